What follows belongs to an exercise in optimizing a design on an open flow for small area; a production flow would make more cautious choices.
In this exercise RTL edits were held to simulation tests only and were not proved equivalent to the original.
Order is by start time. A run may have started before the one above it ended, and the first run may already hold edits.
Not every run is shown, and edits may drop behaviour that the tests do not exercise.

## design/flow/config.mk

```make
export PLATFORM = sky130hd
export DESIGN_NAME = RiscvTesterUncached
export DESIGN_NICKNAME = RiscvTesterUncached
export VERILOG_FILES = /design/flow/design.v
export SDC_FILE = /design/flow/constraint.sdc
export NUM_CORES = 4
export LEC_CHECK = 0
export CAP_MARGIN = 20
export CORE_MARGIN = 2
export CORE_UTILIZATION = 40
export SLEW_MARGIN = 20
```

## design/flow/constraint.sdc

```tcl
create_clock -name core_clock -period 11.0 [get_ports {clk}]
set_input_delay 2.2000 -clock core_clock [delete_from_list [all_inputs] [get_ports {clk}]]
set_output_delay 2.2000 -clock core_clock [all_outputs]
set_load 0.01 [all_outputs]
```

## design/flow/design.v

```verilog
module RiscvTesterUncached (
  output              io_i_cmd_valid,
  input               io_i_cmd_ready,
  output     [31:0]   io_i_cmd_payload_pc,
  input               io_i_rsp_valid,
  output              io_i_rsp_ready,
  input      [31:0]   io_i_rsp_payload_instruction,
  input      [31:0]   io_i_rsp_payload_pc,
  output              io_d_cmd_valid,
  input               io_d_cmd_ready,
  output              io_d_cmd_payload_wr,
  output     [31:0]   io_d_cmd_payload_address,
  output     [31:0]   io_d_cmd_payload_data,
  output     [1:0]    io_d_cmd_payload_size,
  input               io_d_rsp_valid,
  output              io_d_rsp_ready,
  input      [31:0]   io_d_rsp_payload,
  output              io_iCheck_valid,
  output     [31:0]   io_iCheck_payload_address,
  output     [31:0]   io_iCheck_payload_data,
  input               io_iCmdDrive,
  input               io_iRspDrive,
  input               io_dCmdDrive,
  input               io_dRspDrive,
  input               io_doCacheFlush,
  output              io_cpuCmdLog_valid,
  output              io_cpuCmdLog_payload_wr,
  output     [31:0]   io_cpuCmdLog_payload_address,
  output     [31:0]   io_cpuCmdLog_payload_data,
  output     [1:0]    io_cpuCmdLog_payload_size,
  output              io_cpuRspLog_valid,
  output     [31:0]   io_cpuRspLog_payload,
  input      [3:0]    io_interrupt,
  input               clk,
  input               reset
);
  wire                _zz_68;
  wire                _zz_69;
  wire                _zz_70;
  wire                _zz_71;
  wire                _zz_72;
  wire                _zz_73;
  wire                _zz_74;
  wire                _zz_75;
  wire                core_io_i_cmd_valid;
  wire       [31:0]   core_io_i_cmd_payload_pc;
  wire                core_io_i_rsp_ready;
  wire                core_io_d_cmd_valid;
  wire                core_io_d_cmd_payload_wr;
  wire       [31:0]   core_io_d_cmd_payload_address;
  wire       [31:0]   core_io_d_cmd_payload_data;
  wire       [1:0]    core_io_d_cmd_payload_size;
  wire                core_io_d_rsp_ready;
  wire                core__zz_32;
  wire       [31:0]   core__zz_33;
  wire       [31:0]   core__zz_34;
  wire                core__zz_35;
  wire                core__zz_36;
  wire                core__zz_37;
  wire       [31:0]   core__zz_38;
  wire       [31:0]   core__zz_39;
  wire       [1:0]    core__zz_40;
  wire                core__zz_41;
  wire       [31:0]   core__zz_42;
  wire                _zz_76;
  wire                _zz_77;
  wire                _zz_78;
  wire                _zz_79;
  wire                _zz_80;
  wire                _zz_81;
  wire                _zz_82;
  wire                _zz_83;
  wire                _zz_84;
  wire                _zz_85;
  wire                _zz_86;
  wire                _zz_87;
  wire                _zz_1;
  wire                _zz_2;
  wire                _zz_3;
  wire       [31:0]   _zz_4;
  wire       [31:0]   _zz_5;
  wire       [1:0]    _zz_6;
  wire                _zz_7;
  wire                _zz_8;
  wire                _zz_9;
  wire       [31:0]   _zz_10;
  wire       [31:0]   _zz_11;
  wire       [1:0]    _zz_12;
  reg                 _zz_13;
  reg                 _zz_14;
  reg        [31:0]   _zz_15;
  reg        [31:0]   _zz_16;
  reg        [1:0]    _zz_17;
  wire                _zz_18;
  wire                _zz_19;
  wire                _zz_20;
  wire       [31:0]   _zz_21;
  wire       [31:0]   _zz_22;
  wire       [1:0]    _zz_23;
  reg                 _zz_24;
  reg                 _zz_25;
  reg        [31:0]   _zz_26;
  reg        [31:0]   _zz_27;
  reg        [1:0]    _zz_28;
  wire                _zz_29;
  wire                _zz_30;
  wire                _zz_31;
  wire       [31:0]   _zz_32;
  wire       [31:0]   _zz_33;
  wire       [1:0]    _zz_34;
  reg                 _zz_35;
  reg                 _zz_36;
  reg        [31:0]   _zz_37;
  reg        [31:0]   _zz_38;
  reg        [1:0]    _zz_39;
  wire                _zz_40;
  wire                _zz_41;
  wire                _zz_42;
  wire       [31:0]   _zz_43;
  wire       [31:0]   _zz_44;
  wire       [1:0]    _zz_45;
  reg                 _zz_46;
  reg                 _zz_47;
  reg        [31:0]   _zz_48;
  reg        [31:0]   _zz_49;
  reg        [1:0]    _zz_50;
  wire                _zz_51;
  wire                _zz_52;
  wire                _zz_53;
  wire       [31:0]   _zz_54;
  wire       [31:0]   _zz_55;
  wire       [1:0]    _zz_56;
  reg                 _zz_57;
  reg                 _zz_58;
  reg        [31:0]   _zz_59;
  reg        [31:0]   _zz_60;
  reg        [1:0]    _zz_61;
  wire                _zz_62;
  reg                 _zz_63;
  reg                 _zz_64;
  reg        [31:0]   _zz_65;
  reg        [31:0]   _zz_66;
  reg        [1:0]    _zz_67;
  wire                io_d_rsp_m2sPipe_valid;
  wire                io_d_rsp_m2sPipe_ready;
  wire       [31:0]   io_d_rsp_m2sPipe_payload;
  reg                 io_d_rsp_m2sPipe_rValid;
  reg        [31:0]   io_d_rsp_m2sPipe_rData;
  wire                io_d_rsp_m2sPipe_s2mPipe_valid;
  wire                io_d_rsp_m2sPipe_s2mPipe_ready;
  wire       [31:0]   io_d_rsp_m2sPipe_s2mPipe_payload;
  reg                 io_d_rsp_m2sPipe_s2mPipe_rValid;
  reg        [31:0]   io_d_rsp_m2sPipe_s2mPipe_rData;
  wire                io_d_rsp_m2sPipe_s2mPipe_s2mPipe_valid;
  wire                io_d_rsp_m2sPipe_s2mPipe_s2mPipe_ready;
  wire       [31:0]   io_d_rsp_m2sPipe_s2mPipe_s2mPipe_payload;
  reg                 io_d_rsp_m2sPipe_s2mPipe_s2mPipe_rValid;
  reg        [31:0]   io_d_rsp_m2sPipe_s2mPipe_s2mPipe_rData;
  wire                io_d_rsp_m2sPipe_s2mPipe_s2mPipe_s2mPipe_valid;
  wire                io_d_rsp_m2sPipe_s2mPipe_s2mPipe_s2mPipe_ready;
  wire       [31:0]   io_d_rsp_m2sPipe_s2mPipe_s2mPipe_s2mPipe_payload;
  reg                 io_d_rsp_m2sPipe_s2mPipe_s2mPipe_s2mPipe_rValid;
  reg        [31:0]   io_d_rsp_m2sPipe_s2mPipe_s2mPipe_s2mPipe_rData;
  wire                io_d_rsp_m2sPipe_s2mPipe_s2mPipe_s2mPipe_s2mPipe_valid;
  wire                io_d_rsp_m2sPipe_s2mPipe_s2mPipe_s2mPipe_s2mPipe_ready;
  wire       [31:0]   io_d_rsp_m2sPipe_s2mPipe_s2mPipe_s2mPipe_s2mPipe_payload;
  reg                 io_d_rsp_m2sPipe_s2mPipe_s2mPipe_s2mPipe_s2mPipe_rValid;
  reg        [31:0]   io_d_rsp_m2sPipe_s2mPipe_s2mPipe_s2mPipe_s2mPipe_rData;
  wire                io_d_rsp_m2sPipe_s2mPipe_s2mPipe_s2mPipe_s2mPipe_s2mPipe_valid;
  wire                io_d_rsp_m2sPipe_s2mPipe_s2mPipe_s2mPipe_s2mPipe_s2mPipe_ready;
  wire       [31:0]   io_d_rsp_m2sPipe_s2mPipe_s2mPipe_s2mPipe_s2mPipe_s2mPipe_payload;
  reg                 io_d_rsp_m2sPipe_s2mPipe_s2mPipe_s2mPipe_s2mPipe_s2mPipe_rValid;
  reg        [31:0]   io_d_rsp_m2sPipe_s2mPipe_s2mPipe_s2mPipe_s2mPipe_s2mPipe_rData;
  wire                io_d_rsp_m2sPipe_s2mPipe_s2mPipe_s2mPipe_s2mPipe_s2mPipe_s2mPipe_valid;
  wire                io_d_rsp_m2sPipe_s2mPipe_s2mPipe_s2mPipe_s2mPipe_s2mPipe_s2mPipe_ready;
  wire       [31:0]   io_d_rsp_m2sPipe_s2mPipe_s2mPipe_s2mPipe_s2mPipe_s2mPipe_s2mPipe_payload;
  reg                 io_d_rsp_m2sPipe_s2mPipe_s2mPipe_s2mPipe_s2mPipe_s2mPipe_s2mPipe_rValid;
  reg        [31:0]   io_d_rsp_m2sPipe_s2mPipe_s2mPipe_s2mPipe_s2mPipe_s2mPipe_s2mPipe_rData;
  assign _zz_76 = (_zz_2 && (! _zz_8));
  assign _zz_77 = (_zz_8 && (! _zz_19));
  assign _zz_78 = (_zz_19 && (! _zz_30));
  assign _zz_79 = (_zz_30 && (! _zz_41));
  assign _zz_80 = (_zz_41 && (! _zz_52));
  assign _zz_81 = (_zz_52 && (! _zz_62));
  assign _zz_82 = (io_d_rsp_m2sPipe_ready && (! io_d_rsp_m2sPipe_s2mPipe_ready));
  assign _zz_83 = (io_d_rsp_m2sPipe_s2mPipe_ready && (! io_d_rsp_m2sPipe_s2mPipe_s2mPipe_ready));
  assign _zz_84 = (io_d_rsp_m2sPipe_s2mPipe_s2mPipe_ready && (! io_d_rsp_m2sPipe_s2mPipe_s2mPipe_s2mPipe_ready));
  assign _zz_85 = (io_d_rsp_m2sPipe_s2mPipe_s2mPipe_s2mPipe_ready && (! io_d_rsp_m2sPipe_s2mPipe_s2mPipe_s2mPipe_s2mPipe_ready));
  assign _zz_86 = (io_d_rsp_m2sPipe_s2mPipe_s2mPipe_s2mPipe_s2mPipe_ready && (! io_d_rsp_m2sPipe_s2mPipe_s2mPipe_s2mPipe_s2mPipe_s2mPipe_ready));
  assign _zz_87 = (io_d_rsp_m2sPipe_s2mPipe_s2mPipe_s2mPipe_s2mPipe_s2mPipe_ready && (! io_d_rsp_m2sPipe_s2mPipe_s2mPipe_s2mPipe_s2mPipe_s2mPipe_s2mPipe_ready));
  RiscvCore core (
    .io_interrupt_1                  (_zz_68                                                                          ),  
    .io_interrupt_0                  (_zz_69                                                                          ),  
    .io_interrupt_3                  (_zz_70                                                                          ),  
    .io_interrupt_2                  (_zz_71                                                                          ),  
    .io_i_cmd_valid                  (core_io_i_cmd_valid                                                             ),  
    .io_i_cmd_ready                  (_zz_72                                                                          ),  
    .io_i_cmd_payload_pc             (core_io_i_cmd_payload_pc[31:0]                                                  ),  
    .io_i_rsp_valid                  (_zz_73                                                                          ),  
    .io_i_rsp_ready                  (core_io_i_rsp_ready                                                             ),  
    .io_i_rsp_payload_instruction    (io_i_rsp_payload_instruction[31:0]                                              ),  
    .io_i_rsp_payload_pc             (io_i_rsp_payload_pc[31:0]                                                       ),  
    .io_d_cmd_valid                  (core_io_d_cmd_valid                                                             ),  
    .io_d_cmd_ready                  (_zz_74                                                                          ),  
    .io_d_cmd_payload_wr             (core_io_d_cmd_payload_wr                                                        ),  
    .io_d_cmd_payload_address        (core_io_d_cmd_payload_address[31:0]                                             ),  
    .io_d_cmd_payload_data           (core_io_d_cmd_payload_data[31:0]                                                ),  
    .io_d_cmd_payload_size           (core_io_d_cmd_payload_size[1:0]                                                 ),  
    .io_d_rsp_valid                  (_zz_75                                                                          ),  
    .io_d_rsp_ready                  (core_io_d_rsp_ready                                                             ),  
    .io_d_rsp_payload                (io_d_rsp_m2sPipe_s2mPipe_s2mPipe_s2mPipe_s2mPipe_s2mPipe_s2mPipe_payload[31:0]  ),  
    ._zz_32                          (core__zz_32                                                                     ),  
    ._zz_33                          (core__zz_33[31:0]                                                               ),  
    ._zz_34                          (core__zz_34[31:0]                                                               ),  
    ._zz_35                          (core__zz_35                                                                     ),  
    ._zz_36                          (core__zz_36                                                                     ),  
    ._zz_37                          (core__zz_37                                                                     ),  
    ._zz_38                          (core__zz_38[31:0]                                                               ),  
    ._zz_39                          (core__zz_39[31:0]                                                               ),  
    ._zz_40                          (core__zz_40[1:0]                                                                ),  
    ._zz_41                          (core__zz_41                                                                     ),  
    ._zz_42                          (core__zz_42[31:0]                                                               ),  
    .clk                             (clk                                                                             ),  
    .reset                           (reset                                                                           )   
  );
  assign _zz_68 = io_interrupt[1];
  assign _zz_69 = io_interrupt[0];
  assign _zz_70 = io_interrupt[3];
  assign _zz_71 = io_interrupt[2];
  assign _zz_72 = (io_i_cmd_ready && io_iCmdDrive);
  assign io_i_cmd_valid = (core_io_i_cmd_valid && io_iCmdDrive);
  assign io_i_cmd_payload_pc = core_io_i_cmd_payload_pc;
  assign _zz_73 = (io_i_rsp_valid && io_iRspDrive);
  assign io_i_rsp_ready = (core_io_i_rsp_ready && io_iRspDrive);
  assign _zz_1 = (core_io_d_cmd_valid && io_dCmdDrive);
  assign _zz_74 = (_zz_2 && io_dCmdDrive);
  assign _zz_3 = core_io_d_cmd_payload_wr;
  assign _zz_4 = core_io_d_cmd_payload_address;
  assign _zz_5 = core_io_d_cmd_payload_data;
  assign _zz_6 = core_io_d_cmd_payload_size;
  assign _zz_7 = (_zz_1 || _zz_13);
  assign _zz_2 = (! _zz_13);
  assign _zz_9 = (_zz_13 ? _zz_14 : _zz_3);
  assign _zz_10 = (_zz_13 ? _zz_15 : _zz_4);
  assign _zz_11 = (_zz_13 ? _zz_16 : _zz_5);
  assign _zz_12 = (_zz_13 ? _zz_17 : _zz_6);
  assign _zz_18 = (_zz_7 || _zz_24);
  assign _zz_8 = (! _zz_24);
  assign _zz_20 = (_zz_24 ? _zz_25 : _zz_9);
  assign _zz_21 = (_zz_24 ? _zz_26 : _zz_10);
  assign _zz_22 = (_zz_24 ? _zz_27 : _zz_11);
  assign _zz_23 = (_zz_24 ? _zz_28 : _zz_12);
  assign _zz_29 = (_zz_18 || _zz_35);
  assign _zz_19 = (! _zz_35);
  assign _zz_31 = (_zz_35 ? _zz_36 : _zz_20);
  assign _zz_32 = (_zz_35 ? _zz_37 : _zz_21);
  assign _zz_33 = (_zz_35 ? _zz_38 : _zz_22);
  assign _zz_34 = (_zz_35 ? _zz_39 : _zz_23);
  assign _zz_40 = (_zz_29 || _zz_46);
  assign _zz_30 = (! _zz_46);
  assign _zz_42 = (_zz_46 ? _zz_47 : _zz_31);
  assign _zz_43 = (_zz_46 ? _zz_48 : _zz_32);
  assign _zz_44 = (_zz_46 ? _zz_49 : _zz_33);
  assign _zz_45 = (_zz_46 ? _zz_50 : _zz_34);
  assign _zz_51 = (_zz_40 || _zz_57);
  assign _zz_41 = (! _zz_57);
  assign _zz_53 = (_zz_57 ? _zz_58 : _zz_42);
  assign _zz_54 = (_zz_57 ? _zz_59 : _zz_43);
  assign _zz_55 = (_zz_57 ? _zz_60 : _zz_44);
  assign _zz_56 = (_zz_57 ? _zz_61 : _zz_45);
  assign _zz_52 = (! _zz_63);
  assign io_d_cmd_valid = (_zz_51 || _zz_63);
  assign _zz_62 = io_d_cmd_ready;
  assign io_d_cmd_payload_wr = (_zz_63 ? _zz_64 : _zz_53);
  assign io_d_cmd_payload_address = (_zz_63 ? _zz_65 : _zz_54);
  assign io_d_cmd_payload_data = (_zz_63 ? _zz_66 : _zz_55);
  assign io_d_cmd_payload_size = (_zz_63 ? _zz_67 : _zz_56);
  assign io_d_rsp_ready = ((1'b1 && (! io_d_rsp_m2sPipe_valid)) || io_d_rsp_m2sPipe_ready);
  assign io_d_rsp_m2sPipe_valid = io_d_rsp_m2sPipe_rValid;
  assign io_d_rsp_m2sPipe_payload = io_d_rsp_m2sPipe_rData;
  assign io_d_rsp_m2sPipe_s2mPipe_valid = (io_d_rsp_m2sPipe_valid || io_d_rsp_m2sPipe_s2mPipe_rValid);
  assign io_d_rsp_m2sPipe_ready = (! io_d_rsp_m2sPipe_s2mPipe_rValid);
  assign io_d_rsp_m2sPipe_s2mPipe_payload = (io_d_rsp_m2sPipe_s2mPipe_rValid ? io_d_rsp_m2sPipe_s2mPipe_rData : io_d_rsp_m2sPipe_payload);
  assign io_d_rsp_m2sPipe_s2mPipe_s2mPipe_valid = (io_d_rsp_m2sPipe_s2mPipe_valid || io_d_rsp_m2sPipe_s2mPipe_s2mPipe_rValid);
  assign io_d_rsp_m2sPipe_s2mPipe_ready = (! io_d_rsp_m2sPipe_s2mPipe_s2mPipe_rValid);
  assign io_d_rsp_m2sPipe_s2mPipe_s2mPipe_payload = (io_d_rsp_m2sPipe_s2mPipe_s2mPipe_rValid ? io_d_rsp_m2sPipe_s2mPipe_s2mPipe_rData : io_d_rsp_m2sPipe_s2mPipe_payload);
  assign io_d_rsp_m2sPipe_s2mPipe_s2mPipe_s2mPipe_valid = (io_d_rsp_m2sPipe_s2mPipe_s2mPipe_valid || io_d_rsp_m2sPipe_s2mPipe_s2mPipe_s2mPipe_rValid);
  assign io_d_rsp_m2sPipe_s2mPipe_s2mPipe_ready = (! io_d_rsp_m2sPipe_s2mPipe_s2mPipe_s2mPipe_rValid);
  assign io_d_rsp_m2sPipe_s2mPipe_s2mPipe_s2mPipe_payload = (io_d_rsp_m2sPipe_s2mPipe_s2mPipe_s2mPipe_rValid ? io_d_rsp_m2sPipe_s2mPipe_s2mPipe_s2mPipe_rData : io_d_rsp_m2sPipe_s2mPipe_s2mPipe_payload);
  assign io_d_rsp_m2sPipe_s2mPipe_s2mPipe_s2mPipe_s2mPipe_valid = (io_d_rsp_m2sPipe_s2mPipe_s2mPipe_s2mPipe_valid || io_d_rsp_m2sPipe_s2mPipe_s2mPipe_s2mPipe_s2mPipe_rValid);
  assign io_d_rsp_m2sPipe_s2mPipe_s2mPipe_s2mPipe_ready = (! io_d_rsp_m2sPipe_s2mPipe_s2mPipe_s2mPipe_s2mPipe_rValid);
  assign io_d_rsp_m2sPipe_s2mPipe_s2mPipe_s2mPipe_s2mPipe_payload = (io_d_rsp_m2sPipe_s2mPipe_s2mPipe_s2mPipe_s2mPipe_rValid ? io_d_rsp_m2sPipe_s2mPipe_s2mPipe_s2mPipe_s2mPipe_rData : io_d_rsp_m2sPipe_s2mPipe_s2mPipe_s2mPipe_payload);
  assign io_d_rsp_m2sPipe_s2mPipe_s2mPipe_s2mPipe_s2mPipe_s2mPipe_valid = (io_d_rsp_m2sPipe_s2mPipe_s2mPipe_s2mPipe_s2mPipe_valid || io_d_rsp_m2sPipe_s2mPipe_s2mPipe_s2mPipe_s2mPipe_s2mPipe_rValid);
  assign io_d_rsp_m2sPipe_s2mPipe_s2mPipe_s2mPipe_s2mPipe_ready = (! io_d_rsp_m2sPipe_s2mPipe_s2mPipe_s2mPipe_s2mPipe_s2mPipe_rValid);
  assign io_d_rsp_m2sPipe_s2mPipe_s2mPipe_s2mPipe_s2mPipe_s2mPipe_payload = (io_d_rsp_m2sPipe_s2mPipe_s2mPipe_s2mPipe_s2mPipe_s2mPipe_rValid ? io_d_rsp_m2sPipe_s2mPipe_s2mPipe_s2mPipe_s2mPipe_s2mPipe_rData : io_d_rsp_m2sPipe_s2mPipe_s2mPipe_s2mPipe_s2mPipe_payload);
  assign io_d_rsp_m2sPipe_s2mPipe_s2mPipe_s2mPipe_s2mPipe_s2mPipe_s2mPipe_valid = (io_d_rsp_m2sPipe_s2mPipe_s2mPipe_s2mPipe_s2mPipe_s2mPipe_valid || io_d_rsp_m2sPipe_s2mPipe_s2mPipe_s2mPipe_s2mPipe_s2mPipe_s2mPipe_rValid);
  assign io_d_rsp_m2sPipe_s2mPipe_s2mPipe_s2mPipe_s2mPipe_s2mPipe_ready = (! io_d_rsp_m2sPipe_s2mPipe_s2mPipe_s2mPipe_s2mPipe_s2mPipe_s2mPipe_rValid);
  assign io_d_rsp_m2sPipe_s2mPipe_s2mPipe_s2mPipe_s2mPipe_s2mPipe_s2mPipe_payload = (io_d_rsp_m2sPipe_s2mPipe_s2mPipe_s2mPipe_s2mPipe_s2mPipe_s2mPipe_rValid ? io_d_rsp_m2sPipe_s2mPipe_s2mPipe_s2mPipe_s2mPipe_s2mPipe_s2mPipe_rData : io_d_rsp_m2sPipe_s2mPipe_s2mPipe_s2mPipe_s2mPipe_s2mPipe_payload);
  assign io_d_rsp_m2sPipe_s2mPipe_s2mPipe_s2mPipe_s2mPipe_s2mPipe_s2mPipe_ready = (core_io_d_rsp_ready && io_dRspDrive);
  assign _zz_75 = (io_d_rsp_m2sPipe_s2mPipe_s2mPipe_s2mPipe_s2mPipe_s2mPipe_s2mPipe_valid && io_dRspDrive);
  assign io_iCheck_valid = core__zz_32;
  assign io_iCheck_payload_address = core__zz_33;
  assign io_iCheck_payload_data = core__zz_34;
  assign io_cpuCmdLog_valid = (core__zz_35 && core__zz_36);
  assign io_cpuCmdLog_payload_wr = core__zz_37;
  assign io_cpuCmdLog_payload_address = core__zz_38;
  assign io_cpuCmdLog_payload_data = core__zz_39;
  assign io_cpuCmdLog_payload_size = core__zz_40;
  assign io_cpuRspLog_valid = core__zz_41;
  assign io_cpuRspLog_payload = core__zz_42;
  always @ (posedge clk or posedge reset) begin
    if (reset) begin
      _zz_13 <= 1'b0;
      _zz_24 <= 1'b0;
      _zz_35 <= 1'b0;
      _zz_46 <= 1'b0;
      _zz_57 <= 1'b0;
      _zz_63 <= 1'b0;
      io_d_rsp_m2sPipe_rValid <= 1'b0;
      io_d_rsp_m2sPipe_s2mPipe_rValid <= 1'b0;
      io_d_rsp_m2sPipe_s2mPipe_s2mPipe_rValid <= 1'b0;
      io_d_rsp_m2sPipe_s2mPipe_s2mPipe_s2mPipe_rValid <= 1'b0;
      io_d_rsp_m2sPipe_s2mPipe_s2mPipe_s2mPipe_s2mPipe_rValid <= 1'b0;
      io_d_rsp_m2sPipe_s2mPipe_s2mPipe_s2mPipe_s2mPipe_s2mPipe_rValid <= 1'b0;
      io_d_rsp_m2sPipe_s2mPipe_s2mPipe_s2mPipe_s2mPipe_s2mPipe_s2mPipe_rValid <= 1'b0;
    end else begin
      if(_zz_8)begin
        _zz_13 <= 1'b0;
      end
      if(_zz_76)begin
        _zz_13 <= _zz_1;
      end
      if(_zz_19)begin
        _zz_24 <= 1'b0;
      end
      if(_zz_77)begin
        _zz_24 <= _zz_7;
      end
      if(_zz_30)begin
        _zz_35 <= 1'b0;
      end
      if(_zz_78)begin
        _zz_35 <= _zz_18;
      end
      if(_zz_41)begin
        _zz_46 <= 1'b0;
      end
      if(_zz_79)begin
        _zz_46 <= _zz_29;
      end
      if(_zz_52)begin
        _zz_57 <= 1'b0;
      end
      if(_zz_80)begin
        _zz_57 <= _zz_40;
      end
      if(_zz_62)begin
        _zz_63 <= 1'b0;
      end
      if(_zz_81)begin
        _zz_63 <= _zz_51;
      end
      if(io_d_rsp_ready)begin
        io_d_rsp_m2sPipe_rValid <= io_d_rsp_valid;
      end
      if(io_d_rsp_m2sPipe_s2mPipe_ready)begin
        io_d_rsp_m2sPipe_s2mPipe_rValid <= 1'b0;
      end
      if(_zz_82)begin
        io_d_rsp_m2sPipe_s2mPipe_rValid <= io_d_rsp_m2sPipe_valid;
      end
      if(io_d_rsp_m2sPipe_s2mPipe_s2mPipe_ready)begin
        io_d_rsp_m2sPipe_s2mPipe_s2mPipe_rValid <= 1'b0;
      end
      if(_zz_83)begin
        io_d_rsp_m2sPipe_s2mPipe_s2mPipe_rValid <= io_d_rsp_m2sPipe_s2mPipe_valid;
      end
      if(io_d_rsp_m2sPipe_s2mPipe_s2mPipe_s2mPipe_ready)begin
        io_d_rsp_m2sPipe_s2mPipe_s2mPipe_s2mPipe_rValid <= 1'b0;
      end
      if(_zz_84)begin
        io_d_rsp_m2sPipe_s2mPipe_s2mPipe_s2mPipe_rValid <= io_d_rsp_m2sPipe_s2mPipe_s2mPipe_valid;
      end
      if(io_d_rsp_m2sPipe_s2mPipe_s2mPipe_s2mPipe_s2mPipe_ready)begin
        io_d_rsp_m2sPipe_s2mPipe_s2mPipe_s2mPipe_s2mPipe_rValid <= 1'b0;
      end
      if(_zz_85)begin
        io_d_rsp_m2sPipe_s2mPipe_s2mPipe_s2mPipe_s2mPipe_rValid <= io_d_rsp_m2sPipe_s2mPipe_s2mPipe_s2mPipe_valid;
      end
      if(io_d_rsp_m2sPipe_s2mPipe_s2mPipe_s2mPipe_s2mPipe_s2mPipe_ready)begin
        io_d_rsp_m2sPipe_s2mPipe_s2mPipe_s2mPipe_s2mPipe_s2mPipe_rValid <= 1'b0;
      end
      if(_zz_86)begin
        io_d_rsp_m2sPipe_s2mPipe_s2mPipe_s2mPipe_s2mPipe_s2mPipe_rValid <= io_d_rsp_m2sPipe_s2mPipe_s2mPipe_s2mPipe_s2mPipe_valid;
      end
      if(io_d_rsp_m2sPipe_s2mPipe_s2mPipe_s2mPipe_s2mPipe_s2mPipe_s2mPipe_ready)begin
        io_d_rsp_m2sPipe_s2mPipe_s2mPipe_s2mPipe_s2mPipe_s2mPipe_s2mPipe_rValid <= 1'b0;
      end
      if(_zz_87)begin
        io_d_rsp_m2sPipe_s2mPipe_s2mPipe_s2mPipe_s2mPipe_s2mPipe_s2mPipe_rValid <= io_d_rsp_m2sPipe_s2mPipe_s2mPipe_s2mPipe_s2mPipe_s2mPipe_valid;
      end
    end
  end
  always @ (posedge clk) begin
    if(_zz_76)begin
      _zz_14 <= _zz_3;
      _zz_15 <= _zz_4;
      _zz_16 <= _zz_5;
      _zz_17 <= _zz_6;
    end
    if(_zz_77)begin
      _zz_25 <= _zz_9;
      _zz_26 <= _zz_10;
      _zz_27 <= _zz_11;
      _zz_28 <= _zz_12;
    end
    if(_zz_78)begin
      _zz_36 <= _zz_20;
      _zz_37 <= _zz_21;
      _zz_38 <= _zz_22;
      _zz_39 <= _zz_23;
    end
    if(_zz_79)begin
      _zz_47 <= _zz_31;
      _zz_48 <= _zz_32;
      _zz_49 <= _zz_33;
      _zz_50 <= _zz_34;
    end
    if(_zz_80)begin
      _zz_58 <= _zz_42;
      _zz_59 <= _zz_43;
      _zz_60 <= _zz_44;
      _zz_61 <= _zz_45;
    end
    if(_zz_81)begin
      _zz_64 <= _zz_53;
      _zz_65 <= _zz_54;
      _zz_66 <= _zz_55;
      _zz_67 <= _zz_56;
    end
    if(io_d_rsp_ready)begin
      io_d_rsp_m2sPipe_rData <= io_d_rsp_payload;
    end
    if(_zz_82)begin
      io_d_rsp_m2sPipe_s2mPipe_rData <= io_d_rsp_m2sPipe_payload;
    end
    if(_zz_83)begin
      io_d_rsp_m2sPipe_s2mPipe_s2mPipe_rData <= io_d_rsp_m2sPipe_s2mPipe_payload;
    end
    if(_zz_84)begin
      io_d_rsp_m2sPipe_s2mPipe_s2mPipe_s2mPipe_rData <= io_d_rsp_m2sPipe_s2mPipe_s2mPipe_payload;
    end
    if(_zz_85)begin
      io_d_rsp_m2sPipe_s2mPipe_s2mPipe_s2mPipe_s2mPipe_rData <= io_d_rsp_m2sPipe_s2mPipe_s2mPipe_s2mPipe_payload;
    end
    if(_zz_86)begin
      io_d_rsp_m2sPipe_s2mPipe_s2mPipe_s2mPipe_s2mPipe_s2mPipe_rData <= io_d_rsp_m2sPipe_s2mPipe_s2mPipe_s2mPipe_s2mPipe_payload;
    end
    if(_zz_87)begin
      io_d_rsp_m2sPipe_s2mPipe_s2mPipe_s2mPipe_s2mPipe_s2mPipe_s2mPipe_rData <= io_d_rsp_m2sPipe_s2mPipe_s2mPipe_s2mPipe_s2mPipe_s2mPipe_payload;
    end
  end
endmodule
module RiscvCore (
  input               io_interrupt_1,
  input               io_interrupt_0,
  input               io_interrupt_3,
  input               io_interrupt_2,
  output              io_i_cmd_valid,
  input               io_i_cmd_ready,
  output     [31:0]   io_i_cmd_payload_pc,
  input               io_i_rsp_valid,
  output              io_i_rsp_ready,
  input      [31:0]   io_i_rsp_payload_instruction,
  input      [31:0]   io_i_rsp_payload_pc,
  output              io_d_cmd_valid,
  input               io_d_cmd_ready,
  output              io_d_cmd_payload_wr,
  output     [31:0]   io_d_cmd_payload_address,
  output     [31:0]   io_d_cmd_payload_data,
  output     [1:0]    io_d_cmd_payload_size,
  input               io_d_rsp_valid,
  output              io_d_rsp_ready,
  input      [31:0]   io_d_rsp_payload,
  output              _zz_32,
  output     [31:0]   _zz_33,
  output     [31:0]   _zz_34,
  output              _zz_35,
  output              _zz_36,
  output              _zz_37,
  output     [31:0]   _zz_38,
  output     [31:0]   _zz_39,
  output     [1:0]    _zz_40,
  output              _zz_41,
  output     [31:0]   _zz_42,
  input               clk,
  input               reset
);
  reg                 _zz_43;
  wire                _zz_44;
  reg                 _zz_45;
  reg        [31:0]   _zz_46;
  reg        [31:0]   _zz_47;
  wire       [31:0]   execute0_alu_io_result;
  wire       [31:0]   execute0_alu_io_adder;
  wire                DivExtension_divider_io_cmd_ready;
  wire                DivExtension_divider_io_rsp_valid;
  wire       [31:0]   DivExtension_divider_io_rsp_payload_quotient;
  wire       [31:0]   DivExtension_divider_io_rsp_payload_remainder;
  wire                DivExtension_divider_io_rsp_payload_error;
  wire                _zz_48;
  wire                _zz_49;
  wire                _zz_50;
  wire                _zz_51;
  wire                _zz_52;
  wire                _zz_53;
  wire                _zz_54;
  wire                _zz_55;
  wire                _zz_56;
  wire                _zz_57;
  wire                _zz_58;
  wire                _zz_59;
  wire                _zz_60;
  wire                _zz_61;
  wire                _zz_62;
  wire                _zz_63;
  wire                _zz_64;
  wire                _zz_65;
  wire                _zz_66;
  wire                _zz_67;
  wire                _zz_68;
  wire                _zz_69;
  wire                _zz_70;
  wire                _zz_71;
  wire       [1:0]    _zz_72;
  wire                _zz_73;
  wire                _zz_74;
  wire                _zz_75;
  wire                _zz_76;
  wire                _zz_77;
  wire                _zz_78;
  wire                _zz_79;
  wire                _zz_80;
  wire       [1:0]    _zz_81;
  wire       [1:0]    _zz_82;
  wire       [2:0]    _zz_83;
  wire       [31:0]   _zz_84;
  wire       [0:0]    _zz_85;
  wire       [1:0]    _zz_86;
  wire       [19:0]   _zz_87;
  wire       [11:0]   _zz_88;
  wire       [31:0]   _zz_89;
  wire       [4:0]    _zz_90;
  wire       [11:0]   _zz_91;
  wire       [11:0]   _zz_92;
  wire       [3:0]    _zz_93;
  wire       [32:0]   _zz_94;
  wire       [2:0]    _zz_95;
  wire       [1:0]    _zz_96;
  wire       [2:0]    _zz_97;
  wire       [1:0]    _zz_98;
  wire       [1:0]    _zz_99;
  wire       [0:0]    _zz_100;
  wire       [1:0]    _zz_101;
  wire       [1:0]    _zz_102;
  wire       [1:0]    _zz_103;
  wire       [1:0]    _zz_104;
  wire       [49:0]   _zz_105;
  wire       [35:0]   _zz_106;
  wire       [49:0]   _zz_107;
  wire       [35:0]   _zz_108;
  wire       [32:0]   _zz_109;
  wire       [35:0]   _zz_110;
  wire       [49:0]   _zz_111;
  wire       [49:0]   _zz_112;
  wire       [65:0]   _zz_113;
  wire       [65:0]   _zz_114;
  wire       [31:0]   _zz_115;
  wire       [31:0]   _zz_116;
  wire       [4:0]    _zz_117;
  wire       [32:0]   _zz_118;
  wire       [31:0]   _zz_119;
  wire       [32:0]   _zz_120;
  wire                _zz_121;
  wire                _zz_122;
  wire       [15:0]   _zz_123;
  wire       [15:0]   _zz_124;
  reg                 _zz_1;
  reg                 _zz_2;
  reg                 iCmd_valid;
  wire                iCmd_ready;
  wire       [31:0]   iCmd_payload_pc;
  wire                iRsp_valid;
  reg                 iRsp_ready;
  wire       [31:0]   iRsp_payload_instruction;
  wire       [31:0]   iRsp_payload_pc;
  wire                dCmd_valid;
  wire                dCmd_ready;
  wire                dCmd_payload_wr;
  wire       [31:0]   dCmd_payload_address;
  wire       [31:0]   dCmd_payload_data;
  wire       [1:0]    dCmd_payload_size;
  wire                dRsp_valid;
  reg                 dRsp_ready;
  wire       [31:0]   dRsp_payload;
  wire                prefetch_halt;
  reg        [31:0]   prefetch_pc;
  reg                 prefetch_inc;
  reg        [31:0]   prefetch_pcNext;
  reg                 prefetch_pcLoad_valid;
  reg        [31:0]   prefetch_pcLoad_payload;
  reg                 prefetch_resetDone;
  wire                fetch_outInst_valid;
  wire                fetch_outInst_ready;
  wire       [31:0]   fetch_outInst_payload_pc;
  wire       [31:0]   fetch_outInst_payload_instruction;
  wire       [13:0]   fetch_outInst_payload_branchCacheLine_pc;
  wire       [1:0]    fetch_outInst_payload_branchCacheLine_history;
  reg                 fetch_throwIt;
  wire                fetch_flush;
  reg                 fetch_pendingPrefetch_incrementIt;
  reg                 fetch_pendingPrefetch_decrementIt;
  wire       [1:0]    fetch_pendingPrefetch_valueNext;
  reg        [1:0]    fetch_pendingPrefetch_value;
  wire                fetch_pendingPrefetch_willOverflowIfInc;
  wire                fetch_pendingPrefetch_willOverflow;
  reg        [1:0]    fetch_pendingPrefetch_finalIncrement;
  reg        [1:0]    fetch_throwRemaining;
  wire                fetch_throwNextIRsp;
  reg                 iRsp_thrown_valid;
  wire                iRsp_thrown_ready;
  wire       [31:0]   iRsp_thrown_payload_instruction;
  wire       [31:0]   iRsp_thrown_payload_pc;
  wire                decode_inInst_valid;
  reg                 decode_inInst_ready;
  wire       [31:0]   decode_inInst_payload_pc;
  wire       [31:0]   decode_inInst_payload_instruction;
  wire       [13:0]   decode_inInst_payload_branchCacheLine_pc;
  wire       [1:0]    decode_inInst_payload_branchCacheLine_history;
  reg                 fetch_outInst_m2sPipe_rValid;
  reg        [31:0]   fetch_outInst_m2sPipe_rData_pc;
  reg        [31:0]   fetch_outInst_m2sPipe_rData_instruction;
  reg        [13:0]   fetch_outInst_m2sPipe_rData_branchCacheLine_pc;
  reg        [1:0]    fetch_outInst_m2sPipe_rData_branchCacheLine_history;
  reg                 decode_ctrl_instVal;
  reg        [3:0] decode_ctrl_br;
  reg                 decode_ctrl_jmp;
  reg        [1:0] decode_ctrl_op0;
  reg        [1:0] decode_ctrl_op1;
  reg        [3:0] decode_ctrl_alu;
  reg        [1:0] decode_ctrl_wb;
  reg                 decode_ctrl_rfen;
  reg                 decode_ctrl_execute0AluBypass;
  reg                 decode_ctrl_execute1AluBypass;
  wire                decode_ctrl_canInternalyStallWriteBack0;
  reg                 decode_ctrl_men;
  reg        [0:0] decode_ctrl_m;
  wire       [1:0] decode_ctrl_msk;
  reg        [1:0] decode_ctrl_csr;
  wire       [2:0] decode_ctrl_mfs;
  reg                 decode_ctrl_useSrc0;
  reg                 decode_ctrl_useSrc1;
  reg        [1:0]    decode_ctrl_extensionTag;
  reg                 decode_ctrl_fencei;
  wire       [1:0] _zz_3;
  wire                _zz_4;
  wire       [3:0] _zz_5;
  wire       [3:0] _zz_6;
  wire       [3:0] _zz_7;
  wire       [1:0] _zz_8;
  wire                decode_hazard;
  reg                 decode_throwIt;
  reg                 decode_halt;
  wire       [4:0]    decode_addr0;
  wire       [4:0]    decode_addr1;
  wire                decode_addr0IsZero;
  wire                decode_addr1IsZero;
  wire       [31:0]   decode_srcInstruction;
  wire       [4:0]    decode_regFileReadAddress0;
  wire       [4:0]    decode_regFileReadAddress1;
  wire       [31:0]   decode_src0;
  wire       [31:0]   decode_src1;
  wire                _zz_9;
  reg        [10:0]   _zz_10;
  wire                _zz_11;
  reg        [18:0]   _zz_12;
  wire       [31:0]   decode_brjmpImm;
  wire       [31:0]   decode_brJumpPc;
  wire                decode_branchCacheHit;
  wire                decode_staticBranchPrediction;
  wire                decode_shouldTakeBranch;
  wire                decode_outInst_valid;
  wire                decode_outInst_ready;
  wire       [31:0]   decode_outInst_payload_pc;
  wire       [31:0]   decode_outInst_payload_instruction;
  wire                decode_outInst_payload_ctrl_instVal;
  wire       [3:0] decode_outInst_payload_ctrl_br;
  wire                decode_outInst_payload_ctrl_jmp;
  wire       [1:0] decode_outInst_payload_ctrl_op0;
  wire       [1:0] decode_outInst_payload_ctrl_op1;
  wire       [3:0] decode_outInst_payload_ctrl_alu;
  wire       [1:0] decode_outInst_payload_ctrl_wb;
  wire                decode_outInst_payload_ctrl_rfen;
  wire                decode_outInst_payload_ctrl_execute0AluBypass;
  wire                decode_outInst_payload_ctrl_execute1AluBypass;
  wire                decode_outInst_payload_ctrl_canInternalyStallWriteBack0;
  wire                decode_outInst_payload_ctrl_men;
  wire       [0:0] decode_outInst_payload_ctrl_m;
  wire       [1:0] decode_outInst_payload_ctrl_msk;
  wire       [1:0] decode_outInst_payload_ctrl_csr;
  wire       [2:0] decode_outInst_payload_ctrl_mfs;
  wire                decode_outInst_payload_ctrl_useSrc0;
  wire                decode_outInst_payload_ctrl_useSrc1;
  wire       [1:0]    decode_outInst_payload_ctrl_extensionTag;
  wire                decode_outInst_payload_ctrl_fencei;
  wire       [31:0]   decode_outInst_payload_src0;
  wire       [31:0]   decode_outInst_payload_src1;
  wire       [31:0]   decode_outInst_payload_alu_op0;
  wire       [31:0]   decode_outInst_payload_alu_op1;
  wire                decode_outInst_payload_doSub;
  wire                decode_outInst_payload_predictorHasBranch;
  wire                decode_outInst_payload_branchHistory_valid;
  wire       [1:0]    decode_outInst_payload_branchHistory_payload;
  wire                decode_pcLoad_valid;
  wire       [31:0]   decode_pcLoad_payload;
  reg                 decode_inInst_thrown_valid;
  wire                decode_inInst_thrown_ready;
  wire       [31:0]   decode_inInst_thrown_payload_pc;
  wire       [31:0]   decode_inInst_thrown_payload_instruction;
  wire       [13:0]   decode_inInst_thrown_payload_branchCacheLine_pc;
  wire       [1:0]    decode_inInst_thrown_payload_branchCacheLine_history;
  wire                _zz_13;
  reg        [31:0]   _zz_14;
  wire                _zz_15;
  reg        [19:0]   _zz_16;
  wire                _zz_17;
  reg        [19:0]   _zz_18;
  reg        [31:0]   _zz_19;
  wire                decode_flush;
  wire                execute0_inInst_valid;
  reg                 execute0_inInst_ready;
  wire       [31:0]   execute0_inInst_payload_pc;
  wire       [31:0]   execute0_inInst_payload_instruction;
  wire                execute0_inInst_payload_ctrl_instVal;
  wire       [3:0] execute0_inInst_payload_ctrl_br;
  wire                execute0_inInst_payload_ctrl_jmp;
  wire       [1:0] execute0_inInst_payload_ctrl_op0;
  wire       [1:0] execute0_inInst_payload_ctrl_op1;
  wire       [3:0] execute0_inInst_payload_ctrl_alu;
  wire       [1:0] execute0_inInst_payload_ctrl_wb;
  wire                execute0_inInst_payload_ctrl_rfen;
  wire                execute0_inInst_payload_ctrl_execute0AluBypass;
  wire                execute0_inInst_payload_ctrl_execute1AluBypass;
  wire                execute0_inInst_payload_ctrl_canInternalyStallWriteBack0;
  wire                execute0_inInst_payload_ctrl_men;
  wire       [0:0] execute0_inInst_payload_ctrl_m;
  wire       [1:0] execute0_inInst_payload_ctrl_msk;
  wire       [1:0] execute0_inInst_payload_ctrl_csr;
  wire       [2:0] execute0_inInst_payload_ctrl_mfs;
  wire                execute0_inInst_payload_ctrl_useSrc0;
  wire                execute0_inInst_payload_ctrl_useSrc1;
  wire       [1:0]    execute0_inInst_payload_ctrl_extensionTag;
  wire                execute0_inInst_payload_ctrl_fencei;
  wire       [31:0]   execute0_inInst_payload_src0;
  wire       [31:0]   execute0_inInst_payload_src1;
  wire       [31:0]   execute0_inInst_payload_alu_op0;
  wire       [31:0]   execute0_inInst_payload_alu_op1;
  wire                execute0_inInst_payload_doSub;
  wire                execute0_inInst_payload_predictorHasBranch;
  wire                execute0_inInst_payload_branchHistory_valid;
  wire       [1:0]    execute0_inInst_payload_branchHistory_payload;
  reg                 decode_outInst_m2sPipe_rValid;
  reg        [31:0]   decode_outInst_m2sPipe_rData_pc;
  reg        [31:0]   decode_outInst_m2sPipe_rData_instruction;
  reg                 decode_outInst_m2sPipe_rData_ctrl_instVal;
  reg        [3:0] decode_outInst_m2sPipe_rData_ctrl_br;
  reg                 decode_outInst_m2sPipe_rData_ctrl_jmp;
  reg        [1:0] decode_outInst_m2sPipe_rData_ctrl_op0;
  reg        [1:0] decode_outInst_m2sPipe_rData_ctrl_op1;
  reg        [3:0] decode_outInst_m2sPipe_rData_ctrl_alu;
  reg        [1:0] decode_outInst_m2sPipe_rData_ctrl_wb;
  reg                 decode_outInst_m2sPipe_rData_ctrl_rfen;
  reg                 decode_outInst_m2sPipe_rData_ctrl_execute0AluBypass;
  reg                 decode_outInst_m2sPipe_rData_ctrl_execute1AluBypass;
  reg                 decode_outInst_m2sPipe_rData_ctrl_canInternalyStallWriteBack0;
  reg                 decode_outInst_m2sPipe_rData_ctrl_men;
  reg        [0:0] decode_outInst_m2sPipe_rData_ctrl_m;
  reg        [1:0] decode_outInst_m2sPipe_rData_ctrl_msk;
  reg        [1:0] decode_outInst_m2sPipe_rData_ctrl_csr;
  reg        [2:0] decode_outInst_m2sPipe_rData_ctrl_mfs;
  reg                 decode_outInst_m2sPipe_rData_ctrl_useSrc0;
  reg                 decode_outInst_m2sPipe_rData_ctrl_useSrc1;
  reg        [1:0]    decode_outInst_m2sPipe_rData_ctrl_extensionTag;
  reg                 decode_outInst_m2sPipe_rData_ctrl_fencei;
  reg        [31:0]   decode_outInst_m2sPipe_rData_src0;
  reg        [31:0]   decode_outInst_m2sPipe_rData_src1;
  reg        [31:0]   decode_outInst_m2sPipe_rData_alu_op0;
  reg        [31:0]   decode_outInst_m2sPipe_rData_alu_op1;
  reg                 decode_outInst_m2sPipe_rData_doSub;
  reg                 decode_outInst_m2sPipe_rData_predictorHasBranch;
  reg                 decode_outInst_m2sPipe_rData_branchHistory_valid;
  reg        [1:0]    decode_outInst_m2sPipe_rData_branchHistory_payload;
  reg                 execute0_throwIt;
  reg                 execute0_halt;
  wire                execute0_haltFromDataRequest;
  wire                execute0_br_signed;
  wire       [32:0]   execute0_br_src0Ext;
  wire       [32:0]   execute0_br_src1Ext;
  wire                execute0_br_ltx;
  wire                execute0_br_eq;
  reg        [1:0] execute0_br_pc_sel;
  wire                execute0_outInst_valid;
  wire                execute0_outInst_ready;
  wire       [31:0]   execute0_outInst_payload_pc;
  wire       [31:0]   execute0_outInst_payload_instruction;
  wire                execute0_outInst_payload_ctrl_instVal;
  wire       [3:0] execute0_outInst_payload_ctrl_br;
  wire                execute0_outInst_payload_ctrl_jmp;
  wire       [1:0] execute0_outInst_payload_ctrl_op0;
  wire       [1:0] execute0_outInst_payload_ctrl_op1;
  wire       [3:0] execute0_outInst_payload_ctrl_alu;
  wire       [1:0] execute0_outInst_payload_ctrl_wb;
  wire                execute0_outInst_payload_ctrl_rfen;
  wire                execute0_outInst_payload_ctrl_execute0AluBypass;
  wire                execute0_outInst_payload_ctrl_execute1AluBypass;
  wire                execute0_outInst_payload_ctrl_canInternalyStallWriteBack0;
  wire                execute0_outInst_payload_ctrl_men;
  wire       [0:0] execute0_outInst_payload_ctrl_m;
  wire       [1:0] execute0_outInst_payload_ctrl_msk;
  wire       [1:0] execute0_outInst_payload_ctrl_csr;
  wire       [2:0] execute0_outInst_payload_ctrl_mfs;
  wire                execute0_outInst_payload_ctrl_useSrc0;
  wire                execute0_outInst_payload_ctrl_useSrc1;
  wire       [1:0]    execute0_outInst_payload_ctrl_extensionTag;
  wire                execute0_outInst_payload_ctrl_fencei;
  wire                execute0_outInst_payload_br_eq;
  wire                execute0_outInst_payload_br_ltx;
  wire       [31:0]   execute0_outInst_payload_src1;
  reg        [31:0]   execute0_outInst_payload_result;
  wire       [31:0]   execute0_outInst_payload_adder;
  wire                execute0_outInst_payload_predictorHasBranch;
  wire                execute0_outInst_payload_branchHistory_valid;
  wire       [1:0]    execute0_outInst_payload_branchHistory_payload;
  wire       [31:0]   execute0_outInst_payload_pcPlus4;
  wire       [1:0] execute0_outInst_payload_pc_sel;
  wire                execute0_outInst_payload_unalignedMemoryAccessException;
  wire                execute0_outInst_payload_needMemRsp;
  wire       [31:0]   execute0_outInst_payload_dCmdAddress;
  reg                 execute0_inInst_thrown_valid;
  wire                execute0_inInst_thrown_ready;
  wire       [31:0]   execute0_inInst_thrown_payload_pc;
  wire       [31:0]   execute0_inInst_thrown_payload_instruction;
  wire                execute0_inInst_thrown_payload_ctrl_instVal;
  wire       [3:0] execute0_inInst_thrown_payload_ctrl_br;
  wire                execute0_inInst_thrown_payload_ctrl_jmp;
  wire       [1:0] execute0_inInst_thrown_payload_ctrl_op0;
  wire       [1:0] execute0_inInst_thrown_payload_ctrl_op1;
  wire       [3:0] execute0_inInst_thrown_payload_ctrl_alu;
  wire       [1:0] execute0_inInst_thrown_payload_ctrl_wb;
  wire                execute0_inInst_thrown_payload_ctrl_rfen;
  wire                execute0_inInst_thrown_payload_ctrl_execute0AluBypass;
  wire                execute0_inInst_thrown_payload_ctrl_execute1AluBypass;
  wire                execute0_inInst_thrown_payload_ctrl_canInternalyStallWriteBack0;
  wire                execute0_inInst_thrown_payload_ctrl_men;
  wire       [0:0] execute0_inInst_thrown_payload_ctrl_m;
  wire       [1:0] execute0_inInst_thrown_payload_ctrl_msk;
  wire       [1:0] execute0_inInst_thrown_payload_ctrl_csr;
  wire       [2:0] execute0_inInst_thrown_payload_ctrl_mfs;
  wire                execute0_inInst_thrown_payload_ctrl_useSrc0;
  wire                execute0_inInst_thrown_payload_ctrl_useSrc1;
  wire       [1:0]    execute0_inInst_thrown_payload_ctrl_extensionTag;
  wire                execute0_inInst_thrown_payload_ctrl_fencei;
  wire       [31:0]   execute0_inInst_thrown_payload_src0;
  wire       [31:0]   execute0_inInst_thrown_payload_src1;
  wire       [31:0]   execute0_inInst_thrown_payload_alu_op0;
  wire       [31:0]   execute0_inInst_thrown_payload_alu_op1;
  wire                execute0_inInst_thrown_payload_doSub;
  wire                execute0_inInst_thrown_payload_predictorHasBranch;
  wire                execute0_inInst_thrown_payload_branchHistory_valid;
  wire       [1:0]    execute0_inInst_thrown_payload_branchHistory_payload;
  wire                _zz_20;
  reg                 _zz_21;
  reg        [1:0]    _zz_22;
  reg        [1:0]    execute0_pendingDataCmd_readCount;
  wire                execute0_pendingDataCmd_readCountInc;
  wire                execute0_pendingDataCmd_readCountDec;
  reg                 execute0_flush;
  wire                execute1_inInst_valid;
  reg                 execute1_inInst_ready;
  wire       [31:0]   execute1_inInst_payload_pc;
  wire       [31:0]   execute1_inInst_payload_instruction;
  wire                execute1_inInst_payload_ctrl_instVal;
  wire       [3:0] execute1_inInst_payload_ctrl_br;
  wire                execute1_inInst_payload_ctrl_jmp;
  wire       [1:0] execute1_inInst_payload_ctrl_op0;
  wire       [1:0] execute1_inInst_payload_ctrl_op1;
  wire       [3:0] execute1_inInst_payload_ctrl_alu;
  wire       [1:0] execute1_inInst_payload_ctrl_wb;
  wire                execute1_inInst_payload_ctrl_rfen;
  wire                execute1_inInst_payload_ctrl_execute0AluBypass;
  wire                execute1_inInst_payload_ctrl_execute1AluBypass;
  wire                execute1_inInst_payload_ctrl_canInternalyStallWriteBack0;
  wire                execute1_inInst_payload_ctrl_men;
  wire       [0:0] execute1_inInst_payload_ctrl_m;
  wire       [1:0] execute1_inInst_payload_ctrl_msk;
  wire       [1:0] execute1_inInst_payload_ctrl_csr;
  wire       [2:0] execute1_inInst_payload_ctrl_mfs;
  wire                execute1_inInst_payload_ctrl_useSrc0;
  wire                execute1_inInst_payload_ctrl_useSrc1;
  wire       [1:0]    execute1_inInst_payload_ctrl_extensionTag;
  wire                execute1_inInst_payload_ctrl_fencei;
  wire                execute1_inInst_payload_br_eq;
  wire                execute1_inInst_payload_br_ltx;
  wire       [31:0]   execute1_inInst_payload_src1;
  wire       [31:0]   execute1_inInst_payload_result;
  reg        [31:0]   execute1_inInst_payload_adder;
  wire                execute1_inInst_payload_predictorHasBranch;
  wire                execute1_inInst_payload_branchHistory_valid;
  wire       [1:0]    execute1_inInst_payload_branchHistory_payload;
  wire       [31:0]   execute1_inInst_payload_pcPlus4;
  reg        [1:0] execute1_inInst_payload_pc_sel;
  wire                execute1_inInst_payload_unalignedMemoryAccessException;
  wire                execute1_inInst_payload_needMemRsp;
  wire       [31:0]   execute1_inInst_payload_dCmdAddress;
  reg                 execute0_outInst_m2sPipe_rValid;
  reg        [31:0]   execute0_outInst_m2sPipe_rData_pc;
  reg        [31:0]   execute0_outInst_m2sPipe_rData_instruction;
  reg                 execute0_outInst_m2sPipe_rData_ctrl_instVal;
  reg        [3:0] execute0_outInst_m2sPipe_rData_ctrl_br;
  reg                 execute0_outInst_m2sPipe_rData_ctrl_jmp;
  reg        [1:0] execute0_outInst_m2sPipe_rData_ctrl_op0;
  reg        [1:0] execute0_outInst_m2sPipe_rData_ctrl_op1;
  reg        [3:0] execute0_outInst_m2sPipe_rData_ctrl_alu;
  reg        [1:0] execute0_outInst_m2sPipe_rData_ctrl_wb;
  reg                 execute0_outInst_m2sPipe_rData_ctrl_rfen;
  reg                 execute0_outInst_m2sPipe_rData_ctrl_execute0AluBypass;
  reg                 execute0_outInst_m2sPipe_rData_ctrl_execute1AluBypass;
  reg                 execute0_outInst_m2sPipe_rData_ctrl_canInternalyStallWriteBack0;
  reg                 execute0_outInst_m2sPipe_rData_ctrl_men;
  reg        [0:0] execute0_outInst_m2sPipe_rData_ctrl_m;
  reg        [1:0] execute0_outInst_m2sPipe_rData_ctrl_msk;
  reg        [1:0] execute0_outInst_m2sPipe_rData_ctrl_csr;
  reg        [2:0] execute0_outInst_m2sPipe_rData_ctrl_mfs;
  reg                 execute0_outInst_m2sPipe_rData_ctrl_useSrc0;
  reg                 execute0_outInst_m2sPipe_rData_ctrl_useSrc1;
  reg        [1:0]    execute0_outInst_m2sPipe_rData_ctrl_extensionTag;
  reg                 execute0_outInst_m2sPipe_rData_ctrl_fencei;
  reg                 execute0_outInst_m2sPipe_rData_br_eq;
  reg                 execute0_outInst_m2sPipe_rData_br_ltx;
  reg        [31:0]   execute0_outInst_m2sPipe_rData_src1;
  reg        [31:0]   execute0_outInst_m2sPipe_rData_result;
  reg        [31:0]   execute0_outInst_m2sPipe_rData_adder;
  reg                 execute0_outInst_m2sPipe_rData_predictorHasBranch;
  reg                 execute0_outInst_m2sPipe_rData_branchHistory_valid;
  reg        [1:0]    execute0_outInst_m2sPipe_rData_branchHistory_payload;
  reg        [31:0]   execute0_outInst_m2sPipe_rData_pcPlus4;
  reg        [1:0] execute0_outInst_m2sPipe_rData_pc_sel;
  reg                 execute0_outInst_m2sPipe_rData_unalignedMemoryAccessException;
  reg                 execute0_outInst_m2sPipe_rData_needMemRsp;
  reg        [31:0]   execute0_outInst_m2sPipe_rData_dCmdAddress;
  reg                 execute1_halt;
  reg                 execute1_throwIt;
  wire                execute1_pcLoad_valid;
  wire       [31:0]   execute1_pcLoad_payload;
  reg                 _zz_23;
  wire       [13:0]   execute1_line_pc;
  reg        [1:0]    execute1_line_history;
  wire       [2:0]    execute1_newHistory;
  wire                execute1_outInst_valid;
  wire                execute1_outInst_ready;
  wire       [31:0]   execute1_outInst_payload_pc;
  wire       [31:0]   execute1_outInst_payload_instruction;
  wire                execute1_outInst_payload_ctrl_instVal;
  wire       [3:0] execute1_outInst_payload_ctrl_br;
  wire                execute1_outInst_payload_ctrl_jmp;
  wire       [1:0] execute1_outInst_payload_ctrl_op0;
  wire       [1:0] execute1_outInst_payload_ctrl_op1;
  wire       [3:0] execute1_outInst_payload_ctrl_alu;
  wire       [1:0] execute1_outInst_payload_ctrl_wb;
  wire                execute1_outInst_payload_ctrl_rfen;
  wire                execute1_outInst_payload_ctrl_execute0AluBypass;
  wire                execute1_outInst_payload_ctrl_execute1AluBypass;
  wire                execute1_outInst_payload_ctrl_canInternalyStallWriteBack0;
  wire                execute1_outInst_payload_ctrl_men;
  wire       [0:0] execute1_outInst_payload_ctrl_m;
  wire       [1:0] execute1_outInst_payload_ctrl_msk;
  wire       [1:0] execute1_outInst_payload_ctrl_csr;
  wire       [2:0] execute1_outInst_payload_ctrl_mfs;
  wire                execute1_outInst_payload_ctrl_useSrc0;
  wire                execute1_outInst_payload_ctrl_useSrc1;
  wire       [1:0]    execute1_outInst_payload_ctrl_extensionTag;
  wire                execute1_outInst_payload_ctrl_fencei;
  reg        [31:0]   execute1_outInst_payload_result;
  wire       [4:0]    execute1_outInst_payload_regFileAddress;
  wire       [31:0]   execute1_outInst_payload_pcPlus4;
  wire                execute1_outInst_payload_unalignedMemoryAccessException;
  wire                execute1_outInst_payload_needMemRsp;
  wire       [31:0]   execute1_outInst_payload_dCmdAddress;
  reg                 execute1_inInst_thrown_valid;
  wire                execute1_inInst_thrown_ready;
  wire       [31:0]   execute1_inInst_thrown_payload_pc;
  wire       [31:0]   execute1_inInst_thrown_payload_instruction;
  wire                execute1_inInst_thrown_payload_ctrl_instVal;
  wire       [3:0] execute1_inInst_thrown_payload_ctrl_br;
  wire                execute1_inInst_thrown_payload_ctrl_jmp;
  wire       [1:0] execute1_inInst_thrown_payload_ctrl_op0;
  wire       [1:0] execute1_inInst_thrown_payload_ctrl_op1;
  wire       [3:0] execute1_inInst_thrown_payload_ctrl_alu;
  wire       [1:0] execute1_inInst_thrown_payload_ctrl_wb;
  wire                execute1_inInst_thrown_payload_ctrl_rfen;
  wire                execute1_inInst_thrown_payload_ctrl_execute0AluBypass;
  wire                execute1_inInst_thrown_payload_ctrl_execute1AluBypass;
  wire                execute1_inInst_thrown_payload_ctrl_canInternalyStallWriteBack0;
  wire                execute1_inInst_thrown_payload_ctrl_men;
  wire       [0:0] execute1_inInst_thrown_payload_ctrl_m;
  wire       [1:0] execute1_inInst_thrown_payload_ctrl_msk;
  wire       [1:0] execute1_inInst_thrown_payload_ctrl_csr;
  wire       [2:0] execute1_inInst_thrown_payload_ctrl_mfs;
  wire                execute1_inInst_thrown_payload_ctrl_useSrc0;
  wire                execute1_inInst_thrown_payload_ctrl_useSrc1;
  wire       [1:0]    execute1_inInst_thrown_payload_ctrl_extensionTag;
  wire                execute1_inInst_thrown_payload_ctrl_fencei;
  wire                execute1_inInst_thrown_payload_br_eq;
  wire                execute1_inInst_thrown_payload_br_ltx;
  wire       [31:0]   execute1_inInst_thrown_payload_src1;
  wire       [31:0]   execute1_inInst_thrown_payload_result;
  wire       [31:0]   execute1_inInst_thrown_payload_adder;
  wire                execute1_inInst_thrown_payload_predictorHasBranch;
  wire                execute1_inInst_thrown_payload_branchHistory_valid;
  wire       [1:0]    execute1_inInst_thrown_payload_branchHistory_payload;
  wire       [31:0]   execute1_inInst_thrown_payload_pcPlus4;
  wire       [1:0] execute1_inInst_thrown_payload_pc_sel;
  wire                execute1_inInst_thrown_payload_unalignedMemoryAccessException;
  wire                execute1_inInst_thrown_payload_needMemRsp;
  wire       [31:0]   execute1_inInst_thrown_payload_dCmdAddress;
  wire                _zz_24;
  reg                 execute1_flush;
  wire                writeBack_inInst_valid;
  reg                 writeBack_inInst_ready;
  wire       [31:0]   writeBack_inInst_payload_pc;
  wire       [31:0]   writeBack_inInst_payload_instruction;
  wire                writeBack_inInst_payload_ctrl_instVal;
  wire       [3:0] writeBack_inInst_payload_ctrl_br;
  wire                writeBack_inInst_payload_ctrl_jmp;
  wire       [1:0] writeBack_inInst_payload_ctrl_op0;
  wire       [1:0] writeBack_inInst_payload_ctrl_op1;
  wire       [3:0] writeBack_inInst_payload_ctrl_alu;
  wire       [1:0] writeBack_inInst_payload_ctrl_wb;
  wire                writeBack_inInst_payload_ctrl_rfen;
  wire                writeBack_inInst_payload_ctrl_execute0AluBypass;
  wire                writeBack_inInst_payload_ctrl_execute1AluBypass;
  wire                writeBack_inInst_payload_ctrl_canInternalyStallWriteBack0;
  wire                writeBack_inInst_payload_ctrl_men;
  wire       [0:0] writeBack_inInst_payload_ctrl_m;
  wire       [1:0] writeBack_inInst_payload_ctrl_msk;
  wire       [1:0] writeBack_inInst_payload_ctrl_csr;
  wire       [2:0] writeBack_inInst_payload_ctrl_mfs;
  wire                writeBack_inInst_payload_ctrl_useSrc0;
  wire                writeBack_inInst_payload_ctrl_useSrc1;
  wire       [1:0]    writeBack_inInst_payload_ctrl_extensionTag;
  wire                writeBack_inInst_payload_ctrl_fencei;
  reg        [31:0]   writeBack_inInst_payload_result;
  wire       [4:0]    writeBack_inInst_payload_regFileAddress;
  wire       [31:0]   writeBack_inInst_payload_pcPlus4;
  wire                writeBack_inInst_payload_unalignedMemoryAccessException;
  wire                writeBack_inInst_payload_needMemRsp;
  wire       [31:0]   writeBack_inInst_payload_dCmdAddress;
  reg                 execute1_outInst_m2sPipe_rValid;
  reg        [31:0]   execute1_outInst_m2sPipe_rData_pc;
  reg        [31:0]   execute1_outInst_m2sPipe_rData_instruction;
  reg                 execute1_outInst_m2sPipe_rData_ctrl_instVal;
  reg        [3:0] execute1_outInst_m2sPipe_rData_ctrl_br;
  reg                 execute1_outInst_m2sPipe_rData_ctrl_jmp;
  reg        [1:0] execute1_outInst_m2sPipe_rData_ctrl_op0;
  reg        [1:0] execute1_outInst_m2sPipe_rData_ctrl_op1;
  reg        [3:0] execute1_outInst_m2sPipe_rData_ctrl_alu;
  reg        [1:0] execute1_outInst_m2sPipe_rData_ctrl_wb;
  reg                 execute1_outInst_m2sPipe_rData_ctrl_rfen;
  reg                 execute1_outInst_m2sPipe_rData_ctrl_execute0AluBypass;
  reg                 execute1_outInst_m2sPipe_rData_ctrl_execute1AluBypass;
  reg                 execute1_outInst_m2sPipe_rData_ctrl_canInternalyStallWriteBack0;
  reg                 execute1_outInst_m2sPipe_rData_ctrl_men;
  reg        [0:0] execute1_outInst_m2sPipe_rData_ctrl_m;
  reg        [1:0] execute1_outInst_m2sPipe_rData_ctrl_msk;
  reg        [1:0] execute1_outInst_m2sPipe_rData_ctrl_csr;
  reg        [2:0] execute1_outInst_m2sPipe_rData_ctrl_mfs;
  reg                 execute1_outInst_m2sPipe_rData_ctrl_useSrc0;
  reg                 execute1_outInst_m2sPipe_rData_ctrl_useSrc1;
  reg        [1:0]    execute1_outInst_m2sPipe_rData_ctrl_extensionTag;
  reg                 execute1_outInst_m2sPipe_rData_ctrl_fencei;
  reg        [31:0]   execute1_outInst_m2sPipe_rData_result;
  reg        [4:0]    execute1_outInst_m2sPipe_rData_regFileAddress;
  reg        [31:0]   execute1_outInst_m2sPipe_rData_pcPlus4;
  reg                 execute1_outInst_m2sPipe_rData_unalignedMemoryAccessException;
  reg                 execute1_outInst_m2sPipe_rData_needMemRsp;
  reg        [31:0]   execute1_outInst_m2sPipe_rData_dCmdAddress;
  reg                 writeBack_throwIt;
  reg                 writeBack_halt;
  reg        [7:0]    writeBack_irq_sources;
  reg        [7:0]    writeBack_irq_mask;
  wire       [7:0]    writeBack_irq_masked;
  wire                writeBack_irq_inhibate;
  reg                 writeBack_pcLoad_valid;
  reg        [31:0]   writeBack_pcLoad_payload;
  reg                 writeBack_flushMemoryResponse;
  wire                _zz_25;
  reg        [31:0]   _zz_26;
  wire                _zz_27;
  reg        [31:0]   _zz_28;
  reg        [31:0]   writeBack_dataRspFormated;
  reg        [31:0]   writeBack_regFileData;
  wire                writeBack_outInst_valid;
  wire                writeBack_outInst_ready;
  wire       [4:0]    writeBack_outInst_payload_addr;
  wire       [31:0]   writeBack_outInst_payload_data;
  reg                 writeBack_inInst_thrown_valid;
  wire                writeBack_inInst_thrown_ready;
  wire       [31:0]   writeBack_inInst_thrown_payload_pc;
  wire       [31:0]   writeBack_inInst_thrown_payload_instruction;
  wire                writeBack_inInst_thrown_payload_ctrl_instVal;
  wire       [3:0] writeBack_inInst_thrown_payload_ctrl_br;
  wire                writeBack_inInst_thrown_payload_ctrl_jmp;
  wire       [1:0] writeBack_inInst_thrown_payload_ctrl_op0;
  wire       [1:0] writeBack_inInst_thrown_payload_ctrl_op1;
  wire       [3:0] writeBack_inInst_thrown_payload_ctrl_alu;
  wire       [1:0] writeBack_inInst_thrown_payload_ctrl_wb;
  wire                writeBack_inInst_thrown_payload_ctrl_rfen;
  wire                writeBack_inInst_thrown_payload_ctrl_execute0AluBypass;
  wire                writeBack_inInst_thrown_payload_ctrl_execute1AluBypass;
  wire                writeBack_inInst_thrown_payload_ctrl_canInternalyStallWriteBack0;
  wire                writeBack_inInst_thrown_payload_ctrl_men;
  wire       [0:0] writeBack_inInst_thrown_payload_ctrl_m;
  wire       [1:0] writeBack_inInst_thrown_payload_ctrl_msk;
  wire       [1:0] writeBack_inInst_thrown_payload_ctrl_csr;
  wire       [2:0] writeBack_inInst_thrown_payload_ctrl_mfs;
  wire                writeBack_inInst_thrown_payload_ctrl_useSrc0;
  wire                writeBack_inInst_thrown_payload_ctrl_useSrc1;
  wire       [1:0]    writeBack_inInst_thrown_payload_ctrl_extensionTag;
  wire                writeBack_inInst_thrown_payload_ctrl_fencei;
  wire       [31:0]   writeBack_inInst_thrown_payload_result;
  wire       [4:0]    writeBack_inInst_thrown_payload_regFileAddress;
  wire       [31:0]   writeBack_inInst_thrown_payload_pcPlus4;
  wire                writeBack_inInst_thrown_payload_unalignedMemoryAccessException;
  wire                writeBack_inInst_thrown_payload_needMemRsp;
  wire       [31:0]   writeBack_inInst_thrown_payload_dCmdAddress;
  wire                _zz_29;
  wire                writeBack_regFileWrite_valid;
  wire       [4:0]    writeBack_regFileWrite_payload_address;
  wire       [31:0]   writeBack_regFileWrite_payload_data;
  wire                writeBack_flush;
  wire                writeBackBuffer_inInst_valid;
  wire                writeBackBuffer_inInst_ready;
  wire       [4:0]    writeBackBuffer_inInst_payload_addr;
  wire       [31:0]   writeBackBuffer_inInst_payload_data;
  reg                 writeBack_outInst_m2sPipe_rValid;
  reg        [4:0]    writeBack_outInst_m2sPipe_rData_addr;
  reg        [31:0]   writeBack_outInst_m2sPipe_rData_data;
  reg                 hazardTracker_src0Hazard;
  reg                 hazardTracker_src1Hazard;
  wire                hazardTracker_W2R_addr0Match;
  wire                hazardTracker_W2R_addr1Match;
  wire                hazardTracker_A_addr0Match;
  wire                hazardTracker_A_addr1Match;
  wire                hazardTracker_E1_addr0Match;
  wire                hazardTracker_E1_addr1Match;
  wire                hazardTracker_E0_addr0Match;
  wire                hazardTracker_E0_addr1Match;
  reg                 MulExtension_s1_aSigned;
  reg                 MulExtension_s1_bSigned;
  wire       [31:0]   MulExtension_s1_a;
  wire       [31:0]   MulExtension_s1_b;
  wire       [15:0]   MulExtension_s1_aULow;
  wire       [15:0]   MulExtension_s1_bULow;
  wire       [16:0]   MulExtension_s1_aSLow;
  wire       [16:0]   MulExtension_s1_bSLow;
  wire       [16:0]   MulExtension_s1_aHigh;
  wire       [16:0]   MulExtension_s1_bHigh;
  wire       [31:0]   MulExtension_s1_mul_ll;
  wire       [33:0]   MulExtension_s1_mul_lh;
  wire       [33:0]   MulExtension_s1_mul_hl;
  wire       [33:0]   MulExtension_s1_mul_hh;
  reg        [31:0]   MulExtension_s2_mul_ll;
  reg        [33:0]   MulExtension_s2_mul_lh;
  reg        [33:0]   MulExtension_s2_mul_hl;
  reg        [33:0]   MulExtension_s2_mul_hh;
  wire       [49:0]   MulExtension_s2_low;
  reg        [49:0]   MulExtension_s3_low;
  reg        [33:0]   MulExtension_s3_mul_hh;
  wire       [65:0]   MulExtension_s3_result;
  reg                 DivExtension_rspReady;
  reg        [31:0]   DivExtension_rsp;
  wire       [4:0]    barrelShifterLight_s1_amplitude;
  wire                barrelShifterLight_s1_isShift;
  reg                 SimpleInterrupExtension_inIrq;
  reg        [31:0]   SimpleInterrupExtension_exitPc;
  reg        [7:0]    SimpleInterrupExtension_irqValue;
  reg                 _zz_30;
  reg                 _zz_31;
  reg [31:0] regFile [0:31];
  assign _zz_48 = (fetch_throwIt || fetch_throwNextIRsp);
  assign _zz_49 = ((decode_inInst_payload_instruction & 32'h00000003) == 32'h00000003);
  assign _zz_50 = ((decode_inInst_payload_instruction & 32'h0000005c) == 32'h0);
  assign _zz_51 = ((decode_inInst_payload_instruction & 32'h0000007c) == 32'h00000014);
  assign _zz_52 = ((decode_inInst_payload_instruction & 32'h0000007c) == 32'h00000034);
  assign _zz_53 = ((decode_inInst_payload_instruction & 32'h0000005c) == 32'h00000010);
  assign _zz_54 = ((decode_inInst_payload_instruction & 32'h00000020) == 32'h0);
  assign _zz_55 = ((! _zz_4) || (((decode_inInst_payload_instruction & 32'hbe000000) == 32'h0) && (! (decode_inInst_payload_instruction[30] && (! decode_inInst_payload_instruction[14])))));
  assign _zz_56 = ((decode_inInst_payload_instruction & 32'hbe000000) == 32'h0);
  assign _zz_57 = (((decode_inInst_payload_instruction[30] == 1'b0) || (decode_inInst_payload_instruction[14 : 12] == 3'b000)) || (decode_inInst_payload_instruction[14 : 12] == 3'b101));
  assign _zz_58 = ((decode_inInst_payload_instruction & 32'h0000007c) == 32'h0000006c);
  assign _zz_59 = ((decode_inInst_payload_instruction & 32'h0000007c) == 32'h00000064);
  assign _zz_60 = ((decode_inInst_payload_instruction & 32'h0000007c) == 32'h00000060);
  assign _zz_61 = ((decode_inInst_payload_instruction & 32'h0000007c) == 32'h00000070);
  assign _zz_62 = ((decode_inInst_payload_instruction & 32'hfe00407f) == 32'h02000033);
  assign _zz_63 = ((decode_inInst_payload_instruction & 32'hfe00407f) == 32'h02004033);
  assign _zz_64 = ((decode_inInst_payload_instruction & 32'hf800007f) == 32'h0000000b);
  assign _zz_65 = ((decode_inInst_payload_instruction & 32'h00000020) == 32'h0);
  assign _zz_66 = ((! SimpleInterrupExtension_inIrq) && (! writeBack_irq_inhibate));
  assign _zz_67 = ((writeBack_irq_masked & 8'h02) != 8'h0);
  assign _zz_68 = (execute0_inInst_valid && (execute0_inInst_payload_ctrl_extensionTag == 2'b10));
  assign _zz_69 = (execute0_inInst_valid && barrelShifterLight_s1_isShift);
  assign _zz_70 = (barrelShifterLight_s1_amplitude != 5'h0);
  assign _zz_71 = (execute1_inInst_payload_ctrl_extensionTag == 2'b11);
  assign _zz_72 = execute1_inInst_payload_instruction[26 : 25];
  assign _zz_73 = (execute1_inInst_valid && (execute1_inInst_payload_ctrl_extensionTag == 2'b10));
  assign _zz_74 = (((decode_inInst_valid && (! execute0_inInst_valid)) && (! execute1_inInst_valid)) && (! writeBack_inInst_valid));
  assign _zz_75 = (writeBack_inInst_valid && writeBack_inInst_payload_ctrl_rfen);
  assign _zz_76 = (1'b1 || (! writeBack_outInst_valid));
  assign _zz_77 = (execute1_inInst_valid && execute1_outInst_payload_ctrl_rfen);
  assign _zz_78 = ((1'b1 || (! execute1_inInst_payload_ctrl_execute1AluBypass)) || (! execute1_outInst_valid));
  assign _zz_79 = (execute0_inInst_valid && execute0_outInst_payload_ctrl_rfen);
  assign _zz_80 = ((1'b1 || (! execute0_inInst_payload_ctrl_execute0AluBypass)) || (! execute0_outInst_valid));
  assign _zz_81 = execute0_inInst_payload_instruction[13 : 12];
  assign _zz_82 = writeBack_inInst_payload_instruction[13 : 12];
  assign _zz_83 = (prefetch_inc ? 3'b100 : 3'b000);
  assign _zz_84 = {29'd0, _zz_83};
  assign _zz_85 = iRsp_valid;
  assign _zz_86 = {1'd0, _zz_85};
  assign _zz_87 = {{{decode_inInst_payload_instruction[31],decode_inInst_payload_instruction[19 : 12]},decode_inInst_payload_instruction[20]},decode_inInst_payload_instruction[30 : 21]};
  assign _zz_88 = {{{decode_inInst_payload_instruction[31],decode_inInst_payload_instruction[7]},decode_inInst_payload_instruction[30 : 25]},decode_inInst_payload_instruction[11 : 8]};
  assign _zz_89 = (decode_inInst_payload_pc + decode_brjmpImm);
  assign _zz_90 = decode_inInst_payload_instruction[19 : 15];
  assign _zz_91 = decode_inInst_payload_instruction[31 : 20];
  assign _zz_92 = {decode_inInst_payload_instruction[31 : 25],decode_inInst_payload_instruction[11 : 7]};
  assign _zz_93 = execute0_inInst_payload_ctrl_br;
  assign _zz_94 = (execute0_br_src0Ext - execute0_br_src1Ext);
  assign _zz_95 = {{1{execute1_inInst_payload_branchHistory_payload[1]}}, execute1_inInst_payload_branchHistory_payload};
  assign _zz_96 = ((execute1_inInst_payload_pc_sel == 2'b00) ? _zz_98 : _zz_99);
  assign _zz_97 = {{1{_zz_96[1]}}, _zz_96};
  assign _zz_98 = 2'b01;
  assign _zz_99 = 2'b11;
  assign _zz_100 = (execute1_inInst_payload_pc_sel != 2'b00);
  assign _zz_101 = execute1_newHistory[2 : 1];
  assign _zz_102 = 2'b10;
  assign _zz_103 = execute1_newHistory[2 : 1];
  assign _zz_104 = 2'b01;
  assign _zz_105 = ($signed(_zz_107) + $signed(_zz_111));
  assign _zz_106 = ($signed(_zz_108) + $signed(_zz_110));
  assign _zz_107 = {{14{_zz_106[35]}}, _zz_106};
  assign _zz_108 = 36'h0;
  assign _zz_109 = {1'b0,MulExtension_s2_mul_ll};
  assign _zz_110 = {{3{_zz_109[32]}}, _zz_109};
  assign _zz_111 = ({16'd0,MulExtension_s2_mul_lh} <<< 16);
  assign _zz_112 = ({16'd0,MulExtension_s2_mul_hl} <<< 16);
  assign _zz_113 = {{16{MulExtension_s3_low[49]}}, MulExtension_s3_low};
  assign _zz_114 = ({32'd0,MulExtension_s3_mul_hh} <<< 32);
  assign _zz_115 = MulExtension_s3_low[31 : 0];
  assign _zz_116 = MulExtension_s3_result[63 : 32];
  assign _zz_117 = (execute0_inInst_payload_alu_op1[4 : 0] - 5'h01);
  assign _zz_118 = ({1'd0,execute0_inInst_payload_alu_op0} <<< 1);
  assign _zz_119 = (_zz_120 >>> 1);
  assign _zz_120 = {((execute0_inInst_payload_ctrl_alu == 4'b1101) && execute0_inInst_payload_alu_op0[31]),execute0_inInst_payload_alu_op0};
  assign _zz_121 = 1'b1;
  assign _zz_122 = 1'b1;
  assign _zz_123 = execute1_inInst_payload_pc[17 : 2];
  assign _zz_124 = {execute1_line_history,execute1_line_pc};
  always @ (posedge clk) begin
    if(_zz_121) begin
      _zz_46 <= regFile[decode_regFileReadAddress0];
    end
  end
  always @ (posedge clk) begin
    if(_zz_122) begin
      _zz_47 <= regFile[decode_regFileReadAddress1];
    end
  end
  always @ (posedge clk) begin
    if(_zz_1) begin
      regFile[writeBack_regFileWrite_payload_address] <= writeBack_regFileWrite_payload_data;
    end
  end
  Alu_1 execute0_alu (
    .io_func      (execute0_inInst_payload_ctrl_alu[3:0]  ),  
    .io_doSub     (execute0_inInst_payload_doSub          ),  
    .io_src0      (execute0_inInst_payload_alu_op0[31:0]  ),  
    .io_src1      (execute0_inInst_payload_alu_op1[31:0]  ),  
    .io_result    (execute0_alu_io_result[31:0]           ),  
    .io_adder     (execute0_alu_io_adder[31:0]            )   
  );
  MixedDivider DivExtension_divider (
    .io_flush                      (execute1_throwIt                                     ),  
    .io_cmd_valid                  (_zz_43                                               ),  
    .io_cmd_ready                  (DivExtension_divider_io_cmd_ready                    ),  
    .io_cmd_payload_numerator      (execute0_inInst_payload_alu_op0[31:0]                ),  
    .io_cmd_payload_denominator    (execute0_inInst_payload_alu_op1[31:0]                ),  
    .io_cmd_payload_signed         (_zz_44                                               ),  
    .io_rsp_valid                  (DivExtension_divider_io_rsp_valid                    ),  
    .io_rsp_ready                  (_zz_45                                               ),  
    .io_rsp_payload_quotient       (DivExtension_divider_io_rsp_payload_quotient[31:0]   ),  
    .io_rsp_payload_remainder      (DivExtension_divider_io_rsp_payload_remainder[31:0]  ),  
    .io_rsp_payload_error          (DivExtension_divider_io_rsp_payload_error            ),  
    .clk                           (clk                                                  ),  
    .reset                         (reset                                                )   
  );
  always @ (*) begin
    _zz_1 = 1'b0;
    if(writeBack_regFileWrite_valid)begin
      _zz_1 = 1'b1;
    end
  end
  always @ (*) begin
    _zz_2 = 1'b0;
    if(((((execute1_inInst_valid && execute1_inInst_ready) && (execute1_inInst_payload_ctrl_br != 4'b0011)) && (execute1_inInst_payload_ctrl_br != 4'b1000)) && (execute1_inInst_payload_ctrl_br != 4'b0010)))begin
      if((($signed(_zz_101) != $signed(_zz_102)) && ($signed(_zz_103) != $signed(_zz_104))))begin
        _zz_2 = 1'b1;
      end
    end
  end
  assign prefetch_halt = 1'b0;
  always @ (*) begin
    prefetch_pcNext = (prefetch_pc + _zz_84);
    if(prefetch_pcLoad_valid)begin
      prefetch_pcNext = prefetch_pcLoad_payload;
    end
  end
  always @ (*) begin
    iCmd_valid = (prefetch_resetDone && (! prefetch_halt));
    if((fetch_pendingPrefetch_value == 2'b11))begin
      iCmd_valid = 1'b0;
    end
  end
  assign iCmd_payload_pc = prefetch_pcNext;
  always @ (*) begin
    fetch_throwIt = 1'b0;
    if(fetch_flush)begin
      fetch_throwIt = 1'b1;
    end
    if(decode_flush)begin
      fetch_throwIt = 1'b1;
    end
    if(execute0_flush)begin
      fetch_throwIt = 1'b1;
    end
    if(execute1_flush)begin
      fetch_throwIt = 1'b1;
    end
    if(writeBack_flush)begin
      fetch_throwIt = 1'b1;
    end
  end
  assign fetch_flush = 1'b0;
  always @ (*) begin
    fetch_pendingPrefetch_incrementIt = 1'b0;
    if((iCmd_valid && iCmd_ready))begin
      fetch_pendingPrefetch_incrementIt = 1'b1;
    end
  end
  always @ (*) begin
    fetch_pendingPrefetch_decrementIt = 1'b0;
    if((iRsp_valid && iRsp_ready))begin
      fetch_pendingPrefetch_decrementIt = 1'b1;
    end
  end
  assign fetch_pendingPrefetch_willOverflowIfInc = ((fetch_pendingPrefetch_value == 2'b11) && (! fetch_pendingPrefetch_decrementIt));
  assign fetch_pendingPrefetch_willOverflow = (fetch_pendingPrefetch_willOverflowIfInc && fetch_pendingPrefetch_incrementIt);
  always @ (*) begin
    if((fetch_pendingPrefetch_incrementIt && (! fetch_pendingPrefetch_decrementIt)))begin
      fetch_pendingPrefetch_finalIncrement = 2'b01;
    end else begin
      if(((! fetch_pendingPrefetch_incrementIt) && fetch_pendingPrefetch_decrementIt))begin
        fetch_pendingPrefetch_finalIncrement = 2'b11;
      end else begin
        fetch_pendingPrefetch_finalIncrement = 2'b00;
      end
    end
  end
  assign fetch_pendingPrefetch_valueNext = (fetch_pendingPrefetch_value + fetch_pendingPrefetch_finalIncrement);
  assign fetch_throwNextIRsp = (fetch_throwRemaining != 2'b00);
  always @ (*) begin
    iRsp_thrown_valid = iRsp_valid;
    if(_zz_48)begin
      iRsp_thrown_valid = 1'b0;
    end
  end
  always @ (*) begin
    iRsp_ready = iRsp_thrown_ready;
    if(_zz_48)begin
      iRsp_ready = 1'b1;
    end
  end
  assign iRsp_thrown_payload_instruction = iRsp_payload_instruction;
  assign iRsp_thrown_payload_pc = iRsp_payload_pc;
  assign fetch_outInst_valid = iRsp_thrown_valid;
  assign iRsp_thrown_ready = fetch_outInst_ready;
  assign fetch_outInst_payload_pc = iRsp_payload_pc;
  assign fetch_outInst_payload_instruction = iRsp_payload_instruction;
  assign fetch_outInst_payload_branchCacheLine_pc = 14'h0;
  assign fetch_outInst_payload_branchCacheLine_history = 2'b00;
  assign fetch_outInst_ready = ((1'b1 && (! decode_inInst_valid)) || decode_inInst_ready);
  assign decode_inInst_valid = fetch_outInst_m2sPipe_rValid;
  assign decode_inInst_payload_pc = fetch_outInst_m2sPipe_rData_pc;
  assign decode_inInst_payload_instruction = fetch_outInst_m2sPipe_rData_instruction;
  assign decode_inInst_payload_branchCacheLine_pc = fetch_outInst_m2sPipe_rData_branchCacheLine_pc;
  assign decode_inInst_payload_branchCacheLine_history = fetch_outInst_m2sPipe_rData_branchCacheLine_history;
  always @ (*) begin
    decode_ctrl_instVal = 1'b0;
    if(_zz_49)begin
      if(_zz_50)begin
        decode_ctrl_instVal = 1'b1;
      end
      if(_zz_51)begin
        decode_ctrl_instVal = 1'b1;
      end
      if(_zz_52)begin
        decode_ctrl_instVal = 1'b1;
      end
      if(_zz_53)begin
        if(_zz_54)begin
          if(_zz_55)begin
            decode_ctrl_instVal = 1'b1;
          end
        end else begin
          if(_zz_56)begin
            if(_zz_57)begin
              decode_ctrl_instVal = 1'b1;
            end
          end
        end
      end
      if(_zz_58)begin
        decode_ctrl_instVal = 1'b1;
      end
      if(_zz_59)begin
        decode_ctrl_instVal = 1'b1;
      end
      if(_zz_60)begin
        decode_ctrl_instVal = 1'b1;
      end
      if(_zz_61)begin
        decode_ctrl_instVal = 1'b1;
      end
    end
    if(_zz_62)begin
      decode_ctrl_instVal = 1'b1;
    end
    if(_zz_63)begin
      decode_ctrl_instVal = 1'b1;
    end
    if(_zz_64)begin
      decode_ctrl_instVal = 1'b1;
    end
  end
  always @ (*) begin
    decode_ctrl_br = 4'b1000;
    if(_zz_49)begin
      if(_zz_58)begin
        decode_ctrl_br = 4'b0010;
      end
      if(_zz_59)begin
        decode_ctrl_br = 4'b0011;
      end
      if(_zz_60)begin
        decode_ctrl_br = _zz_7;
      end
    end
  end
  always @ (*) begin
    decode_ctrl_jmp = 1'b0;
    if(_zz_49)begin
      if(_zz_58)begin
        decode_ctrl_jmp = 1'b1;
      end
      if(_zz_59)begin
        decode_ctrl_jmp = 1'b1;
      end
    end
  end
  always @ (*) begin
    decode_ctrl_op0 = 2'b00;
    if(_zz_49)begin
      if(_zz_50)begin
        decode_ctrl_op0 = 2'b00;
      end
      if(_zz_51)begin
        decode_ctrl_op0 = 2'b01;
      end
      if(_zz_52)begin
        decode_ctrl_op0 = 2'b01;
      end
      if(_zz_53)begin
        if(_zz_54)begin
          if(_zz_55)begin
            decode_ctrl_op0 = 2'b00;
          end
        end else begin
          if(_zz_56)begin
            if(_zz_57)begin
              decode_ctrl_op0 = 2'b00;
            end
          end
        end
      end
      if(_zz_58)begin
        decode_ctrl_op0 = 2'b11;
      end
      if(_zz_59)begin
        decode_ctrl_op0 = 2'b00;
      end
      if(_zz_60)begin
        decode_ctrl_op0 = 2'b11;
      end
      if(_zz_61)begin
        if(((decode_inInst_payload_instruction & 32'h00004000) == 32'h00004000))begin
          decode_ctrl_op0 = 2'b10;
        end else begin
          decode_ctrl_op0 = 2'b00;
        end
      end
    end
    if(_zz_62)begin
      decode_ctrl_op0 = 2'b00;
    end
    if(_zz_63)begin
      decode_ctrl_op0 = 2'b00;
    end
  end
  always @ (*) begin
    decode_ctrl_op1 = 2'b00;
    if(_zz_49)begin
      if(_zz_50)begin
        if(_zz_65)begin
          decode_ctrl_op1 = 2'b01;
        end else begin
          decode_ctrl_op1 = 2'b10;
        end
      end
      if(_zz_51)begin
        decode_ctrl_op1 = 2'b11;
      end
      if(_zz_53)begin
        if(_zz_54)begin
          if(_zz_55)begin
            decode_ctrl_op1 = 2'b01;
          end
        end else begin
          if(_zz_56)begin
            if(_zz_57)begin
              decode_ctrl_op1 = 2'b00;
            end
          end
        end
      end
      if(_zz_58)begin
        decode_ctrl_op1 = 2'b11;
      end
      if(_zz_59)begin
        decode_ctrl_op1 = 2'b01;
      end
      if(_zz_60)begin
        decode_ctrl_op1 = 2'b11;
      end
    end
    if(_zz_62)begin
      decode_ctrl_op1 = 2'b00;
    end
    if(_zz_63)begin
      decode_ctrl_op1 = 2'b00;
    end
  end
  always @ (*) begin
    decode_ctrl_alu = 4'b0000;
    if(_zz_49)begin
      if(_zz_50)begin
        decode_ctrl_alu = 4'b0000;
      end
      if(_zz_51)begin
        decode_ctrl_alu = 4'b0000;
      end
      if(_zz_52)begin
        decode_ctrl_alu = 4'b1111;
      end
      if(_zz_53)begin
        if(_zz_54)begin
          if(_zz_55)begin
            decode_ctrl_alu = _zz_5;
          end
        end else begin
          if(_zz_56)begin
            if(_zz_57)begin
              decode_ctrl_alu = _zz_6;
            end
          end
        end
      end
      if(_zz_58)begin
        decode_ctrl_alu = 4'b0000;
      end
      if(_zz_59)begin
        decode_ctrl_alu = 4'b0000;
      end
      if(_zz_60)begin
        decode_ctrl_alu = 4'b0000;
      end
      if(_zz_61)begin
        decode_ctrl_alu = 4'b1111;
      end
    end
    if(_zz_64)begin
      decode_ctrl_alu = 4'b1111;
    end
  end
  always @ (*) begin
    decode_ctrl_wb = 2'b00;
    if(_zz_49)begin
      if(_zz_50)begin
        if(_zz_65)begin
          decode_ctrl_wb = 2'b01;
        end
      end
      if(_zz_51)begin
        decode_ctrl_wb = 2'b00;
      end
      if(_zz_52)begin
        decode_ctrl_wb = 2'b00;
      end
      if(_zz_53)begin
        if(_zz_54)begin
          if(_zz_55)begin
            decode_ctrl_wb = 2'b00;
          end
        end else begin
          if(_zz_56)begin
            if(_zz_57)begin
              decode_ctrl_wb = 2'b00;
            end
          end
        end
      end
      if(_zz_58)begin
        decode_ctrl_wb = 2'b10;
      end
      if(_zz_59)begin
        decode_ctrl_wb = 2'b10;
      end
      if(_zz_61)begin
        decode_ctrl_wb = 2'b11;
      end
    end
    if(_zz_62)begin
      decode_ctrl_wb = 2'b00;
    end
    if(_zz_63)begin
      decode_ctrl_wb = 2'b00;
    end
    if(_zz_64)begin
      decode_ctrl_wb = 2'b00;
    end
  end
  always @ (*) begin
    decode_ctrl_rfen = 1'b0;
    if(_zz_49)begin
      if(_zz_50)begin
        if(_zz_65)begin
          decode_ctrl_rfen = 1'b1;
        end
      end
      if(_zz_51)begin
        decode_ctrl_rfen = 1'b1;
      end
      if(_zz_52)begin
        decode_ctrl_rfen = 1'b1;
      end
      if(_zz_53)begin
        if(_zz_54)begin
          if(_zz_55)begin
            decode_ctrl_rfen = 1'b1;
          end
        end else begin
          if(_zz_56)begin
            if(_zz_57)begin
              decode_ctrl_rfen = 1'b1;
            end
          end
        end
      end
      if(_zz_58)begin
        decode_ctrl_rfen = 1'b1;
      end
      if(_zz_59)begin
        decode_ctrl_rfen = 1'b1;
      end
      if(_zz_61)begin
        decode_ctrl_rfen = 1'b1;
      end
    end
    if(_zz_62)begin
      decode_ctrl_rfen = 1'b1;
    end
    if(_zz_63)begin
      decode_ctrl_rfen = 1'b1;
    end
    if(_zz_64)begin
      if(decode_inInst_payload_instruction[25])begin
        decode_ctrl_rfen = 1'b1;
      end
    end
  end
  always @ (*) begin
    decode_ctrl_execute0AluBypass = 1'b0;
    if(_zz_49)begin
      if(_zz_51)begin
        decode_ctrl_execute0AluBypass = 1'b1;
      end
      if(_zz_52)begin
        decode_ctrl_execute0AluBypass = 1'b1;
      end
      if(_zz_53)begin
        if(_zz_54)begin
          if(_zz_55)begin
            decode_ctrl_execute0AluBypass = (! _zz_4);
          end
        end else begin
          if(_zz_56)begin
            if(_zz_57)begin
              decode_ctrl_execute0AluBypass = (! _zz_4);
            end
          end
        end
      end
    end
    if(_zz_62)begin
      decode_ctrl_execute0AluBypass = 1'b0;
    end
    if(_zz_63)begin
      decode_ctrl_execute0AluBypass = 1'b0;
    end
  end
  always @ (*) begin
    decode_ctrl_execute1AluBypass = 1'b0;
    if(_zz_49)begin
      if(_zz_51)begin
        decode_ctrl_execute1AluBypass = 1'b1;
      end
      if(_zz_52)begin
        decode_ctrl_execute1AluBypass = 1'b1;
      end
      if(_zz_53)begin
        if(_zz_54)begin
          if(_zz_55)begin
            decode_ctrl_execute1AluBypass = 1'b1;
          end
        end else begin
          if(_zz_56)begin
            if(_zz_57)begin
              decode_ctrl_execute1AluBypass = 1'b1;
            end
          end
        end
      end
    end
    if(_zz_62)begin
      decode_ctrl_execute1AluBypass = 1'b0;
    end
    if(_zz_63)begin
      decode_ctrl_execute1AluBypass = 1'b1;
    end
  end
  assign decode_ctrl_canInternalyStallWriteBack0 = 1'b0;
  always @ (*) begin
    decode_ctrl_men = 1'b0;
    if(_zz_49)begin
      if(_zz_50)begin
        decode_ctrl_men = 1'b1;
      end
    end
  end
  always @ (*) begin
    decode_ctrl_m = 1'b0;
    if(_zz_49)begin
      if(_zz_50)begin
        if(_zz_65)begin
          decode_ctrl_m = 1'b0;
        end else begin
          decode_ctrl_m = 1'b1;
        end
      end
    end
  end
  assign _zz_3 = decode_inInst_payload_instruction[13 : 12];
  assign decode_ctrl_msk = _zz_3;
  always @ (*) begin
    decode_ctrl_csr = 2'b00;
    if(_zz_49)begin
      if(_zz_61)begin
        decode_ctrl_csr = _zz_8;
      end
    end
  end
  assign decode_ctrl_mfs = 3'b000;
  always @ (*) begin
    decode_ctrl_useSrc0 = 1'b0;
    if(_zz_49)begin
      if(_zz_50)begin
        decode_ctrl_useSrc0 = 1'b1;
      end
      if(_zz_53)begin
        if(_zz_54)begin
          if(_zz_55)begin
            decode_ctrl_useSrc0 = 1'b1;
          end
        end else begin
          if(_zz_56)begin
            if(_zz_57)begin
              decode_ctrl_useSrc0 = 1'b1;
            end
          end
        end
      end
      if(_zz_59)begin
        decode_ctrl_useSrc0 = 1'b1;
      end
      if(_zz_60)begin
        decode_ctrl_useSrc0 = 1'b1;
      end
    end
    if(_zz_62)begin
      decode_ctrl_useSrc0 = 1'b1;
    end
    if(_zz_63)begin
      decode_ctrl_useSrc0 = 1'b1;
    end
  end
  always @ (*) begin
    decode_ctrl_useSrc1 = 1'b0;
    if(_zz_49)begin
      if(_zz_50)begin
        if(! _zz_65) begin
          decode_ctrl_useSrc1 = 1'b1;
        end
      end
      if(_zz_53)begin
        if(! _zz_54) begin
          if(_zz_56)begin
            if(_zz_57)begin
              decode_ctrl_useSrc1 = 1'b1;
            end
          end
        end
      end
      if(_zz_60)begin
        decode_ctrl_useSrc1 = 1'b1;
      end
    end
    if(_zz_62)begin
      decode_ctrl_useSrc1 = 1'b1;
    end
    if(_zz_63)begin
      decode_ctrl_useSrc1 = 1'b1;
    end
  end
  always @ (*) begin
    decode_ctrl_extensionTag = 2'b00;
    if(_zz_62)begin
      decode_ctrl_extensionTag = 2'b01;
    end
    if(_zz_63)begin
      decode_ctrl_extensionTag = 2'b10;
    end
    if(_zz_64)begin
      decode_ctrl_extensionTag = 2'b11;
    end
  end
  always @ (*) begin
    decode_ctrl_fencei = 1'b0;
    if(_zz_49)begin
      decode_ctrl_fencei = ((decode_inInst_payload_instruction & 32'hfffffffc) == 32'h0000100c);
    end
  end
  assign _zz_4 = ((decode_inInst_payload_instruction & 32'h00003000) == 32'h00001000);
  assign _zz_5 = {(_zz_4 && decode_inInst_payload_instruction[30]),decode_inInst_payload_instruction[14 : 12]};
  assign _zz_6 = {decode_inInst_payload_instruction[30],decode_inInst_payload_instruction[14 : 12]};
  assign _zz_7 = {1'b0,decode_inInst_payload_instruction[14 : 12]};
  assign _zz_8 = decode_inInst_payload_instruction[13 : 12];
  always @ (*) begin
    decode_throwIt = 1'b0;
    if(decode_flush)begin
      decode_throwIt = 1'b1;
    end
    if(execute0_flush)begin
      decode_throwIt = 1'b1;
    end
    if(execute1_flush)begin
      decode_throwIt = 1'b1;
    end
    if(writeBack_flush)begin
      decode_throwIt = 1'b1;
    end
  end
  always @ (*) begin
    decode_halt = 1'b0;
    if(decode_hazard)begin
      decode_halt = 1'b1;
    end
    if(_zz_66)begin
      if(! _zz_67) begin
        if(_zz_31)begin
          decode_halt = 1'b1;
        end
      end
    end
  end
  assign decode_addr0 = decode_inInst_payload_instruction[19 : 15];
  assign decode_addr1 = decode_inInst_payload_instruction[24 : 20];
  assign decode_addr0IsZero = (decode_addr0 == 5'h0);
  assign decode_addr1IsZero = (decode_addr1 == 5'h0);
  assign decode_srcInstruction = ((decode_inInst_valid && (! decode_inInst_ready)) ? decode_inInst_payload_instruction : fetch_outInst_payload_instruction);
  assign decode_regFileReadAddress0 = decode_srcInstruction[19 : 15];
  assign decode_regFileReadAddress1 = decode_srcInstruction[24 : 20];
  assign decode_src0 = _zz_46;
  assign decode_src1 = _zz_47;
  assign _zz_9 = _zz_87[19];
  always @ (*) begin
    _zz_10[10] = _zz_9;
    _zz_10[9] = _zz_9;
    _zz_10[8] = _zz_9;
    _zz_10[7] = _zz_9;
    _zz_10[6] = _zz_9;
    _zz_10[5] = _zz_9;
    _zz_10[4] = _zz_9;
    _zz_10[3] = _zz_9;
    _zz_10[2] = _zz_9;
    _zz_10[1] = _zz_9;
    _zz_10[0] = _zz_9;
  end
  assign _zz_11 = _zz_88[11];
  always @ (*) begin
    _zz_12[18] = _zz_11;
    _zz_12[17] = _zz_11;
    _zz_12[16] = _zz_11;
    _zz_12[15] = _zz_11;
    _zz_12[14] = _zz_11;
    _zz_12[13] = _zz_11;
    _zz_12[12] = _zz_11;
    _zz_12[11] = _zz_11;
    _zz_12[10] = _zz_11;
    _zz_12[9] = _zz_11;
    _zz_12[8] = _zz_11;
    _zz_12[7] = _zz_11;
    _zz_12[6] = _zz_11;
    _zz_12[5] = _zz_11;
    _zz_12[4] = _zz_11;
    _zz_12[3] = _zz_11;
    _zz_12[2] = _zz_11;
    _zz_12[1] = _zz_11;
    _zz_12[0] = _zz_11;
  end
  assign decode_brjmpImm = (decode_ctrl_jmp ? {{_zz_10,{{{decode_inInst_payload_instruction[31],decode_inInst_payload_instruction[19 : 12]},decode_inInst_payload_instruction[20]},decode_inInst_payload_instruction[30 : 21]}},1'b0} : {{_zz_12,{{{decode_inInst_payload_instruction[31],decode_inInst_payload_instruction[7]},decode_inInst_payload_instruction[30 : 25]},decode_inInst_payload_instruction[11 : 8]}},1'b0});
  assign decode_brJumpPc = _zz_89;
  assign decode_branchCacheHit = (decode_inInst_payload_branchCacheLine_pc == decode_inInst_payload_pc[31 : 18]);
  assign decode_staticBranchPrediction = (decode_brjmpImm[31] || (decode_ctrl_br == 4'b0010));
  assign decode_shouldTakeBranch = 1'b0;
  assign decode_pcLoad_valid = ((((((decode_inInst_valid && (! decode_throwIt)) && (! decode_hazard)) && decode_outInst_ready) && ((decode_ctrl_br != 4'b0011) && (decode_ctrl_br != 4'b1000))) && decode_ctrl_instVal) && decode_shouldTakeBranch);
  assign decode_pcLoad_payload = decode_brJumpPc;
  always @ (*) begin
    decode_inInst_thrown_valid = decode_inInst_valid;
    if(decode_throwIt)begin
      decode_inInst_thrown_valid = 1'b0;
    end
  end
  always @ (*) begin
    decode_inInst_ready = decode_inInst_thrown_ready;
    if(decode_throwIt)begin
      decode_inInst_ready = 1'b1;
    end
  end
  assign decode_inInst_thrown_payload_pc = decode_inInst_payload_pc;
  assign decode_inInst_thrown_payload_instruction = decode_inInst_payload_instruction;
  assign decode_inInst_thrown_payload_branchCacheLine_pc = decode_inInst_payload_branchCacheLine_pc;
  assign decode_inInst_thrown_payload_branchCacheLine_history = decode_inInst_payload_branchCacheLine_history;
  assign _zz_13 = (! decode_halt);
  assign decode_inInst_thrown_ready = (decode_outInst_ready && _zz_13);
  assign decode_outInst_valid = (decode_inInst_thrown_valid && _zz_13);
  assign decode_outInst_payload_pc = decode_inInst_payload_pc;
  assign decode_outInst_payload_instruction = decode_inInst_payload_instruction;
  assign decode_outInst_payload_ctrl_instVal = decode_ctrl_instVal;
  assign decode_outInst_payload_ctrl_br = decode_ctrl_br;
  assign decode_outInst_payload_ctrl_jmp = decode_ctrl_jmp;
  assign decode_outInst_payload_ctrl_op0 = decode_ctrl_op0;
  assign decode_outInst_payload_ctrl_op1 = decode_ctrl_op1;
  assign decode_outInst_payload_ctrl_alu = decode_ctrl_alu;
  assign decode_outInst_payload_ctrl_wb = decode_ctrl_wb;
  assign decode_outInst_payload_ctrl_rfen = decode_ctrl_rfen;
  assign decode_outInst_payload_ctrl_execute0AluBypass = decode_ctrl_execute0AluBypass;
  assign decode_outInst_payload_ctrl_execute1AluBypass = decode_ctrl_execute1AluBypass;
  assign decode_outInst_payload_ctrl_canInternalyStallWriteBack0 = decode_ctrl_canInternalyStallWriteBack0;
  assign decode_outInst_payload_ctrl_men = decode_ctrl_men;
  assign decode_outInst_payload_ctrl_m = decode_ctrl_m;
  assign decode_outInst_payload_ctrl_msk = decode_ctrl_msk;
  assign decode_outInst_payload_ctrl_csr = decode_ctrl_csr;
  assign decode_outInst_payload_ctrl_mfs = decode_ctrl_mfs;
  assign decode_outInst_payload_ctrl_useSrc0 = decode_ctrl_useSrc0;
  assign decode_outInst_payload_ctrl_useSrc1 = decode_ctrl_useSrc1;
  assign decode_outInst_payload_ctrl_extensionTag = decode_ctrl_extensionTag;
  assign decode_outInst_payload_ctrl_fencei = decode_ctrl_fencei;
  assign decode_outInst_payload_doSub = (decode_outInst_payload_ctrl_alu != 4'b0000);
  assign decode_outInst_payload_src0 = ((! decode_addr0IsZero) ? decode_src0 : 32'h0);
  assign decode_outInst_payload_src1 = ((! decode_addr1IsZero) ? decode_src1 : 32'h0);
  always @ (*) begin
    case(decode_outInst_payload_ctrl_op0)
      2'b01 : begin
        _zz_14 = {decode_inInst_payload_instruction[31 : 12],12'h0};
      end
      2'b10 : begin
        _zz_14 = {27'd0, _zz_90};
      end
      2'b11 : begin
        _zz_14 = decode_brjmpImm;
      end
      default : begin
        _zz_14 = decode_outInst_payload_src0;
      end
    endcase
  end
  assign decode_outInst_payload_alu_op0 = _zz_14;
  assign _zz_15 = _zz_91[11];
  always @ (*) begin
    _zz_16[19] = _zz_15;
    _zz_16[18] = _zz_15;
    _zz_16[17] = _zz_15;
    _zz_16[16] = _zz_15;
    _zz_16[15] = _zz_15;
    _zz_16[14] = _zz_15;
    _zz_16[13] = _zz_15;
    _zz_16[12] = _zz_15;
    _zz_16[11] = _zz_15;
    _zz_16[10] = _zz_15;
    _zz_16[9] = _zz_15;
    _zz_16[8] = _zz_15;
    _zz_16[7] = _zz_15;
    _zz_16[6] = _zz_15;
    _zz_16[5] = _zz_15;
    _zz_16[4] = _zz_15;
    _zz_16[3] = _zz_15;
    _zz_16[2] = _zz_15;
    _zz_16[1] = _zz_15;
    _zz_16[0] = _zz_15;
  end
  assign _zz_17 = _zz_92[11];
  always @ (*) begin
    _zz_18[19] = _zz_17;
    _zz_18[18] = _zz_17;
    _zz_18[17] = _zz_17;
    _zz_18[16] = _zz_17;
    _zz_18[15] = _zz_17;
    _zz_18[14] = _zz_17;
    _zz_18[13] = _zz_17;
    _zz_18[12] = _zz_17;
    _zz_18[11] = _zz_17;
    _zz_18[10] = _zz_17;
    _zz_18[9] = _zz_17;
    _zz_18[8] = _zz_17;
    _zz_18[7] = _zz_17;
    _zz_18[6] = _zz_17;
    _zz_18[5] = _zz_17;
    _zz_18[4] = _zz_17;
    _zz_18[3] = _zz_17;
    _zz_18[2] = _zz_17;
    _zz_18[1] = _zz_17;
    _zz_18[0] = _zz_17;
  end
  always @ (*) begin
    case(decode_outInst_payload_ctrl_op1)
      2'b01 : begin
        _zz_19 = {_zz_16,decode_inInst_payload_instruction[31 : 20]};
      end
      2'b10 : begin
        _zz_19 = {_zz_18,{decode_inInst_payload_instruction[31 : 25],decode_inInst_payload_instruction[11 : 7]}};
      end
      2'b11 : begin
        _zz_19 = decode_inInst_payload_pc;
      end
      default : begin
        _zz_19 = decode_outInst_payload_src1;
      end
    endcase
  end
  assign decode_outInst_payload_alu_op1 = _zz_19;
  assign decode_outInst_payload_predictorHasBranch = decode_pcLoad_valid;
  assign decode_outInst_payload_branchHistory_valid = decode_branchCacheHit;
  assign decode_outInst_payload_branchHistory_payload = decode_inInst_payload_branchCacheLine_history;
  assign decode_flush = 1'b0;
  assign decode_outInst_ready = ((1'b0 && (! execute0_inInst_valid)) || execute0_inInst_ready);
  assign execute0_inInst_valid = decode_outInst_m2sPipe_rValid;
  assign execute0_inInst_payload_pc = decode_outInst_m2sPipe_rData_pc;
  assign execute0_inInst_payload_instruction = decode_outInst_m2sPipe_rData_instruction;
  assign execute0_inInst_payload_ctrl_instVal = decode_outInst_m2sPipe_rData_ctrl_instVal;
  assign execute0_inInst_payload_ctrl_br = decode_outInst_m2sPipe_rData_ctrl_br;
  assign execute0_inInst_payload_ctrl_jmp = decode_outInst_m2sPipe_rData_ctrl_jmp;
  assign execute0_inInst_payload_ctrl_op0 = decode_outInst_m2sPipe_rData_ctrl_op0;
  assign execute0_inInst_payload_ctrl_op1 = decode_outInst_m2sPipe_rData_ctrl_op1;
  assign execute0_inInst_payload_ctrl_alu = decode_outInst_m2sPipe_rData_ctrl_alu;
  assign execute0_inInst_payload_ctrl_wb = decode_outInst_m2sPipe_rData_ctrl_wb;
  assign execute0_inInst_payload_ctrl_rfen = decode_outInst_m2sPipe_rData_ctrl_rfen;
  assign execute0_inInst_payload_ctrl_execute0AluBypass = decode_outInst_m2sPipe_rData_ctrl_execute0AluBypass;
  assign execute0_inInst_payload_ctrl_execute1AluBypass = decode_outInst_m2sPipe_rData_ctrl_execute1AluBypass;
  assign execute0_inInst_payload_ctrl_canInternalyStallWriteBack0 = decode_outInst_m2sPipe_rData_ctrl_canInternalyStallWriteBack0;
  assign execute0_inInst_payload_ctrl_men = decode_outInst_m2sPipe_rData_ctrl_men;
  assign execute0_inInst_payload_ctrl_m = decode_outInst_m2sPipe_rData_ctrl_m;
  assign execute0_inInst_payload_ctrl_msk = decode_outInst_m2sPipe_rData_ctrl_msk;
  assign execute0_inInst_payload_ctrl_csr = decode_outInst_m2sPipe_rData_ctrl_csr;
  assign execute0_inInst_payload_ctrl_mfs = decode_outInst_m2sPipe_rData_ctrl_mfs;
  assign execute0_inInst_payload_ctrl_useSrc0 = decode_outInst_m2sPipe_rData_ctrl_useSrc0;
  assign execute0_inInst_payload_ctrl_useSrc1 = decode_outInst_m2sPipe_rData_ctrl_useSrc1;
  assign execute0_inInst_payload_ctrl_extensionTag = decode_outInst_m2sPipe_rData_ctrl_extensionTag;
  assign execute0_inInst_payload_ctrl_fencei = decode_outInst_m2sPipe_rData_ctrl_fencei;
  assign execute0_inInst_payload_src0 = decode_outInst_m2sPipe_rData_src0;
  assign execute0_inInst_payload_src1 = decode_outInst_m2sPipe_rData_src1;
  assign execute0_inInst_payload_alu_op0 = decode_outInst_m2sPipe_rData_alu_op0;
  assign execute0_inInst_payload_alu_op1 = decode_outInst_m2sPipe_rData_alu_op1;
  assign execute0_inInst_payload_doSub = decode_outInst_m2sPipe_rData_doSub;
  assign execute0_inInst_payload_predictorHasBranch = decode_outInst_m2sPipe_rData_predictorHasBranch;
  assign execute0_inInst_payload_branchHistory_valid = decode_outInst_m2sPipe_rData_branchHistory_valid;
  assign execute0_inInst_payload_branchHistory_payload = decode_outInst_m2sPipe_rData_branchHistory_payload;
  always @ (*) begin
    execute0_throwIt = 1'b0;
    if(execute0_flush)begin
      execute0_throwIt = 1'b1;
    end
    if(execute1_flush)begin
      execute0_throwIt = 1'b1;
    end
    if(writeBack_flush)begin
      execute0_throwIt = 1'b1;
    end
  end
  always @ (*) begin
    execute0_halt = 1'b0;
    if((((execute0_inInst_valid && execute0_inInst_payload_ctrl_men) && (execute0_inInst_payload_ctrl_m == 1'b0)) && (execute0_pendingDataCmd_readCount == 2'b10)))begin
      execute0_halt = 1'b1;
    end
    if(((execute0_inInst_valid && execute0_inInst_payload_ctrl_men) && (execute0_inInst_payload_ctrl_m == 1'b0)))begin
      if((execute1_inInst_valid && execute1_inInst_payload_ctrl_canInternalyStallWriteBack0))begin
        execute0_halt = 1'b1;
      end
      if(((writeBack_inInst_valid && (! writeBack_inInst_ready)) && writeBack_inInst_payload_ctrl_canInternalyStallWriteBack0))begin
        execute0_halt = 1'b1;
      end
    end
    if(_zz_68)begin
      if((! DivExtension_divider_io_cmd_ready))begin
        execute0_halt = 1'b1;
      end
    end
    if(_zz_69)begin
      if(_zz_70)begin
        execute0_halt = 1'b1;
      end
    end
  end
  assign execute0_haltFromDataRequest = ((execute0_inInst_valid && execute0_inInst_payload_ctrl_men) && (! dCmd_ready));
  assign execute0_br_signed = (! _zz_93[1]);
  assign execute0_br_src0Ext = {(execute0_inInst_payload_src0[31] && execute0_br_signed),execute0_inInst_payload_src0};
  assign execute0_br_src1Ext = {(execute0_inInst_payload_src1[31] && execute0_br_signed),execute0_inInst_payload_src1};
  assign execute0_br_ltx = _zz_94[32];
  assign execute0_br_eq = (execute0_inInst_payload_src0 == execute0_inInst_payload_src1);
  always @ (*) begin
    case(execute0_inInst_payload_ctrl_br)
      4'b0001 : begin
        execute0_br_pc_sel = ((! execute0_br_eq) ? 2'b01 : 2'b00);
      end
      4'b0000 : begin
        execute0_br_pc_sel = (execute0_br_eq ? 2'b01 : 2'b00);
      end
      4'b0101, 4'b0111 : begin
        execute0_br_pc_sel = ((! execute0_br_ltx) ? 2'b01 : 2'b00);
      end
      4'b0100, 4'b0110 : begin
        execute0_br_pc_sel = (execute0_br_ltx ? 2'b01 : 2'b00);
      end
      4'b0010 : begin
        execute0_br_pc_sel = 2'b10;
      end
      4'b0011 : begin
        execute0_br_pc_sel = 2'b11;
      end
      default : begin
        execute0_br_pc_sel = 2'b00;
      end
    endcase
  end
  always @ (*) begin
    execute0_inInst_thrown_valid = execute0_inInst_valid;
    if(execute0_throwIt)begin
      execute0_inInst_thrown_valid = 1'b0;
    end
  end
  always @ (*) begin
    execute0_inInst_ready = execute0_inInst_thrown_ready;
    if(execute0_throwIt)begin
      execute0_inInst_ready = 1'b1;
    end
  end
  assign execute0_inInst_thrown_payload_pc = execute0_inInst_payload_pc;
  assign execute0_inInst_thrown_payload_instruction = execute0_inInst_payload_instruction;
  assign execute0_inInst_thrown_payload_ctrl_instVal = execute0_inInst_payload_ctrl_instVal;
  assign execute0_inInst_thrown_payload_ctrl_br = execute0_inInst_payload_ctrl_br;
  assign execute0_inInst_thrown_payload_ctrl_jmp = execute0_inInst_payload_ctrl_jmp;
  assign execute0_inInst_thrown_payload_ctrl_op0 = execute0_inInst_payload_ctrl_op0;
  assign execute0_inInst_thrown_payload_ctrl_op1 = execute0_inInst_payload_ctrl_op1;
  assign execute0_inInst_thrown_payload_ctrl_alu = execute0_inInst_payload_ctrl_alu;
  assign execute0_inInst_thrown_payload_ctrl_wb = execute0_inInst_payload_ctrl_wb;
  assign execute0_inInst_thrown_payload_ctrl_rfen = execute0_inInst_payload_ctrl_rfen;
  assign execute0_inInst_thrown_payload_ctrl_execute0AluBypass = execute0_inInst_payload_ctrl_execute0AluBypass;
  assign execute0_inInst_thrown_payload_ctrl_execute1AluBypass = execute0_inInst_payload_ctrl_execute1AluBypass;
  assign execute0_inInst_thrown_payload_ctrl_canInternalyStallWriteBack0 = execute0_inInst_payload_ctrl_canInternalyStallWriteBack0;
  assign execute0_inInst_thrown_payload_ctrl_men = execute0_inInst_payload_ctrl_men;
  assign execute0_inInst_thrown_payload_ctrl_m = execute0_inInst_payload_ctrl_m;
  assign execute0_inInst_thrown_payload_ctrl_msk = execute0_inInst_payload_ctrl_msk;
  assign execute0_inInst_thrown_payload_ctrl_csr = execute0_inInst_payload_ctrl_csr;
  assign execute0_inInst_thrown_payload_ctrl_mfs = execute0_inInst_payload_ctrl_mfs;
  assign execute0_inInst_thrown_payload_ctrl_useSrc0 = execute0_inInst_payload_ctrl_useSrc0;
  assign execute0_inInst_thrown_payload_ctrl_useSrc1 = execute0_inInst_payload_ctrl_useSrc1;
  assign execute0_inInst_thrown_payload_ctrl_extensionTag = execute0_inInst_payload_ctrl_extensionTag;
  assign execute0_inInst_thrown_payload_ctrl_fencei = execute0_inInst_payload_ctrl_fencei;
  assign execute0_inInst_thrown_payload_src0 = execute0_inInst_payload_src0;
  assign execute0_inInst_thrown_payload_src1 = execute0_inInst_payload_src1;
  assign execute0_inInst_thrown_payload_alu_op0 = execute0_inInst_payload_alu_op0;
  assign execute0_inInst_thrown_payload_alu_op1 = execute0_inInst_payload_alu_op1;
  assign execute0_inInst_thrown_payload_doSub = execute0_inInst_payload_doSub;
  assign execute0_inInst_thrown_payload_predictorHasBranch = execute0_inInst_payload_predictorHasBranch;
  assign execute0_inInst_thrown_payload_branchHistory_valid = execute0_inInst_payload_branchHistory_valid;
  assign execute0_inInst_thrown_payload_branchHistory_payload = execute0_inInst_payload_branchHistory_payload;
  assign _zz_20 = (! (execute0_halt || execute0_haltFromDataRequest));
  assign execute0_inInst_thrown_ready = (execute0_outInst_ready && _zz_20);
  assign execute0_outInst_valid = (execute0_inInst_thrown_valid && _zz_20);
  assign execute0_outInst_payload_pc = execute0_inInst_payload_pc;
  assign execute0_outInst_payload_instruction = execute0_inInst_payload_instruction;
  assign execute0_outInst_payload_predictorHasBranch = execute0_inInst_payload_predictorHasBranch;
  assign execute0_outInst_payload_branchHistory_valid = execute0_inInst_payload_branchHistory_valid;
  assign execute0_outInst_payload_branchHistory_payload = execute0_inInst_payload_branchHistory_payload;
  assign execute0_outInst_payload_ctrl_instVal = execute0_inInst_payload_ctrl_instVal;
  assign execute0_outInst_payload_ctrl_br = execute0_inInst_payload_ctrl_br;
  assign execute0_outInst_payload_ctrl_jmp = execute0_inInst_payload_ctrl_jmp;
  assign execute0_outInst_payload_ctrl_op0 = execute0_inInst_payload_ctrl_op0;
  assign execute0_outInst_payload_ctrl_op1 = execute0_inInst_payload_ctrl_op1;
  assign execute0_outInst_payload_ctrl_alu = execute0_inInst_payload_ctrl_alu;
  assign execute0_outInst_payload_ctrl_wb = execute0_inInst_payload_ctrl_wb;
  assign execute0_outInst_payload_ctrl_rfen = execute0_inInst_payload_ctrl_rfen;
  assign execute0_outInst_payload_ctrl_execute0AluBypass = execute0_inInst_payload_ctrl_execute0AluBypass;
  assign execute0_outInst_payload_ctrl_execute1AluBypass = execute0_inInst_payload_ctrl_execute1AluBypass;
  assign execute0_outInst_payload_ctrl_canInternalyStallWriteBack0 = execute0_inInst_payload_ctrl_canInternalyStallWriteBack0;
  assign execute0_outInst_payload_ctrl_men = execute0_inInst_payload_ctrl_men;
  assign execute0_outInst_payload_ctrl_m = execute0_inInst_payload_ctrl_m;
  assign execute0_outInst_payload_ctrl_msk = execute0_inInst_payload_ctrl_msk;
  assign execute0_outInst_payload_ctrl_csr = execute0_inInst_payload_ctrl_csr;
  assign execute0_outInst_payload_ctrl_mfs = execute0_inInst_payload_ctrl_mfs;
  assign execute0_outInst_payload_ctrl_useSrc0 = execute0_inInst_payload_ctrl_useSrc0;
  assign execute0_outInst_payload_ctrl_useSrc1 = execute0_inInst_payload_ctrl_useSrc1;
  assign execute0_outInst_payload_ctrl_extensionTag = execute0_inInst_payload_ctrl_extensionTag;
  assign execute0_outInst_payload_ctrl_fencei = execute0_inInst_payload_ctrl_fencei;
  assign execute0_outInst_payload_br_eq = execute0_br_eq;
  assign execute0_outInst_payload_br_ltx = execute0_br_ltx;
  assign execute0_outInst_payload_pc_sel = execute0_br_pc_sel;
  assign execute0_outInst_payload_src1 = execute0_inInst_payload_src1;
  always @ (*) begin
    execute0_outInst_payload_result = execute0_alu_io_result;
    if(_zz_69)begin
      execute0_outInst_payload_result = execute0_inInst_payload_alu_op0;
    end
  end
  assign execute0_outInst_payload_adder = execute0_alu_io_adder;
  assign execute0_outInst_payload_pcPlus4 = (execute0_inInst_payload_pc + 32'h00000004);
  assign execute0_outInst_payload_needMemRsp = (execute0_inInst_payload_ctrl_men && (execute0_inInst_payload_ctrl_m == 1'b0));
  assign execute0_outInst_payload_dCmdAddress = dCmd_payload_address;
  always @ (*) begin
    case(execute0_outInst_payload_ctrl_msk)
      2'b01 : begin
        _zz_21 = dCmd_payload_address[0];
      end
      2'b10 : begin
        _zz_21 = (dCmd_payload_address[0] || dCmd_payload_address[1]);
      end
      default : begin
        _zz_21 = 1'b0;
      end
    endcase
  end
  assign execute0_outInst_payload_unalignedMemoryAccessException = (execute0_inInst_payload_ctrl_men && _zz_21);
  assign dCmd_valid = (((((execute0_inInst_valid && execute0_inInst_payload_ctrl_men) && (! execute0_outInst_payload_unalignedMemoryAccessException)) && (! execute0_halt)) && (! execute0_throwIt)) && execute0_outInst_ready);
  assign dCmd_payload_wr = (execute0_inInst_payload_ctrl_m == 1'b1);
  assign dCmd_payload_address = execute0_outInst_payload_adder;
  assign dCmd_payload_data = execute0_inInst_payload_src1;
  always @ (*) begin
    case(execute0_inInst_payload_ctrl_msk)
      2'b00 : begin
        _zz_22 = 2'b00;
      end
      2'b01 : begin
        _zz_22 = 2'b01;
      end
      default : begin
        _zz_22 = 2'b10;
      end
    endcase
  end
  assign dCmd_payload_size = _zz_22;
  assign execute0_pendingDataCmd_readCountInc = ((dCmd_valid && dCmd_ready) && (! dCmd_payload_wr));
  assign execute0_pendingDataCmd_readCountDec = (dRsp_valid && dRsp_ready);
  always @ (*) begin
    execute0_flush = 1'b0;
    if(execute1_pcLoad_valid)begin
      execute0_flush = 1'b1;
    end
  end
  assign execute0_outInst_ready = ((1'b0 && (! execute1_inInst_valid)) || execute1_inInst_ready);
  assign execute1_inInst_valid = execute0_outInst_m2sPipe_rValid;
  assign execute1_inInst_payload_pc = execute0_outInst_m2sPipe_rData_pc;
  assign execute1_inInst_payload_instruction = execute0_outInst_m2sPipe_rData_instruction;
  assign execute1_inInst_payload_ctrl_instVal = execute0_outInst_m2sPipe_rData_ctrl_instVal;
  assign execute1_inInst_payload_ctrl_br = execute0_outInst_m2sPipe_rData_ctrl_br;
  assign execute1_inInst_payload_ctrl_jmp = execute0_outInst_m2sPipe_rData_ctrl_jmp;
  assign execute1_inInst_payload_ctrl_op0 = execute0_outInst_m2sPipe_rData_ctrl_op0;
  assign execute1_inInst_payload_ctrl_op1 = execute0_outInst_m2sPipe_rData_ctrl_op1;
  assign execute1_inInst_payload_ctrl_alu = execute0_outInst_m2sPipe_rData_ctrl_alu;
  assign execute1_inInst_payload_ctrl_wb = execute0_outInst_m2sPipe_rData_ctrl_wb;
  assign execute1_inInst_payload_ctrl_rfen = execute0_outInst_m2sPipe_rData_ctrl_rfen;
  assign execute1_inInst_payload_ctrl_execute0AluBypass = execute0_outInst_m2sPipe_rData_ctrl_execute0AluBypass;
  assign execute1_inInst_payload_ctrl_execute1AluBypass = execute0_outInst_m2sPipe_rData_ctrl_execute1AluBypass;
  assign execute1_inInst_payload_ctrl_canInternalyStallWriteBack0 = execute0_outInst_m2sPipe_rData_ctrl_canInternalyStallWriteBack0;
  assign execute1_inInst_payload_ctrl_men = execute0_outInst_m2sPipe_rData_ctrl_men;
  assign execute1_inInst_payload_ctrl_m = execute0_outInst_m2sPipe_rData_ctrl_m;
  assign execute1_inInst_payload_ctrl_msk = execute0_outInst_m2sPipe_rData_ctrl_msk;
  assign execute1_inInst_payload_ctrl_csr = execute0_outInst_m2sPipe_rData_ctrl_csr;
  assign execute1_inInst_payload_ctrl_mfs = execute0_outInst_m2sPipe_rData_ctrl_mfs;
  assign execute1_inInst_payload_ctrl_useSrc0 = execute0_outInst_m2sPipe_rData_ctrl_useSrc0;
  assign execute1_inInst_payload_ctrl_useSrc1 = execute0_outInst_m2sPipe_rData_ctrl_useSrc1;
  assign execute1_inInst_payload_ctrl_extensionTag = execute0_outInst_m2sPipe_rData_ctrl_extensionTag;
  assign execute1_inInst_payload_ctrl_fencei = execute0_outInst_m2sPipe_rData_ctrl_fencei;
  assign execute1_inInst_payload_br_eq = execute0_outInst_m2sPipe_rData_br_eq;
  assign execute1_inInst_payload_br_ltx = execute0_outInst_m2sPipe_rData_br_ltx;
  assign execute1_inInst_payload_src1 = execute0_outInst_m2sPipe_rData_src1;
  assign execute1_inInst_payload_result = execute0_outInst_m2sPipe_rData_result;
  always @ (*) begin
    execute1_inInst_payload_adder = execute0_outInst_m2sPipe_rData_adder;
    if(execute1_inInst_valid)begin
      if(_zz_71)begin
        case(_zz_72)
          2'b00 : begin
            execute1_inInst_payload_adder = SimpleInterrupExtension_exitPc;
          end
          2'b01 : begin
          end
          2'b10 : begin
          end
          default : begin
          end
        endcase
      end
    end
  end
  assign execute1_inInst_payload_predictorHasBranch = execute0_outInst_m2sPipe_rData_predictorHasBranch;
  assign execute1_inInst_payload_branchHistory_valid = execute0_outInst_m2sPipe_rData_branchHistory_valid;
  assign execute1_inInst_payload_branchHistory_payload = execute0_outInst_m2sPipe_rData_branchHistory_payload;
  assign execute1_inInst_payload_pcPlus4 = execute0_outInst_m2sPipe_rData_pcPlus4;
  always @ (*) begin
    execute1_inInst_payload_pc_sel = execute0_outInst_m2sPipe_rData_pc_sel;
    if(execute1_inInst_valid)begin
      if(_zz_71)begin
        case(_zz_72)
          2'b00 : begin
            execute1_inInst_payload_pc_sel = 2'b10;
          end
          2'b01 : begin
          end
          2'b10 : begin
          end
          default : begin
          end
        endcase
      end
    end
  end
  assign execute1_inInst_payload_unalignedMemoryAccessException = execute0_outInst_m2sPipe_rData_unalignedMemoryAccessException;
  assign execute1_inInst_payload_needMemRsp = execute0_outInst_m2sPipe_rData_needMemRsp;
  assign execute1_inInst_payload_dCmdAddress = execute0_outInst_m2sPipe_rData_dCmdAddress;
  always @ (*) begin
    execute1_halt = 1'b0;
    if(_zz_73)begin
      if((! DivExtension_rspReady))begin
        execute1_halt = 1'b1;
      end
    end
  end
  always @ (*) begin
    execute1_throwIt = 1'b0;
    if(execute1_flush)begin
      execute1_throwIt = 1'b1;
    end
    if(writeBack_flush)begin
      execute1_throwIt = 1'b1;
    end
  end
  always @ (*) begin
    case(execute1_inInst_payload_pc_sel)
      2'b00 : begin
        _zz_23 = execute1_inInst_payload_predictorHasBranch;
      end
      default : begin
        _zz_23 = (! execute1_inInst_payload_predictorHasBranch);
      end
    endcase
  end
  assign execute1_pcLoad_valid = (((! execute1_throwIt) && (execute1_inInst_valid && execute1_inInst_ready)) && _zz_23);
  assign execute1_pcLoad_payload = execute1_inInst_payload_adder;
  assign execute1_newHistory = ($signed(_zz_95) + $signed(_zz_97));
  assign execute1_line_pc = execute1_inInst_payload_pc[31 : 18];
  always @ (*) begin
    if(execute1_inInst_payload_branchHistory_valid)begin
      execute1_line_history = execute1_newHistory[1:0];
    end else begin
      execute1_line_history = {{1{_zz_100[0]}}, _zz_100};
    end
  end
  always @ (*) begin
    execute1_inInst_thrown_valid = execute1_inInst_valid;
    if(execute1_throwIt)begin
      execute1_inInst_thrown_valid = 1'b0;
    end
  end
  always @ (*) begin
    execute1_inInst_ready = execute1_inInst_thrown_ready;
    if(execute1_throwIt)begin
      execute1_inInst_ready = 1'b1;
    end
  end
  assign execute1_inInst_thrown_payload_pc = execute1_inInst_payload_pc;
  assign execute1_inInst_thrown_payload_instruction = execute1_inInst_payload_instruction;
  assign execute1_inInst_thrown_payload_ctrl_instVal = execute1_inInst_payload_ctrl_instVal;
  assign execute1_inInst_thrown_payload_ctrl_br = execute1_inInst_payload_ctrl_br;
  assign execute1_inInst_thrown_payload_ctrl_jmp = execute1_inInst_payload_ctrl_jmp;
  assign execute1_inInst_thrown_payload_ctrl_op0 = execute1_inInst_payload_ctrl_op0;
  assign execute1_inInst_thrown_payload_ctrl_op1 = execute1_inInst_payload_ctrl_op1;
  assign execute1_inInst_thrown_payload_ctrl_alu = execute1_inInst_payload_ctrl_alu;
  assign execute1_inInst_thrown_payload_ctrl_wb = execute1_inInst_payload_ctrl_wb;
  assign execute1_inInst_thrown_payload_ctrl_rfen = execute1_inInst_payload_ctrl_rfen;
  assign execute1_inInst_thrown_payload_ctrl_execute0AluBypass = execute1_inInst_payload_ctrl_execute0AluBypass;
  assign execute1_inInst_thrown_payload_ctrl_execute1AluBypass = execute1_inInst_payload_ctrl_execute1AluBypass;
  assign execute1_inInst_thrown_payload_ctrl_canInternalyStallWriteBack0 = execute1_inInst_payload_ctrl_canInternalyStallWriteBack0;
  assign execute1_inInst_thrown_payload_ctrl_men = execute1_inInst_payload_ctrl_men;
  assign execute1_inInst_thrown_payload_ctrl_m = execute1_inInst_payload_ctrl_m;
  assign execute1_inInst_thrown_payload_ctrl_msk = execute1_inInst_payload_ctrl_msk;
  assign execute1_inInst_thrown_payload_ctrl_csr = execute1_inInst_payload_ctrl_csr;
  assign execute1_inInst_thrown_payload_ctrl_mfs = execute1_inInst_payload_ctrl_mfs;
  assign execute1_inInst_thrown_payload_ctrl_useSrc0 = execute1_inInst_payload_ctrl_useSrc0;
  assign execute1_inInst_thrown_payload_ctrl_useSrc1 = execute1_inInst_payload_ctrl_useSrc1;
  assign execute1_inInst_thrown_payload_ctrl_extensionTag = execute1_inInst_payload_ctrl_extensionTag;
  assign execute1_inInst_thrown_payload_ctrl_fencei = execute1_inInst_payload_ctrl_fencei;
  assign execute1_inInst_thrown_payload_br_eq = execute1_inInst_payload_br_eq;
  assign execute1_inInst_thrown_payload_br_ltx = execute1_inInst_payload_br_ltx;
  assign execute1_inInst_thrown_payload_src1 = execute1_inInst_payload_src1;
  assign execute1_inInst_thrown_payload_result = execute1_inInst_payload_result;
  assign execute1_inInst_thrown_payload_adder = execute1_inInst_payload_adder;
  assign execute1_inInst_thrown_payload_predictorHasBranch = execute1_inInst_payload_predictorHasBranch;
  assign execute1_inInst_thrown_payload_branchHistory_valid = execute1_inInst_payload_branchHistory_valid;
  assign execute1_inInst_thrown_payload_branchHistory_payload = execute1_inInst_payload_branchHistory_payload;
  assign execute1_inInst_thrown_payload_pcPlus4 = execute1_inInst_payload_pcPlus4;
  assign execute1_inInst_thrown_payload_pc_sel = execute1_inInst_payload_pc_sel;
  assign execute1_inInst_thrown_payload_unalignedMemoryAccessException = execute1_inInst_payload_unalignedMemoryAccessException;
  assign execute1_inInst_thrown_payload_needMemRsp = execute1_inInst_payload_needMemRsp;
  assign execute1_inInst_thrown_payload_dCmdAddress = execute1_inInst_payload_dCmdAddress;
  assign _zz_24 = (! execute1_halt);
  assign execute1_inInst_thrown_ready = (execute1_outInst_ready && _zz_24);
  assign execute1_outInst_valid = (execute1_inInst_thrown_valid && _zz_24);
  assign execute1_outInst_payload_pc = execute1_inInst_payload_pc;
  always @ (*) begin
    execute1_outInst_payload_result = execute1_inInst_payload_result;
    if(_zz_73)begin
      execute1_outInst_payload_result = DivExtension_rsp;
    end
    if(execute1_inInst_valid)begin
      if(_zz_71)begin
        case(_zz_72)
          2'b00 : begin
          end
          2'b01 : begin
            execute1_outInst_payload_result = {24'd0, SimpleInterrupExtension_irqValue};
          end
          2'b10 : begin
          end
          default : begin
            execute1_outInst_payload_result = {24'd0, writeBack_irq_mask};
          end
        endcase
      end
    end
  end
  assign execute1_outInst_payload_regFileAddress = execute1_inInst_payload_instruction[11 : 7];
  assign execute1_outInst_payload_ctrl_instVal = execute1_inInst_payload_ctrl_instVal;
  assign execute1_outInst_payload_ctrl_br = execute1_inInst_payload_ctrl_br;
  assign execute1_outInst_payload_ctrl_jmp = execute1_inInst_payload_ctrl_jmp;
  assign execute1_outInst_payload_ctrl_op0 = execute1_inInst_payload_ctrl_op0;
  assign execute1_outInst_payload_ctrl_op1 = execute1_inInst_payload_ctrl_op1;
  assign execute1_outInst_payload_ctrl_alu = execute1_inInst_payload_ctrl_alu;
  assign execute1_outInst_payload_ctrl_wb = execute1_inInst_payload_ctrl_wb;
  assign execute1_outInst_payload_ctrl_rfen = execute1_inInst_payload_ctrl_rfen;
  assign execute1_outInst_payload_ctrl_execute0AluBypass = execute1_inInst_payload_ctrl_execute0AluBypass;
  assign execute1_outInst_payload_ctrl_execute1AluBypass = execute1_inInst_payload_ctrl_execute1AluBypass;
  assign execute1_outInst_payload_ctrl_canInternalyStallWriteBack0 = execute1_inInst_payload_ctrl_canInternalyStallWriteBack0;
  assign execute1_outInst_payload_ctrl_men = execute1_inInst_payload_ctrl_men;
  assign execute1_outInst_payload_ctrl_m = execute1_inInst_payload_ctrl_m;
  assign execute1_outInst_payload_ctrl_msk = execute1_inInst_payload_ctrl_msk;
  assign execute1_outInst_payload_ctrl_csr = execute1_inInst_payload_ctrl_csr;
  assign execute1_outInst_payload_ctrl_mfs = execute1_inInst_payload_ctrl_mfs;
  assign execute1_outInst_payload_ctrl_useSrc0 = execute1_inInst_payload_ctrl_useSrc0;
  assign execute1_outInst_payload_ctrl_useSrc1 = execute1_inInst_payload_ctrl_useSrc1;
  assign execute1_outInst_payload_ctrl_extensionTag = execute1_inInst_payload_ctrl_extensionTag;
  assign execute1_outInst_payload_ctrl_fencei = execute1_inInst_payload_ctrl_fencei;
  assign execute1_outInst_payload_instruction = execute1_inInst_payload_instruction;
  assign execute1_outInst_payload_pcPlus4 = execute1_inInst_payload_pcPlus4;
  assign execute1_outInst_payload_unalignedMemoryAccessException = execute1_inInst_payload_unalignedMemoryAccessException;
  assign execute1_outInst_payload_needMemRsp = execute1_inInst_payload_needMemRsp;
  assign execute1_outInst_payload_dCmdAddress = execute1_inInst_payload_dCmdAddress;
  always @ (*) begin
    execute1_flush = 1'b0;
    if(writeBack_pcLoad_valid)begin
      execute1_flush = 1'b1;
    end
  end
  assign execute1_outInst_ready = ((1'b0 && (! writeBack_inInst_valid)) || writeBack_inInst_ready);
  assign writeBack_inInst_valid = execute1_outInst_m2sPipe_rValid;
  assign writeBack_inInst_payload_pc = execute1_outInst_m2sPipe_rData_pc;
  assign writeBack_inInst_payload_instruction = execute1_outInst_m2sPipe_rData_instruction;
  assign writeBack_inInst_payload_ctrl_instVal = execute1_outInst_m2sPipe_rData_ctrl_instVal;
  assign writeBack_inInst_payload_ctrl_br = execute1_outInst_m2sPipe_rData_ctrl_br;
  assign writeBack_inInst_payload_ctrl_jmp = execute1_outInst_m2sPipe_rData_ctrl_jmp;
  assign writeBack_inInst_payload_ctrl_op0 = execute1_outInst_m2sPipe_rData_ctrl_op0;
  assign writeBack_inInst_payload_ctrl_op1 = execute1_outInst_m2sPipe_rData_ctrl_op1;
  assign writeBack_inInst_payload_ctrl_alu = execute1_outInst_m2sPipe_rData_ctrl_alu;
  assign writeBack_inInst_payload_ctrl_wb = execute1_outInst_m2sPipe_rData_ctrl_wb;
  assign writeBack_inInst_payload_ctrl_rfen = execute1_outInst_m2sPipe_rData_ctrl_rfen;
  assign writeBack_inInst_payload_ctrl_execute0AluBypass = execute1_outInst_m2sPipe_rData_ctrl_execute0AluBypass;
  assign writeBack_inInst_payload_ctrl_execute1AluBypass = execute1_outInst_m2sPipe_rData_ctrl_execute1AluBypass;
  assign writeBack_inInst_payload_ctrl_canInternalyStallWriteBack0 = execute1_outInst_m2sPipe_rData_ctrl_canInternalyStallWriteBack0;
  assign writeBack_inInst_payload_ctrl_men = execute1_outInst_m2sPipe_rData_ctrl_men;
  assign writeBack_inInst_payload_ctrl_m = execute1_outInst_m2sPipe_rData_ctrl_m;
  assign writeBack_inInst_payload_ctrl_msk = execute1_outInst_m2sPipe_rData_ctrl_msk;
  assign writeBack_inInst_payload_ctrl_csr = execute1_outInst_m2sPipe_rData_ctrl_csr;
  assign writeBack_inInst_payload_ctrl_mfs = execute1_outInst_m2sPipe_rData_ctrl_mfs;
  assign writeBack_inInst_payload_ctrl_useSrc0 = execute1_outInst_m2sPipe_rData_ctrl_useSrc0;
  assign writeBack_inInst_payload_ctrl_useSrc1 = execute1_outInst_m2sPipe_rData_ctrl_useSrc1;
  assign writeBack_inInst_payload_ctrl_extensionTag = execute1_outInst_m2sPipe_rData_ctrl_extensionTag;
  assign writeBack_inInst_payload_ctrl_fencei = execute1_outInst_m2sPipe_rData_ctrl_fencei;
  always @ (*) begin
    writeBack_inInst_payload_result = execute1_outInst_m2sPipe_rData_result;
    if((writeBack_inInst_payload_ctrl_extensionTag == 2'b01))begin
      case(_zz_82)
        2'b00 : begin
          writeBack_inInst_payload_result = _zz_115;
        end
        default : begin
          writeBack_inInst_payload_result = _zz_116;
        end
      endcase
    end
  end
  assign writeBack_inInst_payload_regFileAddress = execute1_outInst_m2sPipe_rData_regFileAddress;
  assign writeBack_inInst_payload_pcPlus4 = execute1_outInst_m2sPipe_rData_pcPlus4;
  assign writeBack_inInst_payload_unalignedMemoryAccessException = execute1_outInst_m2sPipe_rData_unalignedMemoryAccessException;
  assign writeBack_inInst_payload_needMemRsp = execute1_outInst_m2sPipe_rData_needMemRsp;
  assign writeBack_inInst_payload_dCmdAddress = execute1_outInst_m2sPipe_rData_dCmdAddress;
  always @ (*) begin
    writeBack_throwIt = (! writeBack_inInst_payload_ctrl_rfen);
    if(writeBack_flush)begin
      writeBack_throwIt = 1'b1;
    end
    if(_zz_66)begin
      if(_zz_67)begin
        writeBack_throwIt = 1'b1;
      end
    end
  end
  always @ (*) begin
    writeBack_halt = 1'b0;
    if((((writeBack_irq_sources & (~ writeBack_irq_mask)) & 8'h02) != 8'h0))begin
      writeBack_halt = 1'b1;
    end
    if((writeBack_inInst_valid && writeBack_inInst_payload_needMemRsp))begin
      if((! dRsp_valid))begin
        writeBack_halt = 1'b1;
      end
    end
    if(writeBack_flushMemoryResponse)begin
      writeBack_halt = 1'b1;
    end
  end
  always @ (*) begin
    writeBack_irq_sources = 8'h0;
    if(writeBack_inInst_valid)begin
      if((! writeBack_inInst_payload_ctrl_instVal))begin
        writeBack_irq_sources[0] = 1'b1;
      end
      if(writeBack_inInst_payload_unalignedMemoryAccessException)begin
        writeBack_irq_sources[1] = 1'b1;
      end
    end
    writeBack_irq_sources[5] = io_interrupt_1;
    writeBack_irq_sources[4] = io_interrupt_0;
    writeBack_irq_sources[7] = io_interrupt_3;
    writeBack_irq_sources[6] = io_interrupt_2;
  end
  assign writeBack_irq_masked = (writeBack_irq_sources & writeBack_irq_mask);
  assign writeBack_irq_inhibate = 1'b0;
  always @ (*) begin
    writeBack_pcLoad_valid = 1'b0;
    if(_zz_66)begin
      if(_zz_67)begin
        writeBack_pcLoad_valid = 1'b1;
      end else begin
        if(_zz_31)begin
          if(_zz_74)begin
            writeBack_pcLoad_valid = 1'b1;
          end
        end
      end
    end
  end
  always @ (*) begin
    writeBack_pcLoad_payload = 32'h0;
    if(_zz_66)begin
      if(_zz_67)begin
        writeBack_pcLoad_payload = 32'h0;
      end else begin
        if(_zz_31)begin
          if(_zz_74)begin
            writeBack_pcLoad_payload = 32'h0;
          end
        end
      end
    end
  end
  always @ (*) begin
    dRsp_ready = 1'b1;
    if(writeBack_flushMemoryResponse)begin
      dRsp_ready = 1'b1;
    end
  end
  assign _zz_25 = (dRsp_payload[7] && (! writeBack_inInst_payload_instruction[14]));
  always @ (*) begin
    _zz_26[31] = _zz_25;
    _zz_26[30] = _zz_25;
    _zz_26[29] = _zz_25;
    _zz_26[28] = _zz_25;
    _zz_26[27] = _zz_25;
    _zz_26[26] = _zz_25;
    _zz_26[25] = _zz_25;
    _zz_26[24] = _zz_25;
    _zz_26[23] = _zz_25;
    _zz_26[22] = _zz_25;
    _zz_26[21] = _zz_25;
    _zz_26[20] = _zz_25;
    _zz_26[19] = _zz_25;
    _zz_26[18] = _zz_25;
    _zz_26[17] = _zz_25;
    _zz_26[16] = _zz_25;
    _zz_26[15] = _zz_25;
    _zz_26[14] = _zz_25;
    _zz_26[13] = _zz_25;
    _zz_26[12] = _zz_25;
    _zz_26[11] = _zz_25;
    _zz_26[10] = _zz_25;
    _zz_26[9] = _zz_25;
    _zz_26[8] = _zz_25;
    _zz_26[7 : 0] = dRsp_payload[7 : 0];
  end
  assign _zz_27 = (dRsp_payload[15] && (! writeBack_inInst_payload_instruction[14]));
  always @ (*) begin
    _zz_28[31] = _zz_27;
    _zz_28[30] = _zz_27;
    _zz_28[29] = _zz_27;
    _zz_28[28] = _zz_27;
    _zz_28[27] = _zz_27;
    _zz_28[26] = _zz_27;
    _zz_28[25] = _zz_27;
    _zz_28[24] = _zz_27;
    _zz_28[23] = _zz_27;
    _zz_28[22] = _zz_27;
    _zz_28[21] = _zz_27;
    _zz_28[20] = _zz_27;
    _zz_28[19] = _zz_27;
    _zz_28[18] = _zz_27;
    _zz_28[17] = _zz_27;
    _zz_28[16] = _zz_27;
    _zz_28[15 : 0] = dRsp_payload[15 : 0];
  end
  always @ (*) begin
    case(writeBack_inInst_payload_ctrl_msk)
      2'b00 : begin
        writeBack_dataRspFormated = _zz_26;
      end
      2'b01 : begin
        writeBack_dataRspFormated = _zz_28;
      end
      default : begin
        writeBack_dataRspFormated = dRsp_payload;
      end
    endcase
  end
  always @ (*) begin
    case(writeBack_inInst_payload_ctrl_wb)
      2'b00 : begin
        writeBack_regFileData = writeBack_inInst_payload_result;
      end
      2'b01 : begin
        writeBack_regFileData = writeBack_dataRspFormated;
      end
      2'b10 : begin
        writeBack_regFileData = writeBack_inInst_payload_pcPlus4;
      end
      default : begin
        writeBack_regFileData = 32'h0;
      end
    endcase
  end
  always @ (*) begin
    writeBack_inInst_thrown_valid = writeBack_inInst_valid;
    if(writeBack_throwIt)begin
      writeBack_inInst_thrown_valid = 1'b0;
    end
  end
  always @ (*) begin
    writeBack_inInst_ready = writeBack_inInst_thrown_ready;
    if(writeBack_throwIt)begin
      writeBack_inInst_ready = 1'b1;
    end
  end
  assign writeBack_inInst_thrown_payload_pc = writeBack_inInst_payload_pc;
  assign writeBack_inInst_thrown_payload_instruction = writeBack_inInst_payload_instruction;
  assign writeBack_inInst_thrown_payload_ctrl_instVal = writeBack_inInst_payload_ctrl_instVal;
  assign writeBack_inInst_thrown_payload_ctrl_br = writeBack_inInst_payload_ctrl_br;
  assign writeBack_inInst_thrown_payload_ctrl_jmp = writeBack_inInst_payload_ctrl_jmp;
  assign writeBack_inInst_thrown_payload_ctrl_op0 = writeBack_inInst_payload_ctrl_op0;
  assign writeBack_inInst_thrown_payload_ctrl_op1 = writeBack_inInst_payload_ctrl_op1;
  assign writeBack_inInst_thrown_payload_ctrl_alu = writeBack_inInst_payload_ctrl_alu;
  assign writeBack_inInst_thrown_payload_ctrl_wb = writeBack_inInst_payload_ctrl_wb;
  assign writeBack_inInst_thrown_payload_ctrl_rfen = writeBack_inInst_payload_ctrl_rfen;
  assign writeBack_inInst_thrown_payload_ctrl_execute0AluBypass = writeBack_inInst_payload_ctrl_execute0AluBypass;
  assign writeBack_inInst_thrown_payload_ctrl_execute1AluBypass = writeBack_inInst_payload_ctrl_execute1AluBypass;
  assign writeBack_inInst_thrown_payload_ctrl_canInternalyStallWriteBack0 = writeBack_inInst_payload_ctrl_canInternalyStallWriteBack0;
  assign writeBack_inInst_thrown_payload_ctrl_men = writeBack_inInst_payload_ctrl_men;
  assign writeBack_inInst_thrown_payload_ctrl_m = writeBack_inInst_payload_ctrl_m;
  assign writeBack_inInst_thrown_payload_ctrl_msk = writeBack_inInst_payload_ctrl_msk;
  assign writeBack_inInst_thrown_payload_ctrl_csr = writeBack_inInst_payload_ctrl_csr;
  assign writeBack_inInst_thrown_payload_ctrl_mfs = writeBack_inInst_payload_ctrl_mfs;
  assign writeBack_inInst_thrown_payload_ctrl_useSrc0 = writeBack_inInst_payload_ctrl_useSrc0;
  assign writeBack_inInst_thrown_payload_ctrl_useSrc1 = writeBack_inInst_payload_ctrl_useSrc1;
  assign writeBack_inInst_thrown_payload_ctrl_extensionTag = writeBack_inInst_payload_ctrl_extensionTag;
  assign writeBack_inInst_thrown_payload_ctrl_fencei = writeBack_inInst_payload_ctrl_fencei;
  assign writeBack_inInst_thrown_payload_result = writeBack_inInst_payload_result;
  assign writeBack_inInst_thrown_payload_regFileAddress = writeBack_inInst_payload_regFileAddress;
  assign writeBack_inInst_thrown_payload_pcPlus4 = writeBack_inInst_payload_pcPlus4;
  assign writeBack_inInst_thrown_payload_unalignedMemoryAccessException = writeBack_inInst_payload_unalignedMemoryAccessException;
  assign writeBack_inInst_thrown_payload_needMemRsp = writeBack_inInst_payload_needMemRsp;
  assign writeBack_inInst_thrown_payload_dCmdAddress = writeBack_inInst_payload_dCmdAddress;
  assign _zz_29 = (! writeBack_halt);
  assign writeBack_inInst_thrown_ready = (writeBack_outInst_ready && _zz_29);
  assign writeBack_outInst_valid = (writeBack_inInst_thrown_valid && _zz_29);
  assign writeBack_outInst_payload_addr = writeBack_inInst_payload_regFileAddress;
  assign writeBack_outInst_payload_data = writeBack_regFileData;
  assign writeBack_regFileWrite_valid = (writeBack_outInst_valid && writeBack_outInst_ready);
  assign writeBack_regFileWrite_payload_address = writeBack_outInst_payload_addr;
  assign writeBack_regFileWrite_payload_data = writeBack_regFileData;
  assign writeBack_flush = 1'b0;
  assign writeBack_outInst_ready = ((1'b0 && (! writeBackBuffer_inInst_valid)) || writeBackBuffer_inInst_ready);
  assign writeBackBuffer_inInst_valid = writeBack_outInst_m2sPipe_rValid;
  assign writeBackBuffer_inInst_payload_addr = writeBack_outInst_m2sPipe_rData_addr;
  assign writeBackBuffer_inInst_payload_data = writeBack_outInst_m2sPipe_rData_data;
  assign writeBackBuffer_inInst_ready = 1'b1;
  always @ (*) begin
    prefetch_pcLoad_valid = execute1_pcLoad_valid;
    if(writeBack_pcLoad_valid)begin
      prefetch_pcLoad_valid = 1'b1;
    end
  end
  always @ (*) begin
    prefetch_pcLoad_payload = execute1_pcLoad_payload;
    if(writeBack_pcLoad_valid)begin
      prefetch_pcLoad_payload = writeBack_pcLoad_payload;
    end
  end
  always @ (*) begin
    hazardTracker_src0Hazard = 1'b0;
    if(writeBackBuffer_inInst_valid)begin
      if(hazardTracker_W2R_addr0Match)begin
        hazardTracker_src0Hazard = 1'b1;
      end
    end
    if(_zz_75)begin
      if(_zz_76)begin
        if(hazardTracker_A_addr0Match)begin
          hazardTracker_src0Hazard = 1'b1;
        end
      end
    end
    if(_zz_77)begin
      if(_zz_78)begin
        if(hazardTracker_E1_addr0Match)begin
          hazardTracker_src0Hazard = 1'b1;
        end
      end
    end
    if(_zz_79)begin
      if(_zz_80)begin
        if(hazardTracker_E0_addr0Match)begin
          hazardTracker_src0Hazard = 1'b1;
        end
      end
    end
    if((decode_addr0IsZero || (! decode_ctrl_useSrc0)))begin
      hazardTracker_src0Hazard = 1'b0;
    end
  end
  always @ (*) begin
    hazardTracker_src1Hazard = 1'b0;
    if(writeBackBuffer_inInst_valid)begin
      if(hazardTracker_W2R_addr1Match)begin
        hazardTracker_src1Hazard = 1'b1;
      end
    end
    if(_zz_75)begin
      if(_zz_76)begin
        if(hazardTracker_A_addr1Match)begin
          hazardTracker_src1Hazard = 1'b1;
        end
      end
    end
    if(_zz_77)begin
      if(_zz_78)begin
        if(hazardTracker_E1_addr1Match)begin
          hazardTracker_src1Hazard = 1'b1;
        end
      end
    end
    if(_zz_79)begin
      if(_zz_80)begin
        if(hazardTracker_E0_addr1Match)begin
          hazardTracker_src1Hazard = 1'b1;
        end
      end
    end
    if((decode_addr1IsZero || (! decode_ctrl_useSrc1)))begin
      hazardTracker_src1Hazard = 1'b0;
    end
  end
  assign decode_hazard = (hazardTracker_src0Hazard || hazardTracker_src1Hazard);
  assign hazardTracker_W2R_addr0Match = (writeBackBuffer_inInst_payload_addr == decode_addr0);
  assign hazardTracker_W2R_addr1Match = (writeBackBuffer_inInst_payload_addr == decode_addr1);
  assign hazardTracker_A_addr0Match = (writeBack_outInst_payload_addr == decode_addr0);
  assign hazardTracker_A_addr1Match = (writeBack_outInst_payload_addr == decode_addr1);
  assign hazardTracker_E1_addr0Match = (execute1_outInst_payload_instruction[11 : 7] == decode_addr0);
  assign hazardTracker_E1_addr1Match = (execute1_outInst_payload_instruction[11 : 7] == decode_addr1);
  assign hazardTracker_E0_addr0Match = (execute0_outInst_payload_instruction[11 : 7] == decode_addr0);
  assign hazardTracker_E0_addr1Match = (execute0_outInst_payload_instruction[11 : 7] == decode_addr1);
  assign MulExtension_s1_a = execute0_inInst_payload_alu_op0;
  assign MulExtension_s1_b = execute0_inInst_payload_alu_op1;
  always @ (*) begin
    case(_zz_81)
      2'b01 : begin
        MulExtension_s1_aSigned = 1'b1;
      end
      2'b10 : begin
        MulExtension_s1_aSigned = 1'b1;
      end
      default : begin
        MulExtension_s1_aSigned = 1'b0;
      end
    endcase
  end
  always @ (*) begin
    case(_zz_81)
      2'b01 : begin
        MulExtension_s1_bSigned = 1'b1;
      end
      2'b10 : begin
        MulExtension_s1_bSigned = 1'b0;
      end
      default : begin
        MulExtension_s1_bSigned = 1'b0;
      end
    endcase
  end
  assign MulExtension_s1_aULow = MulExtension_s1_a[15 : 0];
  assign MulExtension_s1_bULow = MulExtension_s1_b[15 : 0];
  assign MulExtension_s1_aSLow = {1'b0,MulExtension_s1_a[15 : 0]};
  assign MulExtension_s1_bSLow = {1'b0,MulExtension_s1_b[15 : 0]};
  assign MulExtension_s1_aHigh = {(MulExtension_s1_aSigned && MulExtension_s1_a[31]),MulExtension_s1_a[31 : 16]};
  assign MulExtension_s1_bHigh = {(MulExtension_s1_bSigned && MulExtension_s1_b[31]),MulExtension_s1_b[31 : 16]};
  assign MulExtension_s1_mul_ll = (MulExtension_s1_aULow * MulExtension_s1_bULow);
  assign MulExtension_s1_mul_lh = ($signed(MulExtension_s1_aSLow) * $signed(MulExtension_s1_bHigh));
  assign MulExtension_s1_mul_hl = ($signed(MulExtension_s1_aHigh) * $signed(MulExtension_s1_bSLow));
  assign MulExtension_s1_mul_hh = ($signed(MulExtension_s1_aHigh) * $signed(MulExtension_s1_bHigh));
  assign MulExtension_s2_low = ($signed(_zz_105) + $signed(_zz_112));
  assign MulExtension_s3_result = ($signed(_zz_113) + $signed(_zz_114));
  always @ (*) begin
    _zz_43 = 1'b0;
    if(_zz_68)begin
      _zz_43 = execute0_outInst_valid;
    end
  end
  assign _zz_44 = (! execute0_inInst_payload_instruction[12]);
  always @ (*) begin
    _zz_45 = 1'b0;
    if(_zz_73)begin
      _zz_45 = (execute1_inInst_ready && DivExtension_rspReady);
    end
  end
  assign barrelShifterLight_s1_amplitude = execute0_inInst_payload_alu_op1[4 : 0];
  assign barrelShifterLight_s1_isShift = (((execute0_inInst_payload_ctrl_alu == 4'b0001) || (execute0_inInst_payload_ctrl_alu == 4'b0101)) || (execute0_inInst_payload_ctrl_alu == 4'b1101));
  always @ (*) begin
    SimpleInterrupExtension_irqValue = 8'h0;
    SimpleInterrupExtension_irqValue[5] = writeBack_irq_masked[5];
    SimpleInterrupExtension_irqValue[4] = writeBack_irq_masked[4];
    SimpleInterrupExtension_irqValue[7] = writeBack_irq_masked[7];
    SimpleInterrupExtension_irqValue[1] = _zz_30;
    SimpleInterrupExtension_irqValue[6] = writeBack_irq_masked[6];
  end
  assign io_i_cmd_valid = iCmd_valid;
  assign iCmd_ready = io_i_cmd_ready;
  assign io_i_cmd_payload_pc = iCmd_payload_pc;
  assign iRsp_valid = io_i_rsp_valid;
  assign io_i_rsp_ready = iRsp_ready;
  assign iRsp_payload_instruction = io_i_rsp_payload_instruction;
  assign iRsp_payload_pc = io_i_rsp_payload_pc;
  assign io_d_cmd_valid = dCmd_valid;
  assign dCmd_ready = io_d_cmd_ready;
  assign io_d_cmd_payload_wr = dCmd_payload_wr;
  assign io_d_cmd_payload_address = dCmd_payload_address;
  assign io_d_cmd_payload_data = dCmd_payload_data;
  assign io_d_cmd_payload_size = dCmd_payload_size;
  assign dRsp_valid = io_d_rsp_valid;
  assign io_d_rsp_ready = dRsp_ready;
  assign dRsp_payload = io_d_rsp_payload;
  assign _zz_32 = execute0_outInst_valid;
  assign _zz_33 = execute0_outInst_payload_pc;
  assign _zz_34 = execute0_outInst_payload_instruction;
  assign _zz_35 = dCmd_valid;
  assign _zz_36 = dCmd_ready;
  assign _zz_37 = dCmd_payload_wr;
  assign _zz_38 = dCmd_payload_address;
  assign _zz_39 = dCmd_payload_data;
  assign _zz_40 = dCmd_payload_size;
  assign _zz_41 = dRsp_valid;
  assign _zz_42 = writeBack_dataRspFormated;
  always @ (posedge clk or posedge reset) begin
    if (reset) begin
      prefetch_pc <= 32'h00000200;
      prefetch_inc <= 1'b0;
      prefetch_resetDone <= 1'b0;
      fetch_pendingPrefetch_value <= 2'b00;
      fetch_throwRemaining <= 2'b00;
      fetch_outInst_m2sPipe_rValid <= 1'b0;
      decode_outInst_m2sPipe_rValid <= 1'b0;
      execute0_pendingDataCmd_readCount <= 2'b00;
      execute0_outInst_m2sPipe_rValid <= 1'b0;
      execute1_outInst_m2sPipe_rValid <= 1'b0;
      writeBack_irq_mask <= 8'h0;
      writeBack_flushMemoryResponse <= 1'b0;
      writeBack_outInst_m2sPipe_rValid <= 1'b0;
      DivExtension_rspReady <= 1'b0;
      SimpleInterrupExtension_inIrq <= 1'b0;
    end else begin
      prefetch_resetDone <= 1'b1;
      if(((iCmd_valid && iCmd_ready) || prefetch_pcLoad_valid))begin
        prefetch_pc <= prefetch_pcNext;
      end
      if((iCmd_valid && iCmd_ready))begin
        prefetch_inc <= 1'b1;
      end else begin
        if(prefetch_pcLoad_valid)begin
          prefetch_inc <= 1'b0;
        end
      end
      fetch_pendingPrefetch_value <= fetch_pendingPrefetch_valueNext;
      if((fetch_throwNextIRsp && (iRsp_valid && iRsp_ready)))begin
        fetch_throwRemaining <= (fetch_throwRemaining - 2'b01);
      end
      if(fetch_throwIt)begin
        fetch_throwRemaining <= (fetch_pendingPrefetch_value - _zz_86);
      end
      if(fetch_outInst_ready)begin
        fetch_outInst_m2sPipe_rValid <= fetch_outInst_valid;
      end
      if(decode_outInst_ready)begin
        decode_outInst_m2sPipe_rValid <= decode_outInst_valid;
      end
      if((execute0_pendingDataCmd_readCountInc != execute0_pendingDataCmd_readCountDec))begin
        execute0_pendingDataCmd_readCount <= (execute0_pendingDataCmd_readCount + (execute0_pendingDataCmd_readCountInc ? 2'b01 : 2'b11));
      end
      if(execute0_outInst_ready)begin
        execute0_outInst_m2sPipe_rValid <= execute0_outInst_valid;
      end
      if(execute1_outInst_ready)begin
        execute1_outInst_m2sPipe_rValid <= execute1_outInst_valid;
      end
      if((execute0_pendingDataCmd_readCount == 2'b00))begin
        writeBack_flushMemoryResponse <= 1'b0;
      end
      if(writeBack_outInst_ready)begin
        writeBack_outInst_m2sPipe_rValid <= writeBack_outInst_valid;
      end
      if(_zz_73)begin
        DivExtension_rspReady <= (DivExtension_divider_io_rsp_valid && (! execute1_inInst_ready));
      end
      if(execute1_throwIt)begin
        DivExtension_rspReady <= 1'b0;
      end
      if(_zz_66)begin
        if(_zz_67)begin
          writeBack_flushMemoryResponse <= 1'b1;
          SimpleInterrupExtension_inIrq <= 1'b1;
        end else begin
          if(_zz_31)begin
            if(_zz_74)begin
              SimpleInterrupExtension_inIrq <= 1'b1;
            end
          end
        end
      end
      if(execute1_inInst_valid)begin
        if(_zz_71)begin
          case(_zz_72)
            2'b00 : begin
              if((execute1_outInst_valid && execute1_outInst_ready))begin
                SimpleInterrupExtension_inIrq <= 1'b0;
              end
            end
            2'b01 : begin
            end
            2'b10 : begin
              writeBack_irq_mask <= execute1_inInst_payload_result[7:0];
            end
            default : begin
            end
          endcase
        end
      end
    end
  end
  always @ (posedge clk) begin
    if(fetch_outInst_ready)begin
      fetch_outInst_m2sPipe_rData_pc <= fetch_outInst_payload_pc;
      fetch_outInst_m2sPipe_rData_instruction <= fetch_outInst_payload_instruction;
      fetch_outInst_m2sPipe_rData_branchCacheLine_pc <= fetch_outInst_payload_branchCacheLine_pc;
      fetch_outInst_m2sPipe_rData_branchCacheLine_history <= fetch_outInst_payload_branchCacheLine_history;
    end
    if(decode_outInst_ready)begin
      decode_outInst_m2sPipe_rData_pc <= decode_outInst_payload_pc;
      decode_outInst_m2sPipe_rData_instruction <= decode_outInst_payload_instruction;
      decode_outInst_m2sPipe_rData_ctrl_instVal <= decode_outInst_payload_ctrl_instVal;
      decode_outInst_m2sPipe_rData_ctrl_br <= decode_outInst_payload_ctrl_br;
      decode_outInst_m2sPipe_rData_ctrl_jmp <= decode_outInst_payload_ctrl_jmp;
      decode_outInst_m2sPipe_rData_ctrl_op0 <= decode_outInst_payload_ctrl_op0;
      decode_outInst_m2sPipe_rData_ctrl_op1 <= decode_outInst_payload_ctrl_op1;
      decode_outInst_m2sPipe_rData_ctrl_alu <= decode_outInst_payload_ctrl_alu;
      decode_outInst_m2sPipe_rData_ctrl_wb <= decode_outInst_payload_ctrl_wb;
      decode_outInst_m2sPipe_rData_ctrl_rfen <= decode_outInst_payload_ctrl_rfen;
      decode_outInst_m2sPipe_rData_ctrl_execute0AluBypass <= decode_outInst_payload_ctrl_execute0AluBypass;
      decode_outInst_m2sPipe_rData_ctrl_execute1AluBypass <= decode_outInst_payload_ctrl_execute1AluBypass;
      decode_outInst_m2sPipe_rData_ctrl_canInternalyStallWriteBack0 <= decode_outInst_payload_ctrl_canInternalyStallWriteBack0;
      decode_outInst_m2sPipe_rData_ctrl_men <= decode_outInst_payload_ctrl_men;
      decode_outInst_m2sPipe_rData_ctrl_m <= decode_outInst_payload_ctrl_m;
      decode_outInst_m2sPipe_rData_ctrl_msk <= decode_outInst_payload_ctrl_msk;
      decode_outInst_m2sPipe_rData_ctrl_csr <= decode_outInst_payload_ctrl_csr;
      decode_outInst_m2sPipe_rData_ctrl_mfs <= decode_outInst_payload_ctrl_mfs;
      decode_outInst_m2sPipe_rData_ctrl_useSrc0 <= decode_outInst_payload_ctrl_useSrc0;
      decode_outInst_m2sPipe_rData_ctrl_useSrc1 <= decode_outInst_payload_ctrl_useSrc1;
      decode_outInst_m2sPipe_rData_ctrl_extensionTag <= decode_outInst_payload_ctrl_extensionTag;
      decode_outInst_m2sPipe_rData_ctrl_fencei <= decode_outInst_payload_ctrl_fencei;
      decode_outInst_m2sPipe_rData_src0 <= decode_outInst_payload_src0;
      decode_outInst_m2sPipe_rData_src1 <= decode_outInst_payload_src1;
      decode_outInst_m2sPipe_rData_alu_op0 <= decode_outInst_payload_alu_op0;
      decode_outInst_m2sPipe_rData_alu_op1 <= decode_outInst_payload_alu_op1;
      decode_outInst_m2sPipe_rData_doSub <= decode_outInst_payload_doSub;
      decode_outInst_m2sPipe_rData_predictorHasBranch <= decode_outInst_payload_predictorHasBranch;
      decode_outInst_m2sPipe_rData_branchHistory_valid <= decode_outInst_payload_branchHistory_valid;
      decode_outInst_m2sPipe_rData_branchHistory_payload <= decode_outInst_payload_branchHistory_payload;
    end
    if(execute0_outInst_ready)begin
      execute0_outInst_m2sPipe_rData_pc <= execute0_outInst_payload_pc;
      execute0_outInst_m2sPipe_rData_instruction <= execute0_outInst_payload_instruction;
      execute0_outInst_m2sPipe_rData_ctrl_instVal <= execute0_outInst_payload_ctrl_instVal;
      execute0_outInst_m2sPipe_rData_ctrl_br <= execute0_outInst_payload_ctrl_br;
      execute0_outInst_m2sPipe_rData_ctrl_jmp <= execute0_outInst_payload_ctrl_jmp;
      execute0_outInst_m2sPipe_rData_ctrl_op0 <= execute0_outInst_payload_ctrl_op0;
      execute0_outInst_m2sPipe_rData_ctrl_op1 <= execute0_outInst_payload_ctrl_op1;
      execute0_outInst_m2sPipe_rData_ctrl_alu <= execute0_outInst_payload_ctrl_alu;
      execute0_outInst_m2sPipe_rData_ctrl_wb <= execute0_outInst_payload_ctrl_wb;
      execute0_outInst_m2sPipe_rData_ctrl_rfen <= execute0_outInst_payload_ctrl_rfen;
      execute0_outInst_m2sPipe_rData_ctrl_execute0AluBypass <= execute0_outInst_payload_ctrl_execute0AluBypass;
      execute0_outInst_m2sPipe_rData_ctrl_execute1AluBypass <= execute0_outInst_payload_ctrl_execute1AluBypass;
      execute0_outInst_m2sPipe_rData_ctrl_canInternalyStallWriteBack0 <= execute0_outInst_payload_ctrl_canInternalyStallWriteBack0;
      execute0_outInst_m2sPipe_rData_ctrl_men <= execute0_outInst_payload_ctrl_men;
      execute0_outInst_m2sPipe_rData_ctrl_m <= execute0_outInst_payload_ctrl_m;
      execute0_outInst_m2sPipe_rData_ctrl_msk <= execute0_outInst_payload_ctrl_msk;
      execute0_outInst_m2sPipe_rData_ctrl_csr <= execute0_outInst_payload_ctrl_csr;
      execute0_outInst_m2sPipe_rData_ctrl_mfs <= execute0_outInst_payload_ctrl_mfs;
      execute0_outInst_m2sPipe_rData_ctrl_useSrc0 <= execute0_outInst_payload_ctrl_useSrc0;
      execute0_outInst_m2sPipe_rData_ctrl_useSrc1 <= execute0_outInst_payload_ctrl_useSrc1;
      execute0_outInst_m2sPipe_rData_ctrl_extensionTag <= execute0_outInst_payload_ctrl_extensionTag;
      execute0_outInst_m2sPipe_rData_ctrl_fencei <= execute0_outInst_payload_ctrl_fencei;
      execute0_outInst_m2sPipe_rData_br_eq <= execute0_outInst_payload_br_eq;
      execute0_outInst_m2sPipe_rData_br_ltx <= execute0_outInst_payload_br_ltx;
      execute0_outInst_m2sPipe_rData_src1 <= execute0_outInst_payload_src1;
      execute0_outInst_m2sPipe_rData_result <= execute0_outInst_payload_result;
      execute0_outInst_m2sPipe_rData_adder <= execute0_outInst_payload_adder;
      execute0_outInst_m2sPipe_rData_predictorHasBranch <= execute0_outInst_payload_predictorHasBranch;
      execute0_outInst_m2sPipe_rData_branchHistory_valid <= execute0_outInst_payload_branchHistory_valid;
      execute0_outInst_m2sPipe_rData_branchHistory_payload <= execute0_outInst_payload_branchHistory_payload;
      execute0_outInst_m2sPipe_rData_pcPlus4 <= execute0_outInst_payload_pcPlus4;
      execute0_outInst_m2sPipe_rData_pc_sel <= execute0_outInst_payload_pc_sel;
      execute0_outInst_m2sPipe_rData_unalignedMemoryAccessException <= execute0_outInst_payload_unalignedMemoryAccessException;
      execute0_outInst_m2sPipe_rData_needMemRsp <= execute0_outInst_payload_needMemRsp;
      execute0_outInst_m2sPipe_rData_dCmdAddress <= execute0_outInst_payload_dCmdAddress;
    end
    if(execute1_outInst_ready)begin
      execute1_outInst_m2sPipe_rData_pc <= execute1_outInst_payload_pc;
      execute1_outInst_m2sPipe_rData_instruction <= execute1_outInst_payload_instruction;
      execute1_outInst_m2sPipe_rData_ctrl_instVal <= execute1_outInst_payload_ctrl_instVal;
      execute1_outInst_m2sPipe_rData_ctrl_br <= execute1_outInst_payload_ctrl_br;
      execute1_outInst_m2sPipe_rData_ctrl_jmp <= execute1_outInst_payload_ctrl_jmp;
      execute1_outInst_m2sPipe_rData_ctrl_op0 <= execute1_outInst_payload_ctrl_op0;
      execute1_outInst_m2sPipe_rData_ctrl_op1 <= execute1_outInst_payload_ctrl_op1;
      execute1_outInst_m2sPipe_rData_ctrl_alu <= execute1_outInst_payload_ctrl_alu;
      execute1_outInst_m2sPipe_rData_ctrl_wb <= execute1_outInst_payload_ctrl_wb;
      execute1_outInst_m2sPipe_rData_ctrl_rfen <= execute1_outInst_payload_ctrl_rfen;
      execute1_outInst_m2sPipe_rData_ctrl_execute0AluBypass <= execute1_outInst_payload_ctrl_execute0AluBypass;
      execute1_outInst_m2sPipe_rData_ctrl_execute1AluBypass <= execute1_outInst_payload_ctrl_execute1AluBypass;
      execute1_outInst_m2sPipe_rData_ctrl_canInternalyStallWriteBack0 <= execute1_outInst_payload_ctrl_canInternalyStallWriteBack0;
      execute1_outInst_m2sPipe_rData_ctrl_men <= execute1_outInst_payload_ctrl_men;
      execute1_outInst_m2sPipe_rData_ctrl_m <= execute1_outInst_payload_ctrl_m;
      execute1_outInst_m2sPipe_rData_ctrl_msk <= execute1_outInst_payload_ctrl_msk;
      execute1_outInst_m2sPipe_rData_ctrl_csr <= execute1_outInst_payload_ctrl_csr;
      execute1_outInst_m2sPipe_rData_ctrl_mfs <= execute1_outInst_payload_ctrl_mfs;
      execute1_outInst_m2sPipe_rData_ctrl_useSrc0 <= execute1_outInst_payload_ctrl_useSrc0;
      execute1_outInst_m2sPipe_rData_ctrl_useSrc1 <= execute1_outInst_payload_ctrl_useSrc1;
      execute1_outInst_m2sPipe_rData_ctrl_extensionTag <= execute1_outInst_payload_ctrl_extensionTag;
      execute1_outInst_m2sPipe_rData_ctrl_fencei <= execute1_outInst_payload_ctrl_fencei;
      execute1_outInst_m2sPipe_rData_result <= execute1_outInst_payload_result;
      execute1_outInst_m2sPipe_rData_regFileAddress <= execute1_outInst_payload_regFileAddress;
      execute1_outInst_m2sPipe_rData_pcPlus4 <= execute1_outInst_payload_pcPlus4;
      execute1_outInst_m2sPipe_rData_unalignedMemoryAccessException <= execute1_outInst_payload_unalignedMemoryAccessException;
      execute1_outInst_m2sPipe_rData_needMemRsp <= execute1_outInst_payload_needMemRsp;
      execute1_outInst_m2sPipe_rData_dCmdAddress <= execute1_outInst_payload_dCmdAddress;
    end
    if(writeBack_outInst_ready)begin
      writeBack_outInst_m2sPipe_rData_addr <= writeBack_outInst_payload_addr;
      writeBack_outInst_m2sPipe_rData_data <= writeBack_outInst_payload_data;
    end
    if(execute0_outInst_ready)begin
      MulExtension_s2_mul_ll <= MulExtension_s1_mul_ll;
    end
    if(execute0_outInst_ready)begin
      MulExtension_s2_mul_lh <= MulExtension_s1_mul_lh;
    end
    if(execute0_outInst_ready)begin
      MulExtension_s2_mul_hl <= MulExtension_s1_mul_hl;
    end
    if(execute0_outInst_ready)begin
      MulExtension_s2_mul_hh <= MulExtension_s1_mul_hh;
    end
    if(execute1_outInst_ready)begin
      MulExtension_s3_low <= MulExtension_s2_low;
    end
    if(execute1_outInst_ready)begin
      MulExtension_s3_mul_hh <= MulExtension_s2_mul_hh;
    end
    DivExtension_rsp <= (execute1_inInst_payload_instruction[13] ? DivExtension_divider_io_rsp_payload_remainder : DivExtension_divider_io_rsp_payload_quotient);
    if(_zz_69)begin
      if(_zz_70)begin
        decode_outInst_m2sPipe_rData_alu_op1[4 : 0] <= _zz_117;
        case(execute0_inInst_payload_ctrl_alu)
          4'b0001 : begin
            decode_outInst_m2sPipe_rData_alu_op0 <= _zz_118[31:0];
          end
          4'b0101, 4'b1101 : begin
            decode_outInst_m2sPipe_rData_alu_op0 <= _zz_119;
          end
          default : begin
          end
        endcase
      end
    end
    if((! SimpleInterrupExtension_inIrq))begin
      _zz_30 <= writeBack_irq_masked[1];
    end
    if(_zz_66)begin
      if(_zz_67)begin
        SimpleInterrupExtension_exitPc <= writeBack_inInst_payload_pc;
      end else begin
        if(_zz_31)begin
          if(_zz_74)begin
            SimpleInterrupExtension_exitPc <= decode_inInst_payload_pc;
          end
        end
      end
    end
  end
  always @ (posedge clk) begin
    _zz_31 <= ((writeBack_irq_masked & (~ 8'h02)) != 8'h0);
  end
endmodule
module MixedDivider (
  input               io_flush,
  input               io_cmd_valid,
  output              io_cmd_ready,
  input      [31:0]   io_cmd_payload_numerator,
  input      [31:0]   io_cmd_payload_denominator,
  input               io_cmd_payload_signed,
  output              io_rsp_valid,
  input               io_rsp_ready,
  output     [31:0]   io_rsp_payload_quotient,
  output     [31:0]   io_rsp_payload_remainder,
  output              io_rsp_payload_error,
  input               clk,
  input               reset
);
  wire       [31:0]   _zz_5;
  wire       [31:0]   _zz_6;
  reg        [1:0]    _zz_7;
  wire                divider_io_cmd_ready;
  wire                divider_io_rsp_valid;
  wire       [31:0]   divider_io_rsp_payload_quotient;
  wire       [31:0]   divider_io_rsp_payload_remainder;
  wire                divider_io_rsp_payload_error;
  wire       [1:0]    divider_io_rsp_payload_context;
  wire       [31:0]   _zz_8;
  wire       [31:0]   _zz_9;
  wire       [0:0]    _zz_10;
  wire       [31:0]   _zz_11;
  wire       [31:0]   _zz_12;
  wire       [31:0]   _zz_13;
  wire       [0:0]    _zz_14;
  wire       [31:0]   _zz_15;
  wire       [32:0]   _zz_16;
  wire       [32:0]   _zz_17;
  wire       [32:0]   _zz_18;
  wire       [0:0]    _zz_19;
  wire       [32:0]   _zz_20;
  wire       [32:0]   _zz_21;
  wire       [32:0]   _zz_22;
  wire       [32:0]   _zz_23;
  wire       [0:0]    _zz_24;
  wire       [32:0]   _zz_25;
  wire       [31:0]   _zz_1;
  wire       [31:0]   _zz_2;
  wire                _zz_3;
  wire                _zz_4;
  assign _zz_8 = ((_zz_1[31] && io_cmd_payload_signed) ? _zz_9 : _zz_1);
  assign _zz_9 = (~ _zz_1);
  assign _zz_10 = (_zz_1[31] && io_cmd_payload_signed);
  assign _zz_11 = {31'd0, _zz_10};
  assign _zz_12 = ((_zz_2[31] && io_cmd_payload_signed) ? _zz_13 : _zz_2);
  assign _zz_13 = (~ _zz_2);
  assign _zz_14 = (_zz_2[31] && io_cmd_payload_signed);
  assign _zz_15 = {31'd0, _zz_14};
  assign _zz_16 = _zz_17;
  assign _zz_17 = _zz_18;
  assign _zz_18 = ({_zz_3,(_zz_3 ? (~ divider_io_rsp_payload_quotient) : divider_io_rsp_payload_quotient)} + _zz_20);
  assign _zz_19 = _zz_3;
  assign _zz_20 = {32'd0, _zz_19};
  assign _zz_21 = _zz_22;
  assign _zz_22 = _zz_23;
  assign _zz_23 = ({_zz_4,(_zz_4 ? (~ divider_io_rsp_payload_remainder) : divider_io_rsp_payload_remainder)} + _zz_25);
  assign _zz_24 = _zz_4;
  assign _zz_25 = {32'd0, _zz_24};
  UnsignedDivider divider (
    .io_flush                      (io_flush                                ),  
    .io_cmd_valid                  (io_cmd_valid                            ),  
    .io_cmd_ready                  (divider_io_cmd_ready                    ),  
    .io_cmd_payload_numerator      (_zz_5[31:0]                             ),  
    .io_cmd_payload_denominator    (_zz_6[31:0]                             ),  
    .io_cmd_payload_context        (_zz_7[1:0]                              ),  
    .io_rsp_valid                  (divider_io_rsp_valid                    ),  
    .io_rsp_ready                  (io_rsp_ready                            ),  
    .io_rsp_payload_quotient       (divider_io_rsp_payload_quotient[31:0]   ),  
    .io_rsp_payload_remainder      (divider_io_rsp_payload_remainder[31:0]  ),  
    .io_rsp_payload_error          (divider_io_rsp_payload_error            ),  
    .io_rsp_payload_context        (divider_io_rsp_payload_context[1:0]     ),  
    .clk                           (clk                                     ),  
    .reset                         (reset                                   )   
  );
  assign io_cmd_ready = divider_io_cmd_ready;
  assign _zz_1 = io_cmd_payload_numerator;
  assign _zz_5 = (_zz_8 + _zz_11);
  assign _zz_2 = io_cmd_payload_denominator;
  assign _zz_6 = (_zz_12 + _zz_15);
  always @ (*) begin
    _zz_7[0] = (io_cmd_payload_signed && (io_cmd_payload_numerator[31] ^ io_cmd_payload_denominator[31]));
    _zz_7[1] = (io_cmd_payload_signed && io_cmd_payload_numerator[31]);
  end
  assign io_rsp_valid = divider_io_rsp_valid;
  assign _zz_3 = divider_io_rsp_payload_context[0];
  assign io_rsp_payload_quotient = _zz_16[31:0];
  assign _zz_4 = divider_io_rsp_payload_context[1];
  assign io_rsp_payload_remainder = _zz_21[31:0];
  assign io_rsp_payload_error = divider_io_rsp_payload_error;
endmodule
module Alu_1 (
  input      [3:0] io_func,
  input               io_doSub,
  input      [31:0]   io_src0,
  input      [31:0]   io_src1,
  output     [31:0]   io_result,
  output     [31:0]   io_adder
);
  wire       [31:0]   _zz_2;
  wire       [31:0]   _zz_3;
  wire       [31:0]   _zz_4;
  wire       [31:0]   _zz_5;
  wire       [1:0]    _zz_6;
  wire       [31:0]   _zz_7;
  wire       [1:0]    _zz_8;
  wire       [1:0]    _zz_9;
  wire       [0:0]    _zz_10;
  wire       [31:0]   addSub;
  reg        [31:0]   bitwise;
  wire                less;
  reg        [31:0]   _zz_1;
  assign _zz_2 = ($signed(_zz_3) + $signed(_zz_7));
  assign _zz_3 = ($signed(_zz_4) + $signed(_zz_5));
  assign _zz_4 = io_src0;
  assign _zz_5 = (io_doSub ? (~ io_src1) : io_src1);
  assign _zz_6 = (io_doSub ? _zz_8 : _zz_9);
  assign _zz_7 = {{30{_zz_6[1]}}, _zz_6};
  assign _zz_8 = 2'b01;
  assign _zz_9 = 2'b00;
  assign _zz_10 = less;
  assign addSub = _zz_2;
  always @ (*) begin
    case(io_func)
      4'b0111 : begin
        bitwise = (io_src0 & io_src1);
      end
      4'b0110 : begin
        bitwise = (io_src0 | io_src1);
      end
      4'b0100 : begin
        bitwise = (io_src0 ^ io_src1);
      end
      default : begin
        bitwise = io_src0;
      end
    endcase
  end
  assign less = ((io_src0[31] == io_src1[31]) ? addSub[31] : ((io_func == 4'b0011) ? io_src1[31] : io_src0[31]));
  always @ (*) begin
    case(io_func)
      4'b0010, 4'b0011 : begin
        _zz_1 = {31'd0, _zz_10};
      end
      4'b0000, 4'b1000 : begin
        _zz_1 = addSub;
      end
      default : begin
        _zz_1 = bitwise;
      end
    endcase
  end
  assign io_result = _zz_1;
  assign io_adder = addSub;
endmodule
module UnsignedDivider (
  input               io_flush,
  input               io_cmd_valid,
  output reg          io_cmd_ready,
  input      [31:0]   io_cmd_payload_numerator,
  input      [31:0]   io_cmd_payload_denominator,
  input      [1:0]    io_cmd_payload_context,
  output              io_rsp_valid,
  input               io_rsp_ready,
  output     [31:0]   io_rsp_payload_quotient,
  output     [31:0]   io_rsp_payload_remainder,
  output              io_rsp_payload_error,
  output     [1:0]    io_rsp_payload_context,
  input               clk,
  input               reset
);
  wire                _zz_1;
  wire       [0:0]    _zz_2;
  wire       [4:0]    _zz_3;
  wire       [32:0]   _zz_4;
  wire       [32:0]   _zz_5;
  reg                 done;
  reg                 waitRsp;
  reg                 counter_willIncrement;
  reg                 counter_willClear;
  reg        [4:0]    counter_valueNext;
  reg        [4:0]    counter_value;
  wire                counter_willOverflowIfInc;
  wire                counter_willOverflow;
  reg        [31:0]   numerator;
  reg        [31:0]   denominator;
  reg        [1:0]    context_1;
  reg        [31:0]   remainder;
  wire       [32:0]   remainderShifted;
  wire       [32:0]   remainderMinusDenominator;
  assign _zz_1 = ((! waitRsp) || io_rsp_ready);
  assign _zz_2 = counter_willIncrement;
  assign _zz_3 = {4'd0, _zz_2};
  assign _zz_4 = {1'd0, denominator};
  assign _zz_5 = {numerator,(! remainderMinusDenominator[32])};
  always @ (*) begin
    counter_willIncrement = 1'b0;
    if(! done) begin
      counter_willIncrement = 1'b1;
    end
  end
  always @ (*) begin
    counter_willClear = 1'b0;
    if(done)begin
      if(_zz_1)begin
        counter_willClear = 1'b1;
      end
    end
  end
  assign counter_willOverflowIfInc = (counter_value == 5'h1f);
  assign counter_willOverflow = (counter_willOverflowIfInc && counter_willIncrement);
  always @ (*) begin
    counter_valueNext = (counter_value + _zz_3);
    if(counter_willClear)begin
      counter_valueNext = 5'h0;
    end
  end
  assign remainderShifted = {remainder,numerator[31]};
  assign remainderMinusDenominator = (remainderShifted - _zz_4);
  always @ (*) begin
    io_cmd_ready = 1'b0;
    if(done)begin
      if(_zz_1)begin
        io_cmd_ready = 1'b1;
      end
    end else begin
      if(counter_willOverflowIfInc)begin
        io_cmd_ready = 1'b1;
      end
    end
  end
  assign io_rsp_valid = waitRsp;
  assign io_rsp_payload_quotient = numerator;
  assign io_rsp_payload_remainder = remainder;
  assign io_rsp_payload_context = context_1;
  assign io_rsp_payload_error = (denominator == 32'h0);
  always @ (posedge clk or posedge reset) begin
    if (reset) begin
      done <= 1'b1;
      waitRsp <= 1'b0;
      counter_value <= 5'h0;
    end else begin
      counter_value <= counter_valueNext;
      if(io_rsp_ready)begin
        waitRsp <= 1'b0;
      end
      if(done)begin
        if(_zz_1)begin
          done <= (! io_cmd_valid);
        end
      end else begin
        if(counter_willOverflowIfInc)begin
          done <= 1'b1;
          waitRsp <= 1'b1;
        end
      end
      if(io_flush)begin
        done <= 1'b1;
        waitRsp <= 1'b0;
      end
    end
  end
  always @ (posedge clk) begin
    if(done)begin
      if(_zz_1)begin
        remainder <= 32'h0;
        numerator <= io_cmd_payload_numerator;
        denominator <= io_cmd_payload_denominator;
        context_1 <= io_cmd_payload_context;
      end
    end else begin
      remainder <= remainderShifted[31:0];
      numerator <= _zz_5[31:0];
      if((! remainderMinusDenominator[32]))begin
        remainder <= remainderMinusDenominator[31:0];
      end
    end
  end
endmodule
```

## design/flow/run.sh

```bash
#!/bin/bash
# synth_recipe.tcl (not shown) runs the flow's synth.tcl, then flattens the netlist and writes it again
# the make line also repeats each setting of config.mk as NAME=value (left out here)
make -C /OpenROAD-flow-scripts/flow DESIGN_CONFIG=/design/flow/config.mk WORK_HOME=/design/flow/orfs CLKGATE_MAP_FILE= SYNTH_SCRIPT=/design/flow/synth_recipe.tcl finish
```

==> impl_metrics.toml, run 1 <==
[detailed_routing]
first_iter_violations = 15800
drcViolationCount = 0
routed_wl_um = 596000
vias_per_cell = 5.87
drtAntennaViolNets = 0
wl_per_cell_um = 28.4
vias = 123000
drtPass1Iterations = 7

[floorplanning]
rows = 235
chipHeight_um = 645
core_mm2 = 0.410
initial_core_util_pct = 40.2
die_x_um = 645
dieArea_mm2 = 0.417
ios = 380

[clock_tree]
cts-hold-fix-buffers = 0
cts_buffers = 298
cts_buffer_depth = 4
clk_latency_ns = 1.01
cts_resized = 0
clk_pin_slew_ns = 0.06
htree_levels = 5
cts_sinks = 2702
cts_setup_buffers = 0
cts-root-buf = "clkbuf_16"
cts_tree = "yes"

[worst_setup_path]
slowest_delay_ns = 0.97
timing.rr.end = "core.MulExtension_s2_mul_hl[33]"
setup.worst_path.end_class = "primary output"
worstRegToRegCells = 26
cp_max_fo = 17
crit_chain = "buf_4, xor2_1, ha_1, nand3_1, nor3_1, a21oi_1, a211o_1, a21boi_0, o21ai_0, and2_1, xnor2_1, o21ai_0, o21ai_0, inv_1, a21boi_0, o21ai_0, mux2_2, clkdlybuf4s50_1"
crit_buf_inv = 3
arrival_ns = 6.96
worstPathRequired_ns = 8.80
worstSetupStartpointType = "flop"
critPathSlowestCell = "edfxtp_1"
path_delay_family = "compound AO/OA/AOI/OAI gates"
critPathKind = "flop to primary output"
critPathMostFrequentCell = "o21ai_0"
r2r_slack_ns = 2.19
r2r-start = "core.decode_outInst_m2sPipe_rData_alu_op1[3]"

[finish]
drive_above_1_share_pct = 9.85
multi_input_area_mm2 = 0.0773
nFillCells = 37500
area.growth.synth_to_final_pct = 12.7
instances_no_fill = 21000
register_area_mm2 = 0.0794
nets = 17000

[place]
dp_hpwl_um = 409000
place_congestion = 1.01
io_buffers = 378
dp_cells = 20400

[sta]
hold_viol = 0
clock_skew_ns = 0.0858
worst_pin_slew_ns = 1.25
max_freq_mhz = 109
slew_violations = 0
slew_headroom_pct = 15.8
finalSetupViolCount = 0
fin_crit_ns = 9.16
rsz0062_at_grt = "no"
fin_crit_sh_pct = 83.2

[logic_synthesis]
seq_area_frac_synth_pct = 48.2
syn_avg_cell_area_um2 = 10.9
synth_seq_cells = 2702
synth_edf_count = 2487
synth.top_cell.area_share_pct = 45.4
synth_ff_type = "edfxtp_1"
synthesis.nets = 16900
yosysTopAreaCell = "edfxtp_1"
synthTopCellsByArea = "edfxtp_1 (45%), fa_1 (12%), nand2_1 (5.7%)"
synth_area_mm2 = 0.165
async_flop_share_pct = 2.81
synth_warnings = 5
synthDistinctLibCells = 93
synth_cells = 15100

[run]
maxCapViolCount = 0

[worst_hold_path]
hold_path_end = "core.MulExtension_s3_mul_hh[24]"
min_path_type = "flop to flop"
hold_start = "core.MulExtension_s2_mul_hh[24]"
holdPathStages = 0

[global_routing]
grt_usage_pct = 28.0
grt_max_degree = 164
antenna_found_initial = 51
grt-ovfl-total = 0
grt_pass1_vias = 119000
grt_pass1_wl_um = 845000

[status]
status = "no timing/DRC/antenna violations"
==> stage by stage <==
stage | TNS [ns] | area (um2) | hold WS, ns | util, % | worst slack [ns]
floorplan | -174.40 | 165000 | 0.346 | - | -1.03
global placement | 0 | 176000 | 0.401 | 42.9 | 2.13
detailed placement | 0 | 176000 | 0.405 | 42.9 | 2.06
CTS | 0 | 185000 | 0.408 | 45.3 | 1.89
global route | 0 | 185000 | 0.416 | 45.3 | 1.66
finish | 0 | 185000 | 0.405 | 45.3 | 1.85
==> worst max path at each step <==
stage,start,endpoint,slack [ns],depth (start not counted)
2_1_floorplan,io_dRspDrive,io_i_cmd_payload_pc[0],-1.03,9
3_3_place_gp,core.decode_outInst_m2sPipe_rData_alu_op1[3],core.MulExtension_s2_mul_hl[33],2.13,25
3_5_place_dp,core.decode_outInst_m2sPipe_rData_alu_op1[3],core.MulExtension_s2_mul_hl[33],2.06,25
4_1_cts,core.decode_outInst_m2sPipe_rData_alu_op1[8],io_d_cmd_payload_address[25],1.89,18
5_1_grt,core.decode_outInst_m2sPipe_rData_alu_op1[8],io_d_cmd_payload_address[25],1.66,18
6_report,core.decode_outInst_m2sPipe_rData_alu_op1[8],io_d_cmd_payload_address[25],1.85,18
==> state kept, by name, summed over array words and instances, names as in the netlist, 34 cells and up, named ones only <==
name                         flops
core.MulExtension_s2_mul_lh     34
core.MulExtension_s3_low        50
core.regFile                  1024
core.MulExtension_s2_mul_hl     34
==> synth_stat cells, drive strengths merged, types with 34 or more instances <==
cell type     n
a22oi       310
nand4        48
nand2b       75
mux2        502
dfxtp       139
nor2b        88
buf         295
nor4         90
xor2        165
and2         74
fa          984
mux2i       134
a221oi       38
o21ai       361
a32oi       257
xnor2       364
a21oi      1469
o31ai        34
nand3       109
nand2      2485
edfxtp     2487
ha          660
a211oi       82
inv        1361
a21o         85
o21a         64
dfrtp        74
o22ai        44
o211ai       34
nor2        987
nor3         87
clkbuf      641
==> final cells by class <==
| type | count | share of cell area (%) |
|---|---|---|
| Timing Repair Buffer | 760 | 3.75 |
| Antenna cell | 32 | 0.0432 |
| Clock buffer | 397 | 4.36 |
| Multi-Input combinational cell | 10100 | 41.7 |
| Clock inverter | 149 | 0.877 |
| Sequential cell | 2702 | 42.8 |
| Inverter | 1382 | 2.81 |
| Tap cell | 5451 | 3.68 |
==> cells by family (layout without fill, tap and decap cells) <==
family	after synthesis	count (layout)	synth area share, %
and+or+nand+nor	4225	4225	10.7
buffers and inverters	2318	2688	5.43
muxes	636	636	4.27
AOI/OAI and AO/OA	3052	3052	11.5
xor gates and xnor gates	529	529	2.82
adders and majority gates	1645	1645	17.0
other	1	33	0.00228
DFF	2702	2702	48.2
==> cells in the final DEF (no fill, tap or decap), types with 310 or more instances in the layout <==
| cell | synthesis | layout |
|---|---|---|
| clkdlybuf4s50_1 | 0 | 378 |
| fa_1 | 984 | 984 |
| xnor2_1 | 364 | 361 |
| nor2_1 | 987 | 938 |
| ha_1 | 660 | 660 |
| nand2_1 | 2485 | 2479 |
| inv_1 | 1355 | 1348 |
| a22oi_1 | 310 | 310 |
| mux2_2 | 502 | 498 |
| buf_4 | 3 | 357 |
| o21ai_0 | 355 | 337 |
| edfxtp_1 | 2487 | 2487 |
| a21oi_1 | 1469 | 1467 |
==> layer usage <==
metal | vias to the layer above | global-route usage [%] | wire length (um)
li1 | 52800 | - | -
met1 | 61400 | 35.6 | 221000
met2 | 7100 | 43.2 | 264000
met3 | 1618 | 6.59 | 67600
met4 | 26 | 17.3 | 43400
met5 | - | 0 | 339
Power of run 1 is left out: the tool's default activity adds up to more than one toggle a clock period on the data nets, which glitch-free logic cannot reach.
==> inputs of run 2 (changes only) <==
==> design/flow/design.v (replaced) <==
module RvDecode (
  input      [31:0] i,
  output            instVal,
  output     [3:0]  br,
  output            jmp,
  output     [1:0]  op0,
  output     [1:0]  op1,
  output     [3:0]  alu,
  output     [1:0]  wb,
  output            rfen,
  output            men,
  output            mwr,
  output     [1:0]  extTag,
  output            useSrc0,
  output            useSrc1
);
  wire z49 = (i[1:0] == 2'b11);
  wire z50 = ((i & 32'h0000005c) == 32'h0);
  wire z51 = ((i & 32'h0000007c) == 32'h00000014);
  wire z52 = ((i & 32'h0000007c) == 32'h00000034);
  wire z53 = ((i & 32'h0000005c) == 32'h00000010);
  wire z54 = ~i[5];
  wire z4  = (i[13:12] == 2'b01);
  wire z56 = ((i & 32'hbe000000) == 32'h0);
  wire z55 = (~z4) | (z56 & ~(i[30] & ~i[14]));
  wire z57 = (~i[30]) | (i[14:12] == 3'b000) | (i[14:12] == 3'b101);
  wire z58 = ((i & 32'h0000007c) == 32'h0000006c);
  wire z59 = ((i & 32'h0000007c) == 32'h00000064);
  wire z60 = ((i & 32'h0000007c) == 32'h00000060);
  wire z61 = ((i & 32'h0000007c) == 32'h00000070);
  wire z62 = ((i & 32'hfe00407f) == 32'h02000033);
  wire z63 = ((i & 32'hfe00407f) == 32'h02004033);
  wire z64 = ((i & 32'hf800007f) == 32'h0000000b);
  wire z65 = ~i[5];
  wire opimm = z53 & z54 & z55;
  wire opreg = z53 & ~z54 & z56 & z57;
  assign instVal = (z49 & (z50 | z51 | z52 | opimm | opreg | z58 | z59 | z60 | z61)) | z62 | z63 | z64;
  assign br  = (z49 & z60) ? {1'b0, i[14:12]} :
               (z49 & z59) ? 4'b0011 :
               (z49 & z58) ? 4'b0010 : 4'b1000;
  assign jmp = z49 & (z58 | z59);
  assign op0 = (z49 & (z51 | z52)) ? 2'b01 :
               (z49 & (z58 | z60)) ? 2'b11 :
               (z49 & z61 & i[14]) ? 2'b10 : 2'b00;
  assign op1 = (z49 & ((z50 & z65) | opimm | z59)) ? 2'b01 :
               (z49 & z50 & ~z65) ? 2'b10 :
               (z49 & (z51 | z58 | z60)) ? 2'b11 : 2'b00;
  assign alu = ((z49 & (z52 | z61)) | z64) ? 4'b1111 :
               (z49 & opimm) ? {z4 & i[30], i[14:12]} :
               (z49 & opreg) ? {i[30], i[14:12]} : 4'b0000;
  assign wb  = (z49 & z50 & z65) ? 2'b01 :
               (z49 & (z58 | z59)) ? 2'b10 :
               (z49 & z61) ? 2'b11 : 2'b00;
  assign rfen = (z49 & ((z50 & z65) | z51 | z52 | opimm | opreg | z58 | z59 | z61)) | z62 | z63 | (z64 & i[25]);
  assign men = z49 & z50;
  assign mwr = z49 & z50 & ~z65;
  assign extTag = z64 ? 2'b11 : z63 ? 2'b10 : z62 ? 2'b01 : 2'b00;
  assign useSrc0 = (z49 & (z50 | opimm | opreg | z59 | z60)) | z62 | z63;
  assign useSrc1 = (z49 & ((z50 & ~z65) | opreg | z60)) | z62 | z63;
endmodule
module RiscvTesterUncached (
  output              io_i_cmd_valid,
  input               io_i_cmd_ready,
  output     [31:0]   io_i_cmd_payload_pc,
  input               io_i_rsp_valid,
  output              io_i_rsp_ready,
  input      [31:0]   io_i_rsp_payload_instruction,
  input      [31:0]   io_i_rsp_payload_pc,
  output              io_d_cmd_valid,
  input               io_d_cmd_ready,
  output              io_d_cmd_payload_wr,
  output     [31:0]   io_d_cmd_payload_address,
  output     [31:0]   io_d_cmd_payload_data,
  output     [1:0]    io_d_cmd_payload_size,
  input               io_d_rsp_valid,
  output              io_d_rsp_ready,
  input      [31:0]   io_d_rsp_payload,
  output              io_iCheck_valid,
  output     [31:0]   io_iCheck_payload_address,
  output     [31:0]   io_iCheck_payload_data,
  input               io_iCmdDrive,
  input               io_iRspDrive,
  input               io_dCmdDrive,
  input               io_dRspDrive,
  input               io_doCacheFlush,
  output              io_cpuCmdLog_valid,
  output              io_cpuCmdLog_payload_wr,
  output     [31:0]   io_cpuCmdLog_payload_address,
  output     [31:0]   io_cpuCmdLog_payload_data,
  output     [1:0]    io_cpuCmdLog_payload_size,
  output              io_cpuRspLog_valid,
  output     [31:0]   io_cpuRspLog_payload,
  input      [3:0]    io_interrupt,
  input               clk,
  input               reset
);
  integer k;
  wire        c_icmd_valid;
  wire [31:0] c_icmd_pc;
  wire        c_icmd_ready = io_i_cmd_ready & io_iCmdDrive;
  wire        c_irsp_valid = io_i_rsp_valid & io_iRspDrive;
  wire        c_irsp_ready;
  assign io_i_cmd_valid = c_icmd_valid & io_iCmdDrive;
  assign io_i_cmd_payload_pc = c_icmd_pc;
  assign io_i_rsp_ready = c_irsp_ready & io_iRspDrive;
  wire        c_dcmd_valid;
  wire        c_dcmd_wr;
  wire [31:0] c_dcmd_addr;
  wire [31:0] c_dcmd_data;
  wire [1:0]  c_dcmd_size;
  wire        c_drsp_valid;
  wire [31:0] c_drsp_data;
  reg  [6:1]  cv;            
  reg  [5:0]  cwp, crp;      
  reg  [66:0] cmem [0:5];
  wire        cin1 = c_dcmd_valid & io_dCmdDrive;
  wire        c_dcmd_ready = ~cv[1] & io_dCmdDrive;
  wire        cany = |cv;
  reg  [6:1]  cin;
  reg  [6:1]  cv_next;
  always @(*) begin
    cin[1] = cin1;
    for (k = 2; k <= 6; k = k + 1) cin[k] = cin[k-1] | cv[k-1];
    for (k = 1; k <= 5; k = k + 1) cv_next[k] = cv[k+1] & (cv[k] | cin[k]);
    cv_next[6] = ~io_d_cmd_ready & (cv[6] | cin[6]);
  end
  wire        cpush = cin1 & ~cv[1] & (cany | ~io_d_cmd_ready);
  wire        cpop  = cany & io_d_cmd_ready;
  wire [66:0] cin_data = {c_dcmd_wr, c_dcmd_size, c_dcmd_data, c_dcmd_addr};
  reg  [66:0] cout_mem;
  always @(*) begin
    cout_mem = 67'd0;
    for (k = 0; k < 6; k = k + 1) cout_mem = cout_mem | (cmem[k] & {67{crp[k]}});
  end
  wire [66:0] cout = cany ? cout_mem : cin_data;
  always @(posedge clk or posedge reset) begin
    if (reset) begin
      cv  <= 6'd0;
      cwp <= 6'b000001;
      crp <= 6'b000001;
    end else begin
      cv <= cv_next;
      if (cpush) cwp <= {cwp[4:0], cwp[5]};
      if (cpop)  crp <= {crp[4:0], crp[5]};
    end
  end
  always @(posedge clk) begin
    for (k = 0; k < 6; k = k + 1)
      if (cpush & cwp[k]) cmem[k] <= cin_data;
  end
  assign io_d_cmd_valid = cin1 | cany;
  assign io_d_cmd_payload_address = cout[31:0];
  assign io_d_cmd_payload_data    = cout[63:32];
  assign io_d_cmd_payload_size    = cout[65:64];
  assign io_d_cmd_payload_wr      = cout[66];
  reg         r0;
  reg  [6:1]  sv;
  reg  [6:0]  rwp, rrp;
  reg  [31:0] rmem [0:6];
  assign io_d_rsp_ready = ~r0 | ~sv[1];
  reg  [6:1]  sin;
  reg  [6:1]  sv_next;
  always @(*) begin
    sin[1] = r0;
    for (k = 2; k <= 6; k = k + 1) sin[k] = sin[k-1] | sv[k-1];
    for (k = 1; k <= 5; k = k + 1) sv_next[k] = sv[k+1] & (sv[k] | sin[k]);
    sv_next[6] = ~io_dRspDrive & (sv[6] | sin[6]);
  end
  wire        rany = r0 | (|sv);
  wire        rpush = io_d_rsp_valid & io_d_rsp_ready;
  wire        rpop  = rany & io_dRspDrive;
  reg  [31:0] rout;
  always @(*) begin
    rout = 32'd0;
    for (k = 0; k < 7; k = k + 1) rout = rout | (rmem[k] & {32{rrp[k]}});
  end
  always @(posedge clk or posedge reset) begin
    if (reset) begin
      r0  <= 1'b0;
      sv  <= 6'd0;
      rwp <= 7'b0000001;
      rrp <= 7'b0000001;
    end else begin
      if (io_d_rsp_ready) r0 <= io_d_rsp_valid;
      sv <= sv_next;
      if (rpush) rwp <= {rwp[5:0], rwp[6]};
      if (rpop)  rrp <= {rrp[5:0], rrp[6]};
    end
  end
  always @(posedge clk) begin
    for (k = 0; k < 7; k = k + 1)
      if (rpush & rwp[k]) rmem[k] <= io_d_rsp_payload;
  end
  assign c_drsp_valid = rany & io_dRspDrive;
  assign c_drsp_data  = rout;
  reg  [31:0] pf_pc;
  reg         pf_inc;
  reg         pf_resetDone;
  reg  [1:0]  pendPf;
  reg  [1:0]  throwRem;
  reg         d_valid;
  reg  [31:0] d_pc;
  reg  [31:0] d_instr;
  reg         e0_valid;
  reg  [31:0] e0_pc;
  reg  [31:0] e0_instr;
  reg  [31:0] e0_src0;       
  reg  [4:0]  sh_amp;
  reg         sh_started;
  reg  [1:0]  readCount;
  reg         e1_valid;
  reg  [31:0] e1_adder;
  reg  [31:0] e1_result;
  reg         e1_taken;
  reg         e1_unaligned;
  reg         e1_needMemRsp;
  reg  [1:0]  e1_extTag;
  reg         e1_rfen;
  reg  [1:0]  e1_wb;
  reg  [2:0]  e1_f3;
  reg  [4:0]  e1_rd;
  reg  [1:0]  e1_f7;
  reg         e1_instVal;
  reg         wb_valid;
  reg  [31:0] wb_result;
  reg  [4:0]  wb_rd;
  reg  [1:0]  wb_wb;
  reg  [2:0]  wb_f3;
  reg         wb_needMemRsp;
  reg         wb_unaligned;
  reg         wb_instVal;
  reg         wb_rfen;
  reg         w2r_valid;
  reg         rf_wen;
  reg  [4:0]  rf_waddr;
  reg  [31:0] rf_wdata;
  reg  [7:0]  irq_mask;
  reg         flushMemResp;
  reg         inIrq;
  reg  [31:0] exitPc;
  reg         irqUnalignedSeen;
  reg         irqPending;
  reg         rspReady;
  reg         dv_done;
  reg         dv_waitRsp;
  reg  [4:0]  dv_counter;
  reg  [31:0] dv_num;
  reg  [31:0] dv_den;
  reg         dv_denNeg;
  reg  [31:0] dv_rem;
  reg  [1:0]  dv_ctx;
  reg  [31:0] rf [1:31];
  function [31:0] rfRead;
    input [4:0] a;
    integer j;
    begin
      rfRead = 32'h0;
      for (j = 1; j < 32; j = j + 1)
        rfRead = rfRead | (rf[j] & {32{a == j[4:0]}});
    end
  endfunction
  wire        e1_pcLoad_valid;
  wire [31:0] e1_pcLoad_payload;
  wire        wb_pcLoad_valid;
  wire        pcLoad_valid = e1_pcLoad_valid | wb_pcLoad_valid;
  wire [31:0] pcLoad_payload = wb_pcLoad_valid ? 32'h0 : e1_pcLoad_payload;
  wire [31:0] pf_pcNext = pcLoad_valid ? pcLoad_payload : (pf_pc + {29'd0, pf_inc, 2'b00});
  assign c_icmd_valid = pf_resetDone & (pendPf != 2'b11);
  assign c_icmd_pc = pf_pcNext;
  wire        icmd_fire = c_icmd_valid & c_icmd_ready;
  wire        irsp_fire = c_irsp_valid & c_irsp_ready;
  wire        throwNext = (throwRem != 2'b00);
  wire        fetchThrow = pcLoad_valid | throwNext;
  wire        decode_ready;
  wire        fetch_out_ready = ~d_valid | decode_ready;
  assign c_irsp_ready = fetchThrow | fetch_out_ready;
  wire        fetch_out_valid = c_irsp_valid & ~fetchThrow;
  always @(posedge clk or posedge reset) begin
    if (reset) begin
      pf_pc <= 32'h00000200;
      pf_inc <= 1'b0;
      pf_resetDone <= 1'b0;
      pendPf <= 2'b00;
      throwRem <= 2'b00;
      d_valid <= 1'b0;
    end else begin
      pf_resetDone <= 1'b1;
      if (icmd_fire | pcLoad_valid) pf_pc <= pf_pcNext;
      if (icmd_fire) pf_inc <= 1'b1;
      else if (pcLoad_valid) pf_inc <= 1'b0;
      if (icmd_fire & ~irsp_fire) pendPf <= pendPf + 2'b01;
      else if (~icmd_fire & irsp_fire) pendPf <= pendPf - 2'b01;
      if (throwNext & irsp_fire) throwRem <= throwRem - 2'b01;
      if (pcLoad_valid) throwRem <= pendPf - {1'b0, c_irsp_valid};
      if (fetch_out_ready) d_valid <= fetch_out_valid;
    end
  end
  always @(posedge clk) begin
    if (fetch_out_ready) begin
      d_pc <= io_i_rsp_payload_pc;
      d_instr <= io_i_rsp_payload_instruction;
    end
  end
  wire        dd_useSrc0, dd_useSrc1;
  RvDecode dec_d (
    .i(d_instr), .instVal(), .br(), .jmp(), .op0(), .op1(), .alu(), .wb(),
    .rfen(), .men(), .mwr(), .extTag(), .useSrc0(dd_useSrc0), .useSrc1(dd_useSrc1)
  );
  wire [4:0]  d_a0 = d_instr[19:15];
  wire [4:0]  d_a1 = d_instr[24:20];
  wire [31:0] d_src0 = rfRead(d_a0);
  wire        e0_rfen;
  wire        h0 = ((w2r_valid & (rf_waddr == d_a0)) |
                    (wb_valid & wb_rfen & (wb_rd == d_a0)) |
                    (e1_valid & e1_rfen & (e1_rd == d_a0)) |
                    (e0_valid & e0_rfen & (e0_instr[11:7] == d_a0))) &
                   ~((d_a0 == 5'd0) | ~dd_useSrc0);
  wire        h1 = ((w2r_valid & (rf_waddr == d_a1)) |
                    (wb_valid & wb_rfen & (wb_rd == d_a1)) |
                    (e1_valid & e1_rfen & (e1_rd == d_a1)) |
                    (e0_valid & e0_rfen & (e0_instr[11:7] == d_a1))) &
                   ~((d_a1 == 5'd0) | ~dd_useSrc1);
  wire [7:0]  irq_sources;
  wire [7:0]  irq_masked = irq_sources & irq_mask;
  wire        noIrq = ~inIrq;
  wire        irqUnaligned = irq_masked[1];
  wire        decode_halt = h0 | h1 | (noIrq & ~irqUnaligned & irqPending);
  wire        e0_ready;
  assign decode_ready = pcLoad_valid | (e0_ready & ~decode_halt);
  wire        decode_out_valid = d_valid & ~pcLoad_valid & ~decode_halt;
  wire        x_instVal, x_jmp, x_men, x_mwr, x_useSrc0, x_useSrc1;
  wire [3:0]  x_br, x_alu;
  wire [1:0]  x_op0, x_op1, x_wb, x_extTag;
  RvDecode dec_e0 (
    .i(e0_instr), .instVal(x_instVal), .br(x_br), .jmp(x_jmp), .op0(x_op0), .op1(x_op1),
    .alu(x_alu), .wb(x_wb), .rfen(e0_rfen), .men(x_men), .mwr(x_mwr), .extTag(x_extTag),
    .useSrc0(x_useSrc0), .useSrc1(x_useSrc1)
  );
  wire [31:0] ei = e0_instr;
  wire [4:0]  e0_a1 = ei[24:20];
  wire [31:0] e0_src1 = rfRead(e0_a1);
  wire [31:0] brjmpImm = x_jmp ? {{12{ei[31]}}, ei[19:12], ei[20], ei[30:21], 1'b0}
                               : {{20{ei[31]}}, ei[7], ei[30:25], ei[11:8], 1'b0};
  wire [31:0] immI = {{20{ei[31]}}, ei[31:20]};
  wire [31:0] immS = {{20{ei[31]}}, ei[31:25], ei[11:7]};
  wire [31:0] op0v = (x_op0 == 2'b01) ? {ei[31:12], 12'h0} :
                     (x_op0 == 2'b10) ? {27'd0, ei[19:15]} :
                     (x_op0 == 2'b11) ? brjmpImm : e0_src0;
  wire [31:0] op1v = (x_op1 == 2'b01) ? immI :
                     (x_op1 == 2'b10) ? immS :
                     (x_op1 == 2'b11) ? e0_pc : e0_src1;
  wire        doSub = (x_alu != 4'b0000);
  wire [31:0] addSub = op0v + (doSub ? ~op1v : op1v) + {31'd0, doSub};
  wire [31:0] bitwise = (x_alu == 4'b0111) ? (op0v & op1v) :
                        (x_alu == 4'b0110) ? (op0v | op1v) :
                        (x_alu == 4'b0100) ? (op0v ^ op1v) : op0v;
  wire        less = (op0v[31] == op1v[31]) ? addSub[31] :
                     ((x_alu == 4'b0011) ? op1v[31] : op0v[31]);
  wire [31:0] aluRes = ((x_alu == 4'b0010) | (x_alu == 4'b0011)) ? {31'd0, less} :
                       ((x_alu == 4'b0000) | (x_alu == 4'b1000)) ? addSub : bitwise;
  wire        brSigned = ~x_br[1];
  wire [32:0] brDiff = {e0_src0[31] & brSigned, e0_src0} - {e0_src1[31] & brSigned, e0_src1};
  wire        br_ltx = brDiff[32];
  wire        br_eq = (e0_src0 == e0_src1);
  reg         taken;
  always @(*) begin
    case (x_br)
      4'b0001: taken = ~br_eq;
      4'b0000: taken = br_eq;
      4'b0101, 4'b0111: taken = ~br_ltx;
      4'b0100, 4'b0110: taken = br_ltx;
      4'b0010, 4'b0011: taken = 1'b1;
      default: taken = 1'b0;
    endcase
  end
  wire        isShift = (x_alu == 4'b0001) | (x_alu == 4'b0101) | (x_alu == 4'b1101);
  wire        shifting = e0_valid & isShift;
  wire [4:0]  ampCur = sh_started ? sh_amp : op1v[4:0];
  wire        ampNz = (ampCur != 5'd0);
  wire        shiftStep = shifting & ampNz;
  wire [31:0] shifted = (x_alu == 4'b0001) ? {e0_src0[30:0], 1'b0}
                                            : {(x_alu == 4'b1101) & e0_src0[31], e0_src0[31:1]};
  wire        e0_isLoad = e0_valid & x_men & ~x_mwr;
  wire        isDiv0 = e0_valid & (x_extTag == 2'b10);
  wire        dv_cmd_ready;
  wire        e0_halt = (e0_isLoad & (readCount == 2'b10)) | (isDiv0 & ~dv_cmd_ready) | shiftStep;
  wire        e0_haltData = e0_valid & x_men & ~c_dcmd_ready;
  wire        e0_go = ~(e0_halt | e0_haltData);
  wire        e1_ready;
  assign e0_ready = pcLoad_valid | (e1_ready & e0_go);
  wire        e0_out_valid = e0_valid & ~pcLoad_valid & e0_go;
  wire [31:0] dAddr = addSub;
  wire        misal = (ei[13:12] == 2'b01) ? dAddr[0] :
                      (ei[13:12] == 2'b10) ? (dAddr[0] | dAddr[1]) : 1'b0;
  wire        e0_unaligned = x_men & misal;
  assign c_dcmd_valid = e0_valid & x_men & ~e0_unaligned & ~e0_halt & ~pcLoad_valid & e1_ready;
  assign c_dcmd_wr = x_mwr;
  assign c_dcmd_addr = dAddr;
  assign c_dcmd_data = e0_src1;
  assign c_dcmd_size = (ei[13:12] == 2'b00) ? 2'b00 : (ei[13:12] == 2'b01) ? 2'b01 : 2'b10;
  wire        readInc = c_dcmd_valid & c_dcmd_ready & ~x_mwr;
  wire        readDec = c_drsp_valid;
  wire [31:0] e0_result = (x_extTag == 2'b01) ? op1v :
                          x_men ? e0_pc :
                          (x_wb == 2'b10) ? (e0_pc + 32'd4) :
                          shifting ? e0_src0 : aluRes;
  always @(posedge clk or posedge reset) begin
    if (reset) begin
      e0_valid <= 1'b0;
      readCount <= 2'b00;
    end else begin
      if (e0_ready) e0_valid <= decode_out_valid;
      if (readInc != readDec) readCount <= readCount + (readInc ? 2'b01 : 2'b11);
    end
  end
  always @(posedge clk) begin
    if (e0_ready) begin
      e0_pc <= d_pc;
      e0_instr <= d_instr;
    end
    if (shiftStep) begin
      e0_src0 <= shifted;
      sh_amp <= ampCur - 5'd1;
      sh_started <= 1'b1;
    end else if (e0_ready) begin
      e0_src0 <= d_src0;
      sh_started <= 1'b0;
    end
  end
  wire        isDiv1 = e1_valid & (e1_extTag == 2'b10);
  wire        dv_rsp_ready = isDiv1 & e1_ready & rspReady;
  wire        dv_accept = ~dv_waitRsp | dv_rsp_ready;
  wire        dv_last = (dv_counter == 5'h1f);
  assign dv_cmd_ready = dv_done ? dv_accept : dv_last;
  wire        dv_cmd_valid = isDiv0 & e0_out_valid;
  wire        dv_signed = ~ei[12];
  wire        numNeg = dv_signed & op0v[31];
  wire [31:0] numAbs = numNeg ? (~op0v + 32'd1) : op0v;
  wire [32:0] dv_remShifted = {dv_rem, dv_num[31]};
  wire [32:0] dv_rmd = dv_remShifted + {1'b1, dv_den ^ {32{~dv_denNeg}}} + {32'd0, ~dv_denNeg};
  wire        e1_throw = wb_pcLoad_valid;
  always @(posedge clk or posedge reset) begin
    if (reset) begin
      dv_done <= 1'b1;
      dv_waitRsp <= 1'b0;
      dv_counter <= 5'd0;
    end else begin
      if (dv_done) begin
        if (dv_accept) dv_counter <= 5'd0;
      end else begin
        dv_counter <= dv_counter + 5'd1;
      end
      if (dv_rsp_ready) dv_waitRsp <= 1'b0;
      if (dv_done) begin
        if (dv_accept) dv_done <= ~dv_cmd_valid;
      end else if (dv_last) begin
        dv_done <= 1'b1;
        dv_waitRsp <= 1'b1;
      end
      if (e1_throw) begin
        dv_done <= 1'b1;
        dv_waitRsp <= 1'b0;
      end
    end
  end
  always @(posedge clk) begin
    if (dv_done) begin
      if (dv_accept) begin
        dv_rem <= 32'h0;
        dv_num <= numAbs;
        dv_den <= op1v;
        dv_denNeg <= dv_signed & op1v[31];
        dv_ctx <= {numNeg, dv_signed & (op0v[31] ^ op1v[31])};
      end
    end else begin
      dv_rem <= dv_rmd[32] ? dv_remShifted[31:0] : dv_rmd[31:0];
      dv_num <= {dv_num[30:0], ~dv_rmd[32]};
    end
  end
  wire [31:0] dv_sel = e1_f3[1] ? dv_rem : dv_num;
  wire        dv_neg = e1_f3[1] ? dv_ctx[1] : dv_ctx[0];
  wire [31:0] divRsp = dv_neg ? (~dv_sel + 32'd1) : dv_sel;
  wire        ext1 = e1_valid & (e1_extTag == 2'b11);
  wire        extRet = ext1 & (e1_f7 == 2'b00);
  wire        wb_ready;
  wire        e1_halt = isDiv1 & ~rspReady;
  assign e1_ready = e1_throw | (wb_ready & ~e1_halt);
  wire        e1_out_valid = e1_valid & ~e1_throw & ~e1_halt;
  assign e1_pcLoad_valid = ~e1_throw & e1_valid & e1_ready & (extRet | e1_taken);
  assign e1_pcLoad_payload = extRet ? exitPc : e1_adder;
  wire        mulASigned = (e1_f3[1:0] == 2'b01) | (e1_f3[1:0] == 2'b10);
  wire        mulBSigned = (e1_f3[1:0] == 2'b01);
  wire signed [32:0] mulA = {mulASigned & e1_adder[31], e1_adder};
  wire signed [32:0] mulB = {mulBSigned & e1_result[31], e1_result};
  wire signed [65:0] mulP = mulA * mulB;
  wire [31:0] mulRes = (e1_f3[1:0] == 2'b00) ? mulP[31:0] : mulP[63:32];
  wire        isMul1 = (e1_extTag == 2'b01);
  wire [7:0]  irqValue = {irq_masked[7:4], 2'b00, irqUnalignedSeen, 1'b0};
  wire [31:0] e1_out_result = (ext1 & (e1_f7 == 2'b01)) ? {24'd0, irqValue} :
                              (ext1 & (e1_f7 == 2'b11)) ? {24'd0, irq_mask} :
                              isDiv1 ? divRsp : isMul1 ? mulRes : e1_result;
  always @(posedge clk or posedge reset) begin
    if (reset) begin
      e1_valid <= 1'b0;
      rspReady <= 1'b0;
    end else begin
      if (e1_ready) e1_valid <= e0_out_valid;
      if (isDiv1) rspReady <= dv_waitRsp & ~e1_ready;
      if (e1_throw) rspReady <= 1'b0;
    end
  end
  always @(posedge clk) begin
    if (e1_ready) begin
      e1_adder <= (x_extTag == 2'b01) ? op0v : addSub;
      e1_result <= e0_result;
      e1_taken <= taken;
      e1_unaligned <= e0_unaligned;
      e1_needMemRsp <= x_men & ~x_mwr;
      e1_extTag <= x_extTag;
      e1_rfen <= e0_rfen;
      e1_wb <= x_wb;
      e1_f3 <= ei[14:12];
      e1_rd <= ei[11:7];
      e1_f7 <= ei[26:25];
      e1_instVal <= x_instVal;
    end
  end
  assign irq_sources = {io_interrupt[3], io_interrupt[2], io_interrupt[1], io_interrupt[0],
                        2'b00, wb_valid & wb_unaligned, wb_valid & ~wb_instVal};
  wire        takeUnaligned = noIrq & irqUnaligned;
  wire        wb_throw = ~wb_rfen | takeUnaligned;
  wire        pipeEmpty = d_valid & ~e0_valid & ~e1_valid & ~wb_valid;
  wire        takeExt = noIrq & ~irqUnaligned & irqPending & pipeEmpty;
  assign wb_pcLoad_valid = takeUnaligned | takeExt;
  wire        wb_halt = (irq_sources[1] & ~irq_mask[1]) |
                        (wb_valid & wb_needMemRsp & ~c_drsp_valid) | flushMemResp;
  assign wb_ready = ~wb_halt | wb_throw;
  wire        wb_out_valid = wb_valid & ~wb_throw & ~wb_halt;
  wire        ldSign = ~wb_f3[2];
  wire [31:0] dataRsp = (wb_f3[1:0] == 2'b00) ? {{24{c_drsp_data[7] & ldSign}}, c_drsp_data[7:0]} :
                        (wb_f3[1:0] == 2'b01) ? {{16{c_drsp_data[15] & ldSign}}, c_drsp_data[15:0]} :
                        c_drsp_data;
  wire [31:0] rfData = (wb_wb == 2'b01) ? dataRsp : (wb_wb == 2'b11) ? 32'h0 : wb_result;
  always @(posedge clk or posedge reset) begin
    if (reset) begin
      wb_valid <= 1'b0;
      w2r_valid <= 1'b0;
      irq_mask <= 8'h0;
      flushMemResp <= 1'b0;
      inIrq <= 1'b0;
    end else begin
      if (wb_ready) wb_valid <= e1_out_valid;
      w2r_valid <= wb_out_valid;
      if (readCount == 2'b00) flushMemResp <= 1'b0;
      if (takeUnaligned) begin
        flushMemResp <= 1'b1;
        inIrq <= 1'b1;
      end else if (takeExt) begin
        inIrq <= 1'b1;
      end
      if (ext1 & (e1_f7 == 2'b00) & e1_out_valid & wb_ready) inIrq <= 1'b0;
      if (ext1 & (e1_f7 == 2'b10)) irq_mask <= e1_result[7:0];
    end
  end
  always @(posedge clk) begin
    if (wb_ready) begin
      wb_result <= e1_out_result;
      wb_rd <= e1_rd;
      wb_wb <= e1_wb;
      wb_f3 <= e1_f3;
      wb_needMemRsp <= e1_needMemRsp;
      wb_unaligned <= e1_unaligned;
      wb_instVal <= e1_instVal;
      wb_rfen <= e1_rfen;
    end
    rf_wen <= wb_out_valid;
    rf_waddr <= wb_rd;
    rf_wdata <= rfData;
    if (rf_wen & (rf_waddr != 5'd0)) rf[rf_waddr] <= rf_wdata;
    if (noIrq) irqUnalignedSeen <= irqUnaligned;
    irqPending <= ((irq_masked & ~8'h02) != 8'h0);
    if (takeUnaligned) exitPc <= wb_result;
    else if (takeExt) exitPc <= d_pc;
  end
  assign io_iCheck_valid = e0_out_valid;
  assign io_iCheck_payload_address = e0_pc;
  assign io_iCheck_payload_data = e0_instr;
  assign io_cpuCmdLog_valid = c_dcmd_valid & c_dcmd_ready;
  assign io_cpuCmdLog_payload_wr = c_dcmd_wr;
  assign io_cpuCmdLog_payload_address = c_dcmd_addr;
  assign io_cpuCmdLog_payload_data = c_dcmd_data;
  assign io_cpuCmdLog_payload_size = c_dcmd_size;
  assign io_cpuRspLog_valid = c_drsp_valid;
  assign io_cpuRspLog_payload = dataRsp;
endmodule
==> run 2 against run 1 <==
Effect of this change:
- clock-buffer cell count down 118
- critical path type unchanged
- highest routed layer unchanged
- final area is 16% lower
- global-route usage up 5.9 points
- synthesized area shrank 17%
- utilization rose by 0.65 points
- still clean on timing, DRC and antenna
==> impl_metrics.toml, run 2 <==
[logic_synthesis]
synthTopCellsByArea = "edfxtp_1 (45%), fa_1 (16%), a22oi_1 (3.5%)"
synth_seq_cells = 2186
yosysTopAreaCell = "edfxtp_1"
synth_ff_type = "edfxtp_1"
yosysMostFrequentCell = "edfxtp_1"
synth_cells = 11600
synth_warnings = 3
synth_edf_count = 2044
seq_area_frac_synth_pct = 47.3
synth_area_mm2 = 0.137
synth.top_cell.area_share_pct = 44.8
synthesis.nets = 13200
synthDistinctLibCells = 105
async_flop_share_pct = 4.67
synth_common_cells = "edfxtp_1 (2,044), nand2_1 (1,272), inv_1 (1,167)"
syn_avg_cell_area_um2 = 11.8

[floorplanning]
rows = 214
initial_core_util_pct = 40.2
ios = 380
chipHeight_um = 589
dieArea_mm2 = 0.347
core_mm2 = 0.340
die_x_um = 589

[worst_setup_path]
critPathKind = "flop to primary output"
cp.depth = 25
critPathSlowestCell = "nor2_4"
worstRegToRegCells = 28
setup.worst_path.end_class = "primary output"
worstSetupStartpointType = "flop"
startpoint = "e0_instr[24]"
worstPathRequired_ns = 8.80
slowest_delay_ns = 0.83
critPathMostFrequentCell = "a21o_1"
r2r-start = "e1_f3[0]"
r2r_slack_ns = 1.04
timing.rr.end = "wb_result[31]"
cp_max_fo = 14
path_delay_family = "simple AND/OR/NAND/NOR gates"
arrival_ns = 8.67
crit_buf_inv = 5

[finish]
final_common_cell = "edfxtp_1"
drive_above_1_share_pct = 10.0
largest_reg_flops = 992
regMostFlops = "rf"
area.growth.synth_to_final_pct = 14.1
multi_input_area_mm2 = 0.0660
layout_common_cells = "edfxtp_1 (2,044), nand2_1 (1,267), inv_1 (1,165)"
register_area_mm2 = 0.0647
nFillCells = 30700
nets = 13600
reg.largest.list = "rf: 992 flops, cmem: 402 flops, rmem: 224 flops"

[global_routing]
grt_pass1_vias = 104000
grt_pass1_wl_um = 826000
antenna_found_initial = 60
grt_usage_pct = 33.9
grt-ovfl-total = 0
grt_max_degree = 70

[detailed_routing]
met1Wirelength_um = 214000
routed_wl_um = 602000
wl_per_cell_um = 35.9
dr_wl_met3_um = 71300
dr_wl_met2_um = 263000
top_layer = "met5"
first_iter_violations = 17400
drtPass1Iterations = 10
vias_per_cell = 6.37
drcViolationCount = 0
drtAntennaViolNets = 0
vias = 107000

[worst_hold_path]
holdPathStages = 0
hold_start = "e1_wb[0]"
hold_path_end = "wb_wb[0]"
min_path_type = "flop to flop"

[place]
dp_hpwl_um = 420000
pre_cts_slack_ns = 0.536
place_congestion = 1.01
io_buffers = 378

[sta]
fin_crit_ns = 10.87
clock_skew_ns = 0.135
slew_headroom_pct = 9.81
hold_viol = 0
rsz0062_at_grt = "no"
max_freq_mhz = 92.0
fin_crit_sh_pct = 98.8
slew_violations = 0
finalSetupViolCount = 0
setup_slack_ns = 0.128
tns_ns = 0
worst_pin_slew_ns = 1.35
hold_ws_ns = 0.398

[run]
maxCapViolCount = 0

[clock_tree]
clk_pin_slew_ns = 0.06
cts_buffer_depth = 4
cts-root-buf = "clkbuf_16"
htree_levels = 4
cts_tree = "yes"
cts-hold-fix-buffers = 0
cts_sinks = 2186
clk_latency_ns = 0.96
cts_buffers = 230

[status]
status = "no timing/DRC/antenna violations"
-- run 2: cell types whose count changed after synthesis, sizes merged, moves of 238 or more --
| cell | change |
|---|---|
| mux2 | -386 |
| a22o | +274 |
| a22oi | +331 |
| ha | -277 |
| a221oi | +238 |
| edfxtp | -443 |
| nand2 | -1213 |
| nor2 | -496 |
| a21oi | -1150 |
| a32oi | -250 |
-- run 2: stage by stage --
step                std cells  area, um2  util (%)
global placement        16200     148000      43.5
finish                  16800     156000      45.9
CTS                     16700     156000      45.8
detailed placement      16200     148000      43.5
global route            16700     156000      45.9
floorplan               11600     137000         -
-- run 2: worst register-to-register path: cells and delay by family (launching register included) --
| family | cells | cell delay (ns) |
|---|---|---|
| XOR/XNOR | 1 | 0.38 |
| flip-flops | 1 | 0.42 |
| AO/OA/AOI/OAI | 8 | 1.85 |
| buffers and inverters | 5 | 0.95 |
| AND/OR/NAND/NOR | 4 | 0.57 |
| adder cells (fa/ha/maj) | 10 | 5.42 |
-- run 2: repair_timing --
action / 4_1_cts / 5_1_grt
setup endpoints to repair: 19 / 16
gates resized for setup: 3 / 4
buffers inserted: 25 / 14
pin swaps: 7 / 4
cloned: 0 / 0
-- run 2: cell type report --
cell class,instances,area share (%)
Clock inverter,144,0.961
Multi-Input combinational cell,7514,42.2
Antenna cell,47,0.0753
Inverter,1173,2.82
Tap cell,4536,3.63
Clock buffer,279,3.90
Timing Repair Buffer,875,4.95
Sequential cell,2186,41.4
-- run 2: logic make-up (layout without fill, tap and decap cells) --
family | after synthesis | after routing | synth area share (%)
DFF | 2186 | 2186 | 47.3
adders and majority gates | 1510 | 1510 | 20.0
other | 1 | 48 | 0.00274
and+or+nand+nor | 2913 | 2913 | 9.91
AOI/OAI and AO/OA | 2473 | 2473 | 13.3
buffers and inverters | 1911 | 2471 | 5.28
xor gates and xnor gates | 335 | 335 | 2.14
muxes | 282 | 282 | 2.17
-- run 2: worst max path at each step --
stage,to
after floorplan,cmem[0][0]
after global placement,io_cpuCmdLog_payload_address[30]
after detailed placement,io_d_cmd_payload_address[18]
after CTS,io_d_cmd_payload_address[18]
after global routing,io_d_cmd_payload_address[17]
final,io_cpuCmdLog_payload_address[31]
-- run 2: metal layers --
metal,track usage [%],up-vias
li1,-,42600
met1,41.5,53900
met2,51.2,8021
met3,9.97,2132
met4,24.2,38
met5,0.479,-
Power of run 2 is left out for the same reason.
## Run 3: large edit since run 2, in outline
design/flow/design.v: 595 -> 3730 lines; modules unchanged: 0
  RiscvTesterUncached: edited, 535 -> 610 lines
  IncChain: new, 12 lines
  MulBWI: new, 3100 lines, shown in part
  FA3: new, 4 lines
  HA2: new, 4 lines
  removed: RvDecode
==> module RiscvTesterUncached, changes in run 3 <==
@@ -189,6 +189,60 @@
   reg         dv_denNeg;
   reg  [31:0] dv_rem;
   reg  [1:0]  dv_ctx;
+  function [22:0] rvDecode;
+    input [31:0] i;
+    reg z49, z50, z51, z52, z53, z54, z4, z55, z56, z57, z58, z59, z60, z61, z62, z63, z64, z65;
+    reg opimm, opreg;
+    reg instVal, jmp, rfen, men, mwr, useSrc0, useSrc1;
+    reg [3:0] br, alu;
+    reg [1:0] op0, op1, wb, extTag;
+    begin
+      z49 = (i[1:0] == 2'b11);
+      z50 = ((i & 32'h0000005c) == 32'h0);
+      z51 = ((i & 32'h0000007c) == 32'h00000014);
+      z52 = ((i & 32'h0000007c) == 32'h00000034);
+      z53 = ((i & 32'h0000005c) == 32'h00000010);
+      z54 = ~i[5];
+      z4  = (i[13:12] == 2'b01);
+      z56 = ((i & 32'hbe000000) == 32'h0);
+      z55 = (~z4) | (z56 & ~(i[30] & ~i[14]));
+      z57 = (~i[30]) | (i[14:12] == 3'b000) | (i[14:12] == 3'b101);
+      z58 = ((i & 32'h0000007c) == 32'h0000006c);
+      z59 = ((i & 32'h0000007c) == 32'h00000064);
+      z60 = ((i & 32'h0000007c) == 32'h00000060);
+      z61 = ((i & 32'h0000007c) == 32'h00000070);
+      z62 = ((i & 32'hfe00407f) == 32'h02000033);
+      z63 = ((i & 32'hfe00407f) == 32'h02004033);
+      z64 = ((i & 32'hf800007f) == 32'h0000000b);
+      z65 = ~i[5];
+      opimm = z53 & z54 & z55;
+      opreg = z53 & ~z54 & z56 & z57;
+      instVal = (z49 & (z50 | z51 | z52 | opimm | opreg | z58 | z59 | z60 | z61)) | z62 | z63 | z64;
+      br  = (z49 & z60) ? {1'b0, i[14:12]} :
+            (z49 & z59) ? 4'b0011 :
+            (z49 & z58) ? 4'b0010 : 4'b1000;
+      jmp = z49 & (z58 | z59);
+      op0 = (z49 & (z51 | z52)) ? 2'b01 :
+            (z49 & (z58 | z60)) ? 2'b11 :
+            (z49 & z61 & i[14]) ? 2'b10 : 2'b00;
+      op1 = (z49 & ((z50 & z65) | opimm | z59)) ? 2'b01 :
+            (z49 & z50 & ~z65) ? 2'b10 :
+            (z49 & (z51 | z58 | z60)) ? 2'b11 : 2'b00;
+      alu = ((z49 & (z52 | z61)) | z64) ? 4'b1111 :
+            (z49 & opimm) ? {z4 & i[30], i[14:12]} :
+            (z49 & opreg) ? {i[30], i[14:12]} : 4'b0000;
+      wb  = (z49 & z50 & z65) ? 2'b01 :
+            (z49 & (z58 | z59)) ? 2'b10 :
+            (z49 & z61) ? 2'b11 : 2'b00;
+      rfen = (z49 & ((z50 & z65) | z51 | z52 | opimm | opreg | z58 | z59 | z61)) | z62 | z63 | (z64 & i[25]);
+      men = z49 & z50;
+      mwr = z49 & z50 & ~z65;
+      extTag = z64 ? 2'b11 : z63 ? 2'b10 : z62 ? 2'b01 : 2'b00;
+      useSrc0 = (z49 & (z50 | opimm | opreg | z59 | z60)) | z62 | z63;
+      useSrc1 = (z49 & ((z50 & ~z65) | opreg | z60)) | z62 | z63;
+      rvDecode = {instVal, br, jmp, op0, op1, alu, wb, rfen, men, mwr, extTag, useSrc0, useSrc1};
+    end
+  endfunction
   reg  [31:0] rf [1:31];
   function [31:0] rfRead;
     input [4:0] a;
@@ -204,7 +258,10 @@
   wire        wb_pcLoad_valid;
   wire        pcLoad_valid = e1_pcLoad_valid | wb_pcLoad_valid;
   wire [31:0] pcLoad_payload = wb_pcLoad_valid ? 32'h0 : e1_pcLoad_payload;
-  wire [31:0] pf_pcNext = pcLoad_valid ? pcLoad_payload : (pf_pc + {29'd0, pf_inc, 2'b00});
+  wire [31:0] pf_pcInc;
+  IncChain #(.W(30)) u_pfInc (.a(pf_pc[31:2]), .cin(pf_inc), .s(pf_pcInc[31:2]));
+  assign pf_pcInc[1:0] = pf_pc[1:0];
+  wire [31:0] pf_pcNext = pcLoad_valid ? pcLoad_payload : pf_pcInc;
   assign c_icmd_valid = pf_resetDone & (pendPf != 2'b11);
   assign c_icmd_pc = pf_pcNext;
   wire        icmd_fire = c_icmd_valid & c_icmd_ready;
@@ -241,11 +298,9 @@
       d_instr <= io_i_rsp_payload_instruction;
     end
   end
-  wire        dd_useSrc0, dd_useSrc1;
-  RvDecode dec_d (
-    .i(d_instr), .instVal(), .br(), .jmp(), .op0(), .op1(), .alu(), .wb(),
-    .rfen(), .men(), .mwr(), .extTag(), .useSrc0(dd_useSrc0), .useSrc1(dd_useSrc1)
-  );
+  wire [22:0] dd = rvDecode(d_instr);
+  wire        dd_useSrc0 = dd[1];
+  wire        dd_useSrc1 = dd[0];
   wire [4:0]  d_a0 = d_instr[19:15];
   wire [4:0]  d_a1 = d_instr[24:20];
   wire [31:0] d_src0 = rfRead(d_a0);
@@ -268,14 +323,18 @@
   wire        e0_ready;
   assign decode_ready = pcLoad_valid | (e0_ready & ~decode_halt);
   wire        decode_out_valid = d_valid & ~pcLoad_valid & ~decode_halt;
-  wire        x_instVal, x_jmp, x_men, x_mwr, x_useSrc0, x_useSrc1;
-  wire [3:0]  x_br, x_alu;
-  wire [1:0]  x_op0, x_op1, x_wb, x_extTag;
-  RvDecode dec_e0 (
-    .i(e0_instr), .instVal(x_instVal), .br(x_br), .jmp(x_jmp), .op0(x_op0), .op1(x_op1),
-    .alu(x_alu), .wb(x_wb), .rfen(e0_rfen), .men(x_men), .mwr(x_mwr), .extTag(x_extTag),
-    .useSrc0(x_useSrc0), .useSrc1(x_useSrc1)
-  );
+  wire [22:0] xd = rvDecode(e0_instr);
+  wire        x_instVal = xd[22];
+  wire [3:0]  x_br = xd[21:18];
+  wire        x_jmp = xd[17];
+  wire [1:0]  x_op0 = xd[16:15];
+  wire [1:0]  x_op1 = xd[14:13];
+  wire [3:0]  x_alu = xd[12:9];
+  wire [1:0]  x_wb = xd[8:7];
+  assign      e0_rfen = xd[6];
+  wire        x_men = xd[5];
+  wire        x_mwr = xd[4];
+  wire [1:0]  x_extTag = xd[3:2];
   wire [31:0] ei = e0_instr;
   wire [4:0]  e0_a1 = ei[24:20];
   wire [31:0] e0_src1 = rfRead(e0_a1);
@@ -299,9 +358,20 @@
   wire [31:0] aluRes = ((x_alu == 4'b0010) | (x_alu == 4'b0011)) ? {31'd0, less} :
                        ((x_alu == 4'b0000) | (x_alu == 4'b1000)) ? addSub : bitwise;
   wire        brSigned = ~x_br[1];
-  wire [32:0] brDiff = {e0_src0[31] & brSigned, e0_src0} - {e0_src1[31] & brSigned, e0_src1};
-  wire        br_ltx = brDiff[32];
-  wire        br_eq = (e0_src0 == e0_src1);
+  reg  [31:0] cg, cp;
+  integer cd, ci;
+  always @(*) begin
+    cg = e0_src0 & ~e0_src1;
+    cp = ~(e0_src0 ^ e0_src1);
+    for (cd = 1; cd < 32; cd = cd * 2)
+      for (ci = 2*cd-1; ci < 32; ci = ci + 2*cd) begin
+        cg[ci] = cg[ci] | (cp[ci] & cg[ci-cd]);
+        cp[ci] = cp[ci] & cp[ci-cd];
+      end
+  end
+  wire        brCarry = cg[31] | cp[31];
+  wire        br_ltx = (e0_src0[31] & brSigned) ^ ~(e0_src1[31] & brSigned) ^ brCarry;
+  wire        br_eq = cp[31];
   reg         taken;
   always @(*) begin
     case (x_br)
@@ -340,9 +410,13 @@
   assign c_dcmd_size = (ei[13:12] == 2'b00) ? 2'b00 : (ei[13:12] == 2'b01) ? 2'b01 : 2'b10;
   wire        readInc = c_dcmd_valid & c_dcmd_ready & ~x_mwr;
   wire        readDec = c_drsp_valid;
+  wire [31:0] e0_pcPlus4;
+  assign e0_pcPlus4[2] = ~e0_pc[2];
+  IncChain #(.W(29)) u_e0Inc (.a(e0_pc[31:3]), .cin(e0_pc[2]), .s(e0_pcPlus4[31:3]));
+  assign e0_pcPlus4[1:0] = e0_pc[1:0];
   wire [31:0] e0_result = (x_extTag == 2'b01) ? op1v :
                           x_men ? e0_pc :
-                          (x_wb == 2'b10) ? (e0_pc + 32'd4) :
+                          (x_wb == 2'b10) ? e0_pcPlus4 :
                           shifting ? e0_src0 : aluRes;
   always @(posedge clk or posedge reset) begin
     if (reset) begin
@@ -375,7 +449,8 @@
   wire        dv_cmd_valid = isDiv0 & e0_out_valid;
   wire        dv_signed = ~ei[12];
   wire        numNeg = dv_signed & op0v[31];
-  wire [31:0] numAbs = numNeg ? (~op0v + 32'd1) : op0v;
+  wire [31:0] numAbs;
+  IncChain #(.W(32)) u_numAbs (.a(op0v ^ {32{numNeg}}), .cin(numNeg), .s(numAbs));
   wire [32:0] dv_remShifted = {dv_rem, dv_num[31]};
   wire [32:0] dv_rmd = dv_remShifted + {1'b1, dv_den ^ {32{~dv_denNeg}}} + {32'd0, ~dv_denNeg};
   wire        e1_throw = wb_pcLoad_valid;
@@ -419,7 +494,8 @@
   end
   wire [31:0] dv_sel = e1_f3[1] ? dv_rem : dv_num;
   wire        dv_neg = e1_f3[1] ? dv_ctx[1] : dv_ctx[0];
-  wire [31:0] divRsp = dv_neg ? (~dv_sel + 32'd1) : dv_sel;
+  wire [31:0] divRsp;
+  IncChain #(.W(32)) u_divNeg (.a(dv_sel ^ {32{dv_neg}}), .cin(dv_neg), .s(divRsp));
   wire        ext1 = e1_valid & (e1_extTag == 2'b11);
   wire        extRet = ext1 & (e1_f7 == 2'b00);
   wire        wb_ready;
@@ -430,9 +506,8 @@
   assign e1_pcLoad_payload = extRet ? exitPc : e1_adder;
   wire        mulASigned = (e1_f3[1:0] == 2'b01) | (e1_f3[1:0] == 2'b10);
   wire        mulBSigned = (e1_f3[1:0] == 2'b01);
-  wire signed [32:0] mulA = {mulASigned & e1_adder[31], e1_adder};
-  wire signed [32:0] mulB = {mulBSigned & e1_result[31], e1_result};
-  wire signed [65:0] mulP = mulA * mulB;
+  wire [63:0] mulP;
+  MulBWI u_mul (.a(e1_adder), .b(e1_result), .aSigned(mulASigned), .bSigned(mulBSigned), .p(mulP));
   wire [31:0] mulRes = (e1_f3[1:0] == 2'b00) ? mulP[31:0] : mulP[63:32];
   wire        isMul1 = (e1_extTag == 2'b01);
   wire [7:0]  irqValue = {irq_masked[7:4], 2'b00, irqUnalignedSeen, 1'b0};
==> module IncChain as of run 3 <==
module IncChain #(parameter W = 32) (
  input  [W-1:0] a,
  input          cin,
  output [W-1:0] s
);
  wire [W:0] c;
  assign c[0] = cin;
  genvar i;
  generate for (i = 0; i < W; i = i + 1) begin : g
    HA2 u_ha (.a(a[i]), .b(c[i]), .s(s[i]), .co(c[i+1]));
  end endgenerate
endmodule
==> module MulBWI as of run 3, first 63 of 3100 lines <==
module MulBWI (
  input  [31:0] a,
  input  [31:0] b,
  input         aSigned,
  input         bSigned,
  output [63:0] p
);
  wire a32 = aSigned & a[31];
  wire b32 = bSigned & b[31];
  wire pp1 = ~(a[0] & b[0]);
  wire pp2 = ~(a[0] & b[1]);
  wire pp3 = ~(a[1] & b[0]);
  wire pp4 = ~(a[0] & b[2]);
  wire pp5 = ~(a[1] & b[1]);
  wire pp6 = ~(a[2] & b[0]);
  wire pp7 = ~(a[0] & b[3]);
  wire pp8 = ~(a[1] & b[2]);
  wire pp9 = ~(a[2] & b[1]);
  wire pp10 = ~(a[3] & b[0]);
  wire pp11 = ~(a[0] & b[4]);
  wire pp12 = ~(a[1] & b[3]);
  wire pp13 = ~(a[2] & b[2]);
  wire pp14 = ~(a[3] & b[1]);
  wire pp15 = ~(a[4] & b[0]);
  wire pp16 = ~(a[0] & b[5]);
  wire pp17 = ~(a[1] & b[4]);
  wire pp18 = ~(a[2] & b[3]);
  wire pp19 = ~(a[3] & b[2]);
  wire pp20 = ~(a[4] & b[1]);
  wire pp21 = ~(a[5] & b[0]);
  wire pp22 = ~(a[0] & b[6]);
  wire pp23 = ~(a[1] & b[5]);
  wire pp24 = ~(a[2] & b[4]);
  wire pp25 = ~(a[3] & b[3]);
  wire pp26 = ~(a[4] & b[2]);
  wire pp27 = ~(a[5] & b[1]);
  wire pp28 = ~(a[6] & b[0]);
  wire pp29 = ~(a[0] & b[7]);
  wire pp30 = ~(a[1] & b[6]);
  wire pp31 = ~(a[2] & b[5]);
  wire pp32 = ~(a[3] & b[4]);
  wire pp33 = ~(a[4] & b[3]);
  wire pp34 = ~(a[5] & b[2]);
  wire pp35 = ~(a[6] & b[1]);
  wire pp36 = ~(a[7] & b[0]);
  wire pp37 = ~(a[0] & b[8]);
  wire pp38 = ~(a[1] & b[7]);
  wire pp39 = ~(a[2] & b[6]);
  wire pp40 = ~(a[3] & b[5]);
  wire pp41 = ~(a[4] & b[4]);
  wire pp42 = ~(a[5] & b[3]);
  wire pp43 = ~(a[6] & b[2]);
  wire pp44 = ~(a[7] & b[1]);
  wire pp45 = ~(a[8] & b[0]);
  wire pp46 = ~(a[0] & b[9]);
  wire pp47 = ~(a[1] & b[8]);
  wire pp48 = ~(a[2] & b[7]);
  wire pp49 = ~(a[3] & b[6]);
  wire pp50 = ~(a[4] & b[5]);
  wire pp51 = ~(a[5] & b[4]);
  wire pp52 = ~(a[6] & b[3]);
  wire pp53 = ~(a[7] & b[2]);
  wire pp54 = ~(a[8] & b[1]);
==> module FA3 as of run 3 <==
module FA3 (input a, input b, input c, output s, output co);
  assign s = a ^ b ^ c;
  assign co = (a & b) | (a & c) | (b & c);
endmodule
==> module HA2 as of run 3 <==
module HA2 (input a, input b, output s, output co);
  assign s = a ^ b;
  assign co = a & b;
endmodule
--- a/design/flow/config.mk
+++ b/design/flow/config.mk
@@ -9,3 +9,5 @@
 export CORE_MARGIN = 2
 export CORE_UTILIZATION = 40
 export SLEW_MARGIN = 20
+export SYNTH_HIERARCHICAL = 1
+export SYNTH_MINIMUM_KEEP_SIZE = 0
==> run 3 against run 2 <==
Effect of this change:
- synthesized area shrank 7.1%
- critical path depth shrank 2
- die area shrank 7.0%
- register-to-register slack gained 0.41 ns
- maximum frequency grew 0.41%
- synthesized cell count shrank 14%
- first-iteration DRC count grew 1.9%
- clock skew shrank 0.017 ns
- sequential share of layout area grew 2.8 points
- via count shrank 7.2%
- global-route usage grew 0.77 points
- utilization grew 0.21 points
- critical path type unchanged
- critical endpoint is now io_d_cmd_payload_address[28]
==> impl_metrics.toml, run 3 <==
[detailed_routing]
wl_per_cell_um = 38.9
drtAntennaViolNets = 0
first_iter_violations = 17800
routed_wl_um = 574000
drcViolationCount = 0
vias_per_cell = 6.70
drtPass1Iterations = 13
vias = 99000

[worst_setup_path]
r2r-start = "e1_result[17]"
worstRegToRegCells = 21
worstSetupStartpointType = "flop"
endpoint = "io_d_cmd_payload_address[28]"
cp_max_fo = 16
timing.rr.end = "wb_result[2]"
setup.worst_path.end_class = "primary output"
worstPathRequired_ns = 8.80
arrival_ns = 8.63
critPathKind = "flop to primary output"
startpoint = "e0_instr[24]"
r2r_slack_ns = 1.45

[floorplanning]
dieArea_mm2 = 0.323
chipHeight_um = 568
ios = 380
rows = 207
core_mm2 = 0.317
initial_core_util_pct = 40.1
die_x_um = 568

[global_routing]
grt_usage_pct = 34.7
grt_pass1_wl_um = 782000
grt_use_met2_pct = 50.4
busiest_layer = "met2"
met3_usage_pct = 12.1
grt-ovfl-total = 0
antenna_found_initial = 55
grt_pass1_vias = 98000
met1_usage_pct = 41.7
grt_max_degree = 75

[clock_tree]
cts-root-buf = "clkbuf_16"
cts_sinks = 2186
clk_pin_slew_ns = 0.06
cts_buffer_depth = 4
cts_buffers = 233
cts_tree = "yes"
cts-hold-fix-buffers = 0
clk_latency_ns = 0.96
htree_levels = 4

[sta]
hold_ws_ns = 0.417
rsz0062_at_grt = "no"
max_freq_mhz = 92.4
tns_ns = 0
fin_crit_ns = 10.83
slew_violations = 0
slew_headroom_pct = 13.9
finalSetupViolCount = 0
hold_viol = 0
worst_pin_slew_ns = 1.29
clock_skew_ns = 0.118
fin_crit_sh_pct = 98.4

[logic_synthesis]
synth_edf_count = 2044
synth_cells = 10000
synth_ff_type = "edfxtp_1"
synth_seq_cells = 2186
synth_warnings = 10
synthDistinctLibCells = 112
synth_area_mm2 = 0.127
syn_avg_cell_area_um2 = 12.7
yosysTopAreaCell = "edfxtp_1"
synthTopCellsByArea = "edfxtp_1 (48%), fa_1 (16%), a22oi_1 (4.4%)"
async_flop_share_pct = 4.67
synth.top_cell.area_share_pct = 48.2
synthesis.nets = 11500
seq_area_frac_synth_pct = 50.9
yosysMostFrequentCell = "edfxtp_1"
synth_common_cells = "edfxtp_1 (2,044), nand2_1 (1,395), fa_1 (993)"

[place]
place_congestion = 0.990
io_buffers = 378
dp_hpwl_um = 375000

[finish]
reg.largest.list = "rf: 992 flops, cmem: 402 flops, rmem: 224 flops"
multi_input_area_mm2 = 0.0597
fin_util_pct = 46.1
register_area_mm2 = 0.0648
nFillCells = 28000
largest_reg_flops = 992
drive_above_1_share_pct = 11.4
area.growth.synth_to_final_pct = 15.0
final_common_cell = "edfxtp_1"
nets = 11800
layout_common_cells = "edfxtp_1 (2,044), nand2_1 (1,393), fa_1 (993)"
regMostFlops = "rf"

[run]
maxCapViolCount = 0

[worst_hold_path]
min_path_type = "flop to flop"

[status]
status = "no timing/DRC/antenna violations"
==> run 3: critical path, stage by stage, from the launching register on <==
cell	delay, ns
edfxtp_1	0.64
or3_1	0.54
nor2_4	0.75
buf_4	0.51
a22oi_1	0.12
nand4_1	0.12
nor2_1	0.12
a31oi_1	0.30
a21oi_1	0.22
xor2_1	0.26
fa_1	0.49
a21o_1	0.19
a21oi_1	0.28
o21ai_0	0.17
a21o_1	0.26
o21ai_0	0.36
a21oi_1	0.16
nor2_1	0.26
o211ai_1	0.18
nand2_1	0.10
xor2_1	0.76
buf_4	0.24
a21oi_1	0.06
clkdlybuf4s50_1	0.53
==> run 3: modules after synthesis, one instance, submodules excluded, excerpt <==
module / area, um2 / flip-flops and latches / cells
FA3: 20.0 / 0 / 1
MulBWI: 8630 / 0 / 1734
HA2: 12.5 / 0 / 1
RiscvTesterUncached: 97900 / 2186 / 7187
==> run 3: metrics by stage <==
step                      cell area, um2  instances  worst slack [ns]
after floorplan                   127000      10000             0.664
after global placement            138000      14300             0.809
after detailed placement          138000      14300             0.696
after CTS                         146000      14700           0.00538
after global routing              146000      14700            0.0473
final                             146000      14800             0.172
==> run 3: cell families after synthesis <==
logic type                 count (synthesis)  share of synthesized area, %
xor gates and xnor gates                 272                          1.88
DFF                                     2186                          50.9
buffers and inverters                   1013                          3.03
other                                      1                       0.00295
adders and majority gates               1374                          19.4
AOI/OAI and AO/OA                       2216                          12.9
muxes                                    310                          2.57
and+or+nand+nor                         2632                          9.33
==> run 3: timing repair <==
| action | CTS | global route |
|---|---|---|
| pin swaps | 1 | 3 |
| resized for setup | 1 | 4 |
| buffers inserted | 3 | 12 |
| setup endpoints to repair | 7 | 14 |
| endpoints found under the hold margin | 0 | 0 |
| gates cloned | 0 | 0 |
==> run 3: worst min-delay path by stage <==
stage,from,endpoint,slack (ns),depth (start not counted)
2_1_floorplan,d_instr[10],e0_instr[10],0.40,0
3_3_place_gp,d_instr[8],e0_instr[8],0.40,0
3_5_place_dp,d_instr[7],e0_instr[7],0.41,0
4_1_cts,d_instr[7],e0_instr[7],0.42,0
5_1_grt,e1_needMemRsp,wb_needMemRsp,0.43,0
6_report,d_instr[9],e0_instr[9],0.42,0
==> run 3: metal layers <==
metal / wire length (um) / up-vias
li1: - / 38100
met2: 242000 / 8634
met1: 197000 / 49700
met4: 56900 / 48
met5: 307 / -
met3: 77900 / 2508
==> run 3: final cells by class <==
type	count	area share, %
antenna	55	0.0940
timing repair buffer	815	5.08
tap	4180	3.57
inverter	295	0.762
sequential	2186	44.2
clock buffer	297	4.34
clock inverter	139	1.14
multi-input combinational	6805	40.8
Power of run 3 is left out for the same reason.
==> inputs of run 4 (changes only) <==
--- a/design/flow/design.v
+++ b/design/flow/design.v
@@ -173,7 +173,7 @@
   reg         w2r_valid;
   reg         rf_wen;
   reg  [4:0]  rf_waddr;
-  reg  [31:0] rf_wdata;
+  reg  [7:0]  rf_wdata;
   reg  [7:0]  irq_mask;
   reg         flushMemResp;
   reg         inIrq;
@@ -590,8 +590,9 @@
     end
     rf_wen <= wb_out_valid;
     rf_waddr <= wb_rd;
-    rf_wdata <= rfData;
-    if (rf_wen & (rf_waddr != 5'd0)) rf[rf_waddr] <= rf_wdata;
+    rf_wdata <= rfData[7:0];
+    if (wb_out_valid & (wb_rd != 5'd0)) rf[wb_rd][31:8] <= rfData[31:8];
+    if (rf_wen & (rf_waddr != 5'd0)) rf[rf_waddr][7:0] <= rf_wdata;
     if (noIrq) irqUnalignedSeen <= irqUnaligned;
     irqPending <= ((irq_masked & ~8'h02) != 8'h0);
     if (takeUnaligned) exitPc <= wb_result;
--- a/design/flow/config.mk
+++ b/design/flow/config.mk
@@ -8,6 +8,9 @@
 export CAP_MARGIN = 20
 export CORE_MARGIN = 2
 export CORE_UTILIZATION = 40
+export CTS_BUF_LIST = sky130_fd_sc_hd__clkbuf_16
+export CTS_CLUSTER_DIAMETER = 80
+export CTS_CLUSTER_SIZE = 26
 export SLEW_MARGIN = 20
 export SYNTH_HIERARCHICAL = 1
 export SYNTH_MINIMUM_KEEP_SIZE = 0
==> run 4 against run 3 <==
Effect of this change:
- still clean
- critical path depth up 2
- setup slack better by 0.064 ns
- final area down 2.2%
- global-route usage up 0.084 points
- utilization down 1.1 points
- via count up 1.0%
- first-iteration DRC count up 2.2%
- die area up 0.38%
- largest cell class unchanged
- highest routed layer unchanged
==> impl_metrics.toml, run 4 <==
[detailed_routing]
drtPass1Iterations = 13
first_iter_violations = 18200
wl_per_cell_um = 39.4
drcViolationCount = 0
drtAntennaViolNets = 0
vias_per_cell = 6.79
routed_wl_um = 580000
vias = 100000

[floorplanning]
chipHeight_um = 569
initial_core_util_pct = 40.2
dieArea_mm2 = 0.324
core_mm2 = 0.318
rows = 207
die_x_um = 569
ios = 380

[logic_synthesis]
synth.top_cell.area_share_pct = 48.1
synthesis.nets = 11700
synth_cells = 10200
synth_ff_type = "edfxtp_1"
yosysMostFrequentCell = "edfxtp_1"
synth_seq_cells = 2162
synthDistinctLibCells = 121
syn_avg_cell_area_um2 = 12.6
seq_area_frac_synth_pct = 50.3
yosysTopAreaCell = "edfxtp_1"
async_flop_share_pct = 4.72
synth_common_cells = "edfxtp_1 (2,044), nand2_1 (1,423), fa_1 (993)"
synthTopCellsByArea = "edfxtp_1 (48%), fa_1 (16%), a22oi_1 (4.4%)"
synth_area_mm2 = 0.128
synth_warnings = 10
synth_edf_count = 2044

[worst_setup_path]
worstSetupStartpointType = "flop"
critPathMostFrequentCell = "nand2_1"
critPathKind = "flop to primary output"
worstPathRequired_ns = 8.80
path_delay_family = "simple AND/OR/NAND/NOR gates"
timing.rr.end = "wb_result[5]"
slowest_delay_ns = 0.58
arrival_ns = 8.56
r2r_slack_ns = 1.41
critPathSlowestCell = "clkdlybuf4s50_1"
cp_max_fo = 28
setup.worst_path.end_class = "primary output"
worstRegToRegCells = 26
crit_buf_inv = 6
r2r-start = "e1_adder[7]"

[finish]
nets = 11900
largest_reg_flops = 992
final_common_cell = "edfxtp_1"
drive_above_1_share_pct = 10.5
reg.largest.list = "rf: 992 flops, cmem: 402 flops, rmem: 224 flops"
layout_common_cells = "edfxtp_1 (2,044), nand2_1 (1,420), fa_1 (993)"
instances_no_fill = 14700
regMostFlops = "rf"
area.growth.synth_to_final_pct = 12.0

[clock_tree]
cts-root-buf = "clkbuf_16"
clk_pin_slew_ns = 0.10
cts_tree = "yes"
clk_latency_ns = 0.99
htree_levels = 3
cts_buffer_depth = 4
cts_sinks = 2162
cts-hold-fix-buffers = 0
cts_buffers = 118

[place]
dp_hpwl_um = 388000
place_congestion = 1.03
io_buffers = 378
dp_cells = 14400

[worst_hold_path]
hold_start = "d_pc[18]"
holdPathStages = 0
hold_path_end = "e0_pc[18]"
min_path_type = "flop to flop"

[sta]
max_freq_mhz = 92.9
clock_skew_ns = 0.174
tns_ns = 0
finalSetupViolCount = 0
rsz0062_at_grt = "no"
slew_headroom_pct = 11.6
fin_crit_sh_pct = 97.9
hold_viol = 0
fin_crit_ns = 10.76
worst_pin_slew_ns = 1.33
slew_violations = 0

[global_routing]
grt_pass1_wl_um = 786000
antenna_found_initial = 41
grt_usage_pct = 34.8
grt-ovfl-total = 0
grt_max_degree = 85
grt_pass1_vias = 97400

[status]
status = "no timing/DRC/antenna violations"

[run]
maxCapViolCount = 0
==> run 4: cell count changes in the layout (fill, tap and decap cells not counted), sizes merged, moves of 26 or more <==
cell,change
a31oi,+42
buf,+77
bufinv,-33
clkbuf,-174
clkinv,-56
diode,-29
inv,+48
mux2i,-46
nand2,+28
nor2,+43
o211ai,+26
xor2,-26
==> run 4: worst max-delay path by stage <==
stage | from | endpoint | slack [ns] | cells after the start
5_1_grt | e0_instr[20] | io_d_cmd_payload_address[22] | 0.06 | 27
3_5_place_dp | e0_instr[22] | io_d_cmd_payload_address[30] | 0.80 | 21
6_report | e0_instr[20] | io_cpuCmdLog_payload_address[27] | 0.24 | 25
3_3_place_gp | e0_instr[22] | io_d_cmd_payload_address[30] | 0.86 | 21
4_1_cts | e0_instr[20] | io_cpuCmdLog_payload_address[27] | 0.01 | 25
2_1_floorplan | e0_instr[6] | dv_num[31] | 2.09 | 44
==> run 4: area by class of cell <==
class / count / area, um2
diodes: 26 / 65.1
clock buffers: 122 / 3050
clock inverters: 81 / 818
fillers: 28400 / 175000
inverters: 299 / 1130
multi-input cells: 6950 / 60600
flip-flops and latches: 2162 / 64300
well taps: 4180 / 5230
repair buffers: 893 / 7950
==> run 4: through the flow <==
stage / area (um2) / worst slack [ns] / hold WS [ns] / util (%)
after floorplan: 128000 / 2.09 / 0.346 / -
after global placement: 139000 / 0.860 / 0.407 / 43.6
after detailed placement: 139000 / 0.802 / 0.407 / 43.6
after CTS: 143000 / 0.0111 / 0.374 / 44.9
after global routing: 143000 / 0.0629 / 0.396 / 45.0
final: 143000 / 0.236 / 0.369 / 45.0
==> run 4: timing repair <==
| action | CTS | global route |
|---|---|---|
| endpoints found under the setup margin | 9 | 24 |
| gates resized for setup | 3 | 14 |
| buffers inserted | 21 | 22 |
| pin swaps | 6 | 6 |
==> run 4: routing by layer <==
| metal | global-route usage, % | wire length [um] | vias up |
|---|---|---|---|
| met2 | 51.3 | 247000 | 8822 |
| met4 | 25.5 | 53900 | 38 |
| li1 | - | - | 38400 |
| met1 | 42.1 | 199000 | 50200 |
| met3 | 12.0 | 78800 | 2498 |
| met5 | 0.461 | 458 | - |
==> run 4: cells by family (layout without fill, tap and decap cells) <==
logic type | after synthesis | count (layout) | synth area share [%]
flip-flops | 2162 | 2162 | 50.3
buffers and inverters | 1053 | 1395 | 3.19
AO/OA/AOI/OAI | 2313 | 2313 | 13.5
XOR/XNOR | 261 | 261 | 1.80
multiplexers | 252 | 252 | 2.10
AND/OR/NAND/NOR | 2749 | 2749 | 9.76
adder cells (fa/ha/maj) | 1374 | 1374 | 19.3
other | 1 | 27 | 0.00294
==> run 4: modules after synthesis (local to each module, per instance), excerpt <==
module / cell area [um2] / cells
FA3: 20.0 / 1
HA2: 12.5 / 1
MulBWI: 8630 / 1734
RiscvTesterUncached: 98300 / 7348
Power of run 4 is left out for the same reason.
==> inputs of run 5 (changes only) <==
--- a/design/flow/config.mk
+++ b/design/flow/config.mk
@@ -5,12 +5,12 @@
 export SDC_FILE = /design/flow/constraint.sdc
 export NUM_CORES = 4
 export LEC_CHECK = 0
-export CAP_MARGIN = 20
+export CAP_MARGIN = 10
 export CORE_MARGIN = 2
 export CORE_UTILIZATION = 40
 export CTS_BUF_LIST = sky130_fd_sc_hd__clkbuf_16
 export CTS_CLUSTER_DIAMETER = 80
 export CTS_CLUSTER_SIZE = 26
-export SLEW_MARGIN = 20
+export SLEW_MARGIN = 10
 export SYNTH_HIERARCHICAL = 1
 export SYNTH_MINIMUM_KEEP_SIZE = 0
==> run 5 against run 4 <==
Effect of this change:
- still clean on timing, DRC and antenna
- clock skew shrank 0.046 ns
- sequential share of layout area barely moved
- maximum frequency increased by 0.34%
==> impl_metrics.toml, run 5 <==
[worst_setup_path]
cp_max_fo = 13
worstPathRequired_ns = 8.80
arrival_ns = 8.53
setup.worst_path.end_class = "primary output"
critPathKind = "flop to primary output"
slowest_delay_ns = 0.69
worstSetupStartpointType = "flop"
critPathSlowestCell = "nor2_4"
critPathMostFrequentCell = "buf_4"

[floorplanning]
ios = 380
dieArea_mm2 = 0.324
initial_core_util_pct = 40.2
chipHeight_um = 569
rows = 207
die_x_um = 569
core_mm2 = 0.318

[finish]
drive_above_1_share_pct = 10.4
reg.largest.list = "rf: 992 flops, cmem: 402 flops, rmem: 224 flops"
final_common_cell = "edfxtp_1"
nets = 11900
final_area_mm2 = 0.143
nFillCells = 28400
layout_common_cells = "edfxtp_1 (2,044), nand2_1 (1,421), fa_1 (993)"
instances_no_fill = 14700
largest_reg_flops = 992
area.growth.synth_to_final_pct = 12.0
regMostFlops = "rf"

[logic_synthesis]
synth.top_cell.area_share_pct = 48.1
synth_warnings = 10
synthesis.nets = 11700
synth_common_cells = "edfxtp_1 (2,044), nand2_1 (1,423), fa_1 (993)"
synth_edf_count = 2044
synth_ff_type = "edfxtp_1"
synth_seq_cells = 2162
yosysMostFrequentCell = "edfxtp_1"
synthDistinctLibCells = 121
synth_area_mm2 = 0.128
async_flop_share_pct = 4.72
yosysTopAreaCell = "edfxtp_1"
syn_avg_cell_area_um2 = 12.6
synth_cells = 10200
synthTopCellsByArea = "edfxtp_1 (48%), fa_1 (16%), a22oi_1 (4.4%)"
seq_area_frac_synth_pct = 50.3

[clock_tree]
cts_buffer_depth = 4
cts-hold-fix-buffers = 0
cts_buffers = 117
cts_sinks = 2162
clk_latency_ns = 0.96
cts-root-buf = "clkbuf_16"
cts_tree = "yes"
htree_levels = 3
clk_pin_slew_ns = 0.10

[sta]
worst_pin_slew_ns = 1.37
clock_skew_ns = 0.128
hold_viol = 0
max_freq_mhz = 93.2
slew_headroom_pct = 8.56
fin_crit_sh_pct = 97.5
fin_crit_ns = 10.73
tns_ns = 0
finalSetupViolCount = 0
rsz0062_at_grt = "no"
slew_violations = 0

[place]
dpl-instance-area_mm2 = 0.139
io_buffers = 378
dp_cells = 14400
place_congestion = 1.03
dp_hpwl_um = 389000

[detailed_routing]
vias = 100000
first_iter_violations = 17900
wl_per_cell_um = 39.4
vias_per_cell = 6.79
drtPass1Iterations = 12
drtAntennaViolNets = 0
drcViolationCount = 0
routed_wl_um = 579000

[run]
maxCapViolCount = 0

[global_routing]
antenna_found_initial = 45
grt_pass1_vias = 97100
grt_max_degree = 85
grt-ovfl-total = 0
grt_usage_pct = 34.8
grt_pass1_wl_um = 787000

[status]
status = "no timing/DRC/antenna violations"

[worst_hold_path]
min_path_type = "flop to flop"
==> run 5: cell counts after synthesis <==
No cell type changed its count.
==> run 5: cells by family (layout without fill, tap and decap cells) <==
logic type | after synthesis | count (layout) | synth area share [%]
and+or+nand+nor | 2749 | 2749 | 9.76
AOI/OAI and AO/OA | 2313 | 2313 | 13.5
other | 1 | 37 | 0.00294
adders and majority gates | 1374 | 1374 | 19.3
DFF | 2162 | 2162 | 50.3
muxes | 252 | 252 | 2.10
buffers and inverters | 1053 | 1397 | 3.19
xor gates and xnor gates | 261 | 261 | 1.80
==> run 5: modules after synthesis (local to each module, per instance), a selection <==
module | flip-flops and latches | cell area, um2 | cells inside
RiscvTesterUncached | 2162 | 98300 | 7348
FA3 | 0 | 20.0 | 1
MulBWI | 0 | 8630 | 1734
HA2 | 0 | 12.5 | 1
==> run 5: area by class of cell <==
class                           count  area, um2  area share, %
Sequential cell                  2162      64300           44.9
Multi-Input combinational cell   6950      60500           42.3
Clock inverter                     82        803          0.562
Tap cell                         4180       5230           3.66
Antenna cell                       36       90.1         0.0630
Inverter                          299       1130          0.793
Clock buffer                      121       3030           2.12
Timing Repair Buffer              895       7970           5.57
==> run 5: what timing repair did <==
action                                  4_1_cts  5_1_grt
gates resized for setup                       3       14
buffers inserted                             16       33
endpoints found under the setup margin        9       24
pin swaps                                     5       10
==> run 5: critical path, delay by kind of cell (launching register included) <==
kind | cells | cell delay [ns]
and+or+nand+nor | 9 | 2.32
buffers and inverters | 6 | 1.94
AOI/OAI and AO/OA | 7 | 1.87
DFF | 1 | 0.58
adders and majority gates | 1 | 0.40
muxes | 1 | 0.24
xor gates and xnor gates | 1 | 0.22
==> run 5: stage by stage <==
step / setup slack (ns) / hold slack [ns] / utilization (%)
floorplan: 2.09 / 0.346 / -
global placement: 0.860 / 0.407 / 43.6
detailed placement: 0.792 / 0.407 / 43.6
CTS: 0.0145 / 0.435 / 44.9
global route: 0.0719 / 0.437 / 45.0
finish: 0.272 / 0.433 / 45.0
==> run 5: routing by layer <==
| layer | part of all wire [%] | track usage, % | vias to the layer above |
|---|---|---|---|
| met5 | 0.093 | 0.506 | - |
| met4 | 9.3 | 25.3 | 30 |
| met3 | 13 | 12.3 | 2414 |
| met2 | 43 | 51.3 | 8775 |
| met1 | 35 | 42.1 | 50300 |
| li1 | - | - | 38500 |
==> run 5: final timing paths <==
kind	slack, ns	depth (start not counted)	start	endpoint
min	0.43	0	d_instr[11]	e0_instr[11]
min reg2reg	0.43	0	d_instr[11]	e0_instr[11]
min in group asynchronous	1.73	2	reset	rrp[5]
max	0.27	25	e0_instr[20]	io_cpuCmdLog_payload_address[27]
max reg2reg	1.35	24	e1_adder[0]	wb_result[5]
max in group asynchronous	7.84	3	reset	crp[1]
Power of run 5 is left out for the same reason.
==> inputs of run 6 (changes only) <==
--- a/design/flow/config.mk
+++ b/design/flow/config.mk
@@ -9,8 +9,8 @@
 export CORE_MARGIN = 2
 export CORE_UTILIZATION = 40
 export CTS_BUF_LIST = sky130_fd_sc_hd__clkbuf_16
-export CTS_CLUSTER_DIAMETER = 80
-export CTS_CLUSTER_SIZE = 26
+export CTS_CLUSTER_DIAMETER = 75
+export CTS_CLUSTER_SIZE = 28
 export SLEW_MARGIN = 10
 export SYNTH_HIERARCHICAL = 1
 export SYNTH_MINIMUM_KEEP_SIZE = 0
==> run 6 against run 5 <==
Effect of this change:
- cell count is essentially flat
- synthesized cell count is the same
- via count is essentially flat
- critical path type unchanged
- largest cell class unchanged
- die area is the same
- register-to-register slack gained 0.17 ns
- synthesized area is the same
- first-iteration DRC count grew 2.8%
- utilization grew 0.097 points
- setup slack lost 0.032 ns
==> impl_metrics.toml, run 6 <==
[finish]
largest_reg_flops = 992
nFillCells = 28300
fin_util_pct = 45.1
reg.largest.list = "rf: 992 flops, cmem: 402 flops, rmem: 224 flops"
area.growth.synth_to_final_pct = 12.2
final_common_cell = "edfxtp_1"
layout_common_cells = "edfxtp_1 (2,044), nand2_1 (1,421), fa_1 (993)"
multi_input_area_mm2 = 0.0605
drive_above_1_share_pct = 10.6
nets = 11900
regMostFlops = "rf"
register_area_mm2 = 0.0643

[clock_tree]
clk_pin_slew_ns = 0.09
cts_buffers = 121
cts-root-buf = "clkbuf_16"
cts_buffer_depth = 4
htree_levels = 3
cts_tree = "yes"
cts_sinks = 2162
cts-hold-fix-buffers = 0
clk_latency_ns = 1.00

[worst_setup_path]
setup.worst_path.end_class = "primary output"
r2r-start = "e1_adder[7]"
critPathKind = "flop to primary output"
timing.rr.end = "wb_result[5]"
endpoint = "io_cpuCmdLog_payload_address[27]"
worstSetupStartpointType = "flop"
arrival_ns = 8.56
worstRegToRegCells = 26
cp_max_fo = 13
worstPathRequired_ns = 8.80
startpoint = "e0_instr[20]"
r2r_slack_ns = 1.52

[logic_synthesis]
seq_area_frac_synth_pct = 50.3
synth.top_cell.area_share_pct = 48.1
synth_cells = 10200
syn_avg_cell_area_um2 = 12.6
synth_edf_count = 2044
synthesis.nets = 11700
synth_ff_type = "edfxtp_1"
synthTopCellsByArea = "edfxtp_1 (48%), fa_1 (16%), a22oi_1 (4.4%)"
synth_common_cells = "edfxtp_1 (2,044), nand2_1 (1,423), fa_1 (993)"
synthDistinctLibCells = 121
synth_warnings = 10
synth_area_mm2 = 0.128
yosysMostFrequentCell = "edfxtp_1"
synth_seq_cells = 2162
yosysTopAreaCell = "edfxtp_1"
async_flop_share_pct = 4.72

[place]
io_buffers = 378
dp_hpwl_um = 389000
place_congestion = 1.03

[detailed_routing]
drtAntennaViolNets = 0
wl_per_cell_um = 39.4
drcViolationCount = 0
routed_wl_um = 580000
vias = 100000
drtPass1Iterations = 14
first_iter_violations = 18400
vias_per_cell = 6.79

[global_routing]
grt_usage_pct = 34.8
grt_pass1_wl_um = 787000
grt_max_degree = 85
grt_pass1_vias = 97300
antenna_found_initial = 35
grt-ovfl-total = 0

[floorplanning]
chipHeight_um = 569
initial_core_util_pct = 40.2
die_x_um = 569
core_mm2 = 0.318
dieArea_mm2 = 0.324
ios = 380
rows = 207

[sta]
slew_headroom_pct = 8.73
tns_ns = 0
hold_viol = 0
clock_skew_ns = 0.196
worst_pin_slew_ns = 1.37
fin_crit_sh_pct = 97.8
fin_crit_ns = 10.76
max_freq_mhz = 92.9
rsz0062_at_grt = "no"
finalSetupViolCount = 0
slew_violations = 0

[status]
status = "no timing/DRC/antenna violations"

[worst_hold_path]
hold_start = "d_instr[11]"
min_path_type = "flop to flop"

[run]
maxCapViolCount = 0
==> run 6: cell counts after synthesis <==
Identical to the previous run, type by type.
==> run 6: timing repair <==
action / in CTS / in global routing
setup endpoints to repair: 12 / 23
pin swaps: 6 / 5
hold endpoints to repair: 0 / 0
resized for setup: 4 / 12
buffers inserted: 18 / 22
gates cloned: 0 / 0
==> run 6: modules after synthesis (local to each module, per instance), excerpt <==
module | cell area [um2] | cells
HA2 | 12.5 | 1
RiscvTesterUncached | 98300 | 7348
MulBWI | 8630 | 1734
FA3 | 20.0 | 1
==> run 6: metrics by stage <==
step	setup WS, ns	hold slack (ns)	instances	cell area [um2]
floorplan	2.09	0.346	10200	128000
global placement	0.860	0.407	14400	139000
detailed placement	0.792	0.407	14400	139000
CTS	0.00153	0.436	14700	143000
global route	0.00813	0.441	14700	143000
finish	0.240	0.432	14700	143000
==> run 6: area by class of cell <==
| type | instances | share of cell area (%) |
|---|---|---|
| diodes | 41 | 0.0716 |
| inverters | 299 | 0.792 |
| multi-input cells | 6950 | 42.2 |
| flip-flops and latches | 2162 | 44.8 |
| clock buffers | 121 | 2.11 |
| clock inverters | 98 | 0.851 |
| well taps | 4180 | 3.65 |
| repair buffers | 886 | 5.47 |
==> run 6: per-layer routing <==
| layer | wire length, um | track usage [%] |
|---|---|---|
| met1 | 199000 | 42.0 |
| met2 | 248000 | 51.4 |
| met3 | 79600 | 12.4 |
| met4 | 53100 | 25.3 |
| met5 | 236 | 0 |
==> run 6: kinds of logic after synthesis <==
group	Yosys count	synth area share, %
other cells	1	0.00294
compound gates	2313	13.5
simple gates	2749	9.76
mux	252	2.10
flops	2162	50.3
xor+xnor	261	1.80
buf+inv	1053	3.19
fa+ha+maj	1374	19.3
==> run 6: worst max-delay path, cell delays in order (launching register included) <==
cell and delay (ns):
edfxtp_1 0.54, buf_4 0.26, nand2b_1 0.19, buf_4 0.24
nor2_4 0.68, buf_4 0.39, a22oi_1 0.11, nand3_1 0.15
nor2_1 0.06, nand2_1 0.31, inv_1 0.21, o21ai_0 0.25
mux2i_2 0.23, xnor2_1 0.21, ha_1 0.39, and2_1 0.21
a211oi_1 0.09, o31ai_2 0.43, a31oi_1 0.20, o31a_1 0.29
nand3b_1 0.29, a2111oi_4 0.44, or3_1 0.22, nand2_1 0.23
inv_1 0.28, clkdlybuf4s50_1 0.58
==> run 6: worst min-delay path by stage <==
| stage | end | slack (ns) | cells after the start |
|---|---|---|---|
| 3_3_place_gp | e0_instr[7] | 0.41 | 0 |
| 5_1_grt | wb_instVal | 0.44 | 0 |
| 3_5_place_dp | wb_needMemRsp | 0.41 | 0 |
| 2_1_floorplan | rf_waddr[0] | 0.35 | 0 |
| 6_report | e0_instr[11] | 0.43 | 0 |
| 4_1_cts | e0_instr[11] | 0.44 | 0 |
Power of run 6 is left out for the same reason.
==> inputs of run 7 (changes only) <==
--- a/design/flow/config.mk
+++ b/design/flow/config.mk
@@ -9,8 +9,8 @@
 export CORE_MARGIN = 2
 export CORE_UTILIZATION = 40
 export CTS_BUF_LIST = sky130_fd_sc_hd__clkbuf_16
-export CTS_CLUSTER_DIAMETER = 75
-export CTS_CLUSTER_SIZE = 28
+export CTS_CLUSTER_DIAMETER = 80
+export CTS_CLUSTER_SIZE = 27
 export SLEW_MARGIN = 10
 export SYNTH_HIERARCHICAL = 1
 export SYNTH_MINIMUM_KEEP_SIZE = 0
==> run 7 against run 6 <==
Effect of this change:
- the flow now stops in 5_2_route
- synthesized area unchanged
- synthesized cell count unchanged
==> impl_metrics.toml, run 7 <==
[status]
status = "aborted with a tool error"
haltStage = "5_2_route"
error = "Error: rf_wdata\\[1\\] 2 pin not visited #guides = 227"

[clock_tree]
htree_levels = 3
cts-root-buf = "clkbuf_16"
cts_sinks = 2162
cts_setup_buffers = 17
cts_buffers = 115
cts_resized = 3
cts_buffer_depth = 4
cts-hold-fix-buffers = 0

[logic_synthesis]
yosysTopAreaCell = "edfxtp_1"
synthTopCellsByArea = "edfxtp_1 (48%), fa_1 (16%), a22oi_1 (4.4%)"
synth.top_cell.area_share_pct = 48.1
syn_avg_cell_area_um2 = 12.6
async_flop_share_pct = 4.72
synthDistinctLibCells = 121
seq_area_frac_synth_pct = 50.3
synthesis.nets = 11700
synth_ff_type = "edfxtp_1"
synth_seq_cells = 2162
synth_area_mm2 = 0.128
synth_common_cells = "edfxtp_1 (2,044), nand2_1 (1,423), fa_1 (993)"
synth_cells = 10200
yosysMostFrequentCell = "edfxtp_1"
synth_warnings = 10
synth_edf_count = 2044

[global_routing]
grt_max_degree = 85

[sta]
worstEpCategory = "primary output"
grt_repair_worst_endpoint = "io_d_cmd_payload_address[22]"

[floorplanning]
chipHeight_um = 569
die_x_um = 569
rows = 207
ios = 380
initial_core_util_pct = 40.2

[place]
io_buffers = 378
place_congestion = 1.03
dp_hpwl_um = 389000
-- run 7: cell counts after synthesis --
Identical to the previous run, type by type.
-- run 7: stage by stage --
step / hold slack (ns) / setup slack (ns) / utilization (%) / instances / instance area (um2)
CTS: 0.437 / 0.0149 / 44.9 / 14700 / 143000
detailed placement: 0.407 / 0.792 / 43.6 / 14400 / 139000
global placement: 0.407 / 0.860 / 43.6 / 14400 / 139000
floorplan: 0.346 / 2.09 / - / 10200 / 128000
-- run 7: worst min path at each step --
stage | to | slack [ns] | cells past startpoint
2_1_floorplan | rf_waddr[0] | 0.35 | 0
3_3_place_gp | e0_instr[7] | 0.41 | 0
3_5_place_dp | wb_needMemRsp | 0.41 | 0
4_1_cts | wb_needMemRsp | 0.44 | 0
5_1_grt | wb_instVal | 0.44 | 0
-- run 7: per-module statistics from Yosys (local to each module, per instance), excerpt --
| module | times used | flops+latches | cells inside |
|---|---|---|---|
| RiscvTesterUncached | 1 | 2162 | 7348 |
| MulBWI | 1 | 0 | 1734 |
| FA3 | 960 | 0 | 1 |
| HA2 | 123 | 0 | 1 |
-- run 7: kinds of logic after synthesis --
family	Yosys count	share of synthesized area [%]
buffers and inverters	1053	3.19
XOR/XNOR	261	1.80
AND/OR/NAND/NOR	2749	9.76
AO/OA/AOI/OAI	2313	13.5
other	1	0.00294
adder cells (fa/ha/maj)	1374	19.3
flip-flops	2162	50.3
multiplexers	252	2.10

re-timing with driven ports:
The results above use ideal ports. As a check the final layouts listed here were re-extracted and re-timed, cells and wires unchanged.
Step 1 sets driving cells, clkbuf_16 on the clock port and buf_2 on the other inputs (assumed; they add their load-dependent delay and slew).
Step 2, shift: input delay + t, output delay - t, t = (earliest + latest rising clock arrival at the registers) / 2. This alone moves slack from input paths to output paths.
a / b / c = no drivers / after step 1 / after step 2; a / b = the first two.
run	t, ns	slack for setup (ns)	clock arrival spread, ns	worst slew at a driven data input, ns
run 1	1.067	1.845 / 1.746 / 2.186	0.087 / 0.087	0.29
run 2	0.988	0.128 / 0.033 / 1.021	0.148 / 0.148	0.16
run 3	1.000	0.172 / 0.076 / 1.075	0.121 / 0.121	0.20
run 4	1.009	0.236 / 0.131 / 1.140	0.176 / 0.175	0.17
run 5	0.994	0.272 / 0.171 / 1.165	0.128 / 0.129	0.17
run 6	1.005	0.240 / 0.138 / 1.143	0.197 / 0.196	0.17
After both steps every run listed still meets setup and hold.
